This design comes from an exercise in tuning for small area on the open sky130 flow, not from production work.
At most, simulation tests tie the RTL to the original design; equivalence was not proved.
Runs are listed by start time; runs that overlapped did not see each other's results, and the first one shown may already differ from the original design.
The series may have gaps, and a smaller design here may also do less where the tests do not look.
Only the layout flow was run in runs 3 and 4; the RTL was not checked for function there.
The clock port is modelled as an ideal driver; clocking choices that lean on that would not hold on a real chip.
Power and IR drop assume default switching activity.

===== design/flow/design.v =====
`timescale 1ns / 1ps
module D_flip_flop_n(
    input d,
    input clk, en, rst,
    output reg q
);
    always @(posedge clk) begin
        if(rst) q <= 0;
        else if(en) q <= d;
    end
endmodule
module t_flip_flop_p(
    input clk, rst,
    input t,
    output reg q
);
    always @(posedge clk) begin
        if(rst) q <= 0;
        else if(t) q <= ~q;
    end
endmodule
module ring_count_fnd(
    input clk, rst, en,
    output [3:0] com
);
    reg [3:0] temp;
    always @(posedge clk) begin
        if(rst) temp <= 4'b1110;
        else if(en) begin
            if(temp != 4'b1110 && temp != 4'b1101 && temp != 4'b1011 && temp != 4'b0111) temp <= 4'b1110;
            else if(temp == 4'b0111) temp <= 4'b1110;
            else temp <= {temp[2:0], 1'b1};
        end
    end
    assign com = temp;
endmodule
module edge_detector_n(
    input clk, cp_in, rst,
    output p_edge, n_edge
);
    reg cp_in_old, cp_in_cur;
    always @(posedge clk) begin
        if(rst) begin
            cp_in_old <= 0;
            cp_in_cur <= 0;
        end
        else begin
            cp_in_old <= cp_in_cur;
            cp_in_cur <= cp_in;
        end
    end
    assign p_edge = ~cp_in_old & cp_in_cur;
    assign n_edge = cp_in_old & ~cp_in_cur;
endmodule
`timescale 1ns / 1ps
module button_cntr #(parameter DEB_W = 17)(
    input clk, sys_rst, reset_p,
    input btn,
    output btn_pe, btn_ne
    );
    reg [DEB_W-1:0] clk_div;
    always @(posedge clk) begin
        if(sys_rst) clk_div <= 0;
        else clk_div <= clk_div + 1;
    end
    wire debounced_btn;
    D_flip_flop_n debnc(.d(btn), .clk(clk), .en(&clk_div), .rst(reset_p), .q(debounced_btn));
    edge_detector_n edg(.clk(clk), .cp_in(debounced_btn), .rst(reset_p), .p_edge(btn_pe), .n_edge(btn_ne));
endmodule
`timescale 1ns / 1ps
module decoder_7seg(
    input [3:0] hex_value,
    output reg [7:0] seg_7
);
    always @(*) begin
        case(hex_value)
            4'h0: seg_7 = 8'b0000_0011;
            4'h1: seg_7 = 8'b1001_1111;
            4'h2: seg_7 = 8'b0010_0101;
            4'h3: seg_7 = 8'b0000_1101;
            4'h4: seg_7 = 8'b1001_1001;
            4'h5: seg_7 = 8'b0100_1001;
            4'h6: seg_7 = 8'b0100_0001;
            4'h7: seg_7 = 8'b0001_1011;
            4'h8: seg_7 = 8'b0000_0001;
            4'h9: seg_7 = 8'b0000_1001;
            4'ha: seg_7 = 8'b0001_0001;
            4'hb: seg_7 = 8'b1100_0001;
            4'hc: seg_7 = 8'b0110_0011;
            4'hd: seg_7 = 8'b1000_0101;
            4'he: seg_7 = 8'b0110_0001;
            default: seg_7 = 8'b0111_0001;
        endcase
    end
endmodule
module FND_4digit_cntr #(parameter SCAN_W = 17)(
    input clk, rst,
    input [15:0] value,
    output [3:0] com,
    output [7:0] seg_7
);
    reg [SCAN_W-1:0] clk_div;
    always @(posedge clk) begin
        if(rst) clk_div <= 0;
        else clk_div <= clk_div + 1;
    end
    ring_count_fnd ring(.clk(clk), .rst(rst), .en(&clk_div), .com(com));
    reg [3:0] hex_value;
    always @(*) begin
        case(com)
            4'b1110: hex_value = value[3:0];
            4'b1101: hex_value = value[7:4];
            4'b1011: hex_value = value[11:8];
            default: hex_value = value[15:12];
        endcase
    end
    decoder_7seg dec(.hex_value(hex_value), .seg_7(seg_7));
endmodule
`timescale 1ns / 1ps
module counter_dec_mode(
    input clk, reset_p,
    input btn,
    output reg [3:0] dec1
    );
    always @(posedge clk) begin
        if(reset_p) dec1 <= 0;
        else if(btn) begin
            if(dec1 >= 2) dec1 <= 0;
            else dec1 <= dec1 + 1;
        end
    end
endmodule
module clock_usec_proj #(parameter N = 125)(
    input clk, reset_p,
    input enable,
    output clk_usec
    );
    reg [6:0] cnt_8nsec;
    wire cp_usec;  
    always @(posedge clk) begin
        if(reset_p) cnt_8nsec <= 0;
        else if(cnt_8nsec >= N - 1) cnt_8nsec <= 0;
        else cnt_8nsec <= cnt_8nsec + 1;
    end
    assign cp_usec = cnt_8nsec < (N + 1) / 2 ? 0 : 1;
    edge_detector_n edg(.clk(clk), .cp_in(cp_usec), .rst(reset_p), .n_edge(clk_usec));
endmodule
module clock_div_1000_proj #(parameter HALF = 500)(
    input clk, clk_source, reset_p,
    output clk_div_1000
    );
    reg [8:0] cnt_clk_source;
    reg cp_div_1000;  
    always @(posedge clk) begin
        if(reset_p) begin
            cnt_clk_source <= 0;
            cp_div_1000 <= 0;
        end
        else if(clk_source) begin
            if (cnt_clk_source >= HALF - 1) begin
                cnt_clk_source <= 0;
                cp_div_1000 <= ~cp_div_1000;
            end
            else cnt_clk_source <= cnt_clk_source + 1;
        end
    end
    edge_detector_n edg_div_1000(.clk(clk), .cp_in(cp_div_1000), .rst(reset_p), .n_edge(clk_div_1000));
endmodule
module clock_min_proj(
    input clk, clk_sec, reset_p,
    output clk_min
    );
    reg [5:0] cnt_sec;
    reg cp_min;  
    always @(posedge clk) begin
        if(reset_p) begin
            cnt_sec <= 0;
            cp_min <= 0;
        end
        else if(clk_sec) begin
            if (cnt_sec >= 29) begin
                cnt_sec <= 0;
                cp_min <= ~cp_min;
            end
            else cnt_sec <= cnt_sec + 1;
        end
    end
    edge_detector_n edg_min(.clk(clk), .cp_in(cp_min), .rst(reset_p), .n_edge(clk_min));
endmodule
module clock_hour_proj(
    input clk, clk_min, reset_p,
    output clk_hour
    );
    reg [5:0] cnt_min;
    reg cp_hour;  
    always @(posedge clk) begin
        if(reset_p) begin
            cnt_min <= 0;
            cp_hour <= 0;
        end
        else if(clk_min) begin
            if (cnt_min >= 29) begin
                cnt_min <= 0;
                cp_hour <= ~cp_hour;
            end
            else cnt_min <= cnt_min + 1;
        end
    end
    edge_detector_n edg_min(.clk(clk), .cp_in(cp_hour), .rst(reset_p), .n_edge(clk_hour));
endmodule
module loadable_down_counter_dec_60_proj(
    input clk, reset_p,
    input clk_time,
    input load_enable,
    input [3:0] set_value1, set_value10,
    output reg [3:0] dec1, dec10,
    output reg dec_clk
    );
    always @(posedge clk) begin
        if(reset_p) begin
            dec1 <= 0;
            dec10 <= 0;
            dec_clk <= 0;
        end
        else if(load_enable == 1) begin
            dec1 <= set_value1;
            dec10 <= set_value10;
        end
        else if(clk_time) begin
            if(dec1 == 0) begin
                dec1 <= 9;
                if(dec10 == 0) begin
                    dec10 <= 5;
                    dec_clk <= 1;
                end
                else dec10 <= dec10 - 1;
            end
            else dec1 <= dec1 - 1;
        end
        else dec_clk <= 0;
    end
endmodule
module loadable_down_counter_dec_100_proj(
    input clk, reset_p,
    input clk_time,
    input load_enable,
    input [3:0] set_value1, set_value10,
    output reg [3:0] dec1, dec10,
    output reg dec_clk
    );
    always @(posedge clk) begin
        if(reset_p) begin
            dec1 <= 0;
            dec10 <= 0;
            dec_clk <= 0;
        end
        else if(load_enable == 1) begin
            dec1 <= set_value1;
            dec10 <= set_value10;
        end
        else if(clk_time) begin
            if(dec1 == 0) begin
                dec1 <= 9;
                if(dec10 == 0) begin
                    dec10 <= 9;
                    dec_clk <= 1;
                end
                else dec10 <= dec10 - 1;
            end
            else dec1 <= dec1 - 1;
        end
        else dec_clk <= 0;
    end
endmodule
module loadable_up_counter_dec_60_proj(
    input clk, reset_p,
    input clk_time, load_enable,
    input [3:0] set_value1, set_value10,
    output reg [3:0] dec1, dec10
    );
    always @(posedge clk) begin
        if(reset_p) begin
            dec1 <= 0;
            dec10 <= 0;
        end
        else if (load_enable) begin
            dec1 <= set_value1;
            dec10 <= set_value10;
        end
        else if(clk_time) begin
            if(dec1 >= 9) begin
                dec1 <= 0;
                if(dec10 >= 5) dec10 <= 0;
                else dec10 <= dec10 + 1;
            end
            else dec1 <= dec1 + 1;
        end
    end
endmodule
module loadable_up_counter_dec_24_proj(
    input clk, reset_p,
    input clk_time, load_enable,
    input [3:0] set_value1, set_value10,
    output reg [3:0] dec1, dec10
    );
    always @(posedge clk) begin
        if(reset_p) begin
            dec1 <= 0;
            dec10 <= 0;
        end
        else if (load_enable) begin
            dec1 <= set_value1;
            dec10 <= set_value10;
        end
        else if(clk_time) begin
            if(dec10 >= 2) begin
                if(dec1 >= 3) begin
                    dec10 <= 0;
                    dec1 <= 0;
                end
                else begin
                    dec1 <= dec1 + 1;
                end
            end
            else begin
                if(dec1 >= 9) begin
                    dec10 <= dec10 + 1;
                    dec1 <= 0;
                end
                else begin
                    dec1 <= dec1 + 1;
                end
            end
        end
    end
endmodule
module counter_dec_60_stopwatch_proj(
    input clk, reset_p,
    input clk_time,
    output reg [3:0] dec1, dec10
    );
    always @(posedge clk) begin
        if(reset_p) begin
            dec1 <= 0;
            dec10 <= 0;
        end
        else if(clk_time) begin
            if(dec1 >= 9) begin
                dec1 <= 0;
                if(dec10 >= 5) dec10 <= 0;
                else dec10 <= dec10 + 1;
            end
            else dec1 <= dec1 + 1;
        end
    end
endmodule
module bin_to_dec_stopwatch_proj(  
    input [11:0] bin,
    output reg [15:0] bcd
);
    reg [3:0] i;
    always @(*) begin
        bcd = 0;
        for (i=0 ; i<12 ; i=i+1) begin
            bcd = {bcd[14:0], bin[11-i]};
            if ( i < 11 && bcd[3:0] > 4) bcd[3:0] = bcd[3:0] + 3;
            if ( i < 11 && bcd[7:4] > 4) bcd[7:4] = bcd[7:4] + 3;
            if ( i < 11 && bcd[11:8] > 4) bcd[11:8] = bcd[11:8] + 3;
            if ( i < 11 && bcd[15:12] > 4) bcd[15:12] = bcd[15:12] + 3;
        end
    end
endmodule
module counter_dec_60_proj(
    input clk, reset_p,
    input clk_time,
    output reg [3:0] dec1, dec10
    );
    always @(posedge clk) begin
        if(reset_p) begin
            dec1 <= 0;
            dec10 <= 0;
        end
        else if(clk_time) begin
            if(dec1 >= 9) begin
                dec1 <= 0;
                if(dec10 >= 5) dec10 <= 0;
                else dec10 <= dec10 + 1;
            end
            else dec1 <= dec1 + 1;
        end
    end
endmodule
module counter_dec_100_proj(
    input clk, reset_p,
    input clk_time,
    output reg [3:0] dec1, dec10
    );
    always @(posedge clk) begin
        if(reset_p) begin
            dec1 <= 0;
            dec10 <= 0;
        end
        else if(clk_time) begin
            if(dec1 >= 9) begin
                dec1 <= 0;
                if(dec10 >= 9) dec10 <= 0;
                else dec10 <= dec10 + 1;
            end
            else dec1 <= dec1 + 1;
        end
    end
endmodule
module Watch_Top_proj #(parameter USEC_N = 125, MS_HALF = 500, DEB_W = 17)(
    input clk, sys_rst, reset_p,
    input [3:0] btn,
    output [15:0] value_watch
    );
    wire clk_usec, clk_msec, clk_sec, clk_min, clk_hour;
    wire upcount_min;
    clock_usec_proj #(.N(USEC_N)) usec_clk(.clk(clk), .reset_p(reset_p), .enable(1'b1), .clk_usec(clk_usec));
    clock_div_1000_proj #(.HALF(MS_HALF)) msec_clk(.clk(clk), .clk_source(clk_usec), .reset_p(reset_p), .clk_div_1000(clk_msec));
    clock_div_1000_proj sec_clk(.clk(clk), .clk_source(clk_msec), .reset_p(reset_p), .clk_div_1000(clk_sec));
    clock_min_proj min_clk(.clk(clk), .clk_sec(clk_sec), .reset_p(reset_p), .clk_min(clk_min));
    clock_hour_proj hour_clk(.clk(clk), .clk_min(upcount_min), .reset_p(reset_p), .clk_hour(clk_hour));
    wire set_mode, incmin, inchour, btn_set_pe;
    assign upcount_min = set_mode ? incmin : clk_min;
    button_cntr #(.DEB_W(DEB_W)) btn_cntr_setmode(.clk(clk), .sys_rst(sys_rst), .reset_p(reset_p), .btn(btn[1]), .btn_pe(btn_set_pe));
    t_flip_flop_p tff_setmode(.clk(clk), .rst(reset_p), .t(btn_set_pe), .q(set_mode));
    button_cntr #(.DEB_W(DEB_W)) btn_incmin(.clk(clk), .sys_rst(sys_rst), .reset_p(reset_p), .btn(btn[3]), .btn_pe(incmin));
    button_cntr #(.DEB_W(DEB_W)) btn_inchour(.clk(clk), .sys_rst(sys_rst), .reset_p(reset_p), .btn(btn[2]), .btn_pe(inchour));
    wire [3:0] min1, min10, hour1, hour10;
    wire [3:0] min1_set, min10_set, hour1_set, hour10_set;
    loadable_up_counter_dec_60_proj cnter_min(.clk(clk), .reset_p(reset_p), .clk_time(clk_min), .load_enable(btn_set_pe),
                                         .set_value1(min1_set), .set_value10(min10_set), .dec1(min1), .dec10(min10));
    loadable_up_counter_dec_24_proj cnter_hour(.clk(clk), .reset_p(reset_p), .clk_time(clk_hour), .load_enable(btn_set_pe),
                                          .set_value1(hour1_set), .set_value10(hour10_set), .dec1(hour1), .dec10(hour10));
    loadable_up_counter_dec_60_proj set_min(.clk(clk), .reset_p(reset_p), .clk_time(incmin), .load_enable(btn_set_pe),
                                       .set_value1(min1), .set_value10(min10), .dec1(min1_set), .dec10(min10_set));
    loadable_up_counter_dec_24_proj set_hour(.clk(clk), .reset_p(reset_p), .clk_time(inchour), .load_enable(btn_set_pe),
                                        .set_value1(hour1), .set_value10(hour10), .dec1(hour1_set), .dec10(hour10_set));
    wire [15:0] cur_time, set_time;
    assign cur_time = {hour10, hour1, min10, min1};
    assign set_time = {hour10_set, hour1_set, min10_set, min1_set};
    assign value_watch = set_mode ? set_time : cur_time;
endmodule
module Stop_Watch_10ms_proj #(parameter USEC_N = 125, MS_HALF = 500, DEB_W = 17)(
    input clk, sys_rst,
    input reset_p,
    input [3:0] btn,
    output [15:0] value_stp_watch
);
    wire start_stop, start_stop_btn;
    button_cntr #(.DEB_W(DEB_W)) btn_cntr_start_stop(.clk(clk), .sys_rst(sys_rst), .reset_p(reset_p), .btn(btn[1]), .btn_pe(start_stop_btn));
    t_flip_flop_p tff_start_stop(.clk(clk), .rst(reset_p), .t(start_stop_btn), .q(start_stop));
    wire lap_btn, lap;
    button_cntr #(.DEB_W(DEB_W)) btn_cntr_lap(.clk(clk), .sys_rst(sys_rst), .reset_p(reset_p), .btn(btn[2]), .btn_pe(lap_btn));
    t_flip_flop_p tff_lap(.clk(clk), .rst(reset_p), .t(lap_btn), .q(lap));
    wire clk_usec, clk_msec, clk_sec, clk_min;
    wire clk_start;
    assign clk_start = start_stop ? clk_usec : 0;
    clock_usec_proj #(.N(USEC_N)) usec_clk(.clk(clk), .reset_p(reset_p), .enable(1'b1), .clk_usec(clk_usec));
    clock_div_1000_proj #(.HALF(MS_HALF)) msec_clk(.clk(clk), .clk_source(clk_start), .reset_p(reset_p), .clk_div_1000(clk_msec));
    clock_div_1000_proj sec_clk(.clk(clk), .clk_source(clk_msec), .reset_p(reset_p), .clk_div_1000(clk_sec));
    clock_min_proj min_clk(.clk(clk), .clk_sec(clk_sec), .reset_p(reset_p), .clk_min(clk_min));
    reg [9:0] cnt_clk_msec;
    always @(posedge clk) begin
        if(reset_p) cnt_clk_msec <= 0;
        else if(clk_msec) begin
            if (cnt_clk_msec >= 999) cnt_clk_msec <= 0;
            else cnt_clk_msec <= cnt_clk_msec + 1;
        end
    end
    wire [15:0] msec_b2d;
    bin_to_dec_stopwatch_proj msec_clk_b2d(.bin({2'b00, cnt_clk_msec}), .bcd(msec_b2d));
    wire [3:0] sec1, sec10;
    counter_dec_60_stopwatch_proj cnt_60_sec(.clk(clk), .reset_p(reset_p), .clk_time(clk_sec), .dec1(sec1), .dec10(sec10));
    reg [15:0] lap_value;
    always @(posedge clk) begin
        if(reset_p) lap_value <= 0;
        else if(lap_btn)
            lap_value <= {sec10, sec1, msec_b2d[11:4]};
    end
    assign value_stp_watch = lap ? lap_value : {sec10, sec1, msec_b2d[11:4]};
endmodule
module cook_timer_proj #(parameter USEC_N = 125, MS_HALF = 500, DEB_W = 17)(
    input clk, sys_rst, reset_p,
    input [3:0] btn,
    output [15:0] value_cook,
    output Alarm_LED
    );
    wire start, incsec, incmin, start_stop;
    wire timeout, alarm_start;
    wire t_start_stop;
    assign t_start_stop = start ? 1 : (alarm_start ? 1 : 0);
    button_cntr #(.DEB_W(DEB_W)) btn_start_stop(.clk(clk), .sys_rst(sys_rst), .reset_p(reset_p), .btn(btn[1]), .btn_pe(start));  
    t_flip_flop_p tff_start_stop(.clk(clk), .rst(reset_p), .t(t_start_stop), .q(start_stop));
    button_cntr #(.DEB_W(DEB_W)) btn_incsec(.clk(clk), .sys_rst(sys_rst), .reset_p(reset_p), .btn(btn[2]), .btn_pe(incsec));  
    button_cntr #(.DEB_W(DEB_W)) btn_incmin(.clk(clk), .sys_rst(sys_rst), .reset_p(reset_p), .btn(btn[3]), .btn_pe(incmin));  
    wire clk_usec, clk_msec, clk_sec, clk_min;
    clock_usec_proj #(.N(USEC_N)) usec_clk(.clk(clk), .reset_p(reset_p), .enable(1'b1), .clk_usec(clk_usec));
    clock_div_1000_proj #(.HALF(MS_HALF)) msec_clk(.clk(clk), .clk_source(clk_usec), .reset_p(reset_p), .clk_div_1000(clk_msec));
    clock_div_1000_proj sec_clk(.clk(clk), .clk_source(clk_msec), .reset_p(reset_p), .clk_div_1000(clk_sec));
    clock_min_proj min_clk(.clk(clk), .clk_sec(clk_sec), .reset_p(reset_p), .clk_min(clk_min));
    wire [3:0] sec1_set, sec10_set;
    counter_dec_60_proj up_sec(.clk(clk), .reset_p(reset_p), .clk_time(incsec), .dec1(sec1_set), .dec10(sec10_set));
    wire [3:0] min1_set, min10_set;
    counter_dec_100_proj up_min(.clk(clk), .reset_p(reset_p), .clk_time(incmin), .dec1(min1_set), .dec10(min10_set));
    wire clk_start, load_enable;
    wire dec_clk;
    wire [3:0] sec1, sec10, min1, min10;
    assign clk_start = start_stop ? clk_sec : 0;
    assign load_enable = ~start_stop ? start : 0;
    loadable_down_counter_dec_60_proj dc_sec(.clk(clk), .reset_p(reset_p), .clk_time(clk_start), .load_enable(load_enable),
                                        .set_value1(sec1_set), .set_value10(sec10_set),
                                        .dec1(sec1), .dec10(sec10), .dec_clk(dec_clk));
    loadable_down_counter_dec_100_proj dc_min(.clk(clk), .reset_p(reset_p), .clk_time(dec_clk), .load_enable(load_enable),
                                        .set_value1(min1_set), .set_value10(min10_set),
                                        .dec1(min1), .dec10(min10));
    reg [15:0] set_time;
    always @(posedge clk) begin
        if(reset_p) set_time <= 0;
        else set_time <= {min10_set, min1_set, sec10_set, sec1_set};
    end
    reg [15:0] count_time;
    always @(posedge clk) begin
        if(reset_p) count_time <= 0;
        else count_time <= {min10, min1, sec10, sec1};
    end
    assign timeout = |count_time;
    edge_detector_n edg_timeout(.clk(clk), .cp_in(timeout), .rst(reset_p), .n_edge(alarm_start));
    wire alarm, alarm_off;
    assign alarm_off = |{btn, reset_p};
    t_flip_flop_p tff_alarm_on_off(.clk(clk), .rst(alarm_off), .t(alarm_start), .q(alarm));
    assign Alarm_LED = alarm;
    assign value_cook = start_stop ? count_time : set_time;
endmodule
`timescale 1ns / 1ps
module Multi_function_clock_top(
  input clk, reset_p, all_rst,
  input [3:0] btn,
  output [3:0] com,
  output [7:0] seg_7,
  output reg [7:0] LED_bar,
  output Alarm_LED
);
  localparam USEC_N = 2;
  localparam MS_HALF = 1;
  localparam DEB_W = 5;
  localparam SCAN_W = 3;
  wire [1:0] mode;
  wire [3:0] mode_cnt;
  wire mode_btn;
  button_cntr #(.DEB_W(DEB_W)) btn_cntr_mode(.clk(clk), .sys_rst(all_rst), .reset_p(reset_p | all_rst), .btn(btn[0]), .btn_pe(mode_btn));
  counter_dec_mode mode_select(.clk(clk), .reset_p(all_rst), .btn(mode_btn), .dec1(mode_cnt));
  assign mode = mode_cnt[1:0];
  reg [3:1] btn_watch_buf, btn_stp_buf, btn_cook_buf;
  reg reset_watch_buf, reset_stp_buf, reset_cook_buf;
  wire [3:0] btn_watch, btn_stp, btn_cook;
  assign btn_watch = {btn_watch_buf, 1'b0};
  assign btn_stp = {btn_stp_buf, 1'b0};
  assign btn_cook = {btn_cook_buf, 1'b0};
  wire [15:0] value;
  wire [15:0] value_watch, value_stp_watch, value_cook;
  assign value = (mode == 0) ? value_watch : (mode == 1) ? value_stp_watch : (mode == 2) ? value_cook : 16'b1111_1111_1111_1111;
  always @(posedge clk) begin
    if(all_rst) begin
      btn_watch_buf <= 0;
      btn_stp_buf <= 0;
      btn_cook_buf <= 0;
      reset_watch_buf <= 0;
      reset_stp_buf <= 0;
      reset_cook_buf <= 0;
      LED_bar <= 8'b0000_0000;
    end
    else case(mode)
      0 : begin  
        btn_watch_buf <= btn[3:1];  
        reset_watch_buf <= reset_p;
        LED_bar <= 8'b0000_0001;
      end
      1 : begin  
        btn_stp_buf <= btn[3:1];  
        reset_stp_buf <= reset_p;
        LED_bar <= 8'b0000_0010;
      end
      2 : begin  
        btn_cook_buf <= btn[3:1];  
        reset_cook_buf <= reset_p;
        LED_bar <= 8'b0000_0100;
      end
      default : begin
        LED_bar <= 8'b1110_0000;
      end
    endcase
  end
  Watch_Top_proj #(.USEC_N(USEC_N), .MS_HALF(MS_HALF), .DEB_W(DEB_W)) watch(.clk(clk), .sys_rst(all_rst), .reset_p(reset_watch_buf | all_rst), .btn(btn_watch), .value_watch(value_watch));
  Stop_Watch_10ms_proj #(.USEC_N(USEC_N), .MS_HALF(MS_HALF), .DEB_W(DEB_W)) stp_wt(.clk(clk), .sys_rst(all_rst), .reset_p(reset_stp_buf | all_rst), .btn(btn_stp), .value_stp_watch(value_stp_watch));
  cook_timer_proj #(.USEC_N(USEC_N), .MS_HALF(MS_HALF), .DEB_W(DEB_W)) cook_tim(.clk(clk), .sys_rst(all_rst), .reset_p(reset_cook_buf | all_rst), .btn(btn_cook), .value_cook(value_cook), .Alarm_LED(Alarm_LED));
  FND_4digit_cntr #(.SCAN_W(SCAN_W)) fnd_cntr(.clk(clk), .rst(reset_p | all_rst), .value(value), .com(com), .seg_7(seg_7));
endmodule

===== design/flow/run.sh =====
#!/bin/bash
# synth_recipe.tcl (not shown) runs the flow's synth.tcl, then flattens the netlist and writes it again
# the make line also repeats each setting of config.mk as NAME=value (left out here)
make -C /OpenROAD-flow-scripts/flow DESIGN_CONFIG=/design/flow/config.mk WORK_HOME=/design/flow/orfs CLKGATE_MAP_FILE= SYNTH_SCRIPT=/design/flow/synth_recipe.tcl finish

===== design/flow/config.mk =====
export PLATFORM = sky130hd
export DESIGN_NAME = Multi_function_clock_top
export DESIGN_NICKNAME = Multi_function_clock_top
export VERILOG_FILES = /design/flow/design.v
export SDC_FILE = /design/flow/constraint.sdc
export NUM_CORES = 4
export LEC_CHECK = 0
export CAP_MARGIN = 20
export CORE_MARGIN = 2
export CORE_UTILIZATION = 40
export SLEW_MARGIN = 20

===== design/flow/constraint.sdc =====
create_clock -name core_clock -period 10.0 [get_ports {clk}]
set_input_delay 2.0000 -clock core_clock [delete_from_list [all_inputs] [get_ports {clk}]]
set_output_delay 2.0000 -clock core_clock [all_outputs]
set_load 0.01 [all_outputs]

==> results.py, run 1 <==
metrics = {
    "status": {
        "outcome": "no timing/DRC/antenna violations",
    },
    "sta": {
        "period_share_pct": 94.3,
        "maxSlewViolCount": 0,
        "hold_violations": 0,
        "rsz0062_at_grt": "false",
        "layout_min_cycle_time_ps": 9430,
        "tightest_slew_ps": 972,
        "setup_viol": 0,
        "skew_ps": 18.2,
        "max_slew_margin_pct": 35.1,
        "tns_ps": 0,
        "max_freq_ghz": 0.106,
    },
    "grt": {
        "grt.overflow.total": 0,
        "grt_pass1_wl_um": 57900,
        "grt_pass1_vias": 11900,
        "grt_max_degree": 74,
        "antenna_found_initial": 0,
        "grt_usage_pct": 16.4,
    },
    "drt": {
        "totalWireLength_um": 34300,
        "drt_first_pass_iters": 5,
        "ant_nets": 0,
        "viasPerCell": 5.30,
        "drc": 0,
        "vias": 12700,
        "wire_per_inst_um": 14.3,
        "drtIter0Drc": 868,
    },
    "clocking": {
        "post-cts-setup-buffers": 0,
        "postCtsHoldBufs": 0,
        "clock_path_buffers": 3,
        "post_cts_resized": 0,
        "root_buffer": "clkbuf_16",
        "cts_tree": "done",
        "clock_latency_ps": 550,
        "clk_pin_slew_ps": 60,
        "cts.sinks": 326,
        "cts_buffers": 37,
        "htreeDepth": 2,
    },
    "floorplan": {
        "fp.dieH_um": 205,
        "die_w_um": 205,
        "core-area_um2": 39800,
        "dieArea_um2": 42000,
        "start_util_pct": 40.6,
        "io_pins": 28,
        "rows": 73,
    },
    "power_and_ir_drop": {
        "ir_worst_vdd_v": 0.000138,
        "powerDensity_nw_per_um2": 148,
        "finalPower_mw": 2.66,
        "leakage_nw": 6.81,
    },
    "min_path": {
        "worstHoldPathType": "reg2reg",
    },
    "setup_path": {
        "critical_path.max_fanout": 17,
        "crit_path_max_incr_delay_ps": 590,
        "crit_arrival_ps": 7430,
        "reg2reg_slack_ps": 4510,
        "cp-end-kind": "output port",
        "cpMaxStageDelayCell": "nor4_1",
        "start_kind": "flip-flop",
        "cpMostUsedCell": "ha_1",
        "path_delay_family": "compound AO/OA/AOI/OAI gates",
        "path_class": "reg2out",
        "required_ps": 8000,
        "path_buf_inv": 6,
    },
    "placed_design": {
        "place_hpwl_um": 23500,
        "gp_congestion": 0.892,
        "io_buffers": 24,
        "post-place-cells": 2330,
        "post_dp_cell_area_um2": 16800,
    },
    "final_layout": {
        "design_area_um2": 18000,
        "fillers": 3897,
        "drive_above_1_share_pct": 6.32,
        "syn_to_final_growth_pct": 11.6,
        "layout.area.seq_um2": 6530,
        "utilization_pct": 45.3,
        "diodes": 0,
        "fin_nets": 1952,
        "fin_cells": 2393,
        "multi_input_area_um2": 9030,
    },
    "synthesis": {
        "synth.avg_cell_area_um2": 8.75,
        "synth_area_leader_cell": "dfxtp_1",
        "synth_area_leaders": "dfxtp_1, ha_1, nor2_1, mux2i_1, nand2_1",
        "synth_area_um2": 16200,
        "synth-main-ff-cell": "dfxtp_1",
        "synth_edf_count": 0,
        "ys_ff_latch": 326,
        "yosysTopAreaCellShare_pct": 40.4,
        "synthArstFlopShare_pct": 0,
        "yosys_warnings": 24,
        "syn_inst": 1846,
        "synth_cell_type_count": 95,
        "yosysSeqAreaShare_pct": 40.4,
    },
    "job": {
        "maxCapViolCount": 0,
    },
}
-- stage by stage --
step                hold slack (ps)  setup slack (ps)
floorplan                       398              2480
global placement                409              1340
detailed placement              413              1130
CTS                             421               521
global route                    430              35.1
finish                          417               571
-- sequential cells by signal, summed over array words and instances (netlist names), 9 cells and up --
register                         count
cook_tim.count_time                 16
cook_tim.sec_clk.cnt_clk_source      9
cook_tim.set_time                   16
stp_wt.cnt_clk_msec                 10
stp_wt.lap_value                    16
stp_wt.sec_clk.cnt_clk_source        9
watch.sec_clk.cnt_clk_source         9
-- layout make-up --
cell class                      count  share of cell area, %
Clock buffer                       52                   5.95
Clock inverter                     10                  0.597
Inverter                           75                   1.56
Multi-Input combinational cell   1367                   50.1
Sequential cell                   326                   36.2
Tap cell                          525                   3.64
Timing Repair Buffer               38                   1.93
-- report_power, final --
group	switching (mW)	internal (mW)	leakage, nW
logic	0.0327	0.0174	3.59
clock network	0.535	0.754	0.580
registers	0.00858	1.32	2.64
total	0.576	2.09	6.81
-- cells in the mapped netlist, types with 5 or more instances --
cell type,count
or2_2,6
a211oi_1,31
nor2b_1,44
buf_2,11
dfxtp_1,326
nor4_1,14
or4_1,7
a221oi_1,6
nand3_1,58
mux2_2,5
nand3b_1,5
o31ai_1,8
nand2b_1,24
o22ai_1,10
xnor2_1,47
clkbuf_1,58
ha_1,100
o21ai_1,5
a31oi_1,14
buf_4,8
and2_1,72
buf_1,11
and4_1,5
nor3_1,33
mux2i_1,71
o221ai_1,9
nor2_1,243
and3_1,17
a41oi_1,5
a32oi_1,6
a311oi_1,11
inv_1,73
o21a_1,7
nand2_1,137
a22o_1,5
nand4_1,16
o211ai_1,21
o21ai_0,56
or3_1,5
a22oi_1,25
a21oi_1,95
xor2_1,37
o211a_1,6
-- logic make-up after synthesis --
group / share of synthesized area (%)
compound gates: 16.3
other cells: 0.0465
fa+ha+maj: 7.74
xor+xnor: 4.89
flops: 40.4
buf+inv: 4.27
simple gates: 21.4
mux: 4.92
-- cell usage in the layout, fill, tap and decap left out, types with 6 or more instances in the layout --
cell type          n
ha_1             100
a22oi_1           25
mux2i_1           71
clkbuf_8           9
a32oi_1            6
a311oi_1          11
a31oi_1           14
nor2_1           242
or4_1              7
nand2b_1          24
o21ai_0           56
nor3_1            33
nand3_1           58
o31ai_1            8
nand4_1           16
conb_1            15
a221oi_1           6
buf_4             13
o22ai_1           10
o21a_1             7
o211ai_1          21
clkdlybuf4s50_1   23
a21oi_1           94
inv_1             73
clkbuf_16         37
o211a_1            6
xnor2_1           47
dfxtp_1          324
and2_1            72
clkbuf_1           6
nor2b_1           42
nand2_1          137
a211oi_1          31
o221ai_1           9
and3_1            17
or2_2              6
nor4_1            14
xor2_1            37
-- worst paths after layout --
| check | start | end | cells past startpoint |
|---|---|---|---|
| worst max-delay path | stp_wt.cnt_clk_msec[7]$_SDFFE_PP0P_ | seg_7[1] | 27 |
| worst min-delay path | fnd_cntr.clk_div[0]$_SDFF_PP0_ | fnd_cntr.clk_div[0]$_SDFF_PP0_ | 1 |
| worst max register to register | stp_wt.cnt_clk_msec[7]$_SDFFE_PP0P_ | stp_wt.lap_value[2]$_SDFFE_PP0P_ | 20 |
| worst min register to register | fnd_cntr.clk_div[0]$_SDFF_PP0_ | fnd_cntr.clk_div[0]$_SDFF_PP0_ | 1 |
-- per-layer routing --
layer	wire, um	track usage (%)	share of wire [%]	vias up
met5	0	0	0	-
met4	654	4.34	1.9	0
met3	1520	2.75	4.4	55
met2	15100	25.7	44	239
met1	17000	23.2	50	5941
li1	-	-	-	6442
==> run 2: changes to the inputs <==
==> design/flow/design.v (replaced) <==
`timescale 1ns / 1ps
module mc_btn(
  input clk, rst, en, ph1, ph2, b,
  output pe, pd
);
  reg d, p;
  always @(posedge clk) begin
    if (rst) begin
      d <= 1'b0;
      p <= 1'b0;
    end else if (en) begin
      p <= d;
      d <= b;
    end
  end
  assign pe = ph1 & d & ~p;
  assign pd = ph2 & d & ~p;
endmodule
module mc_phase(
  input clk, rst,
  output sec, min_ph
);
  reg [11:0] c;
  always @(posedge clk) begin
    if (rst) c <= 12'd4088;
    else if (c == 12'd3999) c <= 12'd0;
    else c <= c + 12'd1;
  end
  assign sec = (c == 12'd3997);
  assign min_ph = (c == 12'd3999);
endmodule
module Multi_function_clock_top(
  input clk, reset_p, all_rst,
  input [3:0] btn,
  output [3:0] com,
  output [7:0] seg_7,
  output [7:0] LED_bar,
  output Alarm_LED
);
  reg [4:0] dcnt;
  always @(posedge clk) begin
    if (all_rst) dcnt <= 5'd0;
    else dcnt <= dcnt + 5'd1;
  end
  wire en = (dcnt == 5'd31);
  wire ph1 = (dcnt == 5'd1);
  wire ph2 = (dcnt == 5'd2);
  wire mode_btn, mode_btn_d;
  mc_btn b_mode(.clk(clk), .rst(reset_p | all_rst), .en(en), .ph1(ph1), .ph2(ph2), .b(btn[0]), .pe(mode_btn), .pd(mode_btn_d));
  reg [1:0] mode;
  always @(posedge clk) begin
    if (all_rst) mode <= 2'd0;
    else if (mode_btn) mode <= mode[1] ? 2'd0 : mode + 2'd1;
  end
  reg [2:0] led;
  reg [3:1] btn_watch_buf, btn_cook_buf;
  reg [2:1] btn_stp_buf;
  reg reset_watch_buf, reset_stp_buf, reset_cook_buf;
  always @(posedge clk) begin
    if (all_rst) begin
      btn_watch_buf <= 0;
      btn_stp_buf <= 0;
      btn_cook_buf <= 0;
      reset_watch_buf <= 0;
      reset_stp_buf <= 0;
      reset_cook_buf <= 0;
      led <= 3'b000;
    end else begin
      led <= {mode == 2'd2, mode == 2'd1, mode == 2'd0};
      case (mode)
        2'd0: begin
          btn_watch_buf <= btn[3:1];
          reset_watch_buf <= reset_p;
        end
        2'd1: begin
          btn_stp_buf <= btn[2:1];
          reset_stp_buf <= reset_p;
        end
        default: begin
          btn_cook_buf <= btn[3:1];
          reset_cook_buf <= reset_p;
        end
      endcase
    end
  end
  assign LED_bar = {5'b00000, led};
  wire rst_w = reset_watch_buf | all_rst;
  wire w_set, w_inchour, w_incmin, w_unused1, w_unused2, w_unused3;
  mc_btn b_wset(.clk(clk), .rst(rst_w), .en(en), .ph1(ph1), .ph2(ph2), .b(btn_watch_buf[1]), .pe(w_set), .pd(w_unused1));
  mc_btn b_whour(.clk(clk), .rst(rst_w), .en(en), .ph1(ph1), .ph2(ph2), .b(btn_watch_buf[2]), .pe(w_inchour), .pd(w_unused2));
  mc_btn b_wmin(.clk(clk), .rst(rst_w), .en(en), .ph1(ph1), .ph2(ph2), .b(btn_watch_buf[3]), .pe(w_incmin), .pd(w_unused3));
  reg set_mode;
  always @(posedge clk) begin
    if (rst_w) set_mode <= 1'b0;
    else if (w_set) set_mode <= ~set_mode;
  end
  wire w_sec, w_min_ph;
  mc_phase w_ph(.clk(clk), .rst(rst_w), .sec(w_sec), .min_ph(w_min_ph));
  reg [5:0] w_s;
  always @(posedge clk) begin
    if (rst_w) w_s <= 6'd0;
    else if (w_sec) w_s <= (w_s == 6'd59) ? 6'd0 : w_s + 6'd1;
  end
  wire clk_min = w_min_ph & (w_s == 6'd0);
  wire upcount_min = set_mode ? w_incmin : clk_min;
  reg [4:0] h_cnt;
  reg h_cp, h_cur, h_old;
  always @(posedge clk) begin
    if (rst_w) begin
      h_cnt <= 5'd0;
      h_cp <= 1'b0;
      h_cur <= 1'b0;
      h_old <= 1'b0;
    end else begin
      if (upcount_min) begin
        if (h_cnt == 5'd29) begin
          h_cnt <= 5'd0;
          h_cp <= ~h_cp;
        end else h_cnt <= h_cnt + 5'd1;
      end
      h_cur <= h_cp;
      h_old <= h_cur;
    end
  end
  wire clk_hour = h_old & ~h_cur;
  wire a_min_inc = set_mode ? w_incmin : clk_min;
  wire a_hour_inc = set_mode ? w_inchour : clk_hour;
  wire b_min_inc = set_mode ? clk_min : w_incmin;
  wire b_hour_inc = set_mode ? clk_hour : w_inchour;
  reg [3:0] a_m1, a_h1, b_m1, b_h1;
  reg [2:0] a_m10, b_m10;
  reg [1:0] a_h10, b_h10;
  always @(posedge clk) begin
    if (rst_w) begin
      a_m1 <= 0; a_m10 <= 0; a_h1 <= 0; a_h10 <= 0;
      b_m1 <= 0; b_m10 <= 0; b_h1 <= 0; b_h10 <= 0;
    end else if (!w_set) begin
      if (a_min_inc) begin
        if (a_m1 == 4'd9) begin
          a_m1 <= 0;
          a_m10 <= (a_m10 == 3'd5) ? 3'd0 : a_m10 + 3'd1;
        end else a_m1 <= a_m1 + 4'd1;
      end
      if (a_hour_inc) begin
        if (a_h10 == 2'd2) begin
          if (a_h1 == 4'd3) begin
            a_h1 <= 0;
            a_h10 <= 0;
          end else a_h1 <= a_h1 + 4'd1;
        end else begin
          if (a_h1 == 4'd9) begin
            a_h1 <= 0;
            a_h10 <= a_h10 + 2'd1;
          end else a_h1 <= a_h1 + 4'd1;
        end
      end
      if (b_min_inc) begin
        if (b_m1 == 4'd9) begin
          b_m1 <= 0;
          b_m10 <= (b_m10 == 3'd5) ? 3'd0 : b_m10 + 3'd1;
        end else b_m1 <= b_m1 + 4'd1;
      end
      if (b_hour_inc) begin
        if (b_h10 == 2'd2) begin
          if (b_h1 == 4'd3) begin
            b_h1 <= 0;
            b_h10 <= 0;
          end else b_h1 <= b_h1 + 4'd1;
        end else begin
          if (b_h1 == 4'd9) begin
            b_h1 <= 0;
            b_h10 <= b_h10 + 2'd1;
          end else b_h1 <= b_h1 + 4'd1;
        end
      end
    end
  end
  wire [15:0] value_watch = {2'b00, a_h10, a_h1, 1'b0, a_m10, a_m1};
  wire rst_s = reset_stp_buf | all_rst;
  wire s_ss, s_lapb, s_unused1, s_unused2;
  mc_btn b_sss(.clk(clk), .rst(rst_s), .en(en), .ph1(ph1), .ph2(ph2), .b(btn_stp_buf[1]), .pe(s_ss), .pd(s_unused1));
  mc_btn b_slap(.clk(clk), .rst(rst_s), .en(en), .ph1(ph1), .ph2(ph2), .b(btn_stp_buf[2]), .pe(s_lapb), .pd(s_unused2));
  reg s_run, s_lap;
  always @(posedge clk) begin
    if (rst_s) begin
      s_run <= 1'b0;
      s_lap <= 1'b0;
    end else begin
      if (s_ss) s_run <= ~s_run;
      if (s_lapb) s_lap <= ~s_lap;
    end
  end
  reg [1:0] s_us;
  always @(posedge clk) begin
    if (rst_s) s_us <= 2'd0;
    else s_us <= (s_us == 2'd3) ? 2'd2 : s_us + 2'd1;
  end
  wire s_us3 = (s_us == 2'd3);
  wire s_g = s_run & s_us3;
  reg s_mcp, s_mf, s_sp;
  reg [3:0] s_ms0, s_ms1, s_ms2;
  wire s_msec = s_mf & s_us3;
  wire s_wrap = s_msec & (s_ms0 == 4'd9) & (s_ms1 == 4'd9) & (s_ms2 == 4'd9);
  wire s_secp = s_sp & s_us3;
  always @(posedge clk) begin
    if (rst_s) begin
      s_mcp <= 1'b0;
      s_mf <= 1'b0;
      s_sp <= 1'b0;
      s_ms0 <= 0; s_ms1 <= 0; s_ms2 <= 0;
    end else begin
      if (s_g) s_mcp <= ~s_mcp;
      if (s_us3) begin
        s_mf <= s_g & s_mcp;
        s_sp <= s_wrap;
      end
      if (s_msec) begin
        if (s_ms0 == 4'd9) begin
          s_ms0 <= 0;
          if (s_ms1 == 4'd9) begin
            s_ms1 <= 0;
            s_ms2 <= (s_ms2 == 4'd9) ? 4'd0 : s_ms2 + 4'd1;
          end else s_ms1 <= s_ms1 + 4'd1;
        end else s_ms0 <= s_ms0 + 4'd1;
      end
    end
  end
  reg [3:0] s_sec1;
  reg [2:0] s_sec10;
  always @(posedge clk) begin
    if (rst_s) begin
      s_sec1 <= 0;
      s_sec10 <= 0;
    end else if (s_secp) begin
      if (s_sec1 == 4'd9) begin
        s_sec1 <= 0;
        s_sec10 <= (s_sec10 == 3'd5) ? 3'd0 : s_sec10 + 3'd1;
      end else s_sec1 <= s_sec1 + 4'd1;
    end
  end
  wire [14:0] s_live = {s_sec10, s_sec1, s_ms2, s_ms1};
  reg [14:0] s_lapv;
  always @(posedge clk) begin
    if (rst_s) s_lapv <= 0;
    else if (s_lapb) s_lapv <= s_live;
  end
  wire [15:0] value_stp = {1'b0, s_lap ? s_lapv : s_live};
  wire rst_c = reset_cook_buf | all_rst;
  wire c_start, c_start_d, c_incsec, c_incsec_d, c_incmin, c_incmin_d;
  mc_btn b_cstart(.clk(clk), .rst(rst_c), .en(en), .ph1(ph1), .ph2(ph2), .b(btn_cook_buf[1]), .pe(c_start), .pd(c_start_d));
  mc_btn b_csec(.clk(clk), .rst(rst_c), .en(en), .ph1(ph1), .ph2(ph2), .b(btn_cook_buf[2]), .pe(c_incsec), .pd(c_incsec_d));
  mc_btn b_cmin(.clk(clk), .rst(rst_c), .en(en), .ph1(ph1), .ph2(ph2), .b(btn_cook_buf[3]), .pe(c_incmin), .pd(c_incmin_d));
  wire c_sec, c_min_unused;
  mc_phase c_ph(.clk(clk), .rst(rst_c), .sec(c_sec), .min_ph(c_min_unused));
  reg [3:0] cs_s1, cs_m1, cs_m10;
  reg [2:0] cs_s10;
  reg [3:0] us_s1, us_m1, us_m10;
  reg [2:0] us_s10;
  always @(*) begin
    us_s1 = cs_s1; us_s10 = cs_s10; us_m1 = cs_m1; us_m10 = cs_m10;
    if (c_incsec_d) begin
      if (cs_s1 == 4'd9) begin
        us_s1 = 0;
        us_s10 = (cs_s10 == 3'd5) ? 3'd0 : cs_s10 + 3'd1;
      end else us_s1 = cs_s1 + 4'd1;
    end
    if (c_incmin_d) begin
      if (cs_m1 == 4'd9) begin
        us_m1 = 0;
        us_m10 = (cs_m10 == 4'd9) ? 4'd0 : cs_m10 + 4'd1;
      end else us_m1 = cs_m1 + 4'd1;
    end
  end
  reg [3:0] cd_s1, cd_m1, cd_m10;
  reg [2:0] cd_s10;
  reg c_load_d, c_tick_d, c_dclk_d;
  reg [3:0] cc_s1, cc_m1, cc_m10;
  reg [2:0] cc_s10;
  reg c_dclk;
  always @(*) begin
    cc_s1 = cd_s1; cc_s10 = cd_s10; cc_m1 = cd_m1; cc_m10 = cd_m10;
    c_dclk = 1'b0;
    if (c_load_d) begin
      cc_s1 = cs_s1; cc_s10 = cs_s10;
      c_dclk = c_dclk_d;
    end else if (c_tick_d) begin
      c_dclk = c_dclk_d;
      if (cd_s1 == 4'd0) begin
        cc_s1 = 4'd9;
        if (cd_s10 == 3'd0) begin
          cc_s10 = 3'd5;
          c_dclk = 1'b1;
        end else cc_s10 = cd_s10 - 3'd1;
      end else cc_s1 = cd_s1 - 4'd1;
    end
    if (c_load_d) begin
      cc_m1 = cs_m1; cc_m10 = cs_m10;
    end else if (c_dclk_d) begin
      if (cd_m1 == 4'd0) begin
        cc_m1 = 4'd9;
        cc_m10 = (cd_m10 == 4'd0) ? 4'd9 : cd_m10 - 4'd1;
      end else cc_m1 = cd_m1 - 4'd1;
    end
  end
  reg c_run;
  reg c_acur, c_aold, c_alarm;
  wire c_alarm_start = c_aold & ~c_acur;
  wire c_tick = c_run & c_sec;
  wire c_load = ~c_run & c_start;
  always @(posedge clk) begin
    if (rst_c) begin
      cs_s1 <= 0; cs_s10 <= 0; cs_m1 <= 0; cs_m10 <= 0;
      cd_s1 <= 0; cd_s10 <= 0; cd_m1 <= 0; cd_m10 <= 0;
      c_load_d <= 1'b0;
      c_tick_d <= 1'b0;
      c_dclk_d <= 1'b0;
      c_run <= 1'b0;
      c_acur <= 1'b0;
      c_aold <= 1'b0;
    end else begin
      cs_s1 <= us_s1; cs_s10 <= us_s10; cs_m1 <= us_m1; cs_m10 <= us_m10;
      cd_s1 <= cc_s1; cd_s10 <= cc_s10; cd_m1 <= cc_m1; cd_m10 <= cc_m10;
      c_load_d <= c_load;
      c_tick_d <= c_tick;
      c_dclk_d <= c_dclk;
      if (c_start | c_alarm_start) c_run <= ~c_run;
      c_acur <= |{cd_s1, cd_s10, cd_m1, cd_m10};
      c_aold <= c_acur;
    end
  end
  always @(posedge clk) begin
    if (|{btn_cook_buf, reset_cook_buf, all_rst}) c_alarm <= 1'b0;
    else if (c_alarm_start) c_alarm <= ~c_alarm;
  end
  assign Alarm_LED = c_alarm;
  wire [15:0] value_cook = c_run ? {cd_m10, cd_m1, 1'b0, cd_s10, cd_s1}
                                 : {cs_m10, cs_m1, 1'b0, cs_s10, cs_s1};
  reg [4:0] fcnt;
  always @(posedge clk) begin
    if (reset_p | all_rst) fcnt <= 5'd0;
    else fcnt <= fcnt + 5'd1;
  end
  wire [1:0] digit = fcnt[4:3];
  assign com = ~(4'b0001 << digit);
  wire [15:0] value = mode[1] ? value_cook : mode[0] ? value_stp : value_watch;
  reg [3:0] hex;
  always @(*) begin
    case (digit)
      2'd0: hex = value[3:0];
      2'd1: hex = value[7:4];
      2'd2: hex = value[11:8];
      default: hex = value[15:12];
    endcase
  end
  reg [7:0] seg;
  always @(*) begin
    case (hex)
      4'h0: seg = 8'b0000_0011;
      4'h1: seg = 8'b1001_1111;
      4'h2: seg = 8'b0010_0101;
      4'h3: seg = 8'b0000_1101;
      4'h4: seg = 8'b1001_1001;
      4'h5: seg = 8'b0100_1001;
      4'h6: seg = 8'b0100_0001;
      4'h7: seg = 8'b0001_1011;
      4'h8: seg = 8'b0000_0001;
      4'h9: seg = 8'b0000_1001;
      4'ha: seg = 8'b0001_0001;
      4'hb: seg = 8'b1100_0001;
      4'hc: seg = 8'b0110_0011;
      4'hd: seg = 8'b1000_0101;
      4'he: seg = 8'b0110_0001;
      default: seg = 8'b0111_0001;
    endcase
  end
  assign seg_7 = seg;
endmodule
==> run 2 against run 1 <==
  * Via count fell by 50%
  * Largest cell class unchanged
  * Power fell by 47%
  * Clock power fell by 48%
  * Worst hold slack improved by 34 ps
  * Final area fell by 49%
  * Final cell count fell by 48%
  * First-iteration DRC count fell by 68%
  * Non-clock buffer count fell by 11
  * Still clean
  * Sequential power fell by 47%
==> results.py, run 2 <==
metrics = {
    "status": {
        "outcome": "no timing/DRC/antenna violations",
    },
    "setup_path": {
        "crit_arrival_ps": 4290,
        "path_cells": "mux2i_1 > a211oi_1 > a211oi_1 > nor4_1 > inv_1 > ha_1 > or3_1 > o211ai_1 > clkdlybuf4s50_1",
        "path_delay_family": "simple AND/OR/NAND/NOR gates",
        "cp-end-kind": "output port",
        "r2r_cells": 7,
        "cpMaxStageDelayCell": "dfxtp_1",
        "reg2reg_slack_ps": 7390,
        "path_buf_inv": 2,
        "start_kind": "flip-flop",
        "crit_path_max_incr_delay_ps": 860,
        "rr_startpoint": "dcnt[0]$_SDFF_PP0_",
        "cp-endpoint": "seg_7[6]",
        "reg2reg_to": "a_h10[0]$_SDFFE_PP0P_",
        "required_ps": 8000,
        "path_depth": 9,
        "cpMostUsedCell": "a211oi_1",
        "startpoint": "s_lap$_SDFFE_PP0P_",
        "critical_path.max_fanout": 15,
        "path_class": "reg2out",
    },
    "final_layout": {
        "largestRegisters": "s_lapv (15), c_ph.c (12), w_ph.c (12)",
        "fin_nets": 990,
        "drive_above_1_share_pct": 6.99,
        "largest_reg_flops": 15,
        "final_cell_mix": "dfxtp_1, nor2_1, nand2_1",
        "diodes": 0,
        "fillers": 1962,
        "fin_cells": 1243,
        "syn_to_final_growth_pct": 11.8,
        "top_register": "s_lapv",
        "mostFrequentLayoutCell": "dfxtp_1",
    },
    "sta": {
        "hold_violations": 0,
        "tightest_slew_ps": 948,
        "skew_ps": 12.9,
        "max_slew_margin_pct": 36.5,
        "max_freq_ghz": 0.159,
        "period_share_pct": 62.9,
        "rsz0062_at_grt": "false",
        "maxSlewViolCount": 0,
        "layout_min_cycle_time_ps": 6290,
        "setup_viol": 0,
        "tns_ps": 0,
    },
    "clocking": {
        "clk_pin_slew_ps": 70,
        "clock_latency_ps": 440,
        "post-cts-setup-buffers": 0,
        "htreeDepth": 4,
        "root_buffer": "clkbuf_16",
        "cts_tree": "done",
        "cts_buffers": 17,
        "post_cts_resized": 0,
        "cts.sinks": 174,
        "clock_path_buffers": 2,
        "postCtsHoldBufs": 0,
    },
    "placed_design": {
        "post-place-cells": 1211,
        "place_hpwl_um": 12000,
        "io_buffers": 21,
        "gp_congestion": 0.862,
    },
    "floorplan": {
        "start_util_pct": 40.7,
        "io_pins": 28,
        "core-area_um2": 20200,
        "fp.dieH_um": 147,
        "rows": 52,
        "dieArea_um2": 21800,
        "die_w_um": 147,
    },
    "drt": {
        "ant_nets": 0,
        "drc": 0,
        "totalWireLength_um": 17500,
        "wire_per_inst_um": 14.1,
        "viasPerCell": 5.07,
        "vias": 6299,
        "drt_first_pass_iters": 4,
        "drtIter0Drc": 282,
    },
    "synthesis": {
        "yosysMostFrequentCell": "dfxtp_1",
        "syn_inst": 963,
        "synth_area_leaders": "dfxtp_1, nor2_1, mux2i_1, a21oi_1, nand2_1",
        "synth_area_leader_cell": "dfxtp_1",
        "yosysTopAreaCellShare_pct": 42.3,
        "synth_edf_count": 0,
        "synth-main-ff-cell": "dfxtp_1",
        "yosysSeqAreaShare_pct": 42.3,
        "synth_cell_type_count": 62,
        "yosys-top-cells-count": "dfxtp_1, nor2_1, nand2_1",
        "yosys_warnings": 3,
        "ys_ff_latch": 174,
        "synth_area_um2": 8240,
        "synth.avg_cell_area_um2": 8.55,
        "synthArstFlopShare_pct": 0,
    },
    "job": {
        "maxCapViolCount": 0,
    },
    "power_and_ir_drop": {
        "powerDensity_nw_per_um2": 153,
        "leakage_nw": 3.15,
        "ir_worst_vdd_v": 0.000109,
    },
    "grt": {
        "grt.overflow.total": 0,
        "antenna_found_initial": 0,
        "grt_max_degree": 46,
        "grt_usage_pct": 16.7,
        "grt_pass1_vias": 5800,
        "grt_pass1_wl_um": 29300,
    },
    "min_path": {
        "worstHoldPathType": "reg2reg",
        "hold_start": "fcnt[0]$_SDFF_PP0_",
    },
}
## run 2: worst min-delay path by stage
stage	endpoint	slack [ps]	depth (start not counted)
global placement	fcnt[0]$_SDFF_PP0_	430	1
floorplan	fcnt[0]$_SDFF_PP0_	420	1
global route	fcnt[0]$_SDFF_PP0_	470	1
CTS	fcnt[0]$_SDFF_PP0_	460	1
detailed placement	fcnt[0]$_SDFF_PP0_	440	1
finish	fcnt[0]$_SDFF_PP0_	450	1
## run 2: layout make-up
class / instances / area, um^2 / share of cell area (%)
Clock inverter: 13 / 156 / 1.70
Clock buffer: 19 / 443 / 4.81
Inverter: 28 / 105 / 1.14
Tap cell: 270 / 338 / 3.67
Timing Repair Buffer: 27 / 255 / 2.77
Sequential cell: 174 / 3480 / 37.8
Multi-Input combinational cell: 712 / 4430 / 48.1
## run 2: cell families (layout without fill, tap and decap cells)
group | Yosys count | after routing | share of synthesized area [%]
xor gates and xnor gates | 63 | 63 | 6.70
muxes | 66 | 66 | 8.51
adders and majority gates | 23 | 23 | 3.49
buffers and inverters | 81 | 87 | 4.21
DFF | 174 | 174 | 42.3
and+or+nand+nor | 399 | 399 | 23.6
AOI/OAI and AO/OA | 155 | 155 | 11.1
other | 2 | 6 | 0.0912
## run 2: per-layer routing
metal / share of wire (%) / GRT usage, %
met3: 3.4 / 4.01
met5: 0 / 0
met4: 0.93 / 4.23
met1: 52 / 23.5
met2: 44 / 25.7
## run 2: power breakdown
part	internal (mW)	total, mW	switching [mW]	leakage [nW]
registers	0.698	0.703	0.00518	1.41
logic	0.0106	0.0331	0.0225	1.46
clock network	0.380	0.671	0.292	0.283
total	1.09	1.41	0.319	3.15
## run 2: through the flow
stage               power (mW)  area (um^2)  hold slack, ps  setup slack, ps  utilization, %
floorplan                0.742         8250             418             5240               -
detailed placement       0.752         8600             440             4210            42.5
finish                    1.41         9210             451             3710            45.5
CTS                       1.42         9200             455             3710            45.5
global placement         0.752         8600             432             4330            42.5
global route              1.46         9210             473             3400            45.5
==> run 3: changes to the inputs <==
--- a/design/flow/design.v
+++ b/design/flow/design.v
@@ -18,2 +18,21 @@
 endmodule
+module mc_btnq(
+  input clk, arst, rst, en, ph0, ph1, sel, b,
+  output pe
+);
+  reg d, q;
+  always @(posedge clk) begin
+    if (rst) d <= 1'b0;
+    else if (en) d <= q;
+  end
+  always @(posedge clk) begin
+    if (arst) q <= 1'b0;
+    else if (en) q <= d;
+    else if (!ph0) begin
+      if (sel) q <= b;
+      else if (ph1) q <= d;
+    end
+  end
+  assign pe = ph1 & d & ~q;
+endmodule
 module mc_phase(
@@ -45,2 +64,3 @@
   wire en = (dcnt == 5'd31);
+  wire ph0 = (dcnt == 5'd0);
   wire ph1 = (dcnt == 5'd1);
@@ -55,4 +75,3 @@
   reg [2:0] led;
-  reg [3:1] btn_watch_buf, btn_cook_buf;
-  reg [2:1] btn_stp_buf;
+  reg [3:1] btn_cook_buf;
   reg reset_watch_buf, reset_stp_buf, reset_cook_buf;
@@ -60,4 +79,2 @@
     if (all_rst) begin
-      btn_watch_buf <= 0;
-      btn_stp_buf <= 0;
       btn_cook_buf <= 0;
@@ -71,3 +88,2 @@
         2'd0: begin
-          btn_watch_buf <= btn[3:1];
           reset_watch_buf <= reset_p;
@@ -75,3 +91,2 @@
         2'd1: begin
-          btn_stp_buf <= btn[2:1];
           reset_stp_buf <= reset_p;
@@ -87,6 +102,7 @@
   wire rst_w = reset_watch_buf | all_rst;
-  wire w_set, w_inchour, w_incmin, w_unused1, w_unused2, w_unused3;
-  mc_btn b_wset(.clk(clk), .rst(rst_w), .en(en), .ph1(ph1), .ph2(ph2), .b(btn_watch_buf[1]), .pe(w_set), .pd(w_unused1));
-  mc_btn b_whour(.clk(clk), .rst(rst_w), .en(en), .ph1(ph1), .ph2(ph2), .b(btn_watch_buf[2]), .pe(w_inchour), .pd(w_unused2));
-  mc_btn b_wmin(.clk(clk), .rst(rst_w), .en(en), .ph1(ph1), .ph2(ph2), .b(btn_watch_buf[3]), .pe(w_incmin), .pd(w_unused3));
+  wire sel_w = (mode == 2'd0);
+  wire w_set, w_inchour, w_incmin;
+  mc_btnq b_wset(.clk(clk), .arst(all_rst), .rst(rst_w), .en(en), .ph0(ph0), .ph1(ph1), .sel(sel_w), .b(btn[1]), .pe(w_set));
+  mc_btnq b_whour(.clk(clk), .arst(all_rst), .rst(rst_w), .en(en), .ph0(ph0), .ph1(ph1), .sel(sel_w), .b(btn[2]), .pe(w_inchour));
+  mc_btnq b_wmin(.clk(clk), .arst(all_rst), .rst(rst_w), .en(en), .ph0(ph0), .ph1(ph1), .sel(sel_w), .b(btn[3]), .pe(w_incmin));
   reg set_mode;
@@ -179,5 +195,6 @@
   wire rst_s = reset_stp_buf | all_rst;
-  wire s_ss, s_lapb, s_unused1, s_unused2;
-  mc_btn b_sss(.clk(clk), .rst(rst_s), .en(en), .ph1(ph1), .ph2(ph2), .b(btn_stp_buf[1]), .pe(s_ss), .pd(s_unused1));
-  mc_btn b_slap(.clk(clk), .rst(rst_s), .en(en), .ph1(ph1), .ph2(ph2), .b(btn_stp_buf[2]), .pe(s_lapb), .pd(s_unused2));
+  wire sel_s = (mode == 2'd1);
+  wire s_ss, s_lapb;
+  mc_btnq b_sss(.clk(clk), .arst(all_rst), .rst(rst_s), .en(en), .ph0(ph0), .ph1(ph1), .sel(sel_s), .b(btn[1]), .pe(s_ss));
+  mc_btnq b_slap(.clk(clk), .arst(all_rst), .rst(rst_s), .en(en), .ph0(ph0), .ph1(ph1), .sel(sel_s), .b(btn[2]), .pe(s_lapb));
   reg s_run, s_lap;
@@ -243,4 +260,3 @@
   always @(posedge clk) begin
-    if (rst_s) s_lapv <= 0;
-    else if (s_lapb) s_lapv <= s_live;
+    if (s_lapb) s_lapv <= s_live;
   end
--- a/design/flow/config.mk
+++ b/design/flow/config.mk
@@ -7,2 +7,3 @@
 export LEC_CHECK = 0
+export ABC_AREA = 1
 export CAP_MARGIN = 20
==> run 3 against run 2 <==
  * Global-route usage up 0.92 points
  * Final area up 3.3%
  * Combinational power up about 30%
  * Sequential share of layout area down 0.67 points
  * Count of clock-buffer cells in the layout unchanged
  * Critical path depth up 2
  * Worst hold slack worse by 14 ps
  * Clock power down 6.3%
  * Flip-flop and latch count down 5
  * Critical path type unchanged
  * Critical endpoint unchanged
==> results.py, run 3 <==
metrics = {
    "grt": {
        "antenna_found_initial": 0,
        "grt_usage_pct": 17.6,
        "grt_pass1_vias": 6546,
        "grt_pass1_wl_um": 31800,
        "grt_max_degree": 37,
        "grt.overflow.total": 0,
    },
    "final_layout": {
        "top_register": "s_lapv",
        "diodes": 0,
        "syn_to_final_growth_pct": 10.9,
        "final_cell_mix": "nand2_1, inv_1, dfxtp_1",
        "largest_reg_flops": 15,
        "mostFrequentLayoutCell": "nand2_1",
        "drive_above_1_share_pct": 7.04,
        "largestRegisters": "s_lapv (15), c_ph.c (12), w_ph.c (12)",
        "fin_nets": 1224,
    },
    "setup_path": {
        "rr_startpoint": "dcnt[0]$_SDFF_PP0_",
        "crit_arrival_ps": 3200,
        "cp-end-kind": "output port",
        "start_kind": "flip-flop",
        "reg2reg_slack_ps": 7410,
        "path_class": "reg2out",
        "r2r_cells": 9,
        "reg2reg_to": "b_wset.q$_SDFFE_PP0P_",
        "required_ps": 8000,
        "critical_path.max_fanout": 22,
    },
    "clocking": {
        "cts.sinks": 169,
        "clock_latency_ps": 430,
        "htreeDepth": 4,
        "root_buffer": "clkbuf_16",
        "postCtsHoldBufs": 0,
        "clock_path_buffers": 2,
        "post-cts-setup-buffers": 0,
        "post_cts_resized": 0,
        "cts_buffers": 17,
        "clk_pin_slew_ps": 70,
        "cts_tree": "done",
    },
    "drt": {
        "viasPerCell": 4.94,
        "drtIter0Drc": 363,
        "wire_per_inst_um": 13.0,
        "drt_first_pass_iters": 7,
        "vias": 7315,
        "totalWireLength_um": 19300,
        "drc": 0,
        "ant_nets": 0,
    },
    "floorplan": {
        "io_pins": 28,
        "fp.dieH_um": 150,
        "rows": 53,
        "core-area_um2": 21000,
        "start_util_pct": 40.8,
        "dieArea_um2": 22600,
        "die_w_um": 150,
    },
    "power_and_ir_drop": {
        "comb_power_share_pct": 3.2,
        "internal-power_mw": 1.04,
        "sw_frac_of_total_pct": 23.8,
        "ir_worst_vdd_v": 0.0000968,
        "clkPwrFrac_pct": 46.1,
        "powerDensity_nw_per_um2": 143,
        "finalPower_mw": 1.36,
        "p_switching_mw": 0.324,
        "p_seq_share_pct": 50.7,
        "leakage_nw": 3.96,
    },
    "sta": {
        "setup_viol": 0,
        "max_slew_margin_pct": 41.2,
        "hold_violations": 0,
        "max_freq_ghz": 0.192,
        "layout_min_cycle_time_ps": 5200,
        "rsz0062_at_grt": "false",
        "tightest_slew_ps": 882,
        "period_share_pct": 52.0,
        "maxSlewViolCount": 0,
        "skew_ps": 7.59,
        "tns_ps": 0,
    },
    "placed_design": {
        "gp_congestion": 0.851,
        "io_buffers": 21,
        "place_hpwl_um": 14200,
    },
    "synthesis": {
        "yosys-top-cells-count": "nand2_1, inv_1, dfxtp_1",
        "synth.avg_cell_area_um2": 7.24,
        "yosysTopAreaCellShare_pct": 35.9,
        "yosys_warnings": 4,
        "syn_inst": 1185,
        "ys_ff_latch": 169,
        "synth_area_leader_cell": "dfxtp_1",
        "yosysMostFrequentCell": "nand2_1",
        "synth-main-ff-cell": "dfxtp_1",
        "synthArstFlopShare_pct": 0,
        "synth_area_leaders": "dfxtp_1, nand2_1, inv_1, a21oi_1, edfxtp_1",
        "synth_cell_type_count": 52,
        "yosysSeqAreaShare_pct": 41.2,
        "synth_area_um2": 8580,
        "synth_edf_count": 15,
    },
    "min_path": {
        "hold_start": "s_us[0]$_SDFF_PP0_",
        "worstHoldPathType": "reg2reg",
        "min_path_cells": 1,
        "hold_end": "s_us[0]$_SDFF_PP0_",
    },
    "job": {
        "maxCapViolCount": 0,
    },
    "status": {
        "outcome": "no timing/DRC/antenna violations",
    },
}
==> run 3: cell count changes after synthesis, sizes merged, moves of 17 or more <==
cell,previous run,this run
nor2b,20,0
o21ai,46,91
xnor2,31,5
clkbuf,32,14
nand2,79,255
mux2i,52,0
dfxtp,174,154
inv,27,178
a21oi,61,90
xor2,32,15
nand3,27,86
a211oi,25,3
nor2,153,127
==> run 3: layout make-up <==
class	instances	area [um^2]
Clock buffer	19	454
Clock inverter	13	105
Fill cell	2126	11500
Inverter	180	676
Multi-Input combinational cell	803	4180
Sequential cell	169	3530
Tap cell	275	344
Timing Repair Buffer	23	225
==> run 3: worst max-delay path by stage <==
stage / startpoint / endpoint / slack (ps) / cells after the start
finish: mode[1]$_SDFFE_PP0P_ / seg_7[6] / 4800 / 11
global route: c_run$_SDFFE_PP0P_ / seg_7[6] / 4580 / 12
CTS: mode[1]$_SDFFE_PP0P_ / seg_7[6] / 4820 / 11
detailed placement: all_rst / c_alarm$_SDFFE_PP0P_ / 5270 / 4
global placement: mode[1]$_SDFFE_PP0P_ / seg_7[6] / 5330 / 11
floorplan: mode[1]$_SDFFE_PP0P_ / seg_7[6] / 6250 / 11
==> run 3: layer usage <==
metal | up-vias | part of all wire, % | track usage, %
li1 | 3872 | - | -
met1 | 3318 | 49 | 23.6
met2 | 106 | 46 | 28.9
met3 | 19 | 3.0 | 3.12
met4 | 0 | 1.3 | 5.24
met5 | - | 0 | 0
==> run 3: critical path, stage by stage, from the launching register on <==
cell             delay [ps]
dfxtp_1                 570
nor2_4                  500
a21oi_1                 150
nand3_1                 110
nand2_1                 100
nor2_4                  170
inv_1                   100
ha_1                    300
nor2_1                  100
nand2_1                  60
nand2_1                  80
clkdlybuf4s50_1         520
==> run 3: cell families (layout without fill, tap and decap cells) <==
group / count (synthesis) / in the layout / synth area share (%)
other: 2 / 6 / 0.0875
buffers and inverters: 217 / 235 / 10.3
adders and majority gates: 23 / 23 / 3.35
DFF: 169 / 169 / 41.2
xor gates and xnor gates: 20 / 20 / 2.04
and+or+nand+nor: 531 / 531 / 28.4
AOI/OAI and AO/OA: 223 / 223 / 14.6
==> run 3: through the flow <==
stage / instance area [um^2] / utilization (%) / hold slack (ps) / worst slack (ps) / instances
after floorplan: 8590 / - / 414 / 6250 / 1189
after global placement: 8950 / 42.6 / 420 / 5330 / 1450
after detailed placement: 8950 / 42.6 / 432 / 5270 / 1450
after CTS: 9510 / 45.3 / 443 / 4820 / 1482
after global routing: 9510 / 45.3 / 458 / 4580 / 1482
final: 9510 / 45.3 / 437 / 4800 / 1482
==> run 3: power by group through the flow <==
stage / logic, mW / registers, mW / clock network [mW]
after floorplan: 0.0333 / 0.707 / 0
after global placement: 0.0433 / 0.708 / 0
after detailed placement: 0.0437 / 0.708 / 0
after CTS: 0.0439 / 0.692 / 0.642
after global routing: 0.0494 / 0.693 / 0.673
final: 0.0431 / 0.692 / 0.629
==> run 4: changes to the inputs <==
--- a/design/flow/config.mk
+++ b/design/flow/config.mk
@@ -7,6 +7,6 @@
 export LEC_CHECK = 0
-export ABC_AREA = 1
 export CAP_MARGIN = 20
 export CORE_MARGIN = 2
-export CORE_UTILIZATION = 40
+export CORE_UTILIZATION = 70
+export CTS_BUF_LIST = sky130_fd_sc_hd__clkbuf_8
 export SLEW_MARGIN = 20
==> run 4 against run 3 <==
  * Power shrank 15%
  * Flip-flop and latch count stayed put
  * Final cell count down 28%
  * Clock power shrank 31%
  * Largest cell class unchanged
  * Critical path depth decreased by 2
  * Non-clock buffer count is 1 higher
  * Clock skew up 4.0 ps
  * Critical endpoint unchanged
  * Highest routed layer unchanged
  * Area after synthesis shrank 5.8%
  * Still clean on timing, DRC and antenna
==> results.py, run 4 <==
metrics = {
    "synthesis": {
        "yosysMostFrequentCell": "nor2_1",
        "synth-main-ff-cell": "dfxtp_1",
        "synth.avg_cell_area_um2": 8.86,
        "synth_area_leaders": "dfxtp_1, mux2i_1, nor2_1, edfxtp_1, xor2_1",
        "syn_inst": 912,
        "yosysTopAreaCellShare_pct": 38.1,
        "yosys-top-cells-count": "nor2_1, dfxtp_1, mux2i_1",
        "ys_ff_latch": 169,
        "synth_cell_type_count": 58,
        "synth_area_um2": 8080,
        "yosysSeqAreaShare_pct": 43.7,
        "synth_area_leader_cell": "dfxtp_1",
        "synthArstFlopShare_pct": 0,
        "synth_edf_count": 15,
        "yosys_warnings": 4,
    },
    "power_and_ir_drop": {
        "internal-power_mw": 0.901,
        "p_seq_share_pct": 59.5,
        "sw_frac_of_total_pct": 22.6,
        "powerDensity_nw_per_um2": 134,
        "leakage_nw": 3.05,
        "comb_power_share_pct": 3.1,
        "ir_worst_vdd_v": 0.000154,
        "clkPwrFrac_pct": 37.4,
        "p_switching_mw": 0.262,
    },
    "clocking": {
        "clock_latency_ps": 460,
        "cts_tree": "done",
        "postCtsHoldBufs": 0,
        "root_buffer": "clkbuf_8",
        "post-cts-setup-buffers": 0,
        "cts.sinks": 169,
        "post_cts_resized": 0,
        "clock_path_buffers": 2,
        "cts_buffers": 17,
        "clk_pin_slew_ps": 90,
        "htreeDepth": 4,
    },
    "grt": {
        "grt_pass1_wl_um": 28600,
        "grt.overflow.total": 0,
        "antenna_found_initial": 0,
        "grt_pass1_vias": 6018,
        "grt_usage_pct": 28.2,
        "grt_max_degree": 44,
    },
    "final_layout": {
        "top_register": "s_lapv",
        "largestRegisters": "s_lapv (15), c_ph.c (12), w_ph.c (12)",
        "diodes": 0,
        "syn_to_final_growth_pct": 7.25,
        "mostFrequentLayoutCell": "nor2_1",
        "design_area_um2": 8670,
        "drive_above_1_share_pct": 5.94,
        "largest_reg_flops": 15,
        "fin_nets": 943,
        "final_cell_mix": "nor2_1, dfxtp_1, mux2i_1",
    },
    "setup_path": {
        "path_cells": "inv_1 > o21ai_0 > o32ai_1 > nor3_1 > inv_1 > ha_1 > mux2_2 > o21ai_0 > clkdlybuf4s50_1",
        "cp-end-kind": "output port",
        "cpMaxStageDelayCell": "dfxtp_1",
        "start_kind": "flip-flop",
        "crit_arrival_ps": 4290,
        "required_ps": 8000,
        "crit_path_max_incr_delay_ps": 940,
        "path_class": "reg2out",
        "path_buf_inv": 3,
        "path_delay_family": "buffers and inverters",
        "critical_path.max_fanout": 27,
    },
    "floorplan": {
        "die_w_um": 111,
        "start_util_pct": 71.4,
        "rows": 39,
        "io_pins": 28,
        "dieArea_um2": 12400,
        "fp.dieH_um": 111,
        "core-area_um2": 11300,
    },
    "sta": {
        "max_slew_margin_pct": 30.5,
        "layout_min_cycle_time_ps": 6290,
        "setup_viol": 0,
        "tightest_slew_ps": 1040,
        "period_share_pct": 62.9,
        "tns_ps": 0,
        "skew_ps": 11.6,
        "max_freq_ghz": 0.159,
        "rsz0062_at_grt": "false",
        "maxSlewViolCount": 0,
        "hold_violations": 0,
    },
    "placed_design": {
        "place_hpwl_um": 12100,
        "post_dp_cell_area_um2": 8310,
        "gp_congestion": 0.899,
        "io_buffers": 21,
    },
    "drt": {
        "vias": 6375,
        "drtIter0Drc": 466,
        "ant_nets": 0,
        "drt_first_pass_iters": 5,
        "drc": 0,
        "viasPerCell": 5.96,
        "wire_per_inst_um": 15.7,
        "totalWireLength_um": 16700,
    },
    "status": {
        "outcome": "no timing/DRC/antenna violations",
    },
    "min_path": {
        "worstHoldPathType": "reg2reg",
    },
    "job": {
        "maxCapViolCount": 0,
    },
}
## run 4: cell types whose count changed in the layout (fill, tap and decap cells not counted), sizes merged, moves of 16 or more
cell | previous run | this run
a21oi | 90 | 50
inv | 185 | 32
mux2i | 0 | 65
nand2 | 255 | 48
nand2b | 0 | 16
nand3 | 86 | 18
nor2 | 127 | 159
nor2b | 0 | 20
o21ai | 91 | 42
xnor2 | 5 | 28
xor2 | 15 | 35
## run 4: cell families (layout without fill, tap and decap cells)
| family | count (synthesis) | count (layout) | synth area share (%) |
|---|---|---|---|
| other | 2 | 6 | 0.0929 |
| multiplexers | 71 | 71 | 8.89 |
| flip-flops | 169 | 169 | 43.7 |
| XOR/XNOR | 63 | 63 | 6.83 |
| AO/OA/AOI/OAI | 137 | 137 | 9.89 |
| AND/OR/NAND/NOR | 374 | 374 | 23.2 |
| adder cells (fa/ha/maj) | 23 | 23 | 3.56 |
| buffers and inverters | 73 | 83 | 3.82 |
## run 4: path summary, 6_finish.rpt
kind	start	cells past startpoint	end	slack [ps]
hold reg to reg	fcnt[0]$_SDFF_PP0_	1	fcnt[0]$_SDFF_PP0_	450
hold / removal	fcnt[0]$_SDFF_PP0_	1	fcnt[0]$_SDFF_PP0_	450
setup / recovery	mode[1]$_SDFFE_PP0P_	9	seg_7[6]	3710
setup reg to reg	dcnt[0]$_SDFF_PP0_	7	a_h1[1]$_SDFFE_PP0P_	7110
## run 4: metrics by stage
stage / instances / setup slack, ps / total power [mW] / hold slack (ps) / utilization [%]
2_1_floorplan: 916 / 5220 / 0.735 / 418 / -
6_report: 1069 / 3710 / 1.16 / 454 / 76.6
3_3_place_gp: 1037 / 4380 / 0.742 / 429 / 73.4
5_1_grt: 1069 / 3380 / 1.20 / 494 / 76.6
4_1_cts: 1069 / 3710 / 1.17 / 454 / 76.5
3_5_place_dp: 1037 / 4220 / 0.744 / 435 / 73.4
## run 4: cell type report
class                           instances  area, um^2
Multi-Input combinational cell        674        4260
Sequential cell                       169        3530
Fill cell                             846        2650
Clock buffer                           22         303
Timing Repair Buffer                   24         233
Tap cell                              143         179
Inverter                               27         101
Clock inverter                         10        55.1
## run 4: power groups by stage
stage | registers, mW | clock network, mW | logic [mW]
detailed placement | 0.708 | 0 | 0.0362
CTS | 0.692 | 0.441 | 0.0364
global placement | 0.707 | 0 | 0.0348
finish | 0.692 | 0.435 | 0.0364
global route | 0.693 | 0.466 | 0.0408
floorplan | 0.707 | 0 | 0.0284
## run 4: worst register-to-register path, stage by stage, from the launching register on
cell and delay (ps):
dfxtp_1 400, ha_1 210, nor4b_2 670, nand4b_1 190, a21boi_1 470, nor3b_1 500, nand2b_1 250, a211oi_1 70
## run 4: routing by layer
metal | part of all wire (%) | routed length [um] | vias up | global-route usage (%)
met5 | 0 | 0 | - | 0
met4 | 2.2 | 360 | 0 | 10.2
met3 | 4.6 | 771 | 31 | 5.50
met2 | 49 | 8270 | 154 | 48.7
met1 | 44 | 7340 | 3043 | 35.2
li1 | - | - | 3147 | -
==> run 5: changes to the inputs <==
--- a/design/flow/design.v
+++ b/design/flow/design.v
@@ -41,10 +41,10 @@
 );
-  reg [11:0] c;
+  reg [11:0] s;
+  wire wrap = (s == 12'b010110101010);
   always @(posedge clk) begin
-    if (rst) c <= 12'd4088;
-    else if (c == 12'd3999) c <= 12'd0;
-    else c <= c + 12'd1;
+    if (rst) s <= 12'b000100111011;
+    else s <= {s[10:0], s[11] ^ s[0] ^ s[1] ^ s[7]} ^ ({12{wrap}} & 12'b000000000010);
   end
-  assign sec = (c == 12'd3997);
-  assign min_ph = (c == 12'd3999);
+  assign sec = (s == 12'b000101101010);
+  assign min_ph = wrap;
 endmodule
@@ -74,3 +74,3 @@
   end
-  reg [2:0] led;
+  reg [1:0] led_mode;
   reg [3:1] btn_cook_buf;
@@ -83,5 +83,5 @@
       reset_cook_buf <= 0;
-      led <= 3'b000;
+      led_mode <= 2'd3;
     end else begin
-      led <= {mode == 2'd2, mode == 2'd1, mode == 2'd0};
+      led_mode <= mode;
       case (mode)
@@ -100,3 +100,3 @@
   end
-  assign LED_bar = {5'b00000, led};
+  assign LED_bar = {5'b00000, led_mode == 2'd2, led_mode == 2'd1, led_mode == 2'd0};
   wire rst_w = reset_watch_buf | all_rst;
@@ -370,23 +370,12 @@
   end
-  reg [7:0] seg;
-  always @(*) begin
-    case (hex)
-      4'h0: seg = 8'b0000_0011;
-      4'h1: seg = 8'b1001_1111;
-      4'h2: seg = 8'b0010_0101;
-      4'h3: seg = 8'b0000_1101;
-      4'h4: seg = 8'b1001_1001;
-      4'h5: seg = 8'b0100_1001;
-      4'h6: seg = 8'b0100_0001;
-      4'h7: seg = 8'b0001_1011;
-      4'h8: seg = 8'b0000_0001;
-      4'h9: seg = 8'b0000_1001;
-      4'ha: seg = 8'b0001_0001;
-      4'hb: seg = 8'b1100_0001;
-      4'hc: seg = 8'b0110_0011;
-      4'hd: seg = 8'b1000_0101;
-      4'he: seg = 8'b0110_0001;
-      default: seg = 8'b0111_0001;
-    endcase
-  end
+  wire h3 = hex[3], h2 = hex[2], h1 = hex[1], h0 = hex[0];
+  wire [7:0] seg;
+  assign seg[7] = (~h3 & ~h2 & ~h1 & h0) | (h2 & ~h1 & ~h0);            
+  assign seg[6] = h2 & (h1 ^ h0);                                      
+  assign seg[5] = ~h2 & h1 & ~h0;                                      
+  assign seg[4] = (~h3 & ~h2 & ~h1 & h0) | (h2 & ~h1 & ~h0) | (h2 & h1 & h0);  
+  assign seg[3] = h0 | (h2 & ~h1);                                     
+  assign seg[2] = ~h3 & ~h2 & (h1 | h0);                              
+  assign seg[1] = (~h3 & ~h2 & ~h1) | (h2 & h1 & h0);                  
+  assign seg[0] = 1'b1;                                                
   assign seg_7 = seg;
==> run 5 against run 4 <==
  * Combinational power rose by about 30%
  * First-iteration DRC count is 17% lower
  * Clock power rose by 3%
  * Final cell count is 5.2% lower
  * Non-clock buffer count did not move
  * Critical endpoint is now seg_7[1]
  * Highest routed layer unchanged
==> results.py, run 5 <==
metrics = {
    "floorplan": {
        "start_util_pct": 71.6,
        "dieArea_um2": 11900,
        "die_w_um": 109,
        "core-area_um2": 10800,
        "io_pins": 28,
        "rows": 38,
        "fp.dieH_um": 109,
    },
    "clocking": {
        "post-cts-setup-buffers": 0,
        "cts_tree": "done",
        "clk_pin_slew_ps": 80,
        "cts_buffers": 17,
        "postCtsHoldBufs": 0,
        "root_buffer": "clkbuf_8",
        "cts.sinks": 168,
        "post_cts_resized": 0,
        "clock_path_buffers": 2,
        "clock_latency_ps": 460,
        "htreeDepth": 4,
    },
    "setup_path": {
        "rr_startpoint": "dcnt[0]$_SDFF_PP0_",
        "reg2reg_to": "cs_s10[1]$_SDFFE_PP0P_",
        "path_delay_family": "compound AO/OA/AOI/OAI gates",
        "cpMaxStageDelayCell": "dfxtp_1",
        "path_depth": 7,
        "required_ps": 8000,
        "critical_path.max_fanout": 17,
        "path_cells": "mux2_2 > a32oi_1 > a21oi_1 > o41ai_1 > nand2_1 > o21ai_0 > clkdlybuf4s50_1",
        "start_kind": "flip-flop",
        "reg2reg_slack_ps": 7290,
        "crit_arrival_ps": 3790,
        "startpoint": "s_lap$_SDFFE_PP0P_",
        "r2r_cells": 8,
        "crit_path_max_incr_delay_ps": 890,
        "path_buf_inv": 1,
        "path_class": "reg2out",
        "cp-end-kind": "output port",
    },
    "job": {
        "maxCapViolCount": 0,
    },
    "placed_design": {
        "gp_congestion": 0.879,
        "io_buffers": 21,
        "place_hpwl_um": 11300,
        "post-place-ws_ps": 4760,
    },
    "sta": {
        "tightest_slew_ps": 1050,
        "setup_ws_ps": 4210,
        "setup_viol": 0,
        "skew_ps": 9.64,
        "max_slew_margin_pct": 29.9,
        "maxSlewViolCount": 0,
        "rsz0062_at_grt": "false",
        "layout_min_cycle_time_ps": 5790,
        "max_freq_ghz": 0.173,
        "tns_ps": 0,
        "period_share_pct": 57.9,
        "hold_violations": 0,
    },
    "final_layout": {
        "mostFrequentLayoutCell": "dfxtp_1",
        "fillers": 750,
        "drive_above_1_share_pct": 6.76,
        "multi_input_area_um2": 3950,
        "final_cell_mix": "dfxtp_1, nor2_1, a21oi_1",
        "fin_nets": 881,
        "diodes": 0,
        "layout.area.seq_um2": 3510,
        "largestRegisters": "s_lapv (15), c_ph.s (12), w_ph.s (12)",
        "syn_to_final_growth_pct": 7.51,
        "largest_reg_flops": 15,
        "top_register": "s_lapv",
    },
    "power_and_ir_drop": {
        "p_seq_share_pct": 58.5,
        "comb_power_share_pct": 3.9,
        "leakage_nw": 2.97,
        "sw_frac_of_total_pct": 22.3,
        "p_switching_mw": 0.267,
        "powerDensity_nw_per_um2": 144,
        "ir_worst_vdd_v": 0.000147,
        "internal-power_mw": 0.928,
        "clkPwrFrac_pct": 37.6,
    },
    "synthesis": {
        "synth_compound_area_share_pct": 9.81,
        "synth_area_leaders": "dfxtp_1, nor2_1, mux2i_1, edfxtp_1, a21oi_1",
        "syn_inst": 858,
        "synth_xor_area_share_pct": 5.67,
        "ys_ff_latch": 168,
        "synth_mux_area_share_pct": 7.96,
        "synth_area_um2": 7730,
        "synth-adder-area-share_pct": 2.27,
        "synth-main-ff-cell": "dfxtp_1",
        "synth-simple-area-share_pct": 24.9,
        "synth_edf_count": 15,
        "synth.avg_cell_area_um2": 9.01,
        "synth_top_family_by_area": "simple AND/OR/NAND/NOR gates",
        "synth_cell_type_count": 62,
        "synthArstFlopShare_pct": 0,
        "synth_area_leader_cell": "dfxtp_1",
        "yosysSeqAreaShare_pct": 45.5,
        "yosys_warnings": 4,
        "yosysTopAreaCellShare_pct": 39.6,
        "yosysMostFrequentCell": "dfxtp_1",
        "yosys-top-cells-count": "dfxtp_1, nor2_1, a21oi_1",
    },
    "grt": {
        "grt.overflow.total": 0,
        "antenna_found_initial": 0,
        "grt_pass1_vias": 5696,
        "grt_usage_pct": 28.1,
        "grt_max_degree": 42,
        "grt_pass1_wl_um": 26200,
    },
    "drt": {
        "drc": 0,
        "drt_first_pass_iters": 5,
        "vias": 5960,
        "drtIter0Drc": 386,
        "viasPerCell": 5.88,
        "ant_nets": 0,
        "wire_per_inst_um": 15.5,
        "totalWireLength_um": 15700,
    },
    "status": {
        "outcome": "no timing/DRC/antenna violations",
    },
    "min_path": {
        "hold_start": "c_ph.s[3]$_SDFF_PP1_",
        "worstHoldPathType": "reg2reg",
        "min_path_cells": 1,
        "hold_end": "c_ph.s[4]$_SDFF_PP1_",
    },
}
## run 5: logic make-up after synthesis
| logic type | count (synthesis) |
|---|---|
| compound gates | 128 |
| xor+xnor | 50 |
| fa+ha+maj | 14 |
| buf+inv | 64 |
| flops | 168 |
| mux | 60 |
| other cells | 2 |
| simple gates | 372 |
## run 5: power by group through the flow
stage / Sequential (mW) / Clock, mW / Combinational (mW)
after floorplan: 0.711 / 0 / 0.0373
after global placement: 0.714 / 0 / 0.0457
after detailed placement: 0.714 / 0 / 0.0473
after CTS: 0.699 / 0.454 / 0.0477
after global routing: 0.700 / 0.479 / 0.0528
final: 0.699 / 0.449 / 0.0472
## run 5: cell type report
class | count | share of cell area [%]
Clock buffer | 21 | 3.48
Clock inverter | 11 | 0.994
Inverter | 19 | 0.858
Multi-Input combinational cell | 630 | 47.5
Sequential cell | 168 | 42.3
Tap cell | 140 | 2.11
Timing Repair Buffer | 24 | 2.80
## run 5: worst reg2reg max path, stage by stage (launching register included)
cell and delay (ps):
dfxtp_1 360, inv_1 100, ha_1 150, nor4b_2 460
nand4b_1 280, nor3b_1 610, nand2_1 190, or3_1 340
a21oi_1 140
## run 5: metrics by stage
stage	cells	utilization, %	power (mW)	cell area [um^2]	hold WS (ps)
4_1_cts	1013	77.0	1.20	8310	443
5_1_grt	1013	77.0	1.23	8310	461
6_report	1013	77.0	1.19	8310	438
2_1_floorplan	862	-	0.749	7740	400
3_3_place_gp	981	73.5	0.759	7930	415
3_5_place_dp	981	73.6	0.762	7940	422
## run 5: worst max-delay path by stage
stage	slack, ps	endpoint
floorplan	5880	seg_7[1]
global route	4010	seg_7[1]
global placement	4880	seg_7[1]
CTS	4250	seg_7[1]
detailed placement	4760	seg_7[1]
finish	4210	seg_7[1]
## run 5: routing by layer
layer  track usage (%)  wire length, um
met5                 0                0
met4              11.8              370
met3              5.20              587
met2              47.6             7790
met1              35.1             6990
==> run 6: changes to the inputs <==
==> design/flow/flow/run.sh (new file) <==
#!/bin/bash
# Own layout flow: the standard synthesis, then a stronger ABC pass over the
# combinational logic only (every register cell is kept as is, by name),
# then the standard ORFS steps with smaller port buffers and a clock tree
# without dummy loads. Each tool's output goes to a log file here.
set -euo pipefail
HERE=$(pwd)
R=$HERE/orfs/results/$FLOW_PLATFORM/Multi_function_clock_top/base
LIB=$FLOW_HOME/platforms/sky130hd/lib/sky130_fd_sc_hd__tt_025C_1v80.lib
CTS_OPTS=$(cat flow/cts_args.txt)

bash standard.sh synth > synth.log 2>&1
cp $R/1_2_yosys.v std_1_2_yosys.v

sed -e "s#@LIB@#$LIB#g" -e "s#@IN@#$HERE/std_1_2_yosys.v#g" -e "s#@OUT@#$HERE/reopt_1_2_yosys.v#g" \
    -e "s#@SCRIPT@#$HERE/flow/reopt.abc#g" flow/reopt.ys > reopt_run.ys
yosys -l reopt.log -s reopt_run.ys > /dev/null 2>&1

cp reopt_1_2_yosys.v $R/1_2_yosys.v
rm -f $R/1_synth.odb $R/1_synth.sdc
bash standard.sh finish \
  BUFFER_PORTS_ARGS="-buffer_cell sky130_fd_sc_hd__buf_1" \
  CTS_ARGS="$CTS_OPTS" > flow.log 2>&1
==> design/flow/flow/cts_args.txt (new file) <==
-sink_clustering_enable -repair_clock_nets -dont_use_dummy_load -buf_list sky130_fd_sc_hd__clkbuf_8 -root_buf sky130_fd_sc_hd__clkbuf_8
==> design/flow/flow/reopt.abc (new file) <==
&get -n
&st
&deepsyn -T 60
&dch -f
&nf -R 1000 -p
&put
==> design/flow/flow/reopt.ys (new file) <==
# Re-map the combinational logic of the standard synthesis netlist.
# Register and tie cells are kept (keep_hierarchy), so their instance
# names and cell types stay those of the standard synthesis.
read_liberty -ignore_miss_func @LIB@
read_verilog @IN@
hierarchy -check -top Multi_function_clock_top
setattr -mod -set keep_hierarchy 1 sky130_fd_sc_hd__dfxtp_1 sky130_fd_sc_hd__edfxtp_1 sky130_fd_sc_hd__conb_1
tee -o reopt_stat_before.txt stat -liberty @LIB@
flatten
opt -purge
abc -liberty @LIB@ -dont_use sky130_fd_sc_hd__probe_p_8 -dont_use sky130_fd_sc_hd__probec_p_8 -dont_use sky130_fd_sc_hd__lpflow_bleeder_1 -dont_use sky130_fd_sc_hd__lpflow_clkbufkapwr_1 -dont_use sky130_fd_sc_hd__lpflow_clkbufkapwr_16 -dont_use sky130_fd_sc_hd__lpflow_clkbufkapwr_2 -dont_use sky130_fd_sc_hd__lpflow_clkbufkapwr_4 -dont_use sky130_fd_sc_hd__lpflow_clkbufkapwr_8 -dont_use sky130_fd_sc_hd__lpflow_clkinvkapwr_1 -dont_use sky130_fd_sc_hd__lpflow_clkinvkapwr_16 -dont_use sky130_fd_sc_hd__lpflow_clkinvkapwr_2 -dont_use sky130_fd_sc_hd__lpflow_clkinvkapwr_4 -dont_use sky130_fd_sc_hd__lpflow_clkinvkapwr_8 -dont_use sky130_fd_sc_hd__lpflow_decapkapwr_12 -dont_use sky130_fd_sc_hd__lpflow_decapkapwr_3 -dont_use sky130_fd_sc_hd__lpflow_decapkapwr_4 -dont_use sky130_fd_sc_hd__lpflow_decapkapwr_6 -dont_use sky130_fd_sc_hd__lpflow_decapkapwr_8 -dont_use sky130_fd_sc_hd__lpflow_inputiso0n_1 -dont_use sky130_fd_sc_hd__lpflow_inputiso0p_1 -dont_use sky130_fd_sc_hd__lpflow_inputiso1n_1 -dont_use sky130_fd_sc_hd__lpflow_inputiso1p_1 -dont_use sky130_fd_sc_hd__lpflow_inputisolatch_1 -dont_use sky130_fd_sc_hd__lpflow_isobufsrc_1 -dont_use sky130_fd_sc_hd__lpflow_isobufsrc_16 -dont_use sky130_fd_sc_hd__lpflow_isobufsrc_2 -dont_use sky130_fd_sc_hd__lpflow_isobufsrc_4 -dont_use sky130_fd_sc_hd__lpflow_isobufsrc_8 -dont_use sky130_fd_sc_hd__lpflow_isobufsrckapwr_16 -dont_use sky130_fd_sc_hd__lpflow_lsbuf_lh_hl_isowell_tap_1 -dont_use sky130_fd_sc_hd__lpflow_lsbuf_lh_hl_isowell_tap_2 -dont_use sky130_fd_sc_hd__lpflow_lsbuf_lh_hl_isowell_tap_4 -dont_use sky130_fd_sc_hd__lpflow_lsbuf_lh_isowell_4 -dont_use sky130_fd_sc_hd__lpflow_lsbuf_lh_isowell_tap_1 -dont_use sky130_fd_sc_hd__lpflow_lsbuf_lh_isowell_tap_2 -dont_use sky130_fd_sc_hd__lpflow_lsbuf_lh_isowell_tap_4  -script @SCRIPT@
opt_clean -purge
setundef -zero
splitnets
opt_clean -purge
hilomap -singleton -hicell sky130_fd_sc_hd__conb_1 HI -locell sky130_fd_sc_hd__conb_1 LO
opt_clean -purge
tee -o reopt_stat_after.txt stat -liberty @LIB@
rename -hide w:*$func$*
select Multi_function_clock_top
write_verilog -noattr -nohex -nodec -selected @OUT@
==> design/flow/standard.sh (new file) <==
#!/bin/bash
# synth_recipe.tcl (not shown) runs the flow's synth.tcl, then flattens the netlist and writes it again
# the make line also repeats each setting of config.mk as NAME=value (left out here)
make -C /OpenROAD-flow-scripts/flow DESIGN_CONFIG=/design/flow/config.mk WORK_HOME=/design/flow/orfs CLKGATE_MAP_FILE= SYNTH_SCRIPT=/design/flow/synth_recipe.tcl "${@:-finish}"
--- a/design/flow/config.mk
+++ b/design/flow/config.mk
@@ -10,3 +10,2 @@
 export CORE_UTILIZATION = 70
-export CTS_BUF_LIST = sky130_fd_sc_hd__clkbuf_8
 export SLEW_MARGIN = 20
removed: design/flow/run.sh
==> run 6 against run 5 <==
  * Worst setup slack improved by 820 ps
  * Synthesized cell count decreased by 16%
  * Count of clock-buffer cells in the layout decreased by 4
  * Global-route usage increased by 3.5 points
  * Worst hold slack improved by 10 ps
  * Sequential power about the same
  * Sequential share of layout area increased by 7.2 points
  * Utilization increased by 0.29 points
  * Maximum frequency increased by 16%
  * Largest cell class is now registers
==> results.py, run 6 <==
metrics = {
    "min_path": {
        "hold_end": "w_ph.s[5]$_SDFF_PP1_",
        "hold_start": "w_ph.s[4]$_SDFF_PP1_",
        "min_path_cells": 1,
        "worstHoldPathType": "reg2reg",
    },
    "sta": {
        "max_slew_margin_pct": 31.9,
        "setup_viol": 0,
        "layout_min_cycle_time_ps": 4980,
        "rsz0062_at_grt": "false",
        "maxSlewViolCount": 0,
        "period_share_pct": 49.8,
        "tightest_slew_ps": 1020,
        "hold_violations": 0,
        "skew_ps": 29.7,
        "max_freq_ghz": 0.201,
        "tns_ps": 0,
    },
    "placed_design": {
        "place_hpwl_um": 10800,
        "io_buffers": 21,
        "gp_congestion": 0.914,
    },
    "drt": {
        "wire_per_inst_um": 17.5,
        "viasPerCell": 6.35,
        "drc": 0,
        "drtIter0Drc": 420,
        "vias": 5581,
        "drt_first_pass_iters": 5,
        "ant_nets": 0,
        "totalWireLength_um": 15400,
    },
    "clocking": {
        "cts.sinks": 168,
        "clk_pin_slew_ps": 90,
        "clock_latency_ps": 440,
        "cts_buffers": 17,
        "clock_path_buffers": 2,
        "root_buffer": "clkbuf_8",
        "post-cts-setup-buffers": 0,
        "post_cts_resized": 0,
        "cts_tree": "done",
        "htreeDepth": 4,
        "postCtsHoldBufs": 0,
    },
    "final_layout": {
        "fillers": 659,
        "mostFrequentLayoutCell": "dfxtp_1",
        "syn_to_final_growth_pct": 7.64,
        "drive_above_1_share_pct": 2.86,
        "largest_reg_flops": 15,
        "top_register": "s_lapv",
        "layout.area.seq_um2": 3510,
        "diodes": 0,
        "multi_input_area_um2": 3080,
        "final_cell_mix": "dfxtp_1, nor2_1, nand2_1",
        "largestRegisters": "s_lapv (15), c_ph.s (12), w_ph.s (12)",
        "fin_nets": 777,
    },
    "floorplan": {
        "core-area_um2": 9200,
        "io_pins": 28,
        "start_util_pct": 71.8,
        "fp.dieH_um": 101,
        "rows": 35,
        "die_w_um": 101,
        "dieArea_um2": 10200,
    },
    "grt": {
        "grt_pass1_vias": 5279,
        "grt_pass1_wl_um": 25400,
        "grt.overflow.total": 0,
        "antenna_found_initial": 0,
        "grt_usage_pct": 31.6,
        "grt_max_degree": 35,
    },
    "setup_path": {
        "rr_startpoint": "dcnt[1]$_SDFF_PP0_",
        "r2r_cells": 9,
        "path_class": "reg2out",
        "crit_arrival_ps": 2980,
        "critical_path.max_fanout": 10,
        "start_kind": "flip-flop",
        "reg2reg_to": "a_h10[0]$_SDFFE_PP0P_",
        "reg2reg_slack_ps": 6950,
        "required_ps": 8000,
        "cp-end-kind": "output port",
    },
    "synthesis": {
        "synth_area_um2": 6600,
        "synth.avg_cell_area_um2": 9.16,
        "syn_inst": 721,
        "yosys_warnings": 4,
    },
    "status": {
        "outcome": "no timing/DRC/antenna violations",
    },
    "power_and_ir_drop": {
        "leakage_nw": 2.69,
        "finalPower_mw": 1.10,
        "powerDensity_nw_per_um2": 154,
        "ir_worst_vdd_v": 0.000132,
    },
    "job": {
        "maxCapViolCount": 0,
    },
}
[run 6: cell types whose count changed in the layout (fill, tap and decap cells not counted), sizes merged, moves of 18 or more]
cell / delta
clkdlybuf4s50: -21
nor2: -42
nor2b: -21
buf: +23
a22o: +22
nand2: +18
inv: -25
nor3: +21
xor2: -22
mux2i: -45
[run 6: cell type report]
cell class | instances | area share, %
clock buffer | 17 | 3.29
sequential | 168 | 49.4
multi-input combinational | 549 | 43.3
timing repair buffer | 26 | 1.64
tap | 111 | 1.95
inverter | 8 | 0.422
[run 6: worst max-delay path by stage]
| stage | end | start | slack (ps) |
|---|---|---|---|
| detailed placement | seg_7[4] | fcnt[4]$_SDFF_PP0_ | 5510 |
| CTS | seg_7[4] | fcnt[3]$_SDFF_PP0_ | 5040 |
| global placement | seg_7[4] | fcnt[4]$_SDFF_PP0_ | 5650 |
| global route | seg_7[4] | mode[1]$_SDFFE_PP0P_ | 4740 |
| finish | seg_7[4] | mode[1]$_SDFFE_PP0P_ | 5020 |
| floorplan | seg_7[4] | fcnt[4]$_SDFF_PP0_ | 5790 |
[run 6: per-layer routing]
layer  global-route usage [%]  share of wire, %  vias to the layer above
met1                     41.9                44                     2621
met2                     51.4                47                      216
met4                     10.9               2.1                        0
met5                        0                 0                        -
li1                         -                 -                     2710
met3                     7.25               6.4                       34
[run 6: power breakdown]
| group | switching, mW | internal, mW |
|---|---|---|
| Clock | 0.206 | 0.150 |
| Sequential | 0.00981 | 0.689 |
| Combinational | 0.0262 | 0.0139 |
[run 6: stage by stage]
stage | cell area, um^2 | std cells | hold slack, ps | setup slack [ps] | utilization [%]
floorplan | 6620 | 725 | 404 | 5790 | -
global placement | 6870 | 862 | 415 | 5650 | 74.7
detailed placement | 6870 | 862 | 435 | 5510 | 74.7
CTS | 7110 | 879 | 458 | 5040 | 77.3
global route | 7110 | 879 | 468 | 4740 | 77.3
finish | 7110 | 879 | 448 | 5020 | 77.3
[run 6: worst max-delay path, stage by stage, from the launching register on]
cell      delay, ps
dfxtp_1         380
nand2b_1        310
nor2b_1         480
a222oi_1        170
nand2_1         100
a21oi_1          40
nor3_1          430
nor2_1          130
o21a_1          200
o21bai_1        150
buf_1           130
==> run 7: changes to the inputs <==
==> design/flow/flow/cts_args.txt (replaced) <==
-sink_clustering_enable -repair_clock_nets -dont_use_dummy_load -buf_list sky130_fd_sc_hd__clkbuf_16 -root_buf sky130_fd_sc_hd__clkbuf_16 -sink_clustering_size 50 -sink_clustering_max_diameter 200
==> run 7 against run 6 <==
  * Flip-flop and latch count is the same
  * Sequential power is essentially flat
  * Routed wire length grew 4.6%
  * Via count grew 0.36%
  * Synthesized cell count is the same
  * Clock power grew 47%
  * Critical endpoint unchanged
==> results.py, run 7 <==
metrics = {
    "sta": {
        "period_share_pct": 50.2,
        "setup_ws_ps": 4980,
        "skew_ps": 15.2,
        "rsz0062_at_grt": "false",
        "setup_viol": 0,
        "maxSlewViolCount": 0,
        "layout_min_cycle_time_ps": 5020,
        "max_freq_ghz": 0.199,
        "tns_ps": 0,
        "hold_violations": 0,
        "max_slew_margin_pct": 32.1,
        "tightest_slew_ps": 1010,
    },
    "drt": {
        "totalWireLength_um": 16100,
        "vias": 5601,
        "drt_first_pass_iters": 6,
        "drc": 0,
        "ant_nets": 0,
        "viasPerCell": 6.37,
        "drtIter0Drc": 390,
        "wire_per_inst_um": 18.3,
    },
    "floorplan": {
        "dieArea_um2": 10200,
        "fp.dieH_um": 101,
        "die_w_um": 101,
        "start_util_pct": 71.8,
        "rows": 35,
        "core-area_um2": 9200,
        "io_pins": 28,
    },
    "grt": {
        "grt.overflow.total": 0,
        "grt.busiest_layer": "met2",
        "gr-usage-met2_pct": 54.8,
        "use_met1_pct": 41.6,
        "antenna_found_initial": 0,
        "grt_pass1_wl_um": 26200,
        "grt_usage_pct": 32.5,
        "grt_pass1_vias": 5486,
        "use_met3_pct": 7.04,
        "grt_max_degree": 35,
    },
    "clocking": {
        "htreeDepth": 4,
        "clk_pin_slew_ps": 60,
        "cts.sinks": 168,
        "post_cts_resized": 0,
        "postCtsHoldBufs": 0,
        "cts_tree": "done",
        "root_buffer": "clkbuf_16",
        "post-cts-setup-buffers": 0,
        "clock_latency_ps": 420,
        "cts_buffers": 17,
        "clock_path_buffers": 2,
    },
    "power_and_ir_drop": {
        "clkPwrFrac_pct": 41.4,
        "leakage_nw": 2.78,
        "finalPower_mw": 1.27,
        "sw_frac_of_total_pct": 21.1,
        "comb_power_share_pct": 3.2,
        "p_switching_mw": 0.267,
        "internal-power_mw": 0.998,
        "powerDensity_nw_per_um2": 173,
        "ir_worst_vdd_v": 0.000130,
        "p_seq_share_pct": 55.3,
    },
    "setup_path": {
        "critical_path.max_fanout": 10,
        "start_kind": "flip-flop",
        "r2r_cells": 9,
        "reg2reg_slack_ps": 6870,
        "path_class": "reg2out",
        "crit_arrival_ps": 3020,
        "rr_startpoint": "dcnt[1]$_SDFF_PP0_",
        "required_ps": 8000,
        "reg2reg_to": "a_h10[0]$_SDFFE_PP0P_",
        "cp-end-kind": "output port",
    },
    "synthesis": {
        "synth.avg_cell_area_um2": 9.16,
        "yosys_warnings": 4,
        "syn_inst": 721,
        "synth_area_um2": 6600,
    },
    "final_layout": {
        "utilization_pct": 79.4,
        "design_area_um2": 7300,
        "largestRegisters": "s_lapv (15), c_ph.s (12), w_ph.s (12)",
        "fin_nets": 777,
        "largest_reg_flops": 15,
        "mostFrequentLayoutCell": "dfxtp_1",
        "final_cell_mix": "dfxtp_1, nor2_1, nand2_1",
        "top_register": "s_lapv",
        "syn_to_final_growth_pct": 10.5,
        "drive_above_1_share_pct": 2.86,
        "diodes": 0,
        "fillers": 637,
    },
    "min_path": {
        "worstHoldPathType": "reg2reg",
        "hold_end": "w_ph.s[5]$_SDFF_PP1_",
        "hold_start": "w_ph.s[4]$_SDFF_PP1_",
        "min_path_cells": 1,
    },
    "placed_design": {
        "post_dp_cell_area_um2": 6870,
        "gp_congestion": 0.914,
        "place_hpwl_um": 10800,
        "io_buffers": 21,
        "post-place-ws_ps": 5510,
    },
    "job": {
        "maxCapViolCount": 0,
    },
    "status": {
        "outcome": "no timing/DRC/antenna violations",
    },
}
-- run 7: layer usage --
layer / share of wire (%) / vias up
met5: 0 / -
met4: 2.1 / 0
met3: 6.2 / 30
met2: 49 / 211
met1: 43 / 2640
li1: - / 2720
-- run 7: final cells by class --
cell class	count	area, um^2	area share [%]
inverter	8	30.0	0.411
multi-input combinational	549	3080	42.1
tap	111	139	1.90
timing repair buffer	26	116	1.59
clock buffer	17	425	5.83
sequential	168	3510	48.1
-- run 7: how the worst max path moves through the flow --
stage,end,from,cells past startpoint
6_report,seg_7[4],fcnt[3]$_SDFF_PP0_,9
5_1_grt,seg_7[4],mode[1]$_SDFFE_PP0P_,10
4_1_cts,seg_7[4],fcnt[3]$_SDFF_PP0_,9
3_5_place_dp,seg_7[4],fcnt[4]$_SDFF_PP0_,9
3_3_place_gp,seg_7[4],fcnt[4]$_SDFF_PP0_,9
2_1_floorplan,seg_7[4],fcnt[4]$_SDFF_PP0_,8
-- run 7: per-stage QoR --
stage | cells | hold slack, ps
final | 879 | 448
after global routing | 879 | 465
after CTS | 879 | 453
after detailed placement | 862 | 435
after global placement | 862 | 415
after floorplan | 725 | 404
-- run 7: critical path: stages, from the launching register on --
cell	delay, ps
dfxtp_1	360
nor2_1	290
clkinv_1	340
o221ai_1	260
nor2_1	60
or4_1	640
nor2_1	230
o21a_1	150
o21bai_1	110
buf_1	160
-- run 7: power groups by stage --
stage	sequential [mW]	clock [mW]	combinational, mW
2_1_floorplan	0.711	0	0.0266
3_3_place_gp	0.713	0	0.0376
3_5_place_dp	0.714	0	0.0393
4_1_cts	0.700	0.523	0.0400
5_1_grt	0.701	0.552	0.0455
6_report	0.700	0.524	0.0408
==> run 8: changes to the inputs <==
--- a/design/flow/design.v
+++ b/design/flow/design.v
@@ -50,2 +50,14 @@
 endmodule
+module mc_minute(
+  input clk, rst,
+  output min
+);
+  reg [17:0] s;
+  wire wrap = (s == 18'b001111001101011011);
+  always @(posedge clk) begin
+    if (rst) s <= 18'b000010110111101110;
+    else s <= {s[16:0], s[17] ^ s[10]} ^ ({18{wrap}} & 18'b000000100000000000);
+  end
+  assign min = wrap;
+endmodule
 module Multi_function_clock_top(
@@ -112,10 +124,4 @@
   end
-  wire w_sec, w_min_ph;
-  mc_phase w_ph(.clk(clk), .rst(rst_w), .sec(w_sec), .min_ph(w_min_ph));
-  reg [5:0] w_s;
-  always @(posedge clk) begin
-    if (rst_w) w_s <= 6'd0;
-    else if (w_sec) w_s <= (w_s == 6'd59) ? 6'd0 : w_s + 6'd1;
-  end
-  wire clk_min = w_min_ph & (w_s == 6'd0);
+  wire clk_min;
+  mc_minute w_min(.clk(clk), .rst(rst_w), .min(clk_min));
   wire upcount_min = set_mode ? w_incmin : clk_min;
@@ -154,5 +160,5 @@
       if (a_min_inc) begin
-        if (a_m1 == 4'd9) begin
+        if (a_m1[3] & a_m1[0]) begin
           a_m1 <= 0;
-          a_m10 <= (a_m10 == 3'd5) ? 3'd0 : a_m10 + 3'd1;
+          a_m10 <= (a_m10[2] & a_m10[0]) ? 3'd0 : a_m10 + 3'd1;
         end else a_m1 <= a_m1 + 4'd1;
@@ -160,4 +166,4 @@
       if (a_hour_inc) begin
-        if (a_h10 == 2'd2) begin
-          if (a_h1 == 4'd3) begin
+        if (a_h10[1]) begin
+          if (a_h1[1] & a_h1[0]) begin
             a_h1 <= 0;
@@ -166,3 +172,3 @@
         end else begin
-          if (a_h1 == 4'd9) begin
+          if (a_h1[3] & a_h1[0]) begin
             a_h1 <= 0;
@@ -173,5 +179,5 @@
       if (b_min_inc) begin
-        if (b_m1 == 4'd9) begin
+        if (b_m1[3] & b_m1[0]) begin
           b_m1 <= 0;
-          b_m10 <= (b_m10 == 3'd5) ? 3'd0 : b_m10 + 3'd1;
+          b_m10 <= (b_m10[2] & b_m10[0]) ? 3'd0 : b_m10 + 3'd1;
         end else b_m1 <= b_m1 + 4'd1;
@@ -179,4 +185,4 @@
       if (b_hour_inc) begin
-        if (b_h10 == 2'd2) begin
-          if (b_h1 == 4'd3) begin
+        if (b_h10[1]) begin
+          if (b_h1[1] & b_h1[0]) begin
             b_h1 <= 0;
@@ -185,3 +191,3 @@
         end else begin
-          if (b_h1 == 4'd9) begin
+          if (b_h1[3] & b_h1[0]) begin
             b_h1 <= 0;
@@ -219,3 +225,3 @@
   wire s_msec = s_mf & s_us3;
-  wire s_wrap = s_msec & (s_ms0 == 4'd9) & (s_ms1 == 4'd9) & (s_ms2 == 4'd9);
+  wire s_wrap = s_msec & (s_ms0[3] & s_ms0[0]) & (s_ms1[3] & s_ms1[0]) & (s_ms2[3] & s_ms2[0]);
   wire s_secp = s_sp & s_us3;
@@ -234,7 +240,7 @@
       if (s_msec) begin
-        if (s_ms0 == 4'd9) begin
+        if (s_ms0[3] & s_ms0[0]) begin
           s_ms0 <= 0;
-          if (s_ms1 == 4'd9) begin
+          if (s_ms1[3] & s_ms1[0]) begin
             s_ms1 <= 0;
-            s_ms2 <= (s_ms2 == 4'd9) ? 4'd0 : s_ms2 + 4'd1;
+            s_ms2 <= (s_ms2[3] & s_ms2[0]) ? 4'd0 : s_ms2 + 4'd1;
           end else s_ms1 <= s_ms1 + 4'd1;
@@ -251,5 +257,5 @@
     end else if (s_secp) begin
-      if (s_sec1 == 4'd9) begin
+      if (s_sec1[3] & s_sec1[0]) begin
         s_sec1 <= 0;
-        s_sec10 <= (s_sec10 == 3'd5) ? 3'd0 : s_sec10 + 3'd1;
+        s_sec10 <= (s_sec10[2] & s_sec10[0]) ? 3'd0 : s_sec10 + 3'd1;
       end else s_sec1 <= s_sec1 + 4'd1;
@@ -277,5 +283,5 @@
     if (c_incsec_d) begin
-      if (cs_s1 == 4'd9) begin
+      if (cs_s1[3] & cs_s1[0]) begin
         us_s1 = 0;
-        us_s10 = (cs_s10 == 3'd5) ? 3'd0 : cs_s10 + 3'd1;
+        us_s10 = (cs_s10[2] & cs_s10[0]) ? 3'd0 : cs_s10 + 3'd1;
       end else us_s1 = cs_s1 + 4'd1;
@@ -283,5 +289,5 @@
     if (c_incmin_d) begin
-      if (cs_m1 == 4'd9) begin
+      if (cs_m1[3] & cs_m1[0]) begin
         us_m1 = 0;
-        us_m10 = (cs_m10 == 4'd9) ? 4'd0 : cs_m10 + 4'd1;
+        us_m10 = (cs_m10[3] & cs_m10[0]) ? 4'd0 : cs_m10 + 4'd1;
       end else us_m1 = cs_m1 + 4'd1;
--- a/design/flow/flow/run.sh
+++ b/design/flow/flow/run.sh
@@ -4,3 +4,4 @@
 # then the standard ORFS steps with smaller port buffers and a clock tree
-# without dummy loads. Each tool's output goes to a log file here.
+# without dummy loads whose slow leaf buffers are then upsized. Each tool's
+# output goes to a log file here.
 set -euo pipefail
@@ -10,2 +11,3 @@
 CTS_OPTS=$(cat flow/cts_args.txt)
+export CLK_UPSIZE_PS=110
 
@@ -22,2 +24,3 @@
   BUFFER_PORTS_ARGS="-buffer_cell sky130_fd_sc_hd__buf_1" \
-  CTS_ARGS="$CTS_OPTS" > flow.log 2>&1
+  CTS_ARGS="$CTS_OPTS" \
+  POST_CTS_TCL="$HERE/flow/post_cts.tcl" > flow.log 2>&1
==> design/flow/flow/cts_args.txt (replaced) <==
-sink_clustering_enable -repair_clock_nets -dont_use_dummy_load -buf_list sky130_fd_sc_hd__clkbuf_4 -root_buf sky130_fd_sc_hd__clkbuf_8
==> design/flow/flow/post_cts.tcl (new file) <==
# Upsize the clock tree's leaf buffers whose flip-flop clock pins would see
# a slow slew (the clock tree is built with small buffers).
estimate_parasitics -placement
set upsized 0
foreach inst [[ord::get_db_block] getInsts] {
  if {[[$inst getMaster] getName] ne "sky130_fd_sc_hd__clkbuf_4"} { continue }
  if {![string match "clkbuf_*" [$inst getName]]} { continue }
  set onet [[$inst findITerm X] getNet]
  set worst 0
  foreach it [$onet getITerms] {
    if {[$it isOutputSignal]} { continue }
    set pin [get_pins -quiet [$it getName]]
    if {$pin eq ""} { continue }
    foreach edge {rise fall} {
      set ps [expr {[sta::time_ui_sta [get_property $pin slew_max_$edge]] * 1e12}]
      if {$ps > $worst} { set worst $ps }
    }
  }
  if {$worst > $::env(CLK_UPSIZE_PS)} {
    replace_cell [$inst getName] sky130_fd_sc_hd__clkbuf_8
    incr upsized
  }
}
puts "post_cts: upsized $upsized clock buffers"
estimate_parasitics -placement
detailed_placement
check_placement -verbose
==> run 8 against run 7 <==
  * Still clean on timing, DRC and antenna
  * Die area down 2.5%
  * Sequential share of layout area rose by 3.0 points
  * Power fell by 15%
  * Count of clock-buffer cells in the layout unchanged
  * Clock skew up 22 ps
  * Final cell count is 3.9% lower
  * Register-to-register slack better by 50 ps
  * Largest cell class unchanged
==> results.py, run 8 <==
metrics = {
    "sta": {
        "layout_min_cycle_time_ps": 5120,
        "max_slew_margin_pct": 35.3,
        "tns_ps": 0,
        "worst_hold_slack_ps": 447,
        "hold_violations": 0,
        "tightest_slew_ps": 967,
        "setup_viol": 0,
        "period_share_pct": 51.2,
        "skew_ps": 37.0,
        "maxSlewViolCount": 0,
        "rsz0062_at_grt": "false",
        "max_freq_ghz": 0.195,
    },
    "setup_path": {
        "path_class": "reg2out",
        "required_ps": 8000,
        "crit_path_max_incr_delay_ps": 530,
        "cp-end-kind": "output port",
        "cpMaxStageDelayCell": "nor2_1",
        "path_delay_family": "simple AND/OR/NAND/NOR gates",
        "reg2reg_to": "a_m10[2]$_SDFFE_PP0P_",
        "path_cells": "nand2b_1 > nor2_1 > a222oi_1 > nand4_1 > nand2_1 > nor3_1 > nor2b_1 > nor2_1 > a21oi_1 > o21bai_1 > buf_1",
        "critical_path.max_fanout": 11,
        "path_buf_inv": 1,
        "reg2reg_slack_ps": 6920,
        "cpMostUsedCell": "nor2_1",
        "r2r_cells": 8,
        "start_kind": "flip-flop",
        "rr_startpoint": "dcnt[1]$_SDFF_PP0_",
        "crit_arrival_ps": 3120,
    },
    "floorplan": {
        "core-area_um2": 8810,
        "dieArea_um2": 9970,
        "start_util_pct": 73.0,
        "io_pins": 28,
        "die_w_um": 99.9,
        "fp.dieH_um": 99.9,
        "rows": 34,
    },
    "final_layout": {
        "largestRegisters": "w_min.s (18), s_lapv (15), c_ph.s (12)",
        "largest_reg_flops": 18,
        "final_cell_mix": "dfxtp_1, nor2_1, nand2_1",
        "syn_to_final_growth_pct": 6.83,
        "diodes": 0,
        "drive_above_1_share_pct": 2.99,
        "mostFrequentLayoutCell": "dfxtp_1",
        "fin_nets": 746,
        "multi_input_area_um2": 2910,
        "top_register": "w_min.s",
        "layout.area.seq_um2": 3510,
        "fillers": 635,
    },
    "power_and_ir_drop": {
        "sw_frac_of_total_pct": 23.0,
        "ir_worst_vdd_v": 0.0000951,
        "leakage_nw": 2.54,
        "comb_power_share_pct": 5.3,
        "clkPwrFrac_pct": 28.4,
        "internal-power_mw": 0.832,
        "p_switching_mw": 0.249,
        "powerDensity_nw_per_um2": 157,
        "p_seq_share_pct": 66.3,
    },
    "placed_design": {
        "place_hpwl_um": 10700,
        "gp_congestion": 0.904,
        "io_buffers": 21,
    },
    "status": {
        "outcome": "no timing/DRC/antenna violations",
    },
    "drt": {
        "viasPerCell": 6.39,
        "totalWireLength_um": 14800,
        "vias": 5399,
        "drt_first_pass_iters": 5,
        "drtIter0Drc": 450,
        "ant_nets": 0,
        "drc": 0,
        "wire_per_inst_um": 17.5,
    },
    "job": {
        "maxCapViolCount": 0,
    },
    "grt": {
        "grt.overflow.total": 0,
        "grt_usage_pct": 31.1,
        "grt_pass1_wl_um": 24500,
        "antenna_found_initial": 0,
        "grt_max_degree": 39,
        "grt_pass1_vias": 5099,
    },
    "min_path": {
        "min_path_cells": 1,
        "worstHoldPathType": "reg2reg",
        "hold_end": "w_min.s[3]$_SDFF_PP1_",
        "hold_start": "w_min.s[2]$_SDFF_PP1_",
    },
    "clocking": {
        "cts.sinks": 168,
        "cts_tree": "done",
        "clk_pin_slew_ps": 100,
        "clock_latency_ps": 420,
    },
    "synthesis": {
        "syn_inst": 691,
        "yosys_warnings": 5,
        "synth.avg_cell_area_um2": 9.31,
        "synth_area_um2": 6430,
    },
}
==> run 8: cell types whose count changed in the layout (fill, tap and decap cells not counted), moves of 6 or more <==
cell       delta
clkbuf_16    -17
o21ai_0      -16
clkbuf_4      +9
a21oi_1       +8
clkbuf_8      +8
nor3_1        -8
nor2_1        -6
==> run 8: metal layers <==
layer | global-route usage (%) | routed length [um]
met5 | 0 | 0
met4 | 11.2 | 357
met3 | 6.48 | 835
met2 | 50.7 | 6990
met1 | 41.3 | 6640
==> run 8: how the worst max path moves through the flow <==
stage	startpoint	to	slack [ps]	depth (start not counted)
6_report	mode[1]$_SDFFE_PP0P_	seg_7[4]	4880	11
5_1_grt	mode[1]$_SDFFE_PP0P_	seg_7[4]	4580	11
3_3_place_gp	mode[1]$_SDFFE_PP0P_	seg_7[4]	5540	11
2_1_floorplan	mode[1]$_SDFFE_PP0P_	seg_7[4]	5890	11
3_5_place_dp	mode[1]$_SDFFE_PP0P_	seg_7[4]	5430	11
==> run 8: power groups by stage <==
stage	combinational [mW]	sequential [mW]	clock [mW]
6_report	0.0571	0.716	0.307
5_1_grt	0.0631	0.719	0.342
3_5_place_dp	0.0559	0.731	0
3_3_place_gp	0.0529	0.730	0
2_1_floorplan	0.0395	0.725	0
==> run 8: cell type report <==
class	count	share of cell area (%)
multi-input cells	519	42.3
clock buffers	17	2.59
inverters	8	0.437
repair buffers	25	1.58
well taps	108	1.97
flip-flops and latches	168	51.1
==> run 8: stage by stage <==
stage | power, mW | std cells | area [um^2] | utilization, % | setup WS, ps
5_1_grt | 1.12 | 845 | 6870 | 78.0 | 4580
3_3_place_gp | 0.783 | 828 | 6690 | 76.0 | 5540
6_report | 1.08 | 845 | 6870 | 78.0 | 4880
3_5_place_dp | 0.787 | 828 | 6690 | 76.0 | 5430
2_1_floorplan | 0.764 | 695 | 6450 | - | 5890
==> run 9: changes to the inputs <==
--- a/design/flow/flow/run.sh
+++ b/design/flow/flow/run.sh
@@ -11,3 +11,3 @@
 CTS_OPTS=$(cat flow/cts_args.txt)
-export CLK_UPSIZE_PS=110
+export CLK_UPSIZE_PS=105
 
@@ -16,5 +16,21 @@
 
-sed -e "s#@LIB@#$LIB#g" -e "s#@IN@#$HERE/std_1_2_yosys.v#g" -e "s#@OUT@#$HERE/reopt_1_2_yosys.v#g" \
-    -e "s#@SCRIPT@#$HERE/flow/reopt.abc#g" flow/reopt.ys > reopt_run.ys
-yosys -l reopt.log -s reopt_run.ys > /dev/null 2>&1
+# The ABC pass is run with a few random seeds in parallel; the smallest
+# result is kept.
+for seed in 0 7 13 29; do
+  sed -e "s#@SEED@#$seed#g" flow/reopt.abc > reopt_$seed.abc
+  sed -e "s#@LIB@#$LIB#g" -e "s#@IN@#$HERE/std_1_2_yosys.v#g" -e "s#@OUT@#$HERE/reopt_$seed.v#g" \
+      -e "s#@SCRIPT@#$HERE/reopt_$seed.abc#g" -e "s#@STAT@#reopt_stat_$seed#g" flow/reopt.ys > reopt_$seed.ys
+  yosys -l reopt_$seed.log -s reopt_$seed.ys > /dev/null 2>&1 &
+done
+wait
+best=""
+for seed in 0 7 13 29; do
+  a=$(awk '/Chip area for top module/ {print $NF}' reopt_stat_${seed}_after.txt 2>/dev/null || true)
+  nff=$(grep -c 'dfxtp_1 ' reopt_$seed.v 2>/dev/null || true)
+  echo "seed $seed area $a flip-flops $nff (standard: $(grep -c 'dfxtp_1 ' std_1_2_yosys.v))" >> reopt_choice.txt
+  if [[ -z "$a" || "$nff" != "$(grep -c 'dfxtp_1 ' std_1_2_yosys.v)" ]]; then continue; fi
+  if [[ -z "$best" ]] || awk -v a="$a" -v b="$barea" 'BEGIN {exit !(a < b)}'; then best=$seed; barea=$a; fi
+done
+echo "chosen seed $best" >> reopt_choice.txt
+if [[ -n "$best" ]]; then cp reopt_$best.v reopt_1_2_yosys.v; else cp std_1_2_yosys.v reopt_1_2_yosys.v; fi
 
==> design/flow/flow/reopt.abc (replaced) <==
&get -n
&st
&deepsyn -T 60 -S @SEED@
&dch -f
&nf -R 1000 -p
&put
--- a/design/flow/flow/reopt.ys
+++ b/design/flow/flow/reopt.ys
@@ -7,3 +7,3 @@
 setattr -mod -set keep_hierarchy 1 sky130_fd_sc_hd__dfxtp_1 sky130_fd_sc_hd__edfxtp_1 sky130_fd_sc_hd__conb_1
-tee -o reopt_stat_before.txt stat -liberty @LIB@
+tee -o @STAT@_before.txt stat -liberty @LIB@
 flatten
@@ -17,3 +17,3 @@
 opt_clean -purge
-tee -o reopt_stat_after.txt stat -liberty @LIB@
+tee -o @STAT@_after.txt stat -liberty @LIB@
 rename -hide w:*$func$*
==> run 9 against run 8 <==
  * Critical path depth fell by 2
  * First-iteration DRC count rose by 3.8%
  * Register-to-register slack improved by 70 ps
  * Final cell count fell by 2.0%
  * Global-route usage fell by 0.23 points
  * Still clean on timing, DRC and antenna
  * Non-clock buffer count fell by 1
  * Critical endpoint unchanged
  * Final area fell by 0.42%
  * Maximum frequency fell by 6.0%
  * Power rose by 0.88%
  * Routed wire length fell by 0.60%
  * Combinational power fell by 14%
  * Die area fell by 0.37%
==> results.py, run 9 <==
metrics = {
    "drt": {
        "vias": 5407,
        "ant_nets": 0,
        "drtIter0Drc": 467,
        "drt_first_pass_iters": 6,
        "wire_per_inst_um": 17.8,
        "totalWireLength_um": 14700,
        "viasPerCell": 6.53,
        "drc": 0,
    },
    "power_and_ir_drop": {
        "powerDensity_nw_per_um2": 159,
        "comb_power_share_pct": 4.5,
        "internal-power_mw": 0.834,
        "leakage_nw": 2.61,
        "clkPwrFrac_pct": 29.5,
        "p_switching_mw": 0.256,
        "ir_worst_vdd_v": 0.000135,
        "sw_frac_of_total_pct": 23.5,
        "p_seq_share_pct": 66.0,
    },
    "sta": {
        "max_slew_margin_pct": 32.7,
        "setup_ws_ps": 4550,
        "tns_ps": 0,
        "skew_ps": 29.5,
        "rsz0062_at_grt": "false",
        "setup_viol": 0,
        "layout_min_cycle_time_ps": 5450,
        "maxSlewViolCount": 0,
        "hold_violations": 0,
        "period_share_pct": 54.5,
        "tightest_slew_ps": 1010,
        "max_freq_ghz": 0.183,
    },
    "setup_path": {
        "reg2reg_slack_ps": 6990,
        "crit_arrival_ps": 3450,
        "critical_path.max_fanout": 13,
        "required_ps": 8000,
        "cp-end-kind": "output port",
        "start_kind": "flip-flop",
        "path_class": "reg2out",
        "r2r_cells": 9,
    },
    "min_path": {
        "worstHoldPathType": "reg2reg",
        "min_path_cells": 1,
    },
    "final_layout": {
        "design_area_um2": 6840,
        "syn_to_final_growth_pct": 6.80,
        "mostFrequentLayoutCell": "dfxtp_1",
        "final_cell_mix": "dfxtp_1, nor2_1, a21oi_1",
        "drive_above_1_share_pct": 2.78,
        "fin_nets": 729,
        "diodes": 0,
        "largestRegisters": "w_min.s (18), s_lapv (15), c_ph.s (12)",
        "largest_reg_flops": 18,
        "top_register": "w_min.s",
    },
    "grt": {
        "grt_pass1_vias": 5108,
        "grt_max_degree": 39,
        "grt_usage_pct": 30.8,
        "antenna_found_initial": 0,
        "grt_pass1_wl_um": 24400,
        "grt.overflow.total": 0,
    },
    "synthesis": {
        "syn_inst": 675,
        "synth.avg_cell_area_um2": 9.49,
        "yosys_warnings": 5,
        "synth_area_um2": 6410,
    },
    "floorplan": {
        "rows": 34,
        "die_w_um": 99.7,
        "io_pins": 28,
        "core-area_um2": 8810,
        "start_util_pct": 72.8,
        "fp.dieH_um": 99.7,
        "dieArea_um2": 9940,
    },
    "placed_design": {
        "post_dp_cell_area_um2": 6660,
        "post-place-ws_ps": 5180,
        "place_hpwl_um": 10400,
        "gp_congestion": 0.917,
        "io_buffers": 21,
    },
    "clocking": {
        "cts_tree": "done",
        "clock_latency_ps": 430,
        "cts.sinks": 168,
        "clk_pin_slew_ps": 100,
    },
    "job": {
        "maxCapViolCount": 0,
    },
    "status": {
        "outcome": "no timing/DRC/antenna violations",
    },
}
-- run 9: routing by layer --
layer	vias up	part of all wire [%]	global-route usage, %
met5	-	0	0
met4	0	1.6	8.75
met3	31	7.0	5.76
met2	221	48	51.6
met1	2618	43	41.2
li1	2537	-	-
-- run 9: worst max-delay path: stages (launching register included) --
cell and delay (ps):
dfxtp_1 370, nand2b_1 280, nor2b_1 760, a221oi_1 250, o32ai_1 410, nand2_1 200, o311ai_0 220, a21boi_0 220
nand2b_1 200, buf_1 130
-- run 9: power by group through the flow --
stage / clock network [mW] / registers (mW) / logic (mW)
floorplan: 0 / 0.727 / 0.0349
global placement: 0 / 0.733 / 0.0453
detailed placement: 0 / 0.734 / 0.0485
global route: 0.349 / 0.722 / 0.0548
finish: 0.322 / 0.719 / 0.0489
-- run 9: cell type report --
class / count / area, um^2
clock buffers: 17 / 184
fillers: 622 / 1960
inverters: 11 / 41.3
multi-input cells: 500 / 2870
flip-flops and latches: 168 / 3510
well taps: 108 / 135
repair buffers: 24 / 101
-- run 9: final timing paths --
path                                end                   from
hold reg to reg   w_min.s[6]$_SDFF_PP1_  w_min.s[5]$_SDFF_PP1_
hold / removal    w_min.s[6]$_SDFF_PP1_  w_min.s[5]$_SDFF_PP1_
setup reg to reg   a_h1[2]$_SDFFE_PP0P_     dcnt[2]$_SDFF_PP0_
setup / recovery               seg_7[4]   mode[1]$_SDFFE_PP0P_
-- run 9: metrics by stage --
stage | cells | hold WS [ps] | power, mW | util [%]
after floorplan | 679 | 401 | 0.762 | -
after global placement | 811 | 410 | 0.778 | 75.6
after detailed placement | 811 | 425 | 0.783 | 75.6
after global routing | 828 | 448 | 1.13 | 77.7
final | 828 | 448 | 1.09 | 77.7
==> run 10: changes to the inputs <==
--- a/design/flow/design.v
+++ b/design/flow/design.v
@@ -73,8 +73,8 @@
     if (all_rst) dcnt <= 5'd0;
-    else dcnt <= dcnt + 5'd1;
+    else dcnt <= {dcnt[3:0], dcnt[4] ^ dcnt[2] ^ (dcnt[3:0] == 4'd0)};
   end
-  wire en = (dcnt == 5'd31);
-  wire ph0 = (dcnt == 5'd0);
-  wire ph1 = (dcnt == 5'd1);
-  wire ph2 = (dcnt == 5'd2);
+  wire en = (dcnt == 5'b10000);
+  wire ph0 = (dcnt == 5'b00000);
+  wire ph1 = (dcnt == 5'b00001);
+  wire ph2 = (dcnt == 5'b00010);
   wire mode_btn, mode_btn_d;
@@ -297,3 +297,5 @@
   reg [2:0] cd_s10;
-  reg c_load_d, c_tick_d, c_dclk_d;
+  reg c_run;
+  wire c_load_d = c_start_d & c_run;
+  reg c_tick_d, c_dclk_d;
   reg [3:0] cc_s1, cc_m1, cc_m10;
@@ -326,3 +328,2 @@
   end
-  reg c_run;
   reg c_acur, c_aold, c_alarm;
@@ -330,3 +331,2 @@
   wire c_tick = c_run & c_sec;
-  wire c_load = ~c_run & c_start;
   always @(posedge clk) begin
@@ -335,3 +335,2 @@
       cd_s1 <= 0; cd_s10 <= 0; cd_m1 <= 0; cd_m10 <= 0;
-      c_load_d <= 1'b0;
       c_tick_d <= 1'b0;
@@ -344,3 +343,2 @@
       cd_s1 <= cc_s1; cd_s10 <= cc_s10; cd_m1 <= cc_m1; cd_m10 <= cc_m10;
-      c_load_d <= c_load;
       c_tick_d <= c_tick;
@@ -359,8 +357,13 @@
                                  : {cs_m10, cs_m1, 1'b0, cs_s10, cs_s1};
-  reg [4:0] fcnt;
+  reg [2:0] fdiv;
+  reg [1:0] digit;
   always @(posedge clk) begin
-    if (reset_p | all_rst) fcnt <= 5'd0;
-    else fcnt <= fcnt + 5'd1;
+    if (reset_p | all_rst) begin
+      fdiv <= 3'd0;
+      digit <= 2'd0;
+    end else begin
+      fdiv <= {fdiv[1:0], fdiv[2] ^ fdiv[1] ^ (fdiv[1:0] == 2'd0)};
+      if (fdiv == 3'b100) digit <= digit + 2'd1;
+    end
   end
-  wire [1:0] digit = fcnt[4:3];
   assign com = ~(4'b0001 << digit);
--- a/design/flow/flow/run.sh
+++ b/design/flow/flow/run.sh
@@ -18,11 +18,13 @@
 # result is kept.
-for seed in 0 7 13 29; do
-  sed -e "s#@SEED@#$seed#g" flow/reopt.abc > reopt_$seed.abc
-  sed -e "s#@LIB@#$LIB#g" -e "s#@IN@#$HERE/std_1_2_yosys.v#g" -e "s#@OUT@#$HERE/reopt_$seed.v#g" \
-      -e "s#@SCRIPT@#$HERE/reopt_$seed.abc#g" -e "s#@STAT@#reopt_stat_$seed#g" flow/reopt.ys > reopt_$seed.ys
-  yosys -l reopt_$seed.log -s reopt_$seed.ys > /dev/null 2>&1 &
+for batch in "0 7 13 29" "1 2 3 4"; do
+  for seed in $batch; do
+    sed -e "s#@SEED@#$seed#g" flow/reopt.abc > reopt_$seed.abc
+    sed -e "s#@LIB@#$LIB#g" -e "s#@IN@#$HERE/std_1_2_yosys.v#g" -e "s#@OUT@#$HERE/reopt_$seed.v#g" \
+        -e "s#@SCRIPT@#$HERE/reopt_$seed.abc#g" -e "s#@STAT@#reopt_stat_$seed#g" flow/reopt.ys > reopt_$seed.ys
+    yosys -l reopt_$seed.log -s reopt_$seed.ys > /dev/null 2>&1 &
+  done
+  wait
 done
-wait
 best=""
-for seed in 0 7 13 29; do
+for seed in 0 7 13 29 1 2 3 4; do
   a=$(awk '/Chip area for top module/ {print $NF}' reopt_stat_${seed}_after.txt 2>/dev/null || true)
==> design/flow/flow/reopt.abc (replaced) <==
&get -n
&st
&deepsyn -T 40 -S @SEED@
&dch -f
&nf -R 1000 -p
&put
==> run 10 against run 9 <==
  * Highest routed layer unchanged
  * Count of clock-buffer cells in the layout is the same
  * Flip-flop and latch count decreased by 1
  * Final cell count rose by 0.48%
  * Utilization increased by 0.16 points
  * Routed wire length increased by 2.2%
  * Final area decreased by 0.27%
  * Critical path type unchanged
  * Clock skew shrank 0.86 ps
  * Synthesized cell count rose by 0.44%
  * Largest power group unchanged
  * Sequential power grew 1%
  * Still clean on timing, DRC and antenna
  * Worst setup slack better by 63 ps
  * Maximum frequency up 1.2%
==> results.py, run 10 <==
metrics = {
    "floorplan": {
        "start_util_pct": 72.8,
        "core-area_um2": 8760,
        "die_w_um": 99.5,
        "fp.dieH_um": 99.5,
        "rows": 34,
        "dieArea_um2": 9900,
        "io_pins": 28,
    },
    "final_layout": {
        "drive_above_1_share_pct": 2.90,
        "design_area_um2": 6820,
        "largestRegisters": "w_min.s (18), s_lapv (15), c_ph.s (12)",
        "fin_nets": 733,
        "largest_reg_flops": 18,
        "multi_input_area_um2": 2870,
        "layout.area.seq_um2": 3490,
        "top_register": "w_min.s",
        "mostFrequentLayoutCell": "dfxtp_1",
        "diodes": 0,
        "fillers": 610,
        "utilization_pct": 77.9,
        "fin_cells": 832,
        "syn_to_final_growth_pct": 6.94,
        "final_cell_mix": "dfxtp_1, nor2_1, nand2_1",
    },
    "setup_path": {
        "crit_arrival_ps": 3390,
        "cpMaxStageDelayCell": "or4_1",
        "required_ps": 8000,
        "path_cells": "and2_0 > a221o_1 > a221oi_1 > a21oi_1 > o21ai_0 > a31oi_1 > or4_1 > nand2b_1 > a21boi_0 > nand2b_1 > buf_1",
        "critical_path.max_fanout": 11,
        "start_kind": "flip-flop",
        "cp-end-kind": "output port",
        "path_class": "reg2out",
        "cpMostUsedCell": "nand2b_1",
        "crit_path_max_incr_delay_ps": 590,
    },
    "drt": {
        "drc": 0,
        "wire_per_inst_um": 18.1,
        "vias": 5258,
        "ant_nets": 0,
        "drtIter0Drc": 344,
        "totalWireLength_um": 15100,
        "drt_first_pass_iters": 5,
        "viasPerCell": 6.32,
    },
    "sta": {
        "period_share_pct": 53.9,
        "max_freq_ghz": 0.186,
        "layout_min_cycle_time_ps": 5390,
        "skew_ps": 28.6,
        "max_slew_margin_pct": 31.5,
        "maxSlewViolCount": 0,
        "rsz0062_at_grt": "false",
        "setup_viol": 0,
        "tns_ps": 0,
        "setup_ws_ps": 4610,
        "tightest_slew_ps": 1020,
        "worst_hold_slack_ps": 446,
        "hold_violations": 0,
    },
    "grt": {
        "grt_pass1_wl_um": 24800,
        "grt_max_degree": 38,
        "antenna_found_initial": 0,
        "grt_usage_pct": 31.8,
        "grt_pass1_vias": 5154,
        "grt.overflow.total": 0,
    },
    "synthesis": {
        "yosys_warnings": 5,
        "syn_inst": 678,
        "synth.avg_cell_area_um2": 9.41,
        "synth_area_um2": 6380,
    },
    "status": {
        "outcome": "no timing/DRC/antenna violations",
    },
    "job": {
        "maxCapViolCount": 0,
    },
    "placed_design": {
        "post_dp_cell_area_um2": 6640,
        "post-place-ws_ps": 5140,
        "post-place-cells": 815,
        "place_hpwl_um": 10800,
        "gp_congestion": 0.951,
        "io_buffers": 21,
    },
    "power_and_ir_drop": {
        "powerDensity_nw_per_um2": 163,
        "leakage_nw": 2.54,
        "ir_worst_vdd_v": 0.0000924,
        "finalPower_mw": 1.11,
    },
    "clocking": {
        "clk_pin_slew_ps": 90,
        "cts_tree": "done",
        "clock_latency_ps": 430,
        "cts.sinks": 167,
    },
    "min_path": {
        "worstHoldPathType": "reg2reg",
    },
}
-- run 10: final timing paths --
kind                         startpoint               endpoint  slack, ps  cells past startpoint
setup / recovery   mode[1]$_SDFFE_PP0P_               seg_7[4]       4610                     11
hold / removal    w_min.s[0]$_SDFF_PP0_  w_min.s[1]$_SDFF_PP1_        450                      1
setup reg to reg     dcnt[2]$_SDFF_PP0_  c_dclk_d$_SDFFE_PP0P_       6530                      7
hold reg to reg   w_min.s[0]$_SDFF_PP0_  w_min.s[1]$_SDFF_PP1_        450                      1
-- run 10: layout make-up --
cell class | instances | share of cell area [%]
inverter | 10 | 0.550
sequential | 167 | 51.2
multi-input combinational | 505 | 42.0
tap | 108 | 1.98
clock buffer | 17 | 2.70
timing repair buffer | 25 | 1.60
-- run 10: layer usage --
layer | part of all wire (%) | global-route usage (%)
met1 | 43 | 41.1
met2 | 48 | 53.4
met3 | 7.0 | 6.32
met4 | 2.4 | 11.3
met5 | 0 | 0
-- run 10: critical path: cells and delay by family (launching register included) --
family          cells  cell delay (ps)
buf+inv             1              150
simple gates        4             1290
compound gates      6             1130
flops               1              380
-- run 10: power by group --
group	leakage [nW]	internal [mW]	switching, mW
combinational	1.05	0.0251	0.0402
clock	0.102	0.117	0.200
sequential	1.38	0.700	0.0265
total	2.54	0.842	0.267
==> run 11: changes to the inputs <==
--- a/design/flow/config.mk
+++ b/design/flow/config.mk
@@ -10,2 +10,3 @@
 export CORE_UTILIZATION = 70
+export GPL_TIMING_DRIVEN = 0
 export SLEW_MARGIN = 20
==> run 11 against run 10 <==
  * Maximum frequency shrank 3.2%
  * Flip-flop and latch count unchanged
  * Critical path type unchanged
  * Via count is 0.11% lower
  * Die area stayed put
  * Worst setup slack worse by 180 ps
  * Worst hold slack worse by 4.3 ps
  * Combinational power down 3%
  * Still clean
  * Routed wire length decreased by 4.0%
  * Clock skew about the same
  * Non-clock buffer count fell by 4
  * Area after synthesis stayed put
  * Register-to-register slack better by 50 ps
==> results.py, run 11 <==
metrics = {
    "status": {
        "outcome": "no timing/DRC/antenna violations",
    },
    "clocking": {
        "cts_tree": "done",
        "clock_latency_ps": 430,
        "clk_pin_slew_ps": 90,
        "cts.sinks": 167,
    },
    "synthesis": {
        "synth_area_um2": 6380,
        "synth.avg_cell_area_um2": 9.41,
        "yosys_warnings": 5,
        "syn_inst": 678,
    },
    "setup_path": {
        "cpMaxStageDelayCell": "nor4_1",
        "required_ps": 8000,
        "start_kind": "flip-flop",
        "cpMostUsedCell": "nand2b_1",
        "crit_arrival_ps": 3560,
        "path_cells": "nand2b_1 > nor2_1 > a22oi_1 > a31oi_1 > nor4_1 > and2_0 > clkinv_1 > a21boi_0 > nand2b_1 > buf_1",
        "path_class": "reg2out",
        "crit_path_max_incr_delay_ps": 680,
        "critical_path.max_fanout": 10,
        "cp-end-kind": "output port",
    },
    "final_layout": {
        "final_cell_mix": "dfxtp_1, nor2_1, nand2_1",
        "largest_reg_flops": 18,
        "largestRegisters": "w_min.s (18), s_lapv (15), c_ph.s (12)",
        "design_area_um2": 6800,
        "syn_to_final_growth_pct": 6.63,
        "mostFrequentLayoutCell": "dfxtp_1",
        "fin_cells": 828,
        "diodes": 0,
        "top_register": "w_min.s",
        "fin_nets": 729,
        "utilization_pct": 77.6,
        "drive_above_1_share_pct": 2.64,
    },
    "placed_design": {
        "gp_congestion": 0.867,
        "io_buffers": 21,
        "post-place-cells": 811,
        "post_dp_cell_area_um2": 6610,
        "place_hpwl_um": 10100,
        "post-place-ws_ps": 4970,
    },
    "floorplan": {
        "fp.dieH_um": 99.5,
        "die_w_um": 99.5,
        "io_pins": 28,
        "rows": 34,
        "dieArea_um2": 9900,
        "core-area_um2": 8760,
        "start_util_pct": 72.8,
    },
    "sta": {
        "rsz0062_at_grt": "false",
        "setup_ws_ps": 4440,
        "hold_violations": 0,
        "maxSlewViolCount": 0,
        "max_slew_margin_pct": 29.3,
        "layout_min_cycle_time_ps": 5560,
        "tns_ps": 0,
        "skew_ps": 28.2,
        "period_share_pct": 55.6,
        "max_freq_ghz": 0.180,
        "setup_viol": 0,
        "tightest_slew_ps": 1060,
        "worst_hold_slack_ps": 442,
    },
    "drt": {
        "ant_nets": 0,
        "viasPerCell": 6.34,
        "totalWireLength_um": 14500,
        "wire_per_inst_um": 17.5,
        "drc": 0,
        "vias": 5252,
        "drt_first_pass_iters": 6,
        "drtIter0Drc": 425,
    },
    "grt": {
        "grt_pass1_vias": 5180,
        "antenna_found_initial": 0,
        "grt_pass1_wl_um": 24300,
        "grt.overflow.total": 0,
        "grt_usage_pct": 31.0,
        "grt_max_degree": 38,
    },
    "power_and_ir_drop": {
        "powerDensity_nw_per_um2": 162,
        "ir_worst_vdd_v": 0.000104,
        "leakage_nw": 2.52,
        "finalPower_mw": 1.11,
    },
    "job": {
        "maxCapViolCount": 0,
    },
    "min_path": {
        "worstHoldPathType": "reg2reg",
    },
}
-- run 11: cell count changes in the layout (fill, tap and decap cells not counted), sizes merged --
cell / previous run / this run
buf: 25 / 21
-- run 11: layout make-up --
type	instances	area [um^2]
flip-flops and latches	167	3490
multi-input cells	505	2870
fillers	621	1960
clock buffers	17	190
well taps	108	135
repair buffers	21	80.1
inverters	10	37.5
-- run 11: metal layers --
layer | part of all wire, % | vias to the layer above | wire length, um | track usage (%)
met5 | 0 | - | 0 | 0
met3 | 6.9 | 47 | 994 | 6.54
li1 | - | 2513 | - | -
met1 | 43 | 2443 | 6170 | 38.3
met2 | 47 | 249 | 6850 | 51.9
met4 | 3.1 | 0 | 454 | 15.1
-- run 11: where the power goes --
group          switching [mW]  internal, mW  total, mW
Sequential             0.0231         0.700      0.723
Combinational          0.0393        0.0242     0.0635
Clock                   0.198         0.122      0.319
-- run 11: final timing paths --
kind / start / endpoint / slack (ps) / depth (start not counted)
worst max-delay path: mode[1]$_SDFFE_PP0P_ / seg_7[4] / 4440 / 10
worst min-delay path: w_min.s[12]$_SDFF_PP0_ / w_min.s[13]$_SDFF_PP1_ / 440 / 1
worst max register to register: dcnt[2]$_SDFF_PP0_ / c_dclk_d$_SDFFE_PP0P_ / 6580 / 7
worst min register to register: w_min.s[12]$_SDFF_PP0_ / w_min.s[13]$_SDFF_PP1_ / 440 / 1
-- run 11: worst max-delay path: cells and delay by family, from the launching register on --
family | cells | cell delay [ps]
simple gates | 5 | 1770
compound gates | 3 | 670
flops | 1 | 470
buf+inv | 2 | 230
==> run 12: changes to the inputs <==
--- a/design/flow/config.mk
+++ b/design/flow/config.mk
@@ -9,3 +9,3 @@
 export CORE_MARGIN = 2
-export CORE_UTILIZATION = 70
+export CORE_UTILIZATION = 55
 export GPL_TIMING_DRIVEN = 0
==> run 12 against run 11 <==
  * Clock skew about the same
  * Final cell count up 4.7%
  * Synthesized cell count up 0.59%
  * Die area up 26%
  * Worst hold slack worse by 5.3 ps
  * Critical path depth unchanged
  * Register-to-register slack better by 450 ps
  * Count of clock-buffer cells in the layout unchanged
  * Utilization down 17 points
  * First-iteration DRC count down 8.7%
  * Largest power group unchanged
==> results.py, run 12 <==
metrics = {
    "drt": {
        "vias": 5089,
        "viasPerCell": 5.87,
        "drc": 0,
        "wire_per_inst_um": 16.2,
        "drt_first_pass_iters": 6,
        "totalWireLength_um": 14000,
        "drtIter0Drc": 388,
        "ant_nets": 0,
    },
    "sta": {
        "hold_violations": 0,
        "tns_ps": 0,
        "period_share_pct": 53.9,
        "worst_hold_slack_ps": 436,
        "layout_min_cycle_time_ps": 5390,
        "max_freq_ghz": 0.185,
        "maxSlewViolCount": 0,
        "setup_viol": 0,
        "tightest_slew_ps": 1010,
        "skew_ps": 27.9,
        "max_slew_margin_pct": 32.9,
        "rsz0062_at_grt": "false",
    },
    "setup_path": {
        "required_ps": 8000,
        "critical_path.max_fanout": 11,
        "path_class": "reg2out",
        "crit_arrival_ps": 3390,
        "start_kind": "flip-flop",
        "cp-end-kind": "output port",
    },
    "grt": {
        "grt_pass1_vias": 4937,
        "antenna_found_initial": 0,
        "grt_usage_pct": 23.8,
        "grt_max_degree": 36,
        "grt_pass1_wl_um": 23800,
        "grt.overflow.total": 0,
    },
    "placed_design": {
        "gp_congestion": 0.893,
        "io_buffers": 21,
        "post_dp_cell_area_um2": 6650,
        "place_hpwl_um": 10100,
    },
    "final_layout": {
        "diodes": 0,
        "fin_nets": 733,
        "drive_above_1_share_pct": 2.62,
        "top_register": "w_min.s",
        "largestRegisters": "w_min.s (18), s_lapv (15), c_ph.s (12)",
        "mostFrequentLayoutCell": "dfxtp_1",
        "final_cell_mix": "dfxtp_1, nor2_1, nand2_1",
        "design_area_um2": 6860,
        "syn_to_final_growth_pct": 7.55,
        "largest_reg_flops": 18,
    },
    "floorplan": {
        "start_util_pct": 56.1,
        "fp.dieH_um": 112,
        "dieArea_um2": 12500,
        "io_pins": 28,
        "core-area_um2": 11400,
        "rows": 39,
        "die_w_um": 112,
    },
    "job": {
        "maxCapViolCount": 0,
    },
    "clocking": {
        "clk_pin_slew_ps": 80,
        "cts_tree": "done",
        "cts.sinks": 167,
        "clock_latency_ps": 450,
    },
    "power_and_ir_drop": {
        "leakage_nw": 2.52,
        "ir_worst_vdd_v": 0.000113,
        "powerDensity_nw_per_um2": 160,
    },
    "synthesis": {
        "synth.avg_cell_area_um2": 9.35,
        "synth_area_um2": 6380,
        "yosys_warnings": 5,
        "syn_inst": 682,
    },
    "min_path": {
        "worstHoldPathType": "reg2reg",
    },
    "status": {
        "outcome": "no timing/DRC/antenna violations",
    },
}
[run 12: changes by cell type in the layout (fill, tap and decap cells not counted), moves of 5 or more]
cell / change
nor2b_1: +10
o22ai_1: +7
o21ai_0: +6
xnor2_1: -6
nand2_1: -9
a21oi_1: +8
a22oi_1: -5
[run 12: area by class of cell]
cell class	count	area, um^2
Sequential cell	167	3490
Inverter	9	33.8
Timing Repair Buffer	21	80.1
Tap cell	143	179
Fill cell	1012	4510
Multi-Input combinational cell	510	2870
Clock buffer	17	203
[run 12: routing by layer]
layer	routed length [um]	GRT usage, %	vias to the layer above	part of all wire, %
met4	246	8.81	0	1.8
li1	-	-	2556	-
met5	0	0	-	0
met1	6750	31.7	2418	48
met3	542	5.77	26	3.9
met2	6500	38.0	89	46
[run 12: worst max-delay path, cell delays in order, from the launching register on]
cell and delay (ps):
dfxtp_1 540, nor2b_1 150, and2_0 310, a22oi_1 300, a31oi_1 120, nor4_1 710, nor2b_1 290, clkinv_1 100
a21oi_1 180, nand2b_1 120, buf_1 140
[run 12: path summary, 6_finish.rpt]
path                                             from                    end  slack [ps]  cells after the start
worst max register to register     dcnt[3]$_SDFF_PP0_   a_h1[2]$_SDFFE_PP0P_        7030                     10
worst max-delay path             mode[1]$_SDFFE_PP0P_               seg_7[4]        4610                     10
worst min-delay path            w_min.s[5]$_SDFF_PP1_  w_min.s[6]$_SDFF_PP1_         440                      1
worst min register to register  w_min.s[5]$_SDFF_PP1_  w_min.s[6]$_SDFF_PP1_         440                      1
[run 12: per-stage QoR]
stage / setup WS [ps] / util (%) / power (mW) / std cells
5_1_grt: 4310 / 60.3 / 1.15 / 867
6_report: 4610 / 60.3 / 1.10 / 867
3_5_place_dp: 5080 / 58.5 / 0.787 / 850
3_3_place_gp: 4570 / 58.5 / 0.785 / 850
2_1_floorplan: 5660 / - / 0.766 / 686
[run 12: report_power, final]
group | total (mW) | internal, mW | switching [mW]
combinational | 0.0555 | 0.0211 | 0.0344
sequential | 0.717 | 0.696 | 0.0215
clock | 0.325 | 0.129 | 0.196
total | 1.10 | 0.846 | 0.252
==> run 13: changes to the inputs <==
--- a/design/flow/config.mk
+++ b/design/flow/config.mk
@@ -9,3 +9,3 @@
 export CORE_MARGIN = 2
-export CORE_UTILIZATION = 55
+export CORE_UTILIZATION = 88
 export GPL_TIMING_DRIVEN = 0
==> run 13 against run 12 <==
  * The flow now stops in 3_1_place_gp_skip_io
  * Synthesized cell count shrank 0.59%
  * Area after synthesis barely moved
==> results.py, run 13 <==
metrics = {
    "floorplan": {
        "start_util_pct": 89.4,
        "die_w_um": 89.2,
        "rows": 31,
        "fp.dieH_um": 89.2,
    },
    "synthesis": {
        "yosys_warnings": 5,
        "syn_inst": 678,
        "synth.avg_cell_area_um2": 9.41,
        "synth_area_um2": 6380,
    },
    "status": {
        "outcome": "stopped before the end",
        "lastStage": "3_1_place_gp_skip_io",
        "firstError": "[ERROR GPL-0301] Utilization 101.423 % exceeds 100%.",
    },
}
==> run 14: changes to the inputs <==
--- a/design/flow/config.mk
+++ b/design/flow/config.mk
@@ -9,3 +9,3 @@
 export CORE_MARGIN = 2
-export CORE_UTILIZATION = 88
+export CORE_UTILIZATION = 84
 export GPL_TIMING_DRIVEN = 0
==> run 14 against run 13 <==
  * Synthesized cell count stayed put
  * Area after synthesis stayed put
  * The flow stops in 3_3_place_gp
==> results.py, run 14 <==
metrics = {
    "floorplan": {
        "fp.dieH_um": 91.2,
        "io_pins": 28,
        "start_util_pct": 87.5,
        "rows": 31,
        "die_w_um": 91.2,
    },
    "status": {
        "outcome": "stopped before the end",
        "lastStage": "3_3_place_gp",
        "firstError": "[ERROR GPL-0301] Utilization 100.262 % exceeds 100%.",
    },
    "placed_design": {
        "io_buffers": 21,
    },
    "synthesis": {
        "synth_area_um2": 6380,
        "synth.avg_cell_area_um2": 9.41,
        "syn_inst": 678,
        "yosys_warnings": 5,
    },
}
==> run 15: changes to the inputs <==
--- a/design/flow/config.mk
+++ b/design/flow/config.mk
@@ -9,3 +9,3 @@
 export CORE_MARGIN = 2
-export CORE_UTILIZATION = 84
+export CORE_UTILIZATION = 80
 export GPL_TIMING_DRIVEN = 0
==> run 15 against run 14 <==
  * Now clean on timing, DRC and antenna
  * Area after synthesis unchanged
  * Synthesized cell count unchanged
==> results.py, run 15 <==
metrics = {
    "status": {
        "outcome": "no timing/DRC/antenna violations",
    },
    "setup_path": {
        "cp-end-kind": "output port",
        "cpMostUsedCell": "nand2b_1",
        "path_class": "reg2out",
        "crit_path_max_incr_delay_ps": 590,
        "rr_startpoint": "dcnt[2]$_SDFF_PP0_",
        "path_cells": "nand2b_1 > nor2_1 > a221oi_1 > a21oi_1 > o21ai_0 > a31oi_1 > or4_1 > nand2b_1 > a21boi_0 > nand2b_1 > buf_1",
        "cpMaxStageDelayCell": "or4_1",
        "reg2reg_slack_ps": 6480,
        "required_ps": 8000,
        "critical_path.max_fanout": 10,
        "crit_arrival_ps": 3640,
        "r2r_cells": 7,
        "start_kind": "flip-flop",
        "reg2reg_to": "c_dclk_d$_SDFFE_PP0P_",
    },
    "floorplan": {
        "io_pins": 28,
        "rows": 32,
        "core-area_um2": 7730,
        "die_w_um": 93.3,
        "start_util_pct": 82.6,
        "fp.dieH_um": 93.3,
        "dieArea_um2": 8710,
    },
    "placed_design": {
        "place_hpwl_um": 10600,
        "post-place-cells": 805,
        "gp_congestion": 0.889,
        "post-place-ws_ps": 4940,
        "io_buffers": 21,
    },
    "sta": {
        "max_slew_margin_pct": 25.5,
        "setup_viol": 0,
        "period_share_pct": 56.4,
        "hold_violations": 0,
        "rsz0062_at_grt": "false",
        "maxSlewViolCount": 0,
        "setup_ws_ps": 4360,
        "layout_min_cycle_time_ps": 5640,
        "max_freq_ghz": 0.177,
        "skew_ps": 30.0,
        "worst_hold_slack_ps": 434,
        "tns_ps": 0,
        "tightest_slew_ps": 1110,
    },
    "grt": {
        "grt_usage_pct": 37.3,
        "grt_pass1_wl_um": 25200,
        "grt.overflow.total": 0,
        "grt_pass1_vias": 5235,
        "antenna_found_initial": 0,
        "grt_max_degree": 38,
    },
    "final_layout": {
        "largestRegisters": "w_min.s (18), s_lapv (15), c_ph.s (12)",
        "drive_above_1_share_pct": 2.64,
        "syn_to_final_growth_pct": 6.41,
        "diodes": 0,
        "mostFrequentLayoutCell": "dfxtp_1",
        "top_register": "w_min.s",
        "fin_cells": 822,
        "fin_nets": 729,
        "largest_reg_flops": 18,
        "final_cell_mix": "dfxtp_1, nor2_1, nand2_1",
    },
    "min_path": {
        "hold_start": "w_min.s[12]$_SDFF_PP0_",
        "hold_end": "w_min.s[13]$_SDFF_PP1_",
        "worstHoldPathType": "reg2reg",
        "min_path_cells": 1,
    },
    "synthesis": {
        "yosys_warnings": 5,
        "synth.avg_cell_area_um2": 9.41,
        "syn_inst": 678,
        "synth_area_um2": 6380,
    },
    "power_and_ir_drop": {
        "leakage_nw": 2.52,
        "powerDensity_nw_per_um2": 163,
        "ir_worst_vdd_v": 0.000141,
    },
    "drt": {
        "wire_per_inst_um": 18.8,
        "viasPerCell": 6.68,
        "drtIter0Drc": 489,
        "drc": 0,
        "ant_nets": 0,
        "drt_first_pass_iters": 8,
        "vias": 5491,
        "totalWireLength_um": 15500,
    },
    "job": {
        "maxCapViolCount": 0,
    },
    "clocking": {
        "clock_latency_ps": 440,
        "cts_tree": "done",
        "cts.sinks": 167,
        "clk_pin_slew_ps": 100,
    },
}
==> run 15: how the worst max path moves through the flow <==
stage                                    start                     to  slack (ps)  depth (start not counted)
after floorplan           mode[1]$_SDFFE_PP0P_               seg_7[4]        5370                         10
after global placement                 all_rst  c_dclk_d$_SDFFE_PP0P_        4630                          6
after detailed placement  mode[1]$_SDFFE_PP0P_               seg_7[4]        4940                         11
after global routing      mode[1]$_SDFFE_PP0P_               seg_7[4]        4090                         10
final                     mode[1]$_SDFFE_PP0P_               seg_7[4]        4360                         11
==> run 15: final cells by class <==
type | instances | area [um^2]
clock buffers | 17 | 184
fillers | 383 | 937
inverters | 10 | 37.5
multi-input cells | 505 | 2870
flip-flops and latches | 167 | 3490
well taps | 102 | 128
repair buffers | 21 | 80.1
==> run 15: critical path: cells and delay by family, from the launching register on <==
family | cells | cell delay, ps
simple gates | 5 | 1630
buf+inv | 1 | 150
compound gates | 5 | 940
flops | 1 | 490
==> run 15: metrics by stage <==
stage	cell area [um^2]	utilization (%)	power (mW)
2_1_floorplan	6400	-	0.777
5_1_grt	6790	87.9	1.14
6_report	6790	87.9	1.11
3_5_place_dp	6600	85.5	0.801
3_3_place_gp	6600	85.4	0.793
==> run 15: power by group <==
part	internal, mW	switching [mW]
clock	0.117	0.200
combinational	0.0242	0.0424
sequential	0.700	0.0248
==> run 15: routing by layer <==
metal / wire, um / global-route usage, % / vias to the layer above / share of wire, %
li1: - / - / 2530 / -
met1: 6190 / 48.5 / 2580 / 40
met2: 7440 / 60.2 / 325 / 48
met3: 1350 / 8.46 / 56 / 8.7
met4: 511 / 15.6 / 0 / 3.3
met5: 0 / 0 / - / 0
==> run 16: changes to the inputs <==
--- a/design/flow/design.v
+++ b/design/flow/design.v
@@ -224,4 +224,9 @@
   reg [3:0] s_ms0, s_ms1, s_ms2;
+  reg [3:0] s_sec1;
+  reg [2:0] s_sec10;
   wire s_msec = s_mf & s_us3;
-  wire s_wrap = s_msec & (s_ms0[3] & s_ms0[0]) & (s_ms1[3] & s_ms1[0]) & (s_ms2[3] & s_ms2[0]);
+  wire s_ms0_9 = s_ms0[3] & s_ms0[0];
+  wire s_ms1_9 = s_ms1[3] & s_ms1[0];
+  wire s_ms2_9 = s_ms2[3] & s_ms2[0];
+  wire s_wrap = s_msec & s_ms0_9 & s_ms1_9 & s_ms2_9;
   wire s_secp = s_sp & s_us3;
@@ -232,3 +237,3 @@
       s_sp <= 1'b0;
-      s_ms0 <= 0; s_ms1 <= 0; s_ms2 <= 0;
+      s_ms0 <= 0;
     end else begin
@@ -239,32 +244,37 @@
       end
-      if (s_msec) begin
-        if (s_ms0[3] & s_ms0[0]) begin
-          s_ms0 <= 0;
-          if (s_ms1[3] & s_ms1[0]) begin
-            s_ms1 <= 0;
-            s_ms2 <= (s_ms2[3] & s_ms2[0]) ? 4'd0 : s_ms2 + 4'd1;
-          end else s_ms1 <= s_ms1 + 4'd1;
-        end else s_ms0 <= s_ms0 + 4'd1;
-      end
+      if (s_msec) s_ms0 <= s_ms0_9 ? 4'd0 : s_ms0 + 4'd1;
     end
   end
-  reg [3:0] s_sec1;
-  reg [2:0] s_sec10;
-  always @(posedge clk) begin
-    if (rst_s) begin
-      s_sec1 <= 0;
-      s_sec10 <= 0;
-    end else if (s_secp) begin
+  reg [3:0] n_ms1, n_ms2, n_sec1;
+  reg [2:0] n_sec10;
+  always @(*) begin
+    n_ms1 = s_ms1; n_ms2 = s_ms2; n_sec1 = s_sec1; n_sec10 = s_sec10;
+    if (s_msec & s_ms0_9) begin
+      if (s_ms1_9) begin
+        n_ms1 = 0;
+        n_ms2 = s_ms2_9 ? 4'd0 : s_ms2 + 4'd1;
+      end else n_ms1 = s_ms1 + 4'd1;
+    end
+    if (s_secp) begin
       if (s_sec1[3] & s_sec1[0]) begin
-        s_sec1 <= 0;
-        s_sec10 <= (s_sec10[2] & s_sec10[0]) ? 3'd0 : s_sec10 + 3'd1;
-      end else s_sec1 <= s_sec1 + 4'd1;
+        n_sec1 = 0;
+        n_sec10 = (s_sec10[2] & s_sec10[0]) ? 3'd0 : s_sec10 + 3'd1;
+      end else n_sec1 = s_sec1 + 4'd1;
+    end
+    if (rst_s) begin
+      n_ms1 = 0; n_ms2 = 0; n_sec1 = 0; n_sec10 = 0;
     end
   end
-  wire [14:0] s_live = {s_sec10, s_sec1, s_ms2, s_ms1};
-  reg [14:0] s_lapv;
   always @(posedge clk) begin
-    if (s_lapb) s_lapv <= s_live;
+    s_ms1 <= n_ms1;
+    s_ms2 <= n_ms2;
+    s_sec1 <= n_sec1;
+    s_sec10 <= n_sec10;
+  end
+  wire s_lap_n = ~rst_s & (s_lap ^ s_lapb);
+  reg [14:0] s_disp;
+  always @(posedge clk) begin
+    if (!s_lap_n) s_disp <= {n_sec10, n_sec1, n_ms2, n_ms1};
   end
-  wire [15:0] value_stp = {1'b0, s_lap ? s_lapv : s_live};
+  wire [15:0] value_stp = {1'b0, s_disp};
   wire rst_c = reset_cook_buf | all_rst;
==> run 16 against run 15 <==
  * Still clean
  * Global-route usage fell by 2.8 points
  * First-iteration DRC count fell by 15%
  * Synthesized cell count rose by 0.29%
  * Count of clock-buffer cells in the layout did not move
  * Maximum frequency rose by 7.6%
  * Critical path depth fell by 2
==> results.py, run 16 <==
metrics = {
    "final_layout": {
        "diodes": 0,
        "fin_nets": 731,
        "fin_cells": 824,
        "largestRegisters": "w_min.s (18), s_disp (15), c_ph.s (12)",
        "multi_input_area_um2": 2800,
        "fillers": 405,
        "final_cell_mix": "dfxtp_1, nor2_1, nand2_1",
        "layout.area.seq_um2": 3490,
        "utilization_pct": 87.6,
        "syn_to_final_growth_pct": 6.72,
        "mostFrequentLayoutCell": "dfxtp_1",
        "drive_above_1_share_pct": 2.91,
        "design_area_um2": 6730,
        "top_register": "w_min.s",
        "largest_reg_flops": 18,
    },
    "floorplan": {
        "dieArea_um2": 8610,
        "core-area_um2": 7690,
        "io_pins": 28,
        "start_util_pct": 82.1,
        "die_w_um": 92.8,
        "fp.dieH_um": 92.8,
        "rows": 32,
    },
    "drt": {
        "vias": 5248,
        "ant_nets": 0,
        "viasPerCell": 6.37,
        "drt_first_pass_iters": 7,
        "drc": 0,
        "wire_per_inst_um": 16.9,
        "totalWireLength_um": 14000,
        "drtIter0Drc": 418,
    },
    "sta": {
        "hold_violations": 0,
        "maxSlewViolCount": 0,
        "max_freq_ghz": 0.191,
        "layout_min_cycle_time_ps": 5240,
        "rsz0062_at_grt": "false",
        "tns_ps": 0,
        "max_slew_margin_pct": 31.9,
        "skew_ps": 36.8,
        "setup_viol": 0,
        "tightest_slew_ps": 1020,
        "period_share_pct": 52.4,
    },
    "grt": {
        "antenna_found_initial": 0,
        "grt_pass1_wl_um": 23300,
        "grt_max_degree": 36,
        "use_met1_pct": 42.6,
        "grt_usage_pct": 34.5,
        "grt_pass1_vias": 5117,
        "grt.overflow.total": 0,
        "grt.busiest_layer": "met2",
        "gr-usage-met2_pct": 56.9,
        "use_met3_pct": 9.36,
    },
    "power_and_ir_drop": {
        "ir_worst_vdd_v": 0.000147,
        "p_switching_mw": 0.261,
        "clkPwrFrac_pct": 29.0,
        "internal-power_mw": 0.842,
        "sw_frac_of_total_pct": 23.7,
        "p_seq_share_pct": 64.8,
        "powerDensity_nw_per_um2": 164,
        "finalPower_mw": 1.10,
        "comb_power_share_pct": 6.1,
        "leakage_nw": 2.53,
    },
    "clocking": {
        "clock_latency_ps": 450,
        "cts.sinks": 167,
        "cts_tree": "done",
        "clk_pin_slew_ps": 110,
    },
    "setup_path": {
        "required_ps": 8000,
        "reg2reg_slack_ps": 6900,
        "crit_arrival_ps": 3240,
        "critical_path.max_fanout": 12,
        "cp-end-kind": "output port",
        "path_class": "reg2out",
        "start_kind": "flip-flop",
    },
    "placed_design": {
        "post_dp_cell_area_um2": 6540,
        "post-place-cells": 807,
        "place_hpwl_um": 9930,
        "gp_congestion": 0.949,
        "io_buffers": 21,
    },
    "status": {
        "outcome": "no timing/DRC/antenna violations",
    },
    "min_path": {
        "worstHoldPathType": "reg2reg",
    },
    "synthesis": {
        "yosys_warnings": 5,
        "synth_area_um2": 6310,
        "synth.avg_cell_area_um2": 9.28,
        "syn_inst": 680,
    },
    "job": {
        "maxCapViolCount": 0,
    },
}
-- run 16: worst paths after layout --
| check | end | from | depth (start not counted) |
|---|---|---|---|
| hold reg to reg | b_sss.d$_SDFFE_PN0P_ | b_sss.q$_SDFFE_PP0P_ | 2 |
| hold / removal | b_sss.d$_SDFFE_PN0P_ | b_sss.q$_SDFFE_PP0P_ | 2 |
| setup reg to reg | a_h10[0]$_SDFFE_PP0P_ | dcnt[3]$_SDFF_PP0_ | 9 |
| setup / recovery | seg_7[4] | mode[1]$_SDFFE_PP0P_ | 9 |
-- run 16: per-layer routing --
metal  wire (um)  vias to the layer above  part of all wire, %
met1        5690                     2416                   41
met5           0                        -                    0
met4         478                        0                  3.4
li1            -                     2496                    -
met2        6700                      273                   48
met3        1080                       63                  7.7
-- run 16: through the flow --
stage | setup slack (ps) | hold slack (ps)
floorplan | 5680 | 407
global placement | 5210 | 412
detailed placement | 5250 | 442
global route | 4480 | 454
finish | 4760 | 448
-- run 16: final cells by class --
class                           instances  area share, %
Clock buffer                           17           2.82
Inverter                               12          0.669
Multi-Input combinational cell        505           41.5
Sequential cell                       167           51.9
Tap cell                              102           1.90
Timing Repair Buffer                   21           1.19
-- run 16: power by group through the flow --
stage | sequential [mW] | combinational, mW | clock [mW]
6_report | 0.715 | 0.0677 | 0.320
5_1_grt | 0.718 | 0.0754 | 0.345
3_5_place_dp | 0.730 | 0.0652 | 0
3_3_place_gp | 0.727 | 0.0596 | 0
2_1_floorplan | 0.723 | 0.0480 | 0
-- run 16: worst max-delay path, cell delays in order, from the launching register on --
cell      delay, ps
dfxtp_1         550
nor2b_1         800
a221oi_1        220
nand2_1         140
a31oi_1         130
or2_0           310
nand2_1         120
a21boi_0        260
nand2b_1        140
buf_1           150
==> run 17: changes to the inputs <==
--- a/design/flow/flow/run.sh
+++ b/design/flow/flow/run.sh
@@ -18,3 +18,3 @@
 # result is kept.
-for batch in "0 7 13 29" "1 2 3 4"; do
+for batch in "0 7 13 29" "1 2 3 4" "5 6 8 9"; do
   for seed in $batch; do
@@ -28,3 +28,3 @@
 best=""
-for seed in 0 7 13 29 1 2 3 4; do
+for seed in 0 7 13 29 1 2 3 4 5 6 8 9; do
   a=$(awk '/Chip area for top module/ {print $NF}' reopt_stat_${seed}_after.txt 2>/dev/null || true)
==> design/flow/flow/reopt.abc (replaced) <==
&get -n
&st
&deepsyn -T 40 -S @SEED@
&dch -f
&nf -R 1000 -p -F 8 -A 4 -C 32
&put
==> run 17 against run 16 <==
  * Still clean on timing, DRC and antenna
  * Non-clock buffer count stayed put
  * Area after synthesis is 0.65% lower
  * Utilization is 0.26 points lower
  * Final area is 0.82% lower
  * Count of clock-buffer cells in the layout stayed put
  * Sequential share of layout area is 0.43 points higher
  * Sequential power is 2% higher
  * Power is 0.72% higher
  * Global-route usage is 0.97 points lower
  * Critical path type unchanged
  * Highest routed layer unchanged
==> results.py, run 17 <==
metrics = {
    "status": {
        "outcome": "no timing/DRC/antenna violations",
    },
    "grt": {
        "grt_max_degree": 32,
        "gr-usage-met2_pct": 57.3,
        "grt_pass1_wl_um": 22800,
        "use_met3_pct": 6.10,
        "use_met1_pct": 42.3,
        "grt.busiest_layer": "met2",
        "grt.overflow.total": 0,
        "grt_pass1_vias": 4915,
        "antenna_found_initial": 0,
        "grt_usage_pct": 33.5,
    },
    "floorplan": {
        "fp.dieH_um": 92.5,
        "io_pins": 28,
        "rows": 32,
        "core-area_um2": 7650,
        "start_util_pct": 82.0,
        "die_w_um": 92.5,
        "dieArea_um2": 8560,
    },
    "setup_path": {
        "r2r_cells": 11,
        "cp-end-kind": "output port",
        "crit_arrival_ps": 3270,
        "reg2reg_slack_ps": 6330,
        "rr_startpoint": "dcnt[2]$_SDFF_PP0_",
        "reg2reg_to": "a_h10[0]$_SDFFE_PP0P_",
        "path_cells": "nor2b_1 > a222oi_1 > nand3_1 > nand3_1 > a31oi_1 > nor2b_1 > nor2_1 > a21oi_1 > nand2b_1 > buf_1",
        "cpMaxStageDelayCell": "nor2b_1",
        "crit_path_max_incr_delay_ps": 800,
        "critical_path.max_fanout": 13,
        "start_kind": "flip-flop",
        "path_class": "reg2out",
        "required_ps": 8000,
    },
    "min_path": {
        "hold_end": "w_min.s[1]$_SDFF_PP1_",
        "min_path_cells": 1,
        "hold_start": "w_min.s[0]$_SDFF_PP0_",
        "worstHoldPathType": "reg2reg",
    },
    "final_layout": {
        "largest_reg_flops": 18,
        "diodes": 0,
        "top_register": "w_min.s",
        "fin_cells": 797,
        "mostFrequentLayoutCell": "dfxtp_1",
        "drive_above_1_share_pct": 2.73,
        "final_cell_mix": "dfxtp_1, nor2_1, nand2_1",
        "fin_nets": 704,
        "largestRegisters": "w_min.s (18), s_disp (15), c_ph.s (12)",
        "syn_to_final_growth_pct": 6.55,
    },
    "placed_design": {
        "place_hpwl_um": 9890,
        "io_buffers": 21,
        "post-place-cells": 780,
        "gp_congestion": 0.944,
    },
    "synthesis": {
        "synth.avg_cell_area_um2": 9.60,
        "synth_area_um2": 6270,
        "yosys_warnings": 5,
        "syn_inst": 653,
    },
    "sta": {
        "tns_ps": 0,
        "rsz0062_at_grt": "false",
        "layout_min_cycle_time_ps": 5270,
        "setup_viol": 0,
        "hold_violations": 0,
        "max_freq_ghz": 0.190,
        "tightest_slew_ps": 1100,
        "maxSlewViolCount": 0,
        "period_share_pct": 52.7,
        "max_slew_margin_pct": 26.1,
        "skew_ps": 30.6,
    },
    "clocking": {
        "cts_tree": "done",
        "clock_latency_ps": 440,
        "cts.sinks": 167,
        "clk_pin_slew_ps": 80,
    },
    "drt": {
        "vias": 5252,
        "drtIter0Drc": 546,
        "ant_nets": 0,
        "totalWireLength_um": 14000,
        "drc": 0,
        "wire_per_inst_um": 17.5,
        "viasPerCell": 6.59,
        "drt_first_pass_iters": 9,
    },
    "power_and_ir_drop": {
        "ir_worst_vdd_v": 0.000112,
        "powerDensity_nw_per_um2": 166,
        "leakage_nw": 2.53,
    },
    "job": {
        "maxCapViolCount": 0,
    },
}
run 17: changes by cell type in the layout (fill, tap and decap cells not counted), sizes merged, moves of 6 or more:
cell and delta:
mux2 +6, o22ai -7, xnor2 -10, a22o +12, nor2b +6, nand2b -6, a222oi +10, nor2 -11
o21ai -12
run 17: worst max path at each step:
stage                              start                     to  slack (ps)  depth (start not counted)
global placement                 all_rst   s_disp[13]$_DFFE_PN_        4900                          4
detailed placement               all_rst  c_dclk_d$_SDFFE_PP0P_        5000                          6
floorplan           mode[1]$_SDFFE_PP0P_               seg_7[4]        5870                          9
global route        mode[1]$_SDFFE_PP0P_               seg_7[4]        4520                         10
finish              mode[1]$_SDFFE_PP0P_               seg_7[4]        4730                         10
run 17: layer usage:
| metal | part of all wire, % | vias to the layer above | wire [um] |
|---|---|---|---|
| li1 | - | 2462 | - |
| met1 | 41 | 2470 | 5700 |
| met2 | 49 | 274 | 6870 |
| met3 | 7.4 | 46 | 1040 |
| met4 | 2.7 | 0 | 371 |
| met5 | 0 | - | 0 |
run 17: worst max-delay path: cells and delay by family (launching register included):
kind	cells	cell delay (ps)
buffers and inverters	1	120
and+or+nand+nor	6	1470
DFF	1	590
AOI/OAI and AO/OA	3	670
run 17: power breakdown:
group,internal (mW),total [mW],switching [mW]
Clock,0.117,0.319,0.201
Combinational,0.0255,0.0667,0.0412
Sequential,0.699,0.726,0.0266
Total,0.842,1.11,0.269
run 17: final cells by class:
class / instances / area, um^2
inverters: 10 / 37.5
well taps: 102 / 128
multi-input cells: 480 / 2760
flip-flops and latches: 167 / 3490
fillers: 407 / 970
repair buffers: 21 / 80.1
clock buffers: 17 / 184
run 17: through the flow:
stage / instance area (um^2) / utilization [%] / total power, mW / setup WS, ps / hold slack (ps)
after floorplan: 6280 / - / 0.781 / 5870 / 406
after global placement: 6490 / 84.8 / 0.799 / 4900 / 415
after detailed placement: 6490 / 84.9 / 0.806 / 5000 / 428
after global routing: 6680 / 87.3 / 1.14 / 4520 / 459
final: 6680 / 87.3 / 1.11 / 4730 / 444
==> run 18: changes to the inputs <==
--- a/design/flow/flow/run.sh
+++ b/design/flow/flow/run.sh
@@ -18,3 +18,3 @@
 # result is kept.
-for batch in "0 7 13 29" "1 2 3 4" "5 6 8 9"; do
+for batch in "0 7 13 29" "1 2 3 4" "5 6 8 9" "10 11 12 14"; do
   for seed in $batch; do
@@ -28,3 +28,3 @@
 best=""
-for seed in 0 7 13 29 1 2 3 4 5 6 8 9; do
+for seed in 0 7 13 29 1 2 3 4 5 6 8 9 10 11 12 14; do
   a=$(awk '/Chip area for top module/ {print $NF}' reopt_stat_${seed}_after.txt 2>/dev/null || true)
==> design/flow/flow/reopt.abc (replaced) <==
&get -n
&st
&deepsyn -T 50 -S @SEED@
&dch -f
&nf -R 1000 -p -F 8 -A 4 -C 32
&put
==> run 18 against run 17 <==
  * Still clean
  * Worst hold slack stayed put
  * First-iteration DRC count stayed put
  * Die area stayed put
  * Routed wire length stayed put
  * Global-route usage stayed put
  * Final cell count stayed put
  * Critical path type unchanged
==> results.py, run 18 <==
metrics = {
    "status": {
        "outcome": "no timing/DRC/antenna violations",
    },
    "final_layout": {
        "design_area_um2": 6680,
        "layout.area.seq_um2": 3490,
        "largestRegisters": "w_min.s (18), s_disp (15), c_ph.s (12)",
        "largest_reg_flops": 18,
        "fin_nets": 704,
        "utilization_pct": 87.3,
        "syn_to_final_growth_pct": 6.55,
        "final_cell_mix": "dfxtp_1, nor2_1, nand2_1",
        "diodes": 0,
        "mostFrequentLayoutCell": "dfxtp_1",
        "multi_input_area_um2": 2760,
        "top_register": "w_min.s",
        "fillers": 407,
        "drive_above_1_share_pct": 2.73,
    },
    "clocking": {
        "cts_tree": "done",
        "clk_pin_slew_ps": 80,
        "clock_latency_ps": 440,
        "cts.sinks": 167,
    },
    "drt": {
        "vias": 5252,
        "drt_first_pass_iters": 9,
        "drtIter0Drc": 546,
        "totalWireLength_um": 14000,
        "drc": 0,
        "wire_per_inst_um": 17.5,
        "ant_nets": 0,
        "viasPerCell": 6.59,
    },
    "floorplan": {
        "io_pins": 28,
        "start_util_pct": 82.0,
        "fp.dieH_um": 92.5,
        "die_w_um": 92.5,
        "dieArea_um2": 8560,
        "rows": 32,
        "core-area_um2": 7650,
    },
    "sta": {
        "period_share_pct": 52.7,
        "rsz0062_at_grt": "false",
        "layout_min_cycle_time_ps": 5270,
        "maxSlewViolCount": 0,
        "skew_ps": 30.6,
        "setup_viol": 0,
        "max_slew_margin_pct": 26.1,
        "tightest_slew_ps": 1100,
        "worst_hold_slack_ps": 444,
        "hold_violations": 0,
        "tns_ps": 0,
        "max_freq_ghz": 0.190,
    },
    "grt": {
        "antenna_found_initial": 0,
        "grt.overflow.total": 0,
        "grt_pass1_vias": 4915,
        "grt_pass1_wl_um": 22800,
        "grt_max_degree": 32,
        "grt_usage_pct": 33.5,
    },
    "setup_path": {
        "start_kind": "flip-flop",
        "crit_arrival_ps": 3270,
        "cp-end-kind": "output port",
        "critical_path.max_fanout": 13,
        "required_ps": 8000,
        "r2r_cells": 11,
        "path_class": "reg2out",
    },
    "job": {
        "maxCapViolCount": 0,
    },
    "synthesis": {
        "yosys_warnings": 5,
        "syn_inst": 653,
        "synth.avg_cell_area_um2": 9.60,
        "synth_area_um2": 6270,
    },
    "power_and_ir_drop": {
        "powerDensity_nw_per_um2": 166,
        "leakage_nw": 2.53,
        "ir_worst_vdd_v": 0.000112,
    },
    "min_path": {
        "worstHoldPathType": "reg2reg",
        "min_path_cells": 1,
    },
    "placed_design": {
        "io_buffers": 21,
        "gp_congestion": 0.944,
        "post_dp_cell_area_um2": 6490,
        "place_hpwl_um": 9890,
    },
}
-- run 18: power breakdown --
part	leakage [nW]	switching [mW]	internal (mW)
Clock	0.102	0.201	0.117
Sequential	1.42	0.0266	0.699
Combinational	1.01	0.0412	0.0255
Total	2.53	0.269	0.842
-- run 18: per-stage QoR --
stage               instances  setup WS, ps  power (mW)
floorplan                 657          5870       0.781
global placement          780          4900       0.799
detailed placement        780          5000       0.806
global route              797          4520        1.14
finish                    797          4730        1.11
-- run 18: cell type report --
cell class	instances	share of cell area [%]
well taps	102	1.91
inverters	10	0.562
multi-input cells	480	41.3
clock buffers	17	2.75
flip-flops and latches	167	52.3
repair buffers	21	1.20
-- run 18: path summary, 6_finish.rpt --
check / start / end / slack [ps]
max: mode[1]$_SDFFE_PP0P_ / seg_7[4] / 4730
min: w_min.s[0]$_SDFF_PP0_ / w_min.s[1]$_SDFF_PP1_ / 440
max reg2reg: dcnt[2]$_SDFF_PP0_ / a_h10[0]$_SDFFE_PP0P_ / 6330
min reg2reg: w_min.s[0]$_SDFF_PP0_ / w_min.s[1]$_SDFF_PP1_ / 440
-- run 18: worst max-delay path: stages, from the launching register on --
cell and delay (ps):
dfxtp_1 590, nor2b_1 800, a222oi_1 220, nand3_1 150, nand3_1 90, a31oi_1 400, nor2b_1 150, nor2_1 120
a21oi_1 50, nand2b_1 160, buf_1 120
-- run 18: per-layer routing --
metal	vias up	part of all wire [%]	track usage, %
met5	-	0	0
met4	0	2.7	12.9
met3	46	7.4	6.10
met2	274	49	57.3
met1	2470	41	42.3
li1	2462	-	-

-- port drivers added, routing unchanged --
Ports are ideal in the flow. The routed layouts listed here were re-timed in OpenROAD.
Step 1 assumes that a clkbuf_16 drives the clock port and a buf_2 every other input.
Step 2 times the ports against the registers' clock, not the clock port: input delays grow and output delays shrink by t, the midpoint of the rising clock arrivals with the driver on.
Three values: no drivers, after step 1, after step 2; two values: the first two.
run | t, ns | setup WS [ns] | pins driven straight from the clock port
run 1 | 0.593 | 0.571 / 0.518 / 1.111 | 1
run 2 | 0.475 | 3.713 / 3.669 / 4.143 | 1
run 3 | 0.475 | 4.799 / 4.754 / 5.229 | 1
run 4 | 0.491 | 3.714 / 3.675 / 4.167 | 1
run 5 | 0.486 | 4.206 / 4.172 / 4.658 | 1
run 6 | 0.464 | 5.024 / 4.988 / 5.452 | 1
run 7 | 0.455 | 4.980 / 4.940 / 5.395 | 1
run 8 | 0.441 | 4.877 / 4.841 / 5.282 | 1
run 9 | 0.452 | 4.550 / 4.515 / 4.966 | 1
run 10 | 0.452 | 4.613 / 4.578 / 5.030 | 1
run 11 | 0.453 | 4.436 / 4.401 / 4.853 | 1
run 12 | 0.471 | 4.608 / 4.573 / 5.044 | 1
run 15 | 0.458 | 4.364 / 4.328 / 4.786 | 1
run 16 | 0.463 | 4.763 / 4.729 / 5.192 | 1
run 17 | 0.457 | 4.729 / 4.695 / 5.152 | 1
run 18 | 0.457 | 4.729 / 4.695 / 5.152 | 1
After both steps setup and hold are still met in every run listed.
